Source: an optimization exercise on an open RTL-to-GDS flow (aim: small area). Production flows keep margins and buffers that such runs may drop. Where RTL was checked, it was by simulation tests only, not by an equivalence proof against the original. The runs stand in the order in which they began. Some may have run side by side, so a run need not build on the results above it, and the first need not be the original design. Some runs may be left out. An edit can pass the tests and still lose a function that they never use. The RTL of runs 1 to 4 and 20 was laid out without a check of its function. The clock port is modelled as an ideal driver; clocking choices that lean on that would not hold on a real chip. Power and IR drop assume default switching activity.

==> design/flow/design.v <==
`timescale 1ns / 1ps
 `timescale 1ns / 1ps
module request_update (
	input	[31:0] di,
	input	re,	
	input	we,
	input	clk,
	input   rst,
	output	we_n,
	output	re_n,
	output	[8'd3-1:0]	r_adr,
	output	[8'd3-1:0]	w_adr,
	output  r_err,
	output  w_err,
	output  [31:0] data_out
);  
	wire full,empty;
	assign  we_n  = (we & (~full) & (~rst)) | (we & re & full);
	assign  re_n  = re & (~empty)& (~rst);
	assign  w_err  = we & (full);
	assign  r_err  = re & (empty);
	address_update  lut1(
	.clk	(clk),
	.rst	(rst),
	.re		(re),	
	.we		(we),
	.empty	(empty),
	.full	(full),
	.r_adr	(r_adr),
	.w_adr	(w_adr)
	);
	assign data_out  = di;
endmodule
module address_update (
	input   clk,
	input   rst,
	input	re,	
	input	we,
	output  empty,
	output	full,
	output	[8'd3-1:0] r_adr,
	output	[8'd3-1:0] w_adr
);
	reg  [8'd3:0] rd_addr;
	reg  [8'd3:0] wr_addr;
	reg  [3:0] count;
	assign  full  = (rd_addr[8'd3] ^ wr_addr[8'd3]) & (rd_addr[8'd3-1:0]==wr_addr[8'd3-1:0]);
	assign	empty = (rd_addr == wr_addr);
	always @(posedge clk ) begin
		if(rst) begin
			rd_addr <= 4'b0;
		end
		else if(re & ~empty ) begin
			rd_addr <= rd_addr +1'b1;
		end
	end
	always @(posedge clk ) begin
		if(rst) begin
			wr_addr <= 4'b0;
		end
		else if((we & ~full)|(we & re & full)) begin
			wr_addr <= wr_addr +1'b1;
		end
	end
	assign r_adr = rd_addr[8'd3-1:0];
	assign w_adr = wr_addr[8'd3-1:0];
endmodule
 `timescale 1ns / 1ps
module mem_ctr    (
	input	clk,
	input	rst,
	input	WE_N,
	input	RE_N,
	input	[8'd3-1:0] R_ADR,
	input	[8'd3-1:0] W_ADR,
	input	[31:0] DI,
 	output 	ENABLE_0,
	output	WE_0,
	output	[8'd3-2:0] A_0,
	output	[31:0] DI_0,
 	output 	ENABLE_1,
	output	WE_1,
	output	[8'd3-2:0] A_1,
	output	[31:0] DI_1
);
	wire	R_bit, W_bit;
	wire	[8'd3-2:0] R_A;
	wire	[8'd3-2:0] W_A;
	wire	CONFLICT;
	reg		W_bit_D;
	reg		[8'd3-2:0] W_A_D;
	reg		[31:0] DI_D; 	
	reg		flag;
	assign  {R_A,R_bit} = R_ADR;
	assign  {W_A,W_bit} = W_ADR;
	assign	CONFLICT = (RE_N & WE_N )&&(R_bit ^~ W_bit ) ? 1'b1 : 1'b0;
	always @(posedge clk ) begin
		if(rst) begin
			W_bit_D <= 1'b0 ;
			W_A_D	<= 31'b0 ;
			DI_D	<= 31'b0	;
			flag	<= 1'b0 ;
		end
		else if (CONFLICT) begin
			W_bit_D <= W_bit ;
			W_A_D	<= W_A   ;
			DI_D	<= DI	 ;
			flag	<= 1'b1 ;
		end
		else begin
			flag <= 1'b0;
		end
	end
	assign  ENABLE_0 = (RE_N & ~R_bit) | (WE_N & ~W_bit) | (flag & ~W_bit_D) ;
	assign  ENABLE_1 = (RE_N &  R_bit) | (WE_N &  W_bit) | (flag &  W_bit_D) ;
	assign	WE_0 = (~ (RE_N & ~R_bit) ) & ( WE_N & ~W_bit) | (flag & ~W_bit_D) ;
	assign	WE_1 = (~ (RE_N &  R_bit) ) & ( WE_N &  W_bit) | (flag &  W_bit_D) ;
	assign	A_0  = (RE_N & ~R_bit)   ? R_A   :
				   (flag & ~W_bit_D) ? W_A_D :
				   (WE_N & ~W_bit) 	 ? W_A   :
				   					   R_A   ;
	assign	A_1  = (RE_N & R_bit)   ? R_A   :
				   (flag & W_bit_D) ? W_A_D :
				   (WE_N & W_bit)   ? W_A   :
				   					  R_A   ;
	assign  DI_0 = (flag & ~W_bit_D ) ? DI_D:
				   (WE_N & ~W_bit)    ? DI  : 
									    DI_D;
	assign  DI_1 = (flag & W_bit_D )  ? DI_D:
				   (WE_N & W_bit)     ? DI  :
									    DI_D;
endmodule
 `timescale 1ns / 1ps
module single_port_ram (
	input clk,
	input rst,
	input ena,
	input wea,
	input	[31:0]	din,
	input	[8'd3-2:0] addr,
	output reg [31:0]	dout,
	output reg read_valid
);
	parameter  num = 32'b1<<8'd3;
	reg [31:0] ram[num-1:0];
	integer i;
	always @(posedge clk ) begin
		if(rst) begin
			for (i = 0;i<num ;i=i+1 ) begin
				ram[i] <= 32'b0;
			end
			dout <= 32'b0;			
			read_valid <=1'b0;
		end
		else if (ena && wea) begin
			ram[addr] <= din;
			read_valid <= 1'b0;
		end 
		else if (ena && ~wea) begin
			dout <= ram[addr];
			read_valid <=1'b1;
		end
		else
			read_valid <=1'b0;
	end
endmodule
 `timescale 1ns / 1ps
module fifo (
	input [31:0] DI,
	input	RE,
	input	WE,
	input   clk,
	input	rst,
	output	[31:0] res,
	output	read_valid,
	output	r_err,
	output	w_err
);
	wire	we_n;
	wire	re_n;
	wire	[8'd3-1:0]  r_adr;
	wire	[8'd3-1:0]  w_adr;	
	wire	[31:0] d_out;
	wire	read_valid_0,read_valid_1;
	request_update update_addr (
		.di		(DI),
		.re		(RE),	
		.we		(WE),
		.clk	(clk),
		.rst	(rst),
		.we_n	(we_n),
		.re_n	(re_n),
		.r_adr	(r_adr),
		.w_adr	(w_adr),
		.r_err	(r_err),
		.w_err	(w_err),
		.data_out (d_out)
	);
	wire	ENABLE_0,ENABLE_1;
	wire	WE_0,WE_1;
	wire	[8'd3-2:0] A_0;
	wire    [31:0] DI_0;
	wire	[8'd3-2:0] A_1;
	wire    [31:0] DI_1;
	wire    [31:0] RAM_0_out,RAM_1_out;
	mem_ctr mem_ctr_1(
		.clk	(clk),
		.rst	(rst),
		.WE_N	(we_n),
		.RE_N	(re_n),
		.R_ADR	(r_adr),
		.W_ADR	(w_adr),
		.DI		(d_out),
 		.ENABLE_0 (ENABLE_0),
		.WE_0	  (WE_0),
		.A_0	  (A_0)	,
		.DI_0	  (DI_0),
 		.ENABLE_1 (ENABLE_1),
		.WE_1	  (WE_1),
		.A_1	  (A_1),
		.DI_1	  (DI_1)
	);
	single_port_ram RAM_0(
		.clk	(clk),
		.rst	(rst),
		.ena	(ENABLE_0),
		.wea	(WE_0),
		.din	(DI_0),
		.addr	(A_0),
		.dout	(RAM_0_out),
		.read_valid (read_valid_0)
	);
	single_port_ram RAM_1(
		.clk	(clk),
		.rst	(rst),
		.ena	(ENABLE_1),
		.wea	(WE_1),
		.din	(DI_1),
		.addr	(A_1),
		.dout	(RAM_1_out),
		.read_valid (read_valid_1)
	);
	res_mux r(
		.clk	(clk),
		.rd_en	(RE),
		.en0	(read_valid_0),
		.en1	(read_valid_1),
		.data0	(RAM_0_out),
		.data1	(RAM_1_out),
		.out	(res),
		.read_valid (read_valid)
	);
endmodule
module res_mux (
	input	clk,
	input	rd_en,
	input 	en0,
	input 	en1,
	input [31:0] data0,
	input [31:0] data1,
	output [31:0] out,
	output read_valid
);
	reg en0_r;
	reg en1_r;
	assign out = (en0 ) ? data0 :
				 (en1 ) ? data1 :
				 	      32'hffffffff;
	assign read_valid = (en0 | en1);
endmodule
==> design/flow/run.sh <==
#!/bin/bash
# synth_recipe.tcl (not shown) runs the flow's synth.tcl, then flattens the netlist and writes it again
# the make line also repeats each setting of config.mk as NAME=value (left out here)
make -C /OpenROAD-flow-scripts/flow DESIGN_CONFIG=/design/flow/config.mk WORK_HOME=/design/flow/orfs CLKGATE_MAP_FILE= SYNTH_SCRIPT=/design/flow/synth_recipe.tcl finish
==> design/flow/config.mk <==
export PLATFORM = sky130hd
export DESIGN_NAME = fifo
export DESIGN_NICKNAME = fifo
export VERILOG_FILES = /design/flow/design.v
export SDC_FILE = /design/flow/constraint.sdc
export NUM_CORES = 4
export LEC_CHECK = 0
export CAP_MARGIN = 20
export CORE_MARGIN = 2
export CORE_UTILIZATION = 40
export SLEW_MARGIN = 20
==> design/flow/constraint.sdc <==
create_clock -name core_clock -period 5.0 [get_ports {clk}]
set_input_delay 1.0000 -clock core_clock [delete_from_list [all_inputs] [get_ports {clk}]]
set_output_delay 1.0000 -clock core_clock [all_outputs]
set_load 0.01 [all_outputs]
==> run_results.csv, run 1 <==
group,metric,value,unit
outcome,outcome,"finished clean",
power,pwr_density_cell,401,nW/um^2
timing,setup_viol,0,
setup_path,critical_path_class,"flop to flop",
clock_tree,cts_tree,"yes",
clock_tree,cts-root-buf,"clkbuf_16",
setup_path,crit_required,5.17,ns
setup_path,rrSetupSlack,1.08,ns
synthesis,syn_area_per_cell,11.4,sq um
cells_and_area,n_antenna_cell,0,
placed_design,placed_cells,1915,
cells_and_area,final_cell_mix,"305 x nor2_1, 256 x edfxtp_1, 177 x nand2_1, 162 x mux2i_1, 109 x dfxtp_1",
setup_path,critPathCaptureType,"flop",
timing,worst_pin_slew,0.948,ns
detailed_routing,first_pass_iters,5,
detailed_routing,vias_per_cell,5.46,
setup_path,crit_chain,"xor2_1, o41ai_4, nor3_1, nor3b_1, o21ai_0, or3_1, nand2_1, buf_4",
setup_path,path_delay_family,"simple AND/OR/NAND/NOR gates",
synthesis,synth_cell_types,50,
synthesis,synthCells,1395,
power,finalPower,7390,uW
setup_path,worst-path-stages,8,
clock_tree,postCtsHoldBufs,0,
setup_path,start_kind,"flop",
timing,hold_viol_final,0,
cells_and_area,area_growth_syn_to_layout,16.1,%
clock_tree,clock_sinks,366,
global_route,grt_pass1_vias,11100,
detailed_routing,drc_errors,0,
synthesis,yosysTopAreaCellShare,48.4,%
power,p_leak,0.00619,uW
clock_tree,ctsLongestPathBuffers,3,
job,timing.max_cap.violations,0,
synthesis,yosysTopAreaCell,"edfxtp_1",
placed_design,post_dp_cell_area,17200,sq um
min_path,hold_class,"flop to flop",
global_route,overflow,0,
placed_design,dp_hpwl,25600,um
timing,slew_headroom,36.6,%
detailed_routing,drt-total-wl,42800,um
setup_path,r2r-start,"update_addr.lut1.rd_addr[0]",
global_route,grt_start_max_net_pins,46,
floorplan,die_x,203,um
clock_tree,htreeDepth,2,
timing,post-route-period-util,78.4,%
min_path,worstHoldStart,"RAM_0.dout[24]",
cells_and_area,drive_gt1_share,9.79,%
setup_path,worstPathArrival,4.09,ns
timing,fin_hold_ws,0.469,ns
global_route,antenna_found_initial,0,
detailed_routing,antenna_left,0,
setup_path,r2r_end,"RAM_0.ram[2][8]",
synthesis,synth_flop_cell,"edfxtp_1",
cells_and_area,final_area,18400,sq um
min_path,hold-path-endpoint,"RAM_0.dout[24]",
setup_path,slowest_delay,0.68,ns
cells_and_area,fin_nets,1477,
floorplan,ios,71,
setup_path,r2r_cells,8,
setup_path,cp_slowest_cell,"o41ai_4",
synthesis,synth_edf_count,256,
detailed_routing,wire_per_inst,21.5,um
timing,tns,0,ns
clock_tree,cts_setup_buffers,0,
timing,slew_violations,0,
timing,finClkSkew,0.0150,ns
floorplan,initial_core_util,40.8,%
detailed_routing,drt_iter0_drc,732,
synthesis,ys_seq_area_share,62.3,%
floorplan,core,38900,sq um
cells_and_area,finalNonFillerCells,1989,
floorplan,fp-row-count,72,
detailed_routing,num_vias,10900,
power,peakVddDrop,0.260,mV
min_path,whs_path_depth,2,
setup_path,crit_buf_inv,1,
synthesis,synth_area_leaders,"edfxtp_1 48%, dfxtp_1 14%, mux2i_1 10%",
clock_tree,insertion_delay,0.55,ns
synthesis,syn_nets,1433,
timing,max_freq,255,MHz
clock_tree,clk_pin_slew,0.06,ns
timing,rsz0062_at_grt,"false",
clock_tree,cts_buffers,40,
floorplan,fp.dieH,203,um
synthesis,ys_warn_count,3,
floorplan,die_area,41300,sq um
global_route,grt_pass1_wl,66000,um
placed_design,gp_congestion,0.839,
placed_design,port_buffers,70,
setup_path,worstPathMaxFanout,32,
global_route,grt_usage,21.0,%
cells_and_area,final_common_cell,"nor2_1",
timing,period_minus_slack,3.92,ns
clock_tree,cts_resized,0,
synthesis,syn_area,15900,sq um
synthesis,synthArstFlopShare,0,%
synthesis,synth_seq_cells,366,
## logic make-up after synthesis
logic type | count (synthesis) | share of synthesized area (%)
simple gates | 553 | 14.1
flops | 366 | 62.3
mux | 194 | 12.5
compound gates | 159 | 7.21
buf+inv | 109 | 2.99
xor+xnor | 12 | 0.710
fa+ha+maj | 2 | 0.158
## routing by layer
layer	part of all wire, %	GRT usage, %
met4	2.7	6.75
met5	0	0
met2	49	35.8
met3	6.5	3.08
met1	42	27.6
## power breakdown
group	switching, uW	internal, uW
Combinational	616	364
Sequential	82.4	3410
Clock	1200	1710
## stage by stage
| stage | setup slack, ns | util (%) |
|---|---|---|
| floorplan | 0.355 | - |
| global placement | 0.778 | 44.1 |
| detailed placement | 0.631 | 44.1 |
| CTS | 1.15 | 47.4 |
| global route | 0.875 | 47.4 |
| finish | 1.08 | 47.4 |
## flip-flops by register name, summed over array words and instances (netlist names), 2 cells and up
signal and cells:
RAM_0.ram 128, mem_ctr_1.W_A_D 2, RAM_1.dout 32, RAM_0.dout 32, update_addr.lut1.rd_addr 4, RAM_1.ram 128
update_addr.lut1.wr_addr 4, mem_ctr_1.DI_D 32
## worst max path at each step
stage                                            from               end  slack (ns)
final                     update_addr.lut1.rd_addr[0]   RAM_0.ram[2][8]        1.08
after CTS                 update_addr.lut1.rd_addr[0]   RAM_0.ram[2][5]        1.15
after global placement                             RE  RAM_0.ram[2][30]        0.78
after detailed placement                           RE  RAM_0.ram[2][30]        0.63
after global routing      update_addr.lut1.rd_addr[0]   RAM_0.ram[0][8]        0.88
after floorplan                                   rst   RAM_1.ram[0][0]        0.35
## worst register-to-register path, delay by kind of cell (launching register included)
kind,cells,cell delay [ns]
simple gates,4,1.31
compound gates,2,0.91
flops,1,0.63
buf+inv,1,0.49
xor+xnor,1,0.21
## layout make-up
| type | instances | area (sq um) |
|---|---|---|
| fill | 3565 | 20500 |
| sequential | 366 | 9890 |
| multi-input combinational | 920 | 5590 |
| clock buffer | 61 | 1160 |
| timing repair buffer | 104 | 993 |
| tap | 518 | 648 |
| clock inverter | 13 | 120 |
| inverter | 7 | 26.3 |
## synth_stat cells, types with 2 or more instances
master,instances
a21oi_1,36
a31oi_1,2
and2_1,3
and3_1,2
buf_2,19
buf_4,11
clkbuf_1,72
dfxtp_1,110
edfxtp_1,256
ha_1,2
inv_1,6
mux2_2,32
mux2i_1,162
nand2_1,179
nand2b_1,4
nand3_1,6
nand4_1,2
nor2_1,307
nor2b_1,34
nor3_1,3
o21ai_0,39
o221ai_1,64
o2bb2ai_1,2
or2_2,2
or3_1,6
xnor2_1,5
xor2_1,6
==> inputs of run 2 (changes only) <==
==> design/flow/design.v (replaced) <==
module fifo (
	input [31:0] DI,
	input	RE,
	input	WE,
	input   clk,
	input	rst,
	output	[31:0] res,
	output	read_valid,
	output	r_err,
	output	w_err
);
	reg  [3:0]  rp, wp;
	reg  [31:0] mem [0:7];
	reg  [31:0] res_r;
	reg         rv_r;
	wire empty = (rp == wp);
	wire full  = (rp[2:0] == wp[2:0]) & (rp[3] ^ wp[3]);
	wire re_ok = RE & ~empty & ~rst;
	wire we_ok = WE & (~full | RE) & ~rst;
	assign r_err = RE & empty;
	assign w_err = WE & full;
	assign read_valid = rv_r;
	assign res = res_r;
	always @(posedge clk) begin
		if (rst) begin
			rp <= 4'd0;
			wp <= 4'd0;
		end else begin
			if (re_ok) rp <= rp + 4'd1;
			if (we_ok) wp <= wp + 4'd1;
		end
		rv_r <= re_ok;
	end
	always @(posedge clk)
		res_r <= mem[rp[2:0]];
	always @(posedge clk)
		if (we_ok) mem[wp[2:0]] <= DI;
endmodule
==> run 2 against run 1 <==
Compared with the run above:
- non-clock buffer count decreased by 22
- via count decreased by 54%
- combinational power increased by 0.8%
- cell area decreased by 29%
- routed wire length decreased by 53%
- highest routed layer unchanged
- worst setup slack improved by 0.33 ns
- worst hold slack improved by 0.070 ns
- critical path type is now flop to output pin
- die area decreased by 31%
- core utilization increased by 1.7 points
- power decreased by 14%
==> run_results.csv, run 2 <==
group,metric,value,unit
floorplan,die_area,28500,sq um
clock_tree,cts_setup_buffers,0,
setup_path,worstPathArrival,2.59,ns
clock_tree,clock_sinks,297,
timing,rsz0062_at_grt,"false",
timing,finClkSkew,0.0183,ns
detailed_routing,vias_per_cell,5.25,
clock_tree,htreeDepth,1,
setup_path,crit_required,4.00,ns
detailed_routing,route.met2.wl,10500,um
setup_path,r2r-start,"rp[0]",
detailed_routing,first_pass_iters,4,
floorplan,initial_core_util,40.6,%
detailed_routing,drt_iter0_drc,362,
setup_path,r2r_cells,5,
floorplan,die_x,169,um
cells_and_area,final_common_cell,"edfxtp_1",
global_route,overflow,0,
synthesis,synth_edf_count,256,
placed_design,port_buffers,70,
floorplan,ios,71,
global_route,grt_pass1_vias,5350,
timing,tns,0,ns
timing,period_minus_slack,3.59,ns
timing,worst_pin_slew,0.970,ns
power,swShare,22.3,%
clock_tree,cts-root-buf,"clkbuf_16",
synthesis,ys_seq_area_share,78.2,%
detailed_routing,m1WireLength,8250,um
outcome,outcome,"finished clean",
placed_design,post_dp_cell_area,12000,sq um
setup_path,r2r_end,"mem[1][9]",
synthesis,syn_nets,524,
detailed_routing,highest_layer,"met4",
synthesis,synthCells,486,
cells_and_area,fillers,2130,
synthesis,synth.mux.area_fraction,16.7,%
clock_tree,insertion_delay,0.55,ns
global_route,grt_start_max_net_pins,68,
clock_tree,cts_resized,0,
clock_tree,cts_buffers,30,
detailed_routing,drc_errors,0,
cells_and_area,final_area,13200,sq um
power,pwr_density_cell,481,nW/um^2
global_route,grt_pass1_wl,31100,um
synthesis,synth_compound_area_share,0.839,%
timing,setup_viol,0,
power,cellInternalPower,4920,uW
setup_path,critPathCaptureType,"output pin",
cells_and_area,largest_reg_flops,256,
placed_design,dpl_worst_slack,1.19,ns
floorplan,core,26800,sq um
synthesis,synth_top_family_by_area,"multiplexers",
clock_tree,postCtsHoldBufs,0,
min_path,worstHoldStart,"rp[3]",
power,comb_power_share,15.6,%
floorplan,fp.dieH,169,um
setup_path,critical_path_class,"flop to output pin",
synthesis,synthArstFlopShare,0,%
clock_tree,clk_pin_slew,0.06,ns
power,finalPower,6330,uW
synthesis,syn_area_per_cell,22.4,sq um
setup_path,worstPathMaxFanout,32,
synthesis,yosysMostFrequentCell,"edfxtp_1",
cells_and_area,final_cell_mix,"256 x edfxtp_1, 70 x clkdlybuf4s50_1, 64 x mux4_2, 38 x dfxtp_1, 32 x mux2_2",
cells_and_area,fin_nets,614,
detailed_routing,antenna_left,0,
timing,slew_violations,0,
clock_tree,ctsLongestPathBuffers,3,
power,p_leak,0.00415,uW
power,clockPowerShare,37.7,%
power,pwr-share-seq,46.7,%
job,timing.max_cap.violations,0,
synthesis,synth_area_leaders,"edfxtp_1 71%, mux4_2 13%, dfxtp_1 7.5%",
global_route,antenna_found_initial,1,
detailed_routing,num_vias,4947,
synthesis,synthAdderAreaFrac,0.230,%
timing,max_freq,278,MHz
detailed_routing,wl_met3,929,um
placed_design,dp_hpwl,11800,um
synthesis,synth_seq_cells,297,
min_path,whs_path_depth,2,
synthesis,synth-simple-area-share,2.04,%
cells_and_area,area_growth_syn_to_layout,20.9,%
synthesis,yosysTopAreaCell,"edfxtp_1",
clock_tree,cts_tree,"yes",
synthesis,ys_warn_count,1,
timing,hold_viol_final,0,
detailed_routing,wire_per_inst,21.5,um
timing,slew_headroom,35.4,%
synthesis,synthTopCellsByCount,"256 x edfxtp_1, 64 x mux4_2, 41 x dfxtp_1",
min_path,hold_class,"flop to flop",
detailed_routing,drt-total-wl,20300,um
synthesis,synth_cell_types,38,
global_route,grt_usage,14.5,%
synthesis,synth_flop_cell,"edfxtp_1",
placed_design,gp_congestion,0.726,
synthesis,synth-xor-area-share,0.483,%
synthesis,yosysTopAreaCellShare,70.7,%
setup_path,rrSetupSlack,1.99,ns
min_path,hold-path-endpoint,"rp[3]",
cells_and_area,drive_gt1_share,28.8,%
setup_path,start_kind,"flop",
timing,post-route-period-util,71.9,%
floorplan,fp-row-count,60,
power,netSwitchingPower,1410,uW
setup_path,crit_path_start,"rp[0]",
synthesis,syn_area,10900,sq um
timing,setup_ws,1.41,ns
power,peakVddDrop,0.297,mV
[run 2: final cells by class]
class,instances,area (sq um),area share (%)
flip-flops and latches,297,8520,64.7
inverters,5,18.8,0.143
repair buffers,82,843,6.41
clock inverters,20,259,1.97
clock buffers,36,825,6.27
diodes,1,2.50,0.0190
well taps,341,427,3.24
multi-input cells,160,2270,17.2
[run 2: worst max-delay path: stages, from the launching register on]
cell and delay [ns]:
dfxtp_4 0.76, xnor2_1 0.26, nand4_2 0.31, nor2_1 0.17
clkdlybuf4s50_1 0.55
[run 2: metrics by stage]
step,util [%],instances,hold WS (ns)
global placement,44.8,882,0.514
finish,49.1,942,0.539
global route,49.1,941,0.617
CTS,48.8,938,0.542
floorplan,-,486,0.495
detailed placement,44.8,882,0.533
[run 2: worst max path at each step]
stage / slack, ns / cells after the start / to
after floorplan: 0.81 / 4 / mem[4][0]
after global placement: 1.27 / 5 / mem[3][15]
after detailed placement: 1.19 / 4 / mem[5][15]
after CTS: 1.32 / 4 / w_err
after global routing: 1.20 / 4 / w_err
final: 1.41 / 4 / w_err
[run 2: logic make-up (layout without fill, tap and decap cells)]
kind of cell,Yosys count,count (layout)
AO/OA/AOI/OAI,13,13
XOR/XNOR,6,6
adder cells (fa/ha/maj),2,2
buffers and inverters,29,143
flip-flops,297,297
multiplexers,98,98
other,0,1
AND/OR/NAND/NOR,41,41
[run 2: power by group through the flow]
stage / registers [uW] / logic (uW) / clock network (uW)
final: 2960 / 988 / 2390
after global routing: 2980 / 1060 / 2530
after detailed placement: 3020 / 1010 / 0
after global placement: 3010 / 1000 / 0
after floorplan: 2990 / 648 / 0
after CTS: 2970 / 1010 / 2440
[run 2: per-layer routing]
layer	up-vias	track usage, %
met2	138	25.5
li1	2193	-
met1	2577	17.8
met4	0	5.36
met5	-	0
met3	39	2.69
==> inputs of run 3 (changes only) <==
--- a/design/flow/design.v
+++ b/design/flow/design.v
@@ -33,4 +33,11 @@
 	end
+	reg [31:0] head;
+	integer k;
+	always @* begin
+		head = 32'd0;
+		for (k = 0; k < 8; k = k + 1)
+			head = head | (mem[k] & {32{rp[2:0] == k}});
+	end
 	always @(posedge clk)
-		res_r <= mem[rp[2:0]];
+		res_r <= head;
 	always @(posedge clk)
--- a/design/flow/config.mk
+++ b/design/flow/config.mk
@@ -7,5 +7,7 @@
 export LEC_CHECK = 0
+export ABC_AREA = 1
 export CAP_MARGIN = 20
 export CORE_MARGIN = 2
-export CORE_UTILIZATION = 40
+export CORE_UTILIZATION = 60
+export CTS_BUF_LIST = sky130_fd_sc_hd__clkbuf_4 sky130_fd_sc_hd__clkbuf_2
 export SLEW_MARGIN = 20
==> run 3 against run 2 <==
Compared with the run above:
- sequential cell count stayed put
- power is 14% lower
- routed wire length is 1.1% higher
- synthesized cell count is 50% higher
- cell area is 4.2% lower
- sequential share of layout area is 2.8 points higher
- still clean on timing, DRC and antenna
- die area is 35% lower
- non-clock buffer count is 2 lower
- largest power group unchanged
- sequential power is 4% lower
- clock power is 17% lower
- critical path depth is 1 lower
==> run_results.csv, run 3 <==
group,metric,value,unit
cells_and_area,final_area,12600,sq um
clock_tree,ctsLongestPathBuffers,3,
power,p_leak,0.00437,uW
setup_path,crit_required,4.00,ns
synthesis,synthCells,727,
power,pwr_density_cell,434,nW/um^2
detailed_routing,vias_per_cell,5.44,
synthesis,ys_seq_area_share,80.7,%
placed_design,dpl_worst_slack,1.49,ns
setup_path,start_kind,"input port",
detailed_routing,antenna_left,0,
detailed_routing,first_pass_iters,5,
power,pwr-share-seq,52.1,%
timing,fin_hold_ws,0.451,ns
cells_and_area,largest_reg_flops,256,
synthesis,synth_edf_count,256,
floorplan,core,17200,sq um
placed_design,placed_cells,1002,
synthesis,synthTopCellsByCount,"256 x edfxtp_1, 227 x nand2_1, 55 x nand4_1",
global_route,grt_pass1_vias,6229,
setup_path,critPathCaptureType,"output pin",
global_route,grt_usage,22.7,%
clock_tree,insertion_delay,0.66,ns
synthesis,syn_nets,770,
timing,post-route-period-util,68.5,%
clock_tree,cts_tree,"yes",
synthesis,synthArstFlopShare,0,%
placed_design,dp_hpwl,11100,um
power,netSwitchingPower,1280,uW
detailed_routing,drc_errors,0,
placed_design,gp_congestion,0.818,
timing,finClkSkew,0.0242,ns
min_path,hold_class,"flop to flop",
cells_and_area,final_common_cell,"edfxtp_1",
power,clockPowerShare,36.4,%
timing,slew_violations,0,
global_route,grt_pass1_wl,31600,um
synthesis,yosysTopAreaCellShare,72.9,%
cells_and_area,drive_gt1_share,17.0,%
timing,hold_viol_final,0,
placed_design,post_dp_cell_area,11500,sq um
synthesis,syn_area_per_cell,14.5,sq um
floorplan,fp-row-count,48,
setup_path,worstPathArrival,2.42,ns
floorplan,die_area,18700,sq um
synthesis,synth_flop_cell,"edfxtp_1",
power,peakVddDrop,0.272,mV
detailed_routing,num_vias,6206,
timing,setup_ws,1.58,ns
setup_path,worstPathMaxFanout,8,
cells_and_area,finalNonFillerCells,1141,
global_route,overflow,0,
timing,period_minus_slack,3.42,ns
timing,tns,0,ns
clock_tree,cts-root-buf,"clkbuf_4",
detailed_routing,drt-total-wl,20500,um
timing,setup_viol,0,
cells_and_area,fillers,1121,
timing,rsz0062_at_grt,"false",
clock_tree,htreeDepth,3,
global_route,antenna_found_initial,1,
outcome,outcome,"finished clean",
synthesis,synth_seq_cells,297,
synthesis,synth_area_leaders,"edfxtp_1 73%, nand2_1 8.1%, dfxtp_1 7.8%",
power,swShare,23.4,%
synthesis,synth_cell_types,27,
clock_tree,cts_setup_buffers,0,
job,timing.max_cap.violations,0,
clock_tree,postCtsHoldBufs,0,
timing,slew_headroom,28.6,%
synthesis,yosysTopAreaCell,"edfxtp_1",
detailed_routing,drt_iter0_drc,353,
floorplan,ios,71,
timing,max_freq,292,MHz
floorplan,initial_core_util,61.2,%
clock_tree,cts_buffers,75,
setup_path,critical_path_class,"input port to output pin",
clock_tree,clock_sinks,297,
floorplan,die_x,137,um
cells_and_area,fin_nets,901,
cells_and_area,final_cell_mix,"256 x edfxtp_1, 227 x nand2_1, 123 x clkbuf_4, 70 x clkdlybuf4s50_1, 55 x nand4_1",
clock_tree,clk_pin_slew,0.06,ns
timing,worst_pin_slew,1.07,ns
synthesis,yosysMostFrequentCell,"edfxtp_1",
cells_and_area,area_growth_syn_to_layout,19.5,%
synthesis,syn_area,10500,sq um
clock_tree,cts_resized,0,
global_route,grt_start_max_net_pins,33,
detailed_routing,wire_per_inst,17.9,um
placed_design,port_buffers,70,
power,cellInternalPower,4190,uW
floorplan,fp.dieH,137,um
synthesis,ys_warn_count,1,
power,comb_power_share,11.5,%
setup_path,rrSetupSlack,2.25,ns
-- run 3: final timing paths --
check | depth (start not counted) | from | to
max | 3 | WE | w_err
min | 2 | mem[4][14] | res_r[14]
max reg2reg | 6 | rp[2] | mem[0][3]
min reg2reg | 2 | mem[4][14] | res_r[14]
-- run 3: kinds of logic (layout without fill, tap and decap cells) --
family / Yosys count / in the layout / synth area share, %
AOI/OAI and AO/OA: 54 / 54 / 3.08
xor gates and xnor gates: 3 / 3 / 0.320
adders and majority gates: 7 / 7 / 0.830
buffers and inverters: 49 / 237 / 1.95
DFF: 297 / 297 / 80.7
other: 0 / 1 / 0
and+or+nand+nor: 317 / 317 / 13.2
-- run 3: power groups by stage --
stage	clock, uW	combinational, uW	sequential, uW
2_1_floorplan	0	256	2940
3_3_place_gp	0	627	2900
3_5_place_dp	0	635	2900
4_1_cts	2040	639	2850
5_1_grt	2170	689	2860
6_report	1990	629	2850
-- run 3: final cells by class --
cell class | count | area [sq um] | share of cell area (%)
Sequential cell | 297 | 8510 | 67.5
Inverter | 23 | 86.3 | 0.685
Clock buffer | 123 | 923 | 7.32
Multi-Input combinational cell | 381 | 1920 | 15.2
Tap cell | 225 | 282 | 2.23
Timing Repair Buffer | 80 | 848 | 6.73
Antenna cell | 1 | 2.50 | 0.0198
Clock inverter | 11 | 41.3 | 0.327
-- run 3: critical path, stage by stage --
cell	delay, ns
clkdlybuf4s50_1	0.63
nor3b_1	0.23
clkdlybuf4s50_1	0.56
-- run 3: per-stage QoR --
stage	power, uW	utilization (%)
2_1_floorplan	3200	-
3_3_place_gp	3520	66.9
3_5_place_dp	3540	66.9
4_1_cts	5530	72.5
5_1_grt	5710	73.2
6_report	5470	73.2
-- run 3: layer usage --
layer  wire (um)  track usage [%]  vias to the layer above
li1            -                -                     2949
met1        9010             30.0                     3042
met2       10000             37.0                      183
met3        1100             5.04                       32
met4         361             9.49                        0
met5           0                0                        -
==> inputs of run 4 (changes only) <==
--- a/design/flow/design.v
+++ b/design/flow/design.v
@@ -33,11 +33,4 @@
 	end
-	reg [31:0] head;
-	integer k;
-	always @* begin
-		head = 32'd0;
-		for (k = 0; k < 8; k = k + 1)
-			head = head | (mem[k] & {32{rp[2:0] == k}});
-	end
 	always @(posedge clk)
-		res_r <= head;
+		res_r <= mem[rp[2:0]];
 	always @(posedge clk)
==> run 4 against run 3 <==
Compared with the run above:
- combinational power down about 20%
- register-to-register slack worse by 0.31 ns
- clock-buffer cell count down 11
- clock skew up 0.016 ns
- largest cell class unchanged
- fmax down 6.2%
- synthesized area up 4.5%
- power down 3.8%
- still clean on timing, DRC and antenna
- critical path depth up 4
- critical endpoint unchanged
- via count up 12%
- sequential share of layout area down 2.0 points
- critical path type is now flop to output pin
- first-iteration DRC count up 50%
==> run_results.csv, run 4 <==
group,metric,value,unit
clock_tree,cts_setup_buffers,0,
synthesis,yosysTopAreaCellShare,69.7,%
synthesis,synth_area_leaders,"edfxtp_1 70%, dfxtp_1 7.4%, o21ai_0 5.9%",
power,netSwitchingPower,1220,uW
cells_and_area,fin_nets,992,
clock_tree,postCtsHoldBufs,0,
timing,rsz0062_at_grt,"false",
cells_and_area,final_common_cell,"edfxtp_1",
setup_path,critPathCaptureType,"output pin",
cells_and_area,largest_reg_flops,256,
setup_path,r2r_cells,11,
power,peakVddDrop,0.295,mV
detailed_routing,m1WireLength,9330,um
floorplan,fp-row-count,49,
global_route,antenna_found_initial,1,
power,comb_power_share,9.5,%
synthesis,synth_flop_cell,"edfxtp_1",
cells_and_area,fillers,1247,
detailed_routing,num_vias,6969,
setup_path,crit_required,4.00,ns
synthesis,ys_warn_count,1,
detailed_routing,drt_iter0_drc,531,
synthesis,syn_area,11000,sq um
setup_path,critical_path_class,"flop to output pin",
floorplan,core,18000,sq um
setup_path,start_kind,"flop",
min_path,worstHoldStart,"wp[1]",
clock_tree,clk_pin_slew,0.07,ns
timing,slew_headroom,27.8,%
clock_tree,insertion_delay,0.66,ns
detailed_routing,route.met2.wl,10900,um
clock_tree,cts_tree,"yes",
detailed_routing,first_pass_iters,5,
detailed_routing,vias_per_cell,5.62,
floorplan,ios,71,
global_route,grt_pass1_vias,6905,
power,swShare,23.2,%
synthesis,synth_seq_cells,297,
floorplan,initial_core_util,61.2,%
timing,max_freq,274,MHz
power,pwr-share-seq,53.2,%
global_route,overflow,0,
detailed_routing,wire_per_inst,18.0,um
min_path,whs_path_depth,2,
synthesis,syn_area_per_cell,13.0,sq um
floorplan,die_area,19500,sq um
timing,post-route-period-util,73.0,%
synthesis,synth_edf_count,256,
clock_tree,ctsLongestPathBuffers,3,
timing,tns,0,ns
cells_and_area,drive_gt1_share,14.8,%
outcome,outcome,"finished clean",
setup_path,rrSetupSlack,1.94,ns
global_route,grt_usage,23.2,%
clock_tree,cts_buffers,73,
detailed_routing,antenna_left,0,
synthesis,ys_seq_area_share,77.2,%
cells_and_area,final_cell_mix,"256 x edfxtp_1, 136 x nor2_1, 129 x o21ai_0, 120 x nand2_1, 112 x clkbuf_4",
setup_path,worstPathArrival,2.65,ns
detailed_routing,drc_errors,0,
placed_design,dp_hpwl,11800,um
cells_and_area,area_growth_syn_to_layout,17.9,%
clock_tree,htreeDepth,3,
floorplan,die_x,140,um
synthesis,synth_cell_types,28,
timing,worst_pin_slew,1.08,ns
min_path,hold-path-endpoint,"wp[1]",
clock_tree,clock_sinks,297,
global_route,grt_start_max_net_pins,95,
synthesis,synthCells,845,
timing,finClkSkew,0.0401,ns
synthesis,synthTopCellsByCount,"256 x edfxtp_1, 144 x nor2_1, 129 x o21ai_0",
job,timing.max_cap.violations,0,
setup_path,r2r_end,"mem[0][2]",
floorplan,fp.dieH,140,um
timing,setup_viol,0,
synthesis,syn_nets,883,
synthesis,yosysMostFrequentCell,"edfxtp_1",
placed_design,port_buffers,70,
global_route,grt_pass1_wl,35000,um
clock_tree,cts_resized,0,
setup_path,worstPathMaxFanout,39,
timing,hold_viol_final,0,
synthesis,synthArstFlopShare,0,%
power,clockPowerShare,37.3,%
clock_tree,cts-root-buf,"clkbuf_4",
detailed_routing,drt-total-wl,22400,um
timing,slew_violations,0,
synthesis,yosysTopAreaCell,"edfxtp_1",
power,p_leak,0.00459,uW
placed_design,gp_congestion,0.806,
timing,period_minus_slack,3.65,ns
setup_path,r2r-start,"rp[1]",
power,pwr_density_cell,405,nW/um^2
detailed_routing,highest_layer,"met4",
detailed_routing,wl_met3,1590,um
min_path,hold_class,"flop to flop",
timing,fin_hold_ws,0.552,ns
power,cellInternalPower,4040,uW
[run 4: changes by cell type after synthesis, sizes merged, moves of 7 or more]
cell / before / now
a21oi: 36 / 4
a22o: 7 / 0
nor2: 22 / 145
inv: 23 / 15
clkbuf: 14 / 32
a221oi: 7 / 0
nand2: 228 / 123
nand4: 56 / 4
o21ai: 3 / 130
o22ai: 0 / 64
[run 4: cells by family (layout without fill, tap and decap cells)]
| family | count (synthesis) | count (layout) | share of synthesized area, % |
|---|---|---|---|
| other cells | 0 | 1 | 0 |
| simple gates | 279 | 279 | 10.1 |
| flops | 297 | 297 | 77.2 |
| fa+ha+maj | 2 | 2 | 0.227 |
| compound gates | 199 | 199 | 9.78 |
| buf+inv | 65 | 230 | 2.47 |
| xor+xnor | 3 | 3 | 0.238 |
[run 4: area by class of cell]
class	instances	area, sq um	share of cell area, %
Sequential cell	297	8510	65.5
Multi-Input combinational cell	483	2300	17.7
Timing Repair Buffer	84	896	6.89
Clock buffer	112	841	6.47
Tap cell	229	287	2.20
Clock inverter	19	97.6	0.751
Inverter	15	58.8	0.452
Antenna cell	1	2.50	0.0192
[run 4: how the worst max path moves through the flow]
stage               cells after the start         end   from
detailed placement                      7   mem[0][2]    rst
finish                                  7       w_err  rp[0]
global route                            7       w_err  rp[0]
floorplan                               5   mem[0][0]     WE
CTS                                     7       w_err  rp[0]
global placement                        8  mem[0][14]     RE
[run 4: power groups by stage]
stage	clock [uW]	sequential (uW)	combinational, uW
after floorplan	0	2870	258
after global placement	0	2850	488
after detailed placement	0	2850	501
after CTS	2010	2800	503
after global routing	2150	2810	554
final	1960	2800	501
[run 4: per-layer routing]
metal	vias up	track usage (%)
met5	-	0
met4	0	9.89
met3	43	5.20
met2	246	37.4
met1	3358	31.1
li1	3322	-
[run 4: worst max-delay path, stage by stage (launching register included)]
cell,delay (ns)
dfxtp_4,0.60
inv_4,0.24
nand2_2,0.12
nand2_2,0.07
nor2_4,0.17
nand2_1,0.07
nor3b_1,0.18
clkdlybuf4s50_1,0.56
[run 4: stage by stage]
step	setup slack [ns]	power, uW	area (sq um)	util [%]	std cells
2_1_floorplan	1.74	3130	11000	-	845
3_3_place_gp	1.51	3340	11900	66.2	1102
3_5_place_dp	1.44	3350	12000	66.5	1104
4_1_cts	1.30	5310	12900	71.7	1235
5_1_grt	1.14	5510	13000	72.1	1240
6_report	1.35	5260	13000	72.1	1240
==> inputs of run 5 (changes only) <==
--- a/design/flow/design.v
+++ b/design/flow/design.v
@@ -34,5 +34,24 @@
 	always @(posedge clk)
-		res_r <= mem[rp[2:0]];
+		if (we_ok) mem[wp[2:0]] <= DI;
+	wire [7:0] sel = 8'd1 << rp[2:0];
+	wire [31:0] n0, n1, n2;
+	ao222n g0 (.a(mem[0]), .b(mem[1]), .c(mem[2]), .sa(sel[0]), .sb(sel[1]), .sc(sel[2]), .y(n0));
+	ao222n g1 (.a(mem[3]), .b(mem[4]), .c(mem[5]), .sa(sel[3]), .sb(sel[4]), .sc(sel[5]), .y(n1));
+	ao22n  g2 (.a(mem[6]), .b(mem[7]), .sa(sel[6]), .sb(sel[7]), .y(n2));
 	always @(posedge clk)
-		if (we_ok) mem[wp[2:0]] <= DI;
+		res_r <= ~(n0 & n1 & n2);
 endmodule
+module ao222n (
+	input  [31:0] a, b, c,
+	input         sa, sb, sc,
+	output [31:0] y
+);
+	assign y = ~((a & {32{sa}}) | (b & {32{sb}}) | (c & {32{sc}}));
+endmodule
+module ao22n (
+	input  [31:0] a, b,
+	input         sa, sb,
+	output [31:0] y
+);
+	assign y = ~((a & {32{sa}}) | (b & {32{sb}}));
+endmodule
==> design/flow/flow/run.sh (new file) <==
#!/bin/bash
# Standard ORFS layout, with the smallest buffer on the ports and a
# clock tree of small buffers without dummy loads.
export BUFFER_PORTS_ARGS="-buffer_cell sky130_fd_sc_hd__buf_1"
export CTS_ARGS="-sink_clustering_enable -repair_clock_nets -dont_use_dummy_load -buf_list {sky130_fd_sc_hd__clkbuf_8} -sink_clustering_size 20 -sink_clustering_max_diameter 100"
bash standard.sh > standard.log 2>&1
==> design/flow/standard.sh (new file) <==
#!/bin/bash
# synth_recipe.tcl (not shown) runs the flow's synth.tcl, then flattens the netlist and writes it again
# the make line also repeats each setting of config.mk as NAME=value (left out here)
make -C /OpenROAD-flow-scripts/flow DESIGN_CONFIG=/design/flow/config.mk WORK_HOME=/design/flow/orfs CLKGATE_MAP_FILE= SYNTH_SCRIPT=/design/flow/synth_recipe.tcl "${@:-finish}"
==> design/flow/config.mk (replaced) <==
export PLATFORM = sky130hd
export DESIGN_NAME = fifo
export DESIGN_NICKNAME = fifo
export VERILOG_FILES = /design/flow/design.v
export SDC_FILE = /design/flow/constraint.sdc
export NUM_CORES = 4
export LEC_CHECK = 0
export ABC_AREA = 0
export CAP_MARGIN = 20
export CORE_MARGIN = 2
export CORE_UTILIZATION = 70
export SLEW_MARGIN = 20
export SYNTH_HIERARCHICAL = 1
export SYNTH_MINIMUM_KEEP_SIZE = 0
removed: design/flow/run.sh
==> run 5 against run 4 <==
Compared with the run above:
- still clean
- sequential share of layout area up 11 points
- power is 12% lower
- worst hold slack worse by 0.082 ns
- sequential cell count unchanged
- core utilization grew 4.4 points
- global-route usage grew 0.85 points
- clock skew fell by 0.0014 ns
- clock-buffer cell count down 94
- routed wire length fell by 16%
- first-iteration DRC count grew 41%
- clock power shrank about 50%
- synthesized area down 6.0%
- critical path type is now input port to output pin
- largest cell class unchanged
- largest power group unchanged
==> run_results.csv, run 5 <==
group,metric,value,unit
power,peakVddDrop,0.398,mV
clock_tree,cts_buffers,18,
synthesis,synth_edf_count,256,
cells_and_area,final_common_cell,"edfxtp_1",
clock_tree,cts_tree,"yes",
floorplan,core,14500,sq um
cells_and_area,register_area,8510,sq um
setup_path,crit_chain,"buf_1, inv_1, nor3_1, buf_1",
timing,fin_hold_ws,0.470,ns
synthesis,synthCells,539,
setup_path,rrSetupSlack,2.35,ns
cells_and_area,finalNonFillerCells,794,
setup_path,critical_path_class,"input port to output pin",
timing,max_freq,346,MHz
synthesis,ys_seq_area_share,82.1,%
clock_tree,clock_sinks,297,
setup_path,r2r_end,"mem[0][1]",
setup_path,worstPathArrival,1.89,ns
setup_path,cp_slowest_cell,"buf_1",
power,pwr_density_cell,416,nW/um^2
floorplan,fp-row-count,44,
min_path,hold-path-endpoint,"res_r[16]",
global_route,overflow,0,
setup_path,slowest_delay,0.31,ns
synthesis,syn_area_per_cell,19.2,sq um
min_path,hold_class,"flop to flop",
timing,slew_violations,0,
floorplan,initial_core_util,71.6,%
timing,slew_headroom,28.8,%
synthesis,synthTopCellsByCount,"256 x edfxtp_1, 64 x a222oi_1, 41 x dfxtp_1",
clock_tree,postCtsHoldBufs,0,
placed_design,dpl_worst_slack,1.60,ns
timing,tns,0,ns
clock_tree,cts-root-buf,"clkbuf_8",
cells_and_area,n_antenna_cell,0,
detailed_routing,antenna_left,0,
global_route,antenna_found_initial,0,
setup_path,crit_required,4.00,ns
clock_tree,insertion_delay,0.53,ns
power,p_leak,0.00341,uW
clock_tree,htreeDepth,1,
clock_tree,cts_setup_buffers,0,
setup_path,crit_top_cell,"buf_1",
synthesis,synth_cell_types,39,
outcome,outcome,"finished clean",
synthesis,yosysTopAreaCellShare,74.2,%
global_route,grt_start_max_net_pins,33,
timing,setup_viol,0,
clock_tree,clk_pin_slew,0.11,ns
timing,post-route-period-util,57.8,%
detailed_routing,vias_per_cell,6.65,
timing,finClkSkew,0.0387,ns
detailed_routing,drt_iter0_drc,747,
setup_path,crit_buf_inv,3,
placed_design,port_buffers,70,
detailed_routing,first_pass_iters,6,
synthesis,synth_seq_cells,297,
clock_tree,cts_resized,0,
setup_path,start_kind,"input port",
synthesis,synth_flop_cell,"edfxtp_1",
clock_tree,ctsLongestPathBuffers,3,
timing,rsz0062_at_grt,"false",
floorplan,die_x,126,um
floorplan,die_area,15800,sq um
setup_path,worstPathMaxFanout,10,
synthesis,synthArstFlopShare,0,%
cells_and_area,fin_nets,655,
floorplan,ios,71,
synthesis,syn_nets,582,
global_route,grt_usage,24.1,%
cells_and_area,largest_reg_flops,256,
min_path,worstHoldStart,"mem[7][16]",
min_path,whs_path_depth,2,
setup_path,r2r-start,"rp[2]",
synthesis,yosysMostFrequentCell,"edfxtp_1",
setup_path,critPathCaptureType,"output pin",
global_route,grt_pass1_vias,5297,
cells_and_area,final_cell_mix,"256 x edfxtp_1, 70 x buf_1, 64 x a222oi_1, 41 x dfxtp_1, 38 x nand3_1",
cells_and_area,area_growth_syn_to_layout,6.98,%
cells_and_area,fillers,841,
cells_and_area,multi_input_area,1640,sq um
timing,hold_viol_final,0,
timing,worst_pin_slew,1.07,ns
synthesis,syn_area,10400,sq um
detailed_routing,drc_errors,0,
synthesis,synth_area_leaders,"edfxtp_1 74%, dfxtp_1 7.9%, a222oi_1 6.2%",
synthesis,ys_warn_count,7,
synthesis,yosysTopAreaCell,"edfxtp_1",
detailed_routing,wire_per_inst,23.5,um
global_route,grt_pass1_wl,29400,um
placed_design,dp_hpwl,10300,um
placed_design,placed_cells,773,
floorplan,fp.dieH,126,um
setup_path,r2r_cells,5,
job,timing.max_cap.violations,0,
timing,period_minus_slack,2.89,ns
detailed_routing,num_vias,5280,
timing,setup_ws,2.11,ns
cells_and_area,drive_gt1_share,7.70,%
placed_design,gp_congestion,0.767,
detailed_routing,drt-total-wl,18700,um
setup_path,path_delay_family,"buffers and inverters",
## run 5: cell types whose count changed after synthesis, sizes merged, moves of 5 or more
cell and change:
nor2 -132, o21ai -129, nand2 -118, a222oi +64, o22ai -64, a22oi +32, nand3 +32, clkbuf -27
buf +8, inv -8, ha +5, nor3 +5
## run 5: metrics by stage
stage | utilization, % | cell area (sq um) | total power (uW)
after floorplan | - | 10400 | 3460
after detailed placement | 74.3 | 10800 | 3690
after global routing | 76.5 | 11100 | 4800
after global placement | 74.3 | 10800 | 3680
after CTS | 76.0 | 11000 | 4630
final | 76.5 | 11100 | 4610
## run 5: report_power, final
part | switching [uW] | internal, uW | total (uW)
combinational | 438 | 248 | 687
clock | 645 | 327 | 973
sequential | 70.4 | 2880 | 2950
total | 1150 | 3460 | 4610
## run 5: metal layers
metal	share of wire, %	vias up	GRT usage (%)
li1	-	2399	-
met1	41	2602	36.2
met2	49	255	39.2
met3	8.9	24	3.57
met4	1.5	0	4.77
met5	0	-	0
## run 5: worst max-delay path by stage
stage               start          to  slack, ns  cells past startpoint
global placement       WE  mem[0][25]       1.73                      6
finish                 RE       r_err       2.11                      4
detailed placement     WE  mem[0][27]       1.60                      6
CTS                 rp[2]       r_err       2.11                      4
global route           WE  mem[0][31]       1.96                      6
floorplan              WE   mem[0][0]       0.63                      5
## run 5: cells by family (layout without fill, tap and decap cells)
kind of cell,count (synthesis),in the layout,synth area share [%]
DFF,297,297,82.1
AOI/OAI and AO/OA,107,107,9.24
xor gates and xnor gates,6,6,0.652
muxes,2,2,0.193
adders and majority gates,7,7,0.845
and+or+nand+nor,82,82,4.28
buffers and inverters,38,109,2.67
## run 5: worst min-delay path, stage by stage, from the launching register on
cell and delay, ns:
edfxtp_1 0.34, a22oi_1 0.06, nand3_1 0.08
## run 5: per-module statistics from Yosys (local to each module, per instance)
module,copies in the design,cells,flip-flops and latches,area (sq um)
ao22n,1,38,0,289
ao222n,2,41,0,403
fifo,1,419,297,9270
## run 5: area by class of cell
cell class	instances	share of cell area [%]
clock buffers	18	2.24
inverters	7	0.237
multi-input cells	204	14.8
flip-flops and latches	297	76.8
well taps	184	2.08
repair buffers	84	3.91
==> inputs of run 6 (changes only) <==
==> design/flow/flow/run.sh (replaced) <==
#!/bin/bash
# Standard ORFS layout, with the smallest buffer on the ports and a
# clock tree of small buffers without dummy loads.
export BUFFER_PORTS_ARGS="-buffer_cell sky130_fd_sc_hd__buf_1"
export CTS_ARGS="-sink_clustering_enable -repair_clock_nets -dont_use_dummy_load -buf_list {sky130_fd_sc_hd__clkbuf_4} -sink_clustering_size 10 -sink_clustering_max_diameter 100"
bash standard.sh > standard.log 2>&1
==> run 6 against run 5 <==
Compared with the run above:
- still clean
- synthesized area is the same
- clock skew is 0.021 ns lower
- die area unchanged
- combinational power hardly changed
- clock-buffer cell count up 17
- critical path type is now flop to output pin
==> run_results.csv, run 6 <==
group,metric,value,unit
synthesis,syn_area_per_cell,19.2,sq um
setup_path,critPathCaptureType,"output pin",
timing,max_freq,338,MHz
synthesis,synth_edf_count,256,
timing,tns,0,ns
synthesis,synth-simple-area-share,4.28,%
global_route,grt_start_max_net_pins,33,
detailed_routing,first_pass_iters,6,
placed_design,gp_congestion,0.767,
cells_and_area,largest_reg_flops,256,
synthesis,synthCells,539,
clock_tree,ctsLongestPathBuffers,3,
cells_and_area,register_area,8510,sq um
clock_tree,insertion_delay,0.61,ns
timing,slew_headroom,28.0,%
placed_design,dp_hpwl,10300,um
cells_and_area,final_common_cell,"edfxtp_1",
clock_tree,clock_sinks,297,
placed_design,post_dp_cell_area,10800,sq um
setup_path,crit_chain,"xnor2_1, nand3_1, nor3_1, buf_1",
synthesis,synthArstFlopShare,0,%
detailed_routing,wl_met3,1570,um
timing,finClkSkew,0.0181,ns
power,clockPowerShare,21.5,%
global_route,grt_usage,24.5,%
setup_path,critical_path_class,"flop to output pin",
global_route,overflow,0,
power,peakVddDrop,0.301,mV
synthesis,synth_top_family_by_area,"compound AO/OA/AOI/OAI gates",
detailed_routing,wire_per_inst,23.4,um
timing,setup_viol,0,
timing,post-route-period-util,59.2,%
clock_tree,cts_buffers,35,
clock_tree,cts-root-buf,"clkbuf_4",
setup_path,rrSetupSlack,2.32,ns
detailed_routing,m1WireLength,7820,um
power,pwr-share-seq,63.7,%
detailed_routing,highest_layer,"met4",
setup_path,r2r_cells,5,
power,cellInternalPower,3450,uW
synthesis,syn_area,10400,sq um
floorplan,ios,71,
synthesis,synth-xor-area-share,0.652,%
global_route,grt_pass1_vias,5450,
cells_and_area,multi_input_area,1640,sq um
cells_and_area,fillers,845,
floorplan,fp-row-count,44,
detailed_routing,num_vias,5366,
setup_path,slowest_delay,0.58,ns
synthesis,synth_seq_cells,297,
clock_tree,cts_tree,"yes",
synthesis,ys_warn_count,7,
timing,slew_violations,0,
floorplan,die_x,126,um
timing,worst_pin_slew,1.08,ns
floorplan,initial_core_util,71.6,%
setup_path,crit_buf_inv,1,
setup_path,worstPathArrival,1.96,ns
detailed_routing,route.met2.wl,9290,um
cells_and_area,drive_gt1_share,10.1,%
detailed_routing,antenna_left,0,
timing,period_minus_slack,2.96,ns
min_path,hold_class,"flop to flop",
placed_design,port_buffers,70,
clock_tree,postCtsHoldBufs,0,
floorplan,fp.dieH,126,um
timing,fin_hold_ws,0.483,ns
timing,rsz0062_at_grt,"false",
setup_path,crit_path_start,"rp[2]",
cells_and_area,final_cell_mix,"256 x edfxtp_1, 70 x buf_1, 64 x a222oi_1, 41 x dfxtp_1, 38 x nand3_1",
synthesis,yosysTopAreaCell,"edfxtp_1",
cells_and_area,area_growth_syn_to_layout,6.86,%
setup_path,cp_slowest_cell,"dfxtp_1",
synthesis,synth_flop_cell,"edfxtp_1",
clock_tree,clk_pin_slew,0.09,ns
cells_and_area,fin_nets,671,
setup_path,crit_required,4.00,ns
global_route,grt_pass1_wl,29700,um
setup_path,worstPathMaxFanout,11,
synthesis,synth.mux.area_fraction,0.193,%
cells_and_area,n_antenna_cell,0,
detailed_routing,drt_iter0_drc,708,
floorplan,core,14500,sq um
synthesis,synthTopCellsByCount,"256 x edfxtp_1, 64 x a222oi_1, 41 x dfxtp_1",
synthesis,syn_nets,582,
global_route,antenna_found_initial,0,
timing,hold_viol_final,0,
floorplan,die_area,15800,sq um
power,comb_power_share,14.8,%
min_path,worstHoldStart,"mem[5][19]",
synthesis,synthAdderAreaFrac,0.845,%
synthesis,synth_cell_types,39,
detailed_routing,vias_per_cell,6.62,
detailed_routing,drc_errors,0,
outcome,outcome,"finished clean",
synthesis,synth_area_leaders,"edfxtp_1 74%, dfxtp_1 7.9%, a222oi_1 6.2%",
setup_path,start_kind,"flop",
synthesis,synth_compound_area_share,9.24,%
min_path,whs_path_depth,2,
setup_path,r2r-start,"rp[2]",
power,netSwitchingPower,1180,uW
setup_path,path_delay_family,"flip-flops",
job,timing.max_cap.violations,0,
cells_and_area,final_area,11100,sq um
clock_tree,htreeDepth,2,
synthesis,yosysTopAreaCellShare,74.2,%
power,p_leak,0.00343,uW
min_path,hold-path-endpoint,"res_r[19]",
power,pwr_density_cell,419,nW/um^2
synthesis,yosysMostFrequentCell,"edfxtp_1",
detailed_routing,drt-total-wl,18900,um
setup_path,r2r_end,"mem[0][19]",
power,swShare,25.5,%
clock_tree,cts_setup_buffers,0,
synthesis,ys_seq_area_share,82.1,%
clock_tree,cts_resized,0,
[run 6: changes by cell type in the layout (fill, tap and decap cells not counted)]
cell	change
buf_16	-1
clkbuf_4	+35
clkbuf_8	-18
[run 6: through the flow]
stage,setup WS [ns],cells,utilization (%),total power [uW]
floorplan,0.625,539,-,3460
global placement,1.73,773,74.3,3680
detailed placement,1.60,773,74.3,3690
CTS,1.99,808,76.1,4660
global route,1.85,810,76.5,4840
finish,2.04,810,76.5,4640
[run 6: metal layers]
layer,GRT usage [%],vias up
met5,0,-
met4,5.95,0
li1,-,2445
met3,5.52,23
met2,38.7,256
met1,36.1,2642
[run 6: cell families (layout without fill, tap and decap cells)]
| logic type | count (synthesis) | in the layout |
|---|---|---|
| AO/OA/AOI/OAI | 107 | 107 |
| XOR/XNOR | 6 | 6 |
| adder cells (fa/ha/maj) | 7 | 7 |
| buffers and inverters | 38 | 125 |
| flip-flops | 297 | 297 |
| multiplexers | 2 | 2 |
| AND/OR/NAND/NOR | 82 | 82 |
[run 6: layout make-up]
cell class	instances	area share, %
clock buffer	35	2.37
tap	184	2.08
sequential	297	76.9
timing repair buffer	83	3.66
inverter	7	0.237
multi-input combinational	204	14.8
[run 6: worst max path at each step]
stage	end	depth (start not counted)	slack, ns
2_1_floorplan	mem[0][0]	5	0.63
3_3_place_gp	mem[0][25]	6	1.73
3_5_place_dp	mem[0][27]	6	1.60
4_1_cts	r_err	4	1.99
5_1_grt	w_err	4	1.85
6_report	r_err	4	2.04
[run 6: modules after synthesis, one instance, submodules excluded]
module	area, sq um	flip-flops and latches
ao222n	403	0
ao22n	289	0
fifo	9270	297
[run 6: power by group through the flow]
stage | clock network, uW | logic (uW) | registers [uW]
after detailed placement | 0 | 685 | 3010
after global placement | 0 | 678 | 3000
final | 999 | 686 | 2950
after global routing | 1120 | 746 | 2970
after floorplan | 0 | 393 | 3060
after CTS | 1020 | 689 | 2950
[run 6: tightest hold or removal path, delay by kind of cell, from the launching register on]
family          cells  cell delay, ns
flops               1            0.33
compound gates      1            0.06
simple gates        1            0.07
==> inputs of run 7 (changes only) <==
--- a/design/flow/design.v
+++ b/design/flow/design.v
@@ -11,3 +11,4 @@
 );
-	reg  [3:0]  rp, wp;
+	reg  [2:0]  rp, wp;
+	reg         lastw;
 	reg  [31:0] mem [0:7];
@@ -15,6 +16,7 @@
 	reg         rv_r;
-	wire empty = (rp == wp);
-	wire full  = (rp[2:0] == wp[2:0]) & (rp[3] ^ wp[3]);
-	wire re_ok = RE & ~empty & ~rst;
-	wire we_ok = WE & (~full | RE) & ~rst;
+	wire eq    = (rp == wp);
+	wire empty = eq & ~lastw;
+	wire full  = eq & lastw;
+	wire re_ok = RE & ~empty;
+	wire we_ok = WE & (~full | RE);
 	assign r_err = RE & empty;
@@ -25,13 +27,16 @@
 		if (rst) begin
-			rp <= 4'd0;
-			wp <= 4'd0;
+			rp <= 3'd0;
+			wp <= 3'd0;
+			lastw <= 1'b0;
+			rv_r <= 1'b0;
 		end else begin
-			if (re_ok) rp <= rp + 4'd1;
-			if (we_ok) wp <= wp + 4'd1;
+			if (re_ok) rp <= rp + 3'd1;
+			if (we_ok) wp <= wp + 3'd1;
+			if (re_ok != we_ok) lastw <= we_ok;
+			rv_r <= re_ok;
 		end
-		rv_r <= re_ok;
 	end
 	always @(posedge clk)
-		if (we_ok) mem[wp[2:0]] <= DI;
-	wire [7:0] sel = 8'd1 << rp[2:0];
+		if (we_ok) mem[wp] <= DI;
+	wire [7:0] sel = 8'd1 << rp;
 	wire [31:0] n0, n1, n2;
==> run 7 against run 6 <==
Compared with the run above:
- still clean on timing, DRC and antenna
- cell area decreased by 1.8%
- core utilization decreased by 1.1 points
- first-iteration DRC count decreased by 8.9%
- worst setup slack improved by 0.089 ns
- global-route usage increased by 0.16 points
- power decreased by 4.5%
- largest cell class unchanged
- largest power group unchanged
==> run_results.csv, run 7 <==
group,metric,value,unit
synthesis,synthArstFlopShare,0,%
outcome,outcome,"finished clean",
setup_path,crit_buf_inv,1,
power,p_leak,0.00342,uW
setup_path,cp_slowest_cell,"dfxtp_1",
cells_and_area,utilization,75.4,%
setup_path,crit_chain,"xnor2_2, nand3_1, nor3_1, buf_1",
power,pwr-share-seq,65.6,%
synthesis,synth_edf_count,256,
cells_and_area,area_growth_syn_to_layout,5.91,%
clock_tree,ctsLongestPathBuffers,3,
global_route,grt_pass1_vias,5412,
setup_path,path_delay_family,"flip-flops",
global_route,grt_start_max_net_pins,33,
synthesis,ys_warn_count,7,
synthesis,yosysMostFrequentCell,"edfxtp_1",
synthesis,yosysTopAreaCell,"edfxtp_1",
floorplan,ios,71,
timing,tns,0,ns
setup_path,worstPathArrival,1.87,ns
detailed_routing,drc_errors,0,
synthesis,synth-xor-area-share,0.475,%
clock_tree,insertion_delay,0.63,ns
synthesis,synth-simple-area-share,3.75,%
cells_and_area,fin_nets,648,
synthesis,yosysTopAreaCellShare,74.9,%
detailed_routing,drt_iter0_drc,645,
clock_tree,clock_sinks,296,
synthesis,synthAdderAreaFrac,0.853,%
cells_and_area,n_antenna_cell,0,
power,cellInternalPower,3360,uW
floorplan,core,14400,sq um
clock_tree,cts_buffers,35,
power,peakVddDrop,0.261,mV
placed_design,gp_congestion,0.750,
setup_path,crit_required,4.00,ns
timing,setup_viol,0,
timing,slew_violations,0,
clock_tree,postCtsHoldBufs,0,
job,timing.max_cap.violations,0,
cells_and_area,final_common_cell,"edfxtp_1",
timing,period_minus_slack,2.87,ns
floorplan,die_x,125,um
synthesis,syn_nets,559,
cells_and_area,multi_input_area,1550,sq um
global_route,grt_pass1_wl,29300,um
synthesis,synthTopCellsByCount,"256 x edfxtp_1, 64 x a222oi_1, 40 x dfxtp_1",
timing,hold_viol_final,0,
clock_tree,cts-root-buf,"clkbuf_4",
setup_path,worstPathMaxFanout,9,
clock_tree,cts_resized,0,
power,netSwitchingPower,1070,uW
placed_design,post_dp_cell_area,10600,sq um
power,comb_power_share,11.6,%
timing,slew_headroom,33.7,%
power,swShare,24.1,%
timing,finClkSkew,0.0765,ns
global_route,overflow,0,
synthesis,syn_area_per_cell,19.9,sq um
detailed_routing,vias_per_cell,6.68,
synthesis,syn_area,10300,sq um
floorplan,initial_core_util,71.2,%
synthesis,synth.mux.area_fraction,0.634,%
placed_design,dp_hpwl,10100,um
synthesis,synth_area_leaders,"edfxtp_1 75%, dfxtp_1 7.8%, a222oi_1 6.2%",
min_path,hold_class,"flop to flop",
cells_and_area,drive_gt1_share,9.62,%
floorplan,die_area,15700,sq um
synthesis,synth_seq_cells,296,
detailed_routing,drt-total-wl,19000,um
timing,worst_pin_slew,0.995,ns
synthesis,synth_compound_area_share,9.23,%
cells_and_area,final_cell_mix,"256 x edfxtp_1, 70 x buf_1, 64 x a222oi_1, 40 x dfxtp_1, 35 x clkbuf_4",
cells_and_area,register_area,8490,sq um
synthesis,synth_flop_cell,"edfxtp_1",
setup_path,critical_path_class,"flop to output pin",
global_route,antenna_found_initial,0,
detailed_routing,antenna_left,0,
synthesis,synth_top_family_by_area,"compound AO/OA/AOI/OAI gates",
synthesis,ys_seq_area_share,82.7,%
setup_path,start_kind,"flop",
cells_and_area,largest_reg_flops,256,
synthesis,synthCells,516,
placed_design,port_buffers,70,
power,pwr_density_cell,407,nW/um^2
clock_tree,cts_tree,"yes",
detailed_routing,first_pass_iters,7,
detailed_routing,num_vias,5255,
clock_tree,cts_setup_buffers,0,
timing,rsz0062_at_grt,"false",
setup_path,slowest_delay,0.42,ns
clock_tree,htreeDepth,2,
cells_and_area,fillers,874,
floorplan,fp.dieH,125,um
power,clockPowerShare,22.7,%
cells_and_area,final_area,10900,sq um
global_route,grt_usage,24.7,%
timing,post-route-period-util,57.4,%
synthesis,synth_cell_types,30,
detailed_routing,wire_per_inst,24.1,um
floorplan,fp-row-count,44,
setup_path,critPathCaptureType,"output pin",
timing,max_freq,348,MHz
clock_tree,clk_pin_slew,0.10,ns
==> run 7: cell count changes in the layout (fill, tap and decap cells not counted), sizes merged, moves of 3 or more <==
cell and change:
nor2 -5, nand3 -5, mux2 +4, and3b +4, a41oi +3, buf -5
and3 +5
==> run 7: tightest hold or removal path: stages (launching register included) <==
cell,delay [ns]
edfxtp_1,0.33
a222oi_1,0.06
nand3_1,0.07
==> run 7: per-layer routing <==
metal | share of wire, % | global-route usage (%) | routed length (um)
met3 | 7.6 | 5.01 | 1440
met4 | 2.0 | 7.65 | 380
met5 | 0 | 0 | 0
met1 | 40 | 34.0 | 7570
met2 | 51 | 41.0 | 9590
==> run 7: layout make-up <==
class / instances / area share [%]
well taps: 184 / 2.12
flip-flops and latches: 296 / 78.1
inverters: 6 / 0.207
repair buffers: 78 / 2.97
clock buffers: 35 / 2.42
multi-input cells: 188 / 14.2
==> run 7: kinds of logic (layout without fill, tap and decap cells) <==
group,after synthesis,count (layout)
buffers and inverters,32,119
DFF,296,296
and+or+nand+nor,71,71
muxes,6,6
adders and majority gates,7,7
AOI/OAI and AO/OA,101,101
xor gates and xnor gates,3,3
==> run 7: per-stage QoR <==
| step | setup slack (ns) | power, uW | std cells | hold slack, ns |
|---|---|---|---|---|
| 6_report | 2.13 | 4430 | 787 | 0.438 |
| 5_1_grt | 1.95 | 4600 | 787 | 0.480 |
| 4_1_cts | 2.11 | 4460 | 787 | 0.447 |
| 3_5_place_dp | 2.21 | 3490 | 752 | 0.462 |
| 3_3_place_gp | 2.31 | 3470 | 752 | 0.454 |
| 2_1_floorplan | 2.53 | 3300 | 516 | 0.440 |
==> run 7: power by group through the flow <==
stage               Combinational (uW)  Clock [uW]  Sequential (uW)
floorplan                          289           0             3010
global placement                   508           0             2960
detailed placement                 520           0             2970
CTS                                522        1030             2910
global route                       563        1110             2920
finish                             516        1010             2910
==> run 7: modules after synthesis, one instance, submodules excluded <==
module,flip-flops and latches,copies in the design
fifo,296,1
ao222n,0,2
ao22n,0,1
==> run 7: path summary, 6_finish.rpt <==
path	startpoint	to	slack (ns)	cells after the start
max	rp[2]	r_err	2.13	4
min	mem[5][2]	res_r[2]	0.44	2
max reg2reg	rp[2]	mem[6][30]	2.75	3
min reg2reg	mem[5][2]	res_r[2]	0.44	2
==> inputs of run 8 (changes only) <==
==> design/flow/flow/run.sh (replaced) <==
#!/bin/bash
# Standard ORFS layout, with the smallest buffer on the ports, a clock
# tree of small buffers without dummy loads, and a pass after CTS that
# swaps cells for lower-drive ones of the same function where slew,
# capacitance and timing stay within margins.
set -euo pipefail
export BUFFER_PORTS_ARGS="-buffer_cell sky130_fd_sc_hd__buf_1"
export CTS_ARGS="-sink_clustering_enable -repair_clock_nets -dont_use_dummy_load -buf_list {sky130_fd_sc_hd__clkbuf_4} -sink_clustering_size 10 -sink_clustering_max_diameter 100"
bash standard.sh cts > standard_cts.log 2>&1
R=orfs/results/sky130hd/fifo/base
DS_ODB=$R/4_cts.odb DS_SDC=$R/4_cts.sdc openroad -no_init -exit flow/downsize.tcl > downsize.log 2>&1
bash standard.sh > standard.log 2>&1
==> design/flow/flow/downsize.tcl (new file) <==
# Swap each logic and clock-tree cell for the smallest cell of its family
# (same function, lower drive) that keeps slew, capacitance and timing
# within margins. Reads and writes the odb named by DS_ODB.
set plat $::env(FLOW_HOME)/platforms/sky130hd
read_liberty $plat/lib/sky130_fd_sc_hd__tt_025C_1v80.lib
read_db $::env(DS_ODB)
read_sdc $::env(DS_SDC)
source $plat/setRC.tcl
set_propagated_clock [all_clocks]
estimate_parasitics -placement

set clk_slew_max 0.110
set slew_frac 0.2
set setup_min 0.3
set hold_min 0.05

proc max_clk_slew {} {
  set mx 0
  foreach p [get_pins -hierarchical */CLK] {
    set s [get_property $p slew_max]
    if {$s > $mx} { set mx $s }
  }
  return $mx
}

proc design_ok {} {
  global clk_slew_max slew_frac setup_min hold_min
  estimate_parasitics -placement
  if {[sta::max_slew_violation_count] > 0} { return 0 }
  if {[sta::max_capacitance_violation_count] > 0} { return 0 }
  if {[sta::max_slew_check_slack_limit] < $slew_frac} { return 0 }
  if {[sta::worst_slack_cmd max] < $setup_min * 1e-9} { return 0 }
  if {[sta::worst_slack_cmd min] < $hold_min * 1e-9} { return 0 }
  if {[max_clk_slew] > $clk_slew_max} { return 0 }
  return 1
}

puts "start: ok=[design_ok] clk slew [max_clk_slew] setup [sta::worst_slack_cmd max] hold [sta::worst_slack_cmd min]"
set saved 0.0
foreach inst [get_cells *] {
  set m [get_property $inst ref_name]
  if {![regexp {^(sky130_fd_sc_hd__[a-z0-9]+)_([0-9]+)$} $m -> base drv]} { continue }
  if {[string match "*df*" $base] || [string match "*tap*" $base] || [string match "*fill*" $base] || [string match "*decap*" $base] || [string match "*conb*" $base]} { continue }
  set a0 [get_property [get_lib_cells $m] area]
  set cands {}
  foreach lc [get_lib_cells ${base}_*] {
    set n [get_name $lc]
    if {![regexp "^${base}_\[0-9\]+\$" $n]} { continue }
    if {[get_property $lc dont_use]} { continue }
    set a [get_property $lc area]
    if {$a < $a0} { lappend cands [list $a $n] }
  }
  foreach c [lsort -real -index 0 $cands] {
    lassign $c a n
    replace_cell $inst $n
    if {[design_ok]} {
      set saved [expr {$saved + $a0 - $a}]
      puts "downsized [get_full_name $inst] $m -> $n"
      break
    }
    replace_cell $inst $m
  }
}
estimate_parasitics -placement
puts "end: saved $saved um2, clk slew [max_clk_slew] setup [sta::worst_slack_cmd max] hold [sta::worst_slack_cmd min]"
write_db $::env(DS_ODB)
==> run 8 against run 7 <==
Compared with the run above:
- critical path depth stayed put
- synthesized cell count stayed put
- via count is 0.76% higher
- power is 1.0% lower
- routed wire length is 0.23% lower
- sequential share of layout area is 0.60 points higher
- synthesized area stayed put
- non-clock buffer count stayed put
- sequential cell count stayed put
- core utilization is 0.57 points lower
- die area stayed put
- largest cell class unchanged
==> run_results.csv, run 8 <==
group,metric,value,unit
setup_path,critPathCaptureType,"output pin",
cells_and_area,fin_nets,648,
timing,hold_viol_final,0,
power,p_leak,0.00340,uW
cells_and_area,multi_input_area,1500,sq um
synthesis,yosysTopAreaCellShare,74.9,%
synthesis,synth_seq_cells,296,
detailed_routing,drt_iter0_drc,656,
min_path,hold-path-endpoint,"lastw",
global_route,grt_pass1_vias,5413,
floorplan,ios,71,
synthesis,ys_seq_area_share,82.7,%
detailed_routing,vias_per_cell,6.72,
setup_path,start_kind,"flop",
cells_and_area,register_area,8490,sq um
detailed_routing,first_pass_iters,6,
global_route,antenna_found_initial,0,
timing,worst_pin_slew,1.07,ns
setup_path,critical_path_class,"flop to output pin",
global_route,overflow,0,
outcome,outcome,"finished clean",
global_route,grt_use_met1,33.9,%
cells_and_area,final_cell_mix,"256 x edfxtp_1, 71 x buf_1, 64 x a222oi_1, 40 x dfxtp_1, 33 x nand3_1",
synthesis,synth_cell_types,30,
setup_path,r2r-start,"rp[0]",
timing,finClkSkew,0.118,ns
global_route,use_met2,41.0,%
clock_tree,htreeDepth,2,
clock_tree,ctsLongestPathBuffers,3,
clock_tree,cts_resized,0,
floorplan,initial_core_util,71.2,%
setup_path,path_delay_family,"flip-flops",
global_route,grt_start_max_net_pins,33,
synthesis,yosysTopAreaCell,"edfxtp_1",
timing,slew_headroom,28.4,%
placed_design,post_dp_cell_area,10600,sq um
detailed_routing,antenna_left,0,
synthesis,syn_area,10300,sq um
timing,rsz0062_at_grt,"false",
global_route,grtUsageMet3,5.01,%
synthesis,synthCells,516,
timing,slew_violations,0,
cells_and_area,largest_reg_flops,256,
setup_path,cp_slowest_cell,"dfxtp_1",
power,pwr_density_cell,406,nW/um^2
floorplan,core,14400,sq um
setup_path,worstPathArrival,2.30,ns
timing,setup_viol,0,
synthesis,syn_nets,559,
synthesis,synth_edf_count,256,
detailed_routing,drt-total-wl,18900,um
cells_and_area,drive_gt1_share,8.29,%
floorplan,fp.dieH,125,um
clock_tree,cts_buffers,35,
clock_tree,clk_pin_slew,0.10,ns
synthesis,synth_area_leaders,"edfxtp_1 75%, dfxtp_1 7.8%, a222oi_1 6.2%",
setup_path,crit_chain,"xnor2_1, nand3_1, nor3_1, buf_1",
setup_path,crit_buf_inv,1,
cells_and_area,area_growth_syn_to_layout,5.11,%
detailed_routing,drc_errors,0,
timing,tns,0,ns
clock_tree,cts_tree,"yes",
synthesis,synth_flop_cell,"edfxtp_1",
clock_tree,cts_setup_buffers,0,
timing,max_freq,303,MHz
floorplan,die_x,125,um
min_path,worstHoldStart,"RE",
floorplan,fp-row-count,44,
clock_tree,clock_sinks,296,
synthesis,ys_warn_count,7,
timing,fin_hold_ws,0.287,ns
setup_path,r2r_end,"res_r[11]",
setup_path,rrSetupSlack,2.30,ns
setup_path,crit_required,4.00,ns
placed_design,gp_congestion,0.750,
synthesis,yosysMostFrequentCell,"edfxtp_1",
timing,period_minus_slack,3.30,ns
setup_path,worstPathMaxFanout,9,
job,timing.max_cap.violations,0,
detailed_routing,wire_per_inst,24.0,um
cells_and_area,fillers,891,
timing,post-route-period-util,66.0,%
cells_and_area,final_common_cell,"edfxtp_1",
setup_path,slowest_delay,0.40,ns
synthesis,syn_area_per_cell,19.9,sq um
floorplan,die_area,15700,sq um
placed_design,port_buffers,70,
placed_design,dp_hpwl,10100,um
clock_tree,insertion_delay,0.98,ns
global_route,grt_pass1_wl,29300,um
clock_tree,postCtsHoldBufs,0,
synthesis,synthArstFlopShare,0,%
power,peakVddDrop,0.260,mV
synthesis,synthTopCellsByCount,"256 x edfxtp_1, 64 x a222oi_1, 40 x dfxtp_1",
global_route,grt-busiest-layer,"met2",
min_path,hold_class,"input port to flop",
clock_tree,cts-root-buf,"clkbuf_4",
power,finalPower,4390,uW
min_path,whs_path_depth,2,
global_route,grt_usage,24.7,%
detailed_routing,num_vias,5295,
cells_and_area,final_area,10800,sq um
setup_path,worst-path-stages,4,
setup_path,r2r_cells,5,
[run 8: through the flow]
step	instances	worst slack (ns)	util, %
2_1_floorplan	516	2.53	-
3_3_place_gp	752	2.31	73.6
3_5_place_dp	752	2.21	73.6
4_1_cts	787	2.11	75.4
5_1_grt	787	1.40	74.8
6_report	788	1.70	74.8
[run 8: per-layer routing]
layer  share of wire, %  routed length [um]  up-vias
li1                   -                   -     2359
met1                 40                7500     2642
met2                 50                9550      251
met3                7.9                1500       43
met4                2.0                 375        0
met5                  0                   0        -
[run 8: Yosys stat by module, one instance, submodules excluded]
module / flip-flops and latches / cells
fifo: 296 / 396
ao22n: 0 / 38
ao222n: 0 / 41
[run 8: cell type report]
cell class | count | share of cell area (%)
inverter | 6 | 0.209
timing repair buffer | 78 | 2.79
antenna | 1 | 0.0232
clock buffer | 35 | 2.30
tap | 184 | 2.13
multi-input combinational | 188 | 13.9
sequential | 296 | 78.7
[run 8: worst max-delay path by stage]
stage | startpoint | endpoint | slack, ns
after floorplan | RE | mem[0][0] | 2.53
final | rp[2] | r_err | 1.70
after global routing | wp[0] | r_err | 1.40
after detailed placement | WE | mem[0][11] | 2.21
after CTS | rp[2] | r_err | 2.11
after global placement | WE | mem[0][16] | 2.31
[run 8: where the power goes]
| part | internal [uW] | total [uW] | switching (uW) |
|---|---|---|---|
| registers | 2860 | 2910 | 50.3 |
| logic | 172 | 500 | 329 |
| clock network | 296 | 979 | 683 |
| total | 3320 | 4390 | 1060 |
[run 8: cells by family after synthesis]
group | Yosys count | share of synthesized area, %
DFF | 296 | 82.7
AOI/OAI and AO/OA | 101 | 9.23
and+or+nand+nor | 71 | 3.75
buffers and inverters | 32 | 2.38
adders and majority gates | 7 | 0.853
muxes | 6 | 0.634
xor gates and xnor gates | 3 | 0.475
==> inputs of run 9 (changes only) <==
--- a/design/flow/config.mk
+++ b/design/flow/config.mk
@@ -10,3 +10,4 @@
 export CORE_MARGIN = 2
-export CORE_UTILIZATION = 70
+export CORE_UTILIZATION = 80
+export PLACE_DENSITY = 0.9
 export SLEW_MARGIN = 20
==> run 9 against run 8 <==
Compared with the run above:
- non-clock buffer count unchanged
- die area is 12% lower
- largest cell class unchanged
- sequential share of layout area fell by 0.49 points
- clock skew decreased by 0.058 ns
- worst hold slack improved by 0.19 ns
- via count grew 5.2%
- synthesized area is the same
- worst setup slack improved by 0.43 ns
- sequential power about the same
- critical path depth did not move
==> run_results.csv, run 9 <==
group,metric,value,unit
detailed_routing,first_pass_iters,7,
global_route,grt_pass1_vias,5693,
clock_tree,htreeDepth,2,
placed_design,dpl_worst_slack,2.25,ns
timing,hold_viol_final,0,
synthesis,syn_area_per_cell,19.9,sq um
min_path,hold_class,"flop to flop",
placed_design,port_buffers,70,
outcome,outcome,"finished clean",
synthesis,ys_warn_count,7,
power,finalPower,4470,uW
floorplan,die_area,13800,sq um
placed_design,placed_cells,740,
timing,setup_ws,2.13,ns
power,peakVddDrop,0.301,mV
global_route,grt_start_max_net_pins,33,
cells_and_area,finalNonFillerCells,775,
detailed_routing,vias_per_cell,7.19,
job,timing.max_cap.violations,0,
setup_path,critPathCaptureType,"output pin",
clock_tree,cts_buffers,35,
timing,tns,0,ns
cells_and_area,drive_gt1_share,9.62,%
power,pwr_density_cell,411,nW/um^2
detailed_routing,antenna_left,0,
timing,period_minus_slack,2.87,ns
synthesis,yosysTopAreaCellShare,74.9,%
floorplan,initial_core_util,81.7,%
cells_and_area,fillers,538,
cells_and_area,largest_reg_flops,256,
floorplan,ios,71,
setup_path,crit_required,4.00,ns
clock_tree,cts-root-buf,"clkbuf_4",
synthesis,yosysTopAreaCell,"edfxtp_1",
detailed_routing,drt_iter0_drc,760,
synthesis,synth_flop_cell,"edfxtp_1",
global_route,antenna_found_initial,0,
clock_tree,clk_pin_slew,0.12,ns
synthesis,synth_edf_count,256,
setup_path,critical_path_class,"flop to output pin",
synthesis,synthArstFlopShare,0,%
power,p_leak,0.00342,uW
synthesis,synthTopCellsByCount,"256 x edfxtp_1, 64 x a222oi_1, 40 x dfxtp_1",
setup_path,worstPathArrival,1.87,ns
clock_tree,cts_tree,"yes",
cells_and_area,register_area,8490,sq um
timing,slew_violations,0,
clock_tree,ctsLongestPathBuffers,3,
detailed_routing,num_vias,5572,
floorplan,fp-row-count,41,
detailed_routing,highest_layer,"met4",
clock_tree,insertion_delay,0.60,ns
floorplan,die_x,117,um
cells_and_area,final_common_cell,"edfxtp_1",
detailed_routing,route.met2.wl,10500,um
synthesis,ys_seq_area_share,82.7,%
timing,finClkSkew,0.0594,ns
cells_and_area,n_antenna_cell,0,
detailed_routing,drt-total-wl,20400,um
placed_design,dp_hpwl,10600,um
detailed_routing,drc_errors,0,
placed_design,gp_congestion,0.770,
cells_and_area,area_growth_syn_to_layout,5.76,%
synthesis,synth_area_leaders,"edfxtp_1 75%, dfxtp_1 7.8%, a222oi_1 6.2%",
synthesis,yosysMostFrequentCell,"edfxtp_1",
detailed_routing,m1WireLength,7140,um
floorplan,core,12600,sq um
global_route,grt_pass1_wl,30300,um
cells_and_area,final_cell_mix,"256 x edfxtp_1, 70 x buf_1, 64 x a222oi_1, 40 x dfxtp_1, 35 x clkbuf_4",
clock_tree,clock_sinks,296,
setup_path,start_kind,"flop",
timing,max_freq,349,MHz
timing,rsz0062_at_grt,"false",
timing,slew_headroom,35.4,%
floorplan,fp.dieH,117,um
detailed_routing,wl_met3,2010,um
cells_and_area,fin_nets,648,
global_route,overflow,0,
cells_and_area,multi_input_area,1550,sq um
synthesis,synth_cell_types,30,
global_route,grt_usage,30.6,%
timing,setup_viol,0,
clock_tree,postCtsHoldBufs,0,
synthesis,synthCells,516,
synthesis,syn_area,10300,sq um
synthesis,synth_seq_cells,296,
clock_tree,cts_setup_buffers,0,
setup_path,worstPathMaxFanout,9,
detailed_routing,wire_per_inst,26.3,um
synthesis,syn_nets,559,
clock_tree,cts_resized,0,
timing,post-route-period-util,57.4,%
timing,worst_pin_slew,0.969,ns
## run 9: modules after synthesis, one instance, submodules excluded
module,cell area [sq um],flops+latches,times used
fifo,9170,296,1
ao22n,289,0,1
ao222n,403,0,2
## run 9: critical path, stage by stage, from the launching register on
cell and delay [ns]:
dfxtp_1 0.44, xnor2_2 0.35, nand3_1 0.18, nor3_1 0.16, buf_1 0.17
## run 9: metal layers
layer	GRT usage [%]	vias to the layer above
li1	-	2361
met1	40.3	2711
met2	49.6	426
met3	5.82	74
met4	16.2	0
met5	0	-
## run 9: where the power goes
part | switching (uW) | internal [uW] | total (uW) | leakage [uW]
combinational | 355 | 182 | 538 | 0.000601
sequential | 60.6 | 2860 | 2920 | 0.00266
clock | 686 | 326 | 1010 | 0.000161
## run 9: area by class of cell
cell class,count,share of cell area [%]
sequential,296,78.2
tap,172,1.98
inverter,6,0.207
clock buffer,35,2.42
multi-input combinational,188,14.2
timing repair buffer,78,2.97
## run 9: stage by stage
step / hold WS [ns] / instance area [sq um] / utilization, %
2_1_floorplan: 0.440 / 10300 / -
3_3_place_gp: 0.455 / 10600 / 84.3
3_5_place_dp: 0.463 / 10600 / 84.3
4_1_cts: 0.485 / 10900 / 86.4
5_1_grt: 0.508 / 10900 / 86.4
6_report: 0.480 / 10900 / 86.4
## run 9: path summary, 6_finish.rpt
path	startpoint	endpoint	slack [ns]	cells past startpoint
worst max-delay path	rp[2]	r_err	2.13	4
worst min-delay path	mem[5][27]	res_r[27]	0.48	2
worst max register to register	rp[2]	mem[7][27]	2.71	3
worst min register to register	mem[5][27]	res_r[27]	0.48	2
## run 9: cells by family (layout without fill, tap and decap cells)
logic type / Yosys count / count (layout) / share of synthesized area (%)
AOI/OAI and AO/OA: 101 / 101 / 9.23
xor gates and xnor gates: 3 / 3 / 0.475
adders and majority gates: 7 / 7 / 0.853
buffers and inverters: 32 / 119 / 2.38
DFF: 296 / 296 / 82.7
muxes: 6 / 6 / 0.634
and+or+nand+nor: 71 / 71 / 3.75
==> inputs of run 10 (changes only) <==
--- a/design/flow/flow/run.sh
+++ b/design/flow/flow/run.sh
@@ -10,3 +10,3 @@
 R=orfs/results/sky130hd/fifo/base
-DS_ODB=$R/4_cts.odb DS_SDC=$R/4_cts.sdc openroad -no_init -exit flow/downsize.tcl > downsize.log 2>&1
+DS_SLEW_FRAC=0.1 DS_ODB=$R/4_cts.odb DS_SDC=$R/4_cts.sdc openroad -no_init -exit flow/downsize.tcl > downsize.log 2>&1
 bash standard.sh > standard.log 2>&1
--- a/design/flow/flow/downsize.tcl
+++ b/design/flow/flow/downsize.tcl
@@ -11,6 +11,7 @@
 
-set clk_slew_max 0.110
-set slew_frac 0.2
-set setup_min 0.3
-set hold_min 0.05
+proc envor {name def} { if {[info exists ::env($name)]} { return $::env($name) } { return $def } }
+set clk_slew_max [envor DS_CLK_SLEW 0.110]
+set slew_frac [envor DS_SLEW_FRAC 0.2]
+set setup_min [envor DS_SETUP 0.3]
+set hold_min [envor DS_HOLD 0.1]
 
@@ -26,3 +27,3 @@
 proc design_ok {} {
-  global clk_slew_max slew_frac setup_min hold_min
+  global clk_slew_max slew_frac cap_frac setup_min hold_min
   estimate_parasitics -placement
@@ -31,2 +32,3 @@
   if {[sta::max_slew_check_slack_limit] < $slew_frac} { return 0 }
+  if {[sta::max_capacitance_check_slack_limit] < $cap_frac} { return 0 }
   if {[sta::worst_slack_cmd max] < $setup_min * 1e-9} { return 0 }
@@ -37,2 +39,10 @@
 
+# never demand more than the layout already has
+estimate_parasitics -placement
+set clk_slew_max [expr {max($clk_slew_max, [max_clk_slew])}]
+set slew_frac [expr {min($slew_frac, [sta::max_slew_check_slack_limit])}]
+set cap_frac [expr {min($slew_frac, [sta::max_capacitance_check_slack_limit])}]
+set setup_min [expr {min($setup_min, [sta::worst_slack_cmd max] * 1e9)}]
+set hold_min [expr {min($hold_min, [sta::worst_slack_cmd min] * 1e9)}]
+puts "limits: clk slew $clk_slew_max slew frac $slew_frac setup $setup_min hold $hold_min"
 puts "start: ok=[design_ok] clk slew [max_clk_slew] setup [sta::worst_slack_cmd max] hold [sta::worst_slack_cmd min]"
--- a/design/flow/config.mk
+++ b/design/flow/config.mk
@@ -8,7 +8,6 @@
 export ABC_AREA = 0
-export CAP_MARGIN = 20
+export CAP_MARGIN = 5
 export CORE_MARGIN = 2
-export CORE_UTILIZATION = 80
-export PLACE_DENSITY = 0.9
-export SLEW_MARGIN = 20
+export CORE_UTILIZATION = 70
+export SLEW_MARGIN = 5
 export SYNTH_HIERARCHICAL = 1
==> run 10 against run 9 <==
Compared with the run above:
- cell count is 1.8% higher
- clock skew rose by 0.065 ns
- cell area is 0.54% lower
- worst hold slack got worse by 0.19 ns
- via count fell by 5.5%
- synthesized area is the same
- critical path depth did not move
- die area rose by 14%
- sequential cell count is the same
- power shrank 1.9%
- synthesized cell count unchanged
- combinational power shrank 6.7%
- still clean
==> run_results.csv, run 10 <==
group,metric,value,unit
setup_path,start_kind,"flop",
power,comb_power_share,11.4,%
floorplan,initial_core_util,71.2,%
cells_and_area,largest_reg_flops,256,
floorplan,core,14400,sq um
floorplan,die_x,125,um
floorplan,fp-row-count,44,
timing,setup_ws,1.70,ns
power,clockPowerShare,22.2,%
placed_design,post_dp_cell_area,10600,sq um
cells_and_area,fillers,891,
timing,hold_viol_final,0,
cells_and_area,final_common_cell,"edfxtp_1",
synthesis,synth_area_leaders,"edfxtp_1 75%, dfxtp_1 7.8%, a222oi_1 6.2%",
power,swShare,24.1,%
detailed_routing,drt-total-wl,19000,um
clock_tree,cts_buffers,35,
timing,fin_hold_ws,0.292,ns
synthesis,synthCells,516,
placed_design,port_buffers,70,
synthesis,synthTopCellsByCount,"256 x edfxtp_1, 64 x a222oi_1, 40 x dfxtp_1",
setup_path,r2r-start,"rp[0]",
job,timing.max_cap.violations,0,
detailed_routing,wire_per_inst,24.1,um
cells_and_area,final_area,10800,sq um
clock_tree,clock_sinks,296,
global_route,overflow,0,
placed_design,dpl_worst_slack,2.21,ns
synthesis,ys_seq_area_share,82.7,%
power,pwr-share-seq,66.3,%
synthesis,synth-simple-area-share,3.75,%
min_path,worstHoldStart,"RE",
synthesis,yosysTopAreaCell,"edfxtp_1",
synthesis,syn_area,10300,sq um
detailed_routing,drc_errors,0,
floorplan,ios,71,
global_route,grt_pass1_vias,5413,
power,netSwitchingPower,1060,uW
power,cellInternalPower,3320,uW
synthesis,ys_warn_count,7,
timing,tns,0,ns
synthesis,synthAdderAreaFrac,0.853,%
power,p_leak,0.00340,uW
timing,post-route-period-util,66.1,%
setup_path,rrSetupSlack,2.26,ns
synthesis,synth_top_family_by_area,"compound AO/OA/AOI/OAI gates",
cells_and_area,area_growth_syn_to_layout,5.19,%
detailed_routing,drt_iter0_drc,587,
timing,rsz0062_at_grt,"false",
global_route,grt_usage,24.7,%
clock_tree,htreeDepth,2,
global_route,grt_pass1_wl,29300,um
min_path,whs_path_depth,2,
cells_and_area,utilization,74.9,%
global_route,grt_start_max_net_pins,33,
setup_path,critical_path_class,"flop to output pin",
timing,worst_pin_slew,1.22,ns
min_path,hold_class,"input port to flop",
clock_tree,cts_tree,"yes",
setup_path,r2r_cells,5,
clock_tree,ctsLongestPathBuffers,3,
placed_design,dp_hpwl,10100,um
timing,max_freq,303,MHz
detailed_routing,antenna_left,0,
power,pwr_density_cell,406,nW/um^2
synthesis,synthArstFlopShare,0,%
synthesis,yosysTopAreaCellShare,74.9,%
clock_tree,postCtsHoldBufs,0,
synthesis,synth_cell_types,30,
synthesis,synth.mux.area_fraction,0.634,%
floorplan,fp.dieH,125,um
detailed_routing,num_vias,5265,
setup_path,crit_required,4.00,ns
timing,setup_viol,0,
timing,period_minus_slack,3.30,ns
clock_tree,cts-root-buf,"clkbuf_4",
synthesis,synth-xor-area-share,0.475,%
cells_and_area,final_cell_mix,"256 x edfxtp_1, 73 x buf_1, 64 x a222oi_1, 40 x dfxtp_1, 33 x nand3_1",
synthesis,synth_seq_cells,296,
floorplan,die_area,15700,sq um
clock_tree,insertion_delay,0.98,ns
synthesis,yosysMostFrequentCell,"edfxtp_1",
timing,slew_violations,0,
power,peakVddDrop,0.258,mV
outcome,outcome,"finished clean",
setup_path,critPathCaptureType,"output pin",
clock_tree,cts_setup_buffers,0,
synthesis,synth_compound_area_share,9.23,%
placed_design,gp_congestion,0.750,
synthesis,synth_flop_cell,"edfxtp_1",
cells_and_area,fin_nets,649,
detailed_routing,vias_per_cell,6.67,
setup_path,r2r_end,"res_r[11]",
clock_tree,cts_resized,0,
cells_and_area,drive_gt1_share,8.11,%
synthesis,syn_area_per_cell,19.9,sq um
global_route,antenna_found_initial,0,
synthesis,syn_nets,559,
clock_tree,clk_pin_slew,0.10,ns
setup_path,worstPathMaxFanout,9,
timing,finClkSkew,0.124,ns
setup_path,worstPathArrival,2.30,ns
min_path,hold-path-endpoint,"lastw",
timing,slew_headroom,18.5,%
detailed_routing,first_pass_iters,9,
synthesis,synth_edf_count,256,
==> run 10: worst max-delay path: stages, from the launching register on <==
cell and delay, ns:
dfxtp_1 0.41, xnor2_1 0.38, nand3_1 0.18, nor3_1 0.17, buf_1 0.17
==> run 10: worst max-delay path by stage <==
stage	from	to	slack, ns
global route	wp[0]	r_err	1.40
finish	rp[2]	r_err	1.70
global placement	WE	mem[0][16]	2.31
CTS	rp[2]	r_err	2.11
detailed placement	WE	mem[0][11]	2.21
floorplan	RE	mem[0][0]	2.53
==> run 10: final cells by class <==
cell class	instances	area, sq um	area share (%)
Inverter	6	22.5	0.209
Sequential cell	296	8490	78.6
Antenna cell	1	2.50	0.0232
Multi-Input combinational cell	188	1500	13.9
Timing Repair Buffer	79	310	2.87
Tap cell	184	230	2.13
Clock buffer	35	248	2.29
==> run 10: per-module statistics from Yosys, one instance, submodules excluded <==
module / cells inside / copies in the design / flip-flops and latches / area (sq um)
fifo: 396 / 1 / 296 / 9170
ao22n: 38 / 1 / 0 / 289
ao222n: 41 / 2 / 0 / 403
==> run 10: per-stage QoR <==
| step | cells | total power [uW] |
|---|---|---|
| 3_5_place_dp | 752 | 3490 |
| 3_3_place_gp | 752 | 3470 |
| 2_1_floorplan | 516 | 3300 |
| 6_report | 789 | 4380 |
| 4_1_cts | 787 | 4460 |
| 5_1_grt | 788 | 4550 |
==> run 10: cell families (layout without fill, tap and decap cells) <==
kind of cell | after synthesis | after routing
multiplexers | 6 | 6
XOR/XNOR | 3 | 3
AO/OA/AOI/OAI | 101 | 101
buffers and inverters | 32 | 120
flip-flops | 296 | 296
other | 0 | 1
AND/OR/NAND/NOR | 71 | 71
adder cells (fa/ha/maj) | 7 | 7
==> run 10: routing by layer <==
| layer | GRT usage [%] | vias to the layer above | share of wire [%] |
|---|---|---|---|
| met1 | 33.9 | 2629 | 40 |
| met4 | 7.65 | 0 | 1.9 |
| li1 | - | 2363 | - |
| met3 | 5.01 | 42 | 7.5 |
| met5 | 0 | - | 0 |
| met2 | 41.0 | 231 | 50 |
==> run 10: power by group through the flow <==
stage / Clock, uW / Sequential [uW] / Combinational, uW
final: 973 / 2910 / 502
after floorplan: 0 / 3010 / 289
after global routing: 1080 / 2920 / 548
after CTS: 1030 / 2910 / 522
after detailed placement: 0 / 2970 / 520
after global placement: 0 / 2960 / 508
==> inputs of run 11 (changes only) <==
--- a/design/flow/design.v
+++ b/design/flow/design.v
@@ -40,3 +40,4 @@
 		if (we_ok) mem[wp] <= DI;
-	wire [7:0] sel = 8'd1 << rp;
+	wire [7:0] sel;
+	dec3 rdec (.a(rp), .y(sel));
 	wire [31:0] n0, n1, n2;
@@ -62 +63,7 @@
 endmodule
+module dec3 (
+	input  [2:0] a,
+	output [7:0] y
+);
+	assign y = 8'd1 << a;
+endmodule
==> design/flow/flow/run.sh (replaced) <==
#!/bin/bash
# Standard ORFS layout with these changes:
# - synthesis is the standard flow's, but ABC maps with an area-oriented script
#   (flow/area.abc) instead of ORFS's speed script;
# - the ports get the smallest buffer;
# - the clock tree uses small buffers and no dummy loads;
# - after CTS, cells are swapped for lower-drive ones of the same
#   function where slew, capacitance and timing stay within margins.
set -euo pipefail
export FLOW_SYNTH=$PWD/synth_recipe.tcl
export AREA_ABC_SCRIPT=$PWD/flow/area.abc
export BUFFER_PORTS_ARGS="-buffer_cell sky130_fd_sc_hd__buf_1"
export CTS_ARGS="-sink_clustering_enable -repair_clock_nets -dont_use_dummy_load -buf_list {sky130_fd_sc_hd__clkbuf_4} -sink_clustering_size 10 -sink_clustering_max_diameter 100"
SYN=SYNTH_SCRIPT=$PWD/flow/synth_abc.tcl
bash standard.sh $SYN cts > standard_cts.log 2>&1
R=orfs/results/sky130hd/fifo/base
DS_ODB=$R/4_cts.odb DS_SDC=$R/4_cts.sdc openroad -no_init -exit flow/downsize.tcl > downsize.log 2>&1
bash standard.sh $SYN finish > standard.log 2>&1
==> design/flow/flow/area.abc (new file) <==
&get -n
&st
&dch
&nf -a
&put
==> design/flow/flow/synth_abc.tcl (new file) <==
# The standard flow's synthesis script, with ABC run on an area-oriented script of our
# own (AREA_ABC_SCRIPT) in place of ORFS's: every other argument, the
# dont_use list included, is kept.
proc abc {args} {
  set i [lsearch -exact $args -script]
  if {$i >= 0} {
    set args [lreplace $args $i [expr {$i + 1}] -script $::env(AREA_ABC_SCRIPT)]
  }
  yosys abc {*}$args
}
source $::env(FLOW_SYNTH)
--- a/design/flow/config.mk
+++ b/design/flow/config.mk
@@ -8,6 +8,6 @@
 export ABC_AREA = 0
-export CAP_MARGIN = 5
+export CAP_MARGIN = 20
 export CORE_MARGIN = 2
 export CORE_UTILIZATION = 70
-export SLEW_MARGIN = 5
+export SLEW_MARGIN = 20
 export SYNTH_HIERARCHICAL = 1
==> run 11 against run 10 <==
Compared with the run above:
- still clean on timing, DRC and antenna
- synthesized area is 4.0% lower
- worst setup slack better by 0.12 ns
- non-clock buffer count is 8 higher
- die area is 3.9% lower
- clock skew is 0.072 ns higher
==> run_results.csv, run 11 <==
group,metric,value,unit
power,peakVddDrop,0.269,mV
global_route,grt_start_max_net_pins,33,
setup_path,worstPathMaxFanout,11,
job,timing.max_cap.violations,0,
floorplan,die_x,123,um
timing,rsz0062_at_grt,"false",
setup_path,cp_slowest_cell,"dfxtp_1",
setup_path,crit_required,4.00,ns
floorplan,die_area,15000,sq um
synthesis,yosysMostFrequentCell,"edfxtp_1",
min_path,hold_class,"input port to flop",
cells_and_area,area_growth_syn_to_layout,9.07,%
clock_tree,cts_resized,0,
placed_design,post_dp_cell_area,10500,sq um
detailed_routing,antenna_left,0,
timing,max_freq,314,MHz
setup_path,crit_chain,"xnor2_1, and4_1, and2_0, buf_1",
synthesis,synthArstFlopShare,0,%
floorplan,ios,71,
synthesis,synth_area_leaders,"edfxtp_1 78%, dfxtp_1 8.1%, a222oi_1 6.5%",
clock_tree,clock_sinks,296,
synthesis,synthTopCellsByCount,"256 x edfxtp_1, 64 x a222oi_1, 40 x dfxtp_1",
synthesis,syn_area_per_cell,20.7,sq um
synthesis,ys_warn_count,7,
cells_and_area,final_area,10700,sq um
clock_tree,clk_pin_slew,0.11,ns
synthesis,syn_nets,514,
detailed_routing,drt-total-wl,19000,um
global_route,grt_usage,26.0,%
global_route,grt_pass1_vias,5204,
detailed_routing,wl_met3,1720,um
synthesis,syn_area,9850,sq um
cells_and_area,multi_input_area,1410,sq um
cells_and_area,utilization,77.7,%
detailed_routing,num_vias,5279,
timing,hold_viol_final,0,
timing,worst_pin_slew,1.20,ns
outcome,outcome,"finished clean",
detailed_routing,m1WireLength,7530,um
detailed_routing,drt_iter0_drc,755,
cells_and_area,largest_reg_flops,256,
timing,setup_viol,0,
power,p_leak,0.00334,uW
timing,tns,0,ns
global_route,overflow,0,
floorplan,initial_core_util,71.3,%
detailed_routing,route.met2.wl,9260,um
clock_tree,cts_tree,"yes",
placed_design,gp_congestion,0.765,
min_path,worstHoldStart,"DI[22]",
detailed_routing,highest_layer,"met4",
placed_design,dp_hpwl,10500,um
power,finalPower,4580,uW
setup_path,r2r-start,"rp[0]",
placed_design,placed_cells,741,
cells_and_area,fin_nets,638,
cells_and_area,drive_gt1_share,8.53,%
timing,finClkSkew,0.196,ns
detailed_routing,wire_per_inst,24.4,um
clock_tree,postCtsHoldBufs,0,
clock_tree,cts-root-buf,"clkbuf_4",
synthesis,synth_seq_cells,296,
cells_and_area,fillers,766,
timing,slew_violations,0,
power,pwr_density_cell,426,nW/um^2
timing,period_minus_slack,3.18,ns
placed_design,port_buffers,70,
detailed_routing,first_pass_iters,9,
clock_tree,ctsLongestPathBuffers,3,
clock_tree,insertion_delay,1.09,ns
clock_tree,cts_setup_buffers,0,
timing,slew_headroom,20.2,%
synthesis,ys_seq_area_share,86.1,%
global_route,antenna_found_initial,1,
floorplan,fp.dieH,123,um
cells_and_area,finalNonFillerCells,779,
setup_path,critical_path_class,"flop to output pin",
setup_path,start_kind,"flop",
synthesis,synth_flop_cell,"edfxtp_1",
synthesis,synth_edf_count,256,
detailed_routing,drc_errors,0,
setup_path,slowest_delay,0.58,ns
global_route,grt_pass1_wl,28700,um
synthesis,synthCells,476,
synthesis,synth_cell_types,25,
timing,post-route-period-util,63.6,%
cells_and_area,final_common_cell,"edfxtp_1",
detailed_routing,vias_per_cell,6.78,
setup_path,worstPathArrival,2.18,ns
synthesis,yosysTopAreaCellShare,78.0,%
setup_path,critPathCaptureType,"output pin",
clock_tree,htreeDepth,2,
clock_tree,cts_buffers,35,
floorplan,core,13800,sq um
cells_and_area,final_cell_mix,"256 x edfxtp_1, 74 x buf_1, 64 x a222oi_1, 40 x dfxtp_1",
setup_path,crit_path_start,"rp[0]",
floorplan,fp-row-count,43,
cells_and_area,register_area,8490,sq um
synthesis,yosysTopAreaCell,"edfxtp_1",
-- run 11: final cells by class --
cell class / instances / share of cell area, %
Clock buffer: 35 / 2.28
Multi-Input combinational cell: 178 / 13.1
Inverter: 2 / 0.0699
Tap cell: 180 / 2.10
Sequential cell: 296 / 79.0
Antenna cell: 1 / 0.0233
Timing Repair Buffer: 87 / 3.46
-- run 11: Yosys stat by module, one instance, submodules excluded --
module / flops+latches / cells / cell area (sq um)
ao222n: 0 / 32 / 320
ao22n: 0 / 32 / 240
dec3: 0 / 8 / 60.1
fifo: 296 / 372 / 8910
-- run 11: worst max-delay path: cells and delay by family (launching register included) --
kind	cells	cell delay, ns
xor gates and xnor gates	1	0.19
DFF	1	0.58
buffers and inverters	1	0.14
and+or+nand+nor	2	0.35
-- run 11: worst paths after layout --
kind / slack (ns) / cells after the start / endpoint
worst max register to register: 2.09 / 5 / mem[2][2]
worst min register to register: 0.36 / 2 / res_r[30]
worst max-delay path: 1.82 / 4 / r_err
worst min-delay path: 0.25 / 1 / mem[0][22]
-- run 11: routing by layer --
metal	up-vias	global-route usage, %
met5	-	0
met3	42	5.58
met4	0	8.69
met1	2605	36.8
met2	296	41.4
li1	2336	-
-- run 11: cell families after synthesis --
group,synth area share [%]
adders and majority gates,0.356
AOI/OAI and AO/OA,9.17
DFF,86.1
and+or+nand+nor,3.71
buffers and inverters,0.0762
xor gates and xnor gates,0.444
muxes,0.102
-- run 11: per-stage QoR --
step	hold slack, ns	setup slack, ns
floorplan	0.440	0.202
global route	0.162	1.59
finish	0.252	1.82
CTS	0.481	1.95
detailed placement	0.463	1.70
global placement	0.454	1.75
-- run 11: power breakdown --
group / switching [uW] / internal, uW
Combinational: 418 / 221
Clock: 682 / 291
Sequential: 70.4 / 2900
Total: 1170 / 3410
==> inputs of run 12 (changes only) <==
==> design/flow/flow/area.abc (replaced) <==
strash
dch
amap
topo
==> run 12 against run 11 <==
Compared with the run above:
- largest power group unchanged
- critical path type unchanged
- synthesized cell count rose by 1.3%
- still clean on timing, DRC and antenna
- core utilization is 0.20 points higher
- worst setup slack got worse by 0.36 ns
- highest routed layer unchanged
==> run_results.csv, run 12 <==
group,metric,value,unit
global_route,grt_pass1_vias,5292,
clock_tree,cts_buffers,35,
global_route,grt_start_max_net_pins,33,
timing,setup_viol,0,
clock_tree,postCtsHoldBufs,0,
detailed_routing,vias_per_cell,6.74,
timing,fin_hold_ws,0.246,ns
setup_path,slowest_delay,0.53,ns
synthesis,syn_area_per_cell,20.4,sq um
power,p_leak,0.00331,uW
setup_path,worstPathArrival,2.55,ns
synthesis,ys_seq_area_share,86.3,%
floorplan,core,13800,sq um
timing,tns,0,ns
setup_path,critical_path_class,"flop to output pin",
clock_tree,cts_tree,"yes",
synthesis,synthArstFlopShare,0,%
cells_and_area,final_area,10800,sq um
detailed_routing,first_pass_iters,10,
synthesis,ys_warn_count,7,
floorplan,initial_core_util,71.2,%
timing,hold_viol_final,0,
floorplan,die_x,123,um
floorplan,fp-row-count,43,
setup_path,cp_slowest_cell,"dfxtp_1",
clock_tree,insertion_delay,1.09,ns
placed_design,port_buffers,70,
clock_tree,cts_resized,0,
job,timing.max_cap.violations,0,
clock_tree,ctsLongestPathBuffers,3,
power,pwr_density_cell,393,nW/um^2
cells_and_area,finalNonFillerCells,782,
timing,finClkSkew,0.283,ns
cells_and_area,fin_nets,641,
synthesis,synth_cell_types,19,
clock_tree,cts_setup_buffers,0,
cells_and_area,area_growth_syn_to_layout,9.51,%
setup_path,worstPathMaxFanout,9,
placed_design,post_dp_cell_area,10500,sq um
floorplan,ios,71,
synthesis,synth_flop_cell,"edfxtp_1",
synthesis,synth_seq_cells,296,
power,peakVddDrop,0.274,mV
timing,max_freq,282,MHz
synthesis,syn_nets,520,
synthesis,synth_edf_count,256,
synthesis,synthTopCellsByCount,"256 x edfxtp_1, 64 x a222oi_1, 40 x dfxtp_1",
cells_and_area,fillers,749,
detailed_routing,antenna_left,0,
setup_path,crit_required,4.00,ns
setup_path,crit_buf_inv,2,
timing,post-route-period-util,70.9,%
setup_path,r2r-start,"rp[1]",
setup_path,start_kind,"flop",
timing,slew_headroom,27.6,%
setup_path,critPathCaptureType,"output pin",
timing,slew_violations,0,
timing,rsz0062_at_grt,"false",
outcome,outcome,"finished clean",
min_path,worstHoldStart,"DI[30]",
detailed_routing,drc_errors,0,
synthesis,yosysTopAreaCellShare,78.1,%
clock_tree,clock_sinks,296,
detailed_routing,drt-total-wl,18600,um
clock_tree,cts-root-buf,"clkbuf_4",
clock_tree,htreeDepth,2,
clock_tree,clk_pin_slew,0.11,ns
cells_and_area,final_common_cell,"edfxtp_1",
timing,period_minus_slack,3.55,ns
placed_design,dp_hpwl,10200,um
cells_and_area,final_cell_mix,"256 x edfxtp_1, 74 x buf_1, 64 x a222oi_1, 40 x dfxtp_1",
detailed_routing,num_vias,5274,
detailed_routing,drt_iter0_drc,768,
cells_and_area,utilization,77.9,%
cells_and_area,largest_reg_flops,256,
floorplan,die_area,15000,sq um
setup_path,crit_path_start,"rp[0]",
timing,worst_pin_slew,1.08,ns
min_path,hold_class,"input port to flop",
synthesis,yosysMostFrequentCell,"edfxtp_1",
setup_path,crit_chain,"clkinv_1, a221oi_1, o221ai_1, or2_0, nor2_1, buf_1",
detailed_routing,wire_per_inst,23.8,um
placed_design,gp_congestion,0.795,
synthesis,syn_area,9840,sq um
global_route,grt_usage,26.2,%
synthesis,yosysTopAreaCell,"edfxtp_1",
global_route,grt_pass1_wl,28800,um
cells_and_area,drive_gt1_share,8.49,%
floorplan,fp.dieH,123,um
synthesis,synth_area_leaders,"edfxtp_1 78%, dfxtp_1 8.1%, a222oi_1 6.5%",
placed_design,placed_cells,742,
global_route,antenna_found_initial,1,
setup_path,path_delay_family,"flip-flops",
synthesis,synthCells,482,
global_route,overflow,0,
run 12: cell count changes after synthesis, sizes merged, moves of 3 or more:
cell,change
and3b,-3
and3,-3
xnor2,-5
clkinv,+11
or2,+3
run 12: kinds of logic after synthesis:
logic type,count (synthesis),synth area share (%)
AOI/OAI and AO/OA,111,10.1
adders and majority gates,2,0.254
buffers and inverters,13,0.496
DFF,296,86.3
and+or+nand+nor,60,2.91
run 12: routing by layer:
layer | track usage (%) | vias to the layer above | part of all wire (%)
li1 | - | 2353 | -
met1 | 36.3 | 2648 | 41
met2 | 43.2 | 251 | 50
met3 | 4.69 | 22 | 7.7
met4 | 8.91 | 0 | 1.6
met5 | 0 | - | 0
run 12: modules after synthesis (local to each module, per instance):
module,flip-flops and latches,cells inside,area (sq um)
fifo,296,375,8910
ao222n,0,32,320
ao22n,0,32,240
dec3,0,11,51.3
run 12: path summary, 6_finish.rpt:
check | endpoint | slack, ns | depth (start not counted)
worst max-delay path | w_err | 1.45 | 6
worst min-delay path | mem[4][30] | 0.25 | 1
worst max register to register | mem[3][14] | 1.82 | 9
worst min register to register | res_r[7] | 0.33 | 2
run 12: layout make-up:
type                    count  area, sq um  area share, %
multi-input cells         173         1360           12.6
well taps                 180          225           2.09
clock buffers              35          245           2.28
flip-flops and latches    296         8490           78.8
repair buffers             84          403           3.74
diodes                      1         2.50         0.0232
inverters                  13         48.8          0.453
run 12: metrics by stage:
| stage | worst slack, ns | power, uW |
|---|---|---|
| global placement | 1.93 | 3310 |
| detailed placement | 1.75 | 3330 |
| finish | 1.45 | 4240 |
| CTS | 1.65 | 4300 |
| floorplan | 1.77 | 3140 |
| global route | 1.23 | 4410 |
run 12: power by group:
group	switching [uW]	internal [uW]	leakage (uW)
clock network	672	292	0.000152
registers	42.0	2820	0.00266
logic	273	138	0.000496
==> inputs of run 13 (changes only) <==
--- a/design/flow/flow/run.sh
+++ b/design/flow/flow/run.sh
@@ -16,3 +16,3 @@
 R=orfs/results/sky130hd/fifo/base
-DS_ODB=$R/4_cts.odb DS_SDC=$R/4_cts.sdc openroad -no_init -exit flow/downsize.tcl > downsize.log 2>&1
+DS_SLEW_FRAC=0.1 DS_ODB=$R/4_cts.odb DS_SDC=$R/4_cts.sdc openroad -no_init -exit flow/downsize.tcl > downsize.log 2>&1
 bash standard.sh $SYN finish > standard.log 2>&1
==> design/flow/flow/area.abc (replaced) <==
&get -n
&st
&dch
&nf -a
&put
--- a/design/flow/config.mk
+++ b/design/flow/config.mk
@@ -8,6 +8,6 @@
 export ABC_AREA = 0
-export CAP_MARGIN = 20
+export CAP_MARGIN = 0
 export CORE_MARGIN = 2
 export CORE_UTILIZATION = 70
-export SLEW_MARGIN = 20
+export SLEW_MARGIN = 0
 export SYNTH_HIERARCHICAL = 1
==> run 13 against run 12 <==
Compared with the run above:
- routed wire length increased by 2.1%
- critical path depth decreased by 2
- sequential share of layout area increased by 0.54 points
- synthesized area increased by 0.15%
- sequential cell count unchanged
- register-to-register slack about the same
- worst setup slack improved by 0.36 ns
- synthesized cell count decreased by 1.2%
- power increased by 8.0%
- sequential power increased by 4%
- largest cell class unchanged
==> run_results.csv, run 13 <==
group,metric,value,unit
setup_path,crit_required,4.00,ns
placed_design,dp_hpwl,10500,um
floorplan,core,13800,sq um
synthesis,yosysMostFrequentCell,"edfxtp_1",
global_route,grt_start_max_net_pins,33,
min_path,hold_class,"input port to flop",
detailed_routing,first_pass_iters,8,
power,peakVddDrop,0.270,mV
setup_path,critical_path_class,"flop to output pin",
cells_and_area,final_cell_mix,"256 x edfxtp_1, 75 x buf_1, 64 x a222oi_1, 40 x dfxtp_1",
power,p_leak,0.00332,uW
global_route,grt_usage,26.0,%
timing,finClkSkew,0.197,ns
clock_tree,insertion_delay,1.08,ns
detailed_routing,drt_iter0_drc,757,
global_route,antenna_found_initial,1,
clock_tree,cts_buffers,35,
synthesis,synth_area_leaders,"edfxtp_1 78%, dfxtp_1 8.1%, a222oi_1 6.5%",
floorplan,fp-row-count,43,
timing,period_minus_slack,3.18,ns
setup_path,worstPathArrival,2.18,ns
floorplan,die_x,123,um
detailed_routing,num_vias,5288,
detailed_routing,antenna_left,0,
synthesis,syn_nets,514,
synthesis,synth_seq_cells,296,
timing,worst_pin_slew,1.29,ns
cells_and_area,fin_nets,636,
detailed_routing,drc_errors,0,
clock_tree,ctsLongestPathBuffers,3,
setup_path,start_kind,"flop",
timing,rsz0062_at_grt,"false",
timing,fin_hold_ws,0.256,ns
cells_and_area,drive_gt1_share,8.05,%
synthesis,ys_seq_area_share,86.1,%
timing,tns,0,ns
setup_path,worstPathMaxFanout,11,
timing,post-route-period-util,63.7,%
clock_tree,cts_tree,"yes",
outcome,outcome,"finished clean",
clock_tree,cts_setup_buffers,0,
floorplan,fp.dieH,123,um
global_route,overflow,0,
synthesis,yosysTopAreaCellShare,78.0,%
placed_design,port_buffers,70,
clock_tree,postCtsHoldBufs,0,
synthesis,synth_cell_types,25,
detailed_routing,vias_per_cell,6.81,
floorplan,die_area,15000,sq um
setup_path,critPathCaptureType,"output pin",
global_route,grt_pass1_wl,28700,um
power,pwr_density_cell,427,nW/um^2
synthesis,synthArstFlopShare,0,%
synthesis,synth_flop_cell,"edfxtp_1",
synthesis,yosysTopAreaCell,"edfxtp_1",
timing,slew_headroom,14.1,%
synthesis,syn_area_per_cell,20.7,sq um
detailed_routing,drt-total-wl,19000,um
detailed_routing,wire_per_inst,24.4,um
floorplan,initial_core_util,71.3,%
cells_and_area,final_common_cell,"edfxtp_1",
timing,slew_violations,0,
job,timing.max_cap.violations,0,
cells_and_area,largest_reg_flops,256,
synthesis,ys_warn_count,7,
synthesis,synth_edf_count,256,
floorplan,ios,71,
clock_tree,htreeDepth,2,
timing,max_freq,314,MHz
timing,hold_viol_final,0,
setup_path,rrSetupSlack,1.83,ns
synthesis,synthTopCellsByCount,"256 x edfxtp_1, 64 x a222oi_1, 40 x dfxtp_1",
cells_and_area,area_growth_syn_to_layout,8.60,%
synthesis,synthCells,476,
synthesis,syn_area,9850,sq um
timing,setup_viol,0,
clock_tree,clk_pin_slew,0.11,ns
clock_tree,cts_resized,0,
clock_tree,cts-root-buf,"clkbuf_4",
placed_design,gp_congestion,0.765,
clock_tree,clock_sinks,296,
global_route,grt_pass1_vias,5204,
[run 13: cell count changes after synthesis, moves of 3 or more]
cell and change:
or2_0 -3, clkinv_1 -11, and3_1 +3, xnor2_1 +5, and3b_1 +3
[run 13: power breakdown]
part	internal (uW)	leakage, uW	total [uW]	switching [uW]
clock	291	0.000147	972	681
combinational	215	0.000511	635	420
sequential	2900	0.00266	2970	70.5
total	3400	0.00332	4570	1170
[run 13: critical path, stage by stage, from the launching register on]
cell     delay [ns]
dfxtp_1        0.58
xnor2_1        0.19
and4_1         0.23
and2_0         0.12
buf_1          0.14
[run 13: cells by family after synthesis]
kind of cell	count (synthesis)	synth area share, %
AOI/OAI and AO/OA	100	9.17
xor gates and xnor gates	5	0.444
adders and majority gates	3	0.356
buffers and inverters	2	0.0762
DFF	296	86.1
muxes	1	0.102
and+or+nand+nor	69	3.71
[run 13: final cells by class]
type	instances	area, sq um
inverters	2	7.51
well taps	180	225
diodes	1	2.50
fillers	776	3130
clock buffers	35	245
multi-input cells	178	1400
flip-flops and latches	296	8490
repair buffers	85	332
[run 13: per-layer routing]
metal	global-route usage (%)	wire length [um]	up-vias
met4	8.69	454	0
met2	41.4	9340	306
met1	36.8	7510	2613
li1	-	-	2331
met5	0	0	-
met3	5.58	1690	38
[run 13: path summary, 6_finish.rpt]
kind / startpoint / end / cells after the start
setup / recovery: rp[0] / r_err / 4
hold / removal: DI[22] / mem[0][22] / 1
setup reg to reg: rp[0] / mem[2][2] / 5
hold reg to reg: mem[7][30] / res_r[30] / 2
[run 13: per-module statistics from Yosys (local to each module, per instance)]
| module | flip-flops and latches | copies in the design | cell area [sq um] |
|---|---|---|---|
| fifo | 296 | 1 | 8910 |
| ao222n | 0 | 2 | 320 |
| ao22n | 0 | 1 | 240 |
| dec3 | 0 | 1 | 60.1 |
[run 13: metrics by stage]
step | util, % | instances | total power, uW | worst slack [ns] | cell area [sq um]
detailed placement | 76.1 | 741 | 3670 | 1.70 | 10500
global placement | 76.1 | 741 | 3640 | 1.75 | 10500
global route | 77.4 | 777 | 4760 | 1.52 | 10700
CTS | 78.0 | 776 | 4650 | 1.95 | 10800
finish | 77.4 | 777 | 4570 | 1.82 | 10700
floorplan | - | 476 | 3380 | 0.202 | 9850
==> inputs of run 14 (changes only) <==
--- a/design/flow/flow/run.sh
+++ b/design/flow/flow/run.sh
@@ -12,3 +12,3 @@
 export BUFFER_PORTS_ARGS="-buffer_cell sky130_fd_sc_hd__buf_1"
-export CTS_ARGS="-sink_clustering_enable -repair_clock_nets -dont_use_dummy_load -buf_list {sky130_fd_sc_hd__clkbuf_4} -sink_clustering_size 10 -sink_clustering_max_diameter 100"
+export CTS_ARGS="-sink_clustering_enable -repair_clock_nets -dont_use_dummy_load -buf_list {sky130_fd_sc_hd__clkbuf_8} -sink_clustering_size 12 -sink_clustering_max_diameter 100"
 SYN=SYNTH_SCRIPT=$PWD/flow/synth_abc.tcl
@@ -16,3 +16,3 @@
 R=orfs/results/sky130hd/fifo/base
-DS_SLEW_FRAC=0.1 DS_ODB=$R/4_cts.odb DS_SDC=$R/4_cts.sdc openroad -no_init -exit flow/downsize.tcl > downsize.log 2>&1
+DS_SLEW_FRAC=0.1 DS_CLK_SLEW=0.118 DS_ODB=$R/4_cts.odb DS_SDC=$R/4_cts.sdc openroad -no_init -exit flow/downsize.tcl > downsize.log 2>&1
 bash standard.sh $SYN finish > standard.log 2>&1
==> run 14 against run 13 <==
Compared with the run above:
- still clean
- core utilization decreased by 0.054 points
- combinational power about the same
- register-to-register slack worse by 0.08 ns
- critical endpoint is now mem[2][6]
- highest routed layer unchanged
==> run_results.csv, run 14 <==
group,metric,value,unit
placed_design,gp_congestion,0.765,
clock_tree,postCtsHoldBufs,0,
detailed_routing,highest_layer,"met4",
clock_tree,cts_resized,0,
synthesis,synth_flop_cell,"edfxtp_1",
synthesis,syn_nets,514,
global_route,grt_pass1_vias,5127,
synthesis,yosysTopAreaCellShare,78.0,%
clock_tree,cts_tree,"yes",
job,timing.max_cap.violations,0,
timing,period_minus_slack,3.25,ns
detailed_routing,drt_iter0_drc,833,
global_route,antenna_found_initial,1,
synthesis,synth_cell_types,25,
cells_and_area,fin_nets,629,
synthesis,syn_area,9850,sq um
setup_path,cp_slowest_cell,"nor3_2",
min_path,hold_class,"flop to flop",
cells_and_area,area_growth_syn_to_layout,8.52,%
setup_path,critPathCaptureType,"flop",
floorplan,initial_core_util,71.3,%
setup_path,r2r_cells,5,
timing,worst_pin_slew,1.25,ns
timing,max_freq,308,MHz
setup_path,slowest_delay,0.98,ns
floorplan,die_x,123,um
floorplan,die_area,15000,sq um
clock_tree,cts_setup_buffers,0,
clock_tree,clk_pin_slew,0.12,ns
cells_and_area,fillers,768,
cells_and_area,drive_gt1_share,7.47,%
detailed_routing,first_pass_iters,7,
outcome,outcome,"finished clean",
timing,finClkSkew,0.155,ns
floorplan,fp-row-count,43,
detailed_routing,m1WireLength,7530,um
placed_design,placed_cells,741,
setup_path,rrSetupSlack,1.75,ns
synthesis,ys_seq_area_share,86.1,%
synthesis,synthCells,476,
timing,rsz0062_at_grt,"false",
cells_and_area,final_cell_mix,"256 x edfxtp_1, 75 x buf_1, 64 x a222oi_1, 40 x dfxtp_1",
setup_path,critical_path_class,"flop to flop",
detailed_routing,wl_met3,1590,um
timing,fin_hold_ws,0.461,ns
floorplan,core,13800,sq um
global_route,grt_start_max_net_pins,33,
detailed_routing,num_vias,5258,
detailed_routing,antenna_left,0,
timing,setup_viol,0,
cells_and_area,register_area,8490,sq um
cells_and_area,final_common_cell,"edfxtp_1",
setup_path,worstPathArrival,3.55,ns
cells_and_area,largest_reg_flops,256,
setup_path,crit_required,5.30,ns
global_route,grt_pass1_wl,28300,um
power,peakVddDrop,0.295,mV
floorplan,fp.dieH,123,um
setup_path,crit_path_start,"rp[2]",
cells_and_area,multi_input_area,1400,sq um
setup_path,r2r_end,"mem[2][6]",
power,p_leak,0.00331,uW
clock_tree,htreeDepth,1,
synthesis,synthArstFlopShare,0,%
detailed_routing,wire_per_inst,24.4,um
placed_design,port_buffers,70,
setup_path,worstPathMaxFanout,19,
timing,slew_violations,0,
timing,hold_viol_final,0,
timing,post-route-period-util,65.0,%
clock_tree,clock_sinks,296,
detailed_routing,drc_errors,0,
setup_path,crit_chain,"xnor2_1, nand4_1, o21ai_0, nor3_2, buf_2",
min_path,hold-path-endpoint,"res_r[3]",
power,finalPower,4560,uW
detailed_routing,drt-total-wl,18800,um
cells_and_area,utilization,77.3,%
floorplan,ios,71,
clock_tree,cts-root-buf,"clkbuf_8",
detailed_routing,route.met2.wl,9310,um
synthesis,yosysTopAreaCell,"edfxtp_1",
synthesis,yosysMostFrequentCell,"edfxtp_1",
clock_tree,cts_buffers,28,
detailed_routing,vias_per_cell,6.83,
min_path,whs_path_depth,2,
cells_and_area,finalNonFillerCells,770,
synthesis,synth_seq_cells,296,
clock_tree,insertion_delay,0.77,ns
power,pwr_density_cell,426,nW/um^2
timing,slew_headroom,16.6,%
timing,tns,0,ns
global_route,overflow,0,
clock_tree,ctsLongestPathBuffers,3,
synthesis,synth_area_leaders,"edfxtp_1 78%, dfxtp_1 8.1%, a222oi_1 6.5%",
setup_path,r2r-start,"rp[2]",
synthesis,ys_warn_count,7,
setup_path,start_kind,"flop",
min_path,worstHoldStart,"mem[5][3]",
placed_design,dp_hpwl,10500,um
synthesis,syn_area_per_cell,20.7,sq um
global_route,grt_usage,25.5,%
synthesis,synth_edf_count,256,
synthesis,synthTopCellsByCount,"256 x edfxtp_1, 64 x a222oi_1, 40 x dfxtp_1",
[run 14: cell types whose count changed in the layout (fill, tap and decap cells not counted)]
| cell | delta |
|---|---|
| clkbuf_1 | -3 |
| clkbuf_4 | -8 |
| clkbuf_2 | -1 |
| clkbuf_8 | +5 |
[run 14: per-stage QoR]
step,worst slack [ns],instance area [sq um]
floorplan,0.202,9850
global placement,1.75,10500
detailed placement,1.70,10500
CTS,1.97,10900
global route,1.42,10700
finish,1.75,10700
[run 14: worst max-delay path by stage]
stage,end,cells past startpoint
floorplan,mem[0][0],2
global placement,mem[2][18],4
detailed placement,mem[2][9],4
CTS,mem[2][6],5
global route,mem[2][17],5
finish,mem[2][6],5
[run 14: cell families (layout without fill, tap and decap cells)]
logic type | count (synthesis) | count (layout) | synth area share [%]
other | 0 | 1 | 0
muxes | 1 | 1 | 0.102
DFF | 296 | 296 | 86.1
and+or+nand+nor | 69 | 69 | 3.71
xor gates and xnor gates | 5 | 5 | 0.444
buffers and inverters | 2 | 115 | 0.0762
AOI/OAI and AO/OA | 100 | 100 | 9.17
adders and majority gates | 3 | 3 | 0.356
[run 14: per-module statistics from Yosys, one instance, submodules excluded]
module	flops+latches	cells
fifo	296	372
ao222n	0	32
ao22n	0	32
dec3	0	8
[run 14: report_power, final]
part	total, uW	leakage, uW	switching (uW)	internal, uW
Sequential	2970	0.00266	69.7	2900
Clock	958	0.000138	662	295
Combinational	634	0.000511	418	215
Total	4560	0.00331	1150	3410
[run 14: final cells by class]
cell class | count | area share, %
Sequential cell | 296 | 79.4
Multi-Input combinational cell | 178 | 13.1
Timing Repair Buffer | 85 | 3.10
Clock buffer | 28 | 2.22
Tap cell | 180 | 2.11
Inverter | 2 | 0.0702
Antenna cell | 1 | 0.0234
[run 14: layer usage]
metal  up-vias  track usage (%)
met5         -                0
met4         0             7.04
met3        31             4.51
met2       297             41.3
met1      2619             36.7
li1       2311                -
[run 14: critical path, delay by kind of cell, from the launching register on]
family | cells | cell delay, ns
xor gates and xnor gates | 1 | 0.15
and+or+nand+nor | 2 | 1.14
DFF | 1 | 0.56
AOI/OAI and AO/OA | 1 | 0.25
buffers and inverters | 1 | 0.67
==> inputs of run 15 (changes only) <==
--- a/design/flow/flow/run.sh
+++ b/design/flow/flow/run.sh
@@ -12,3 +12,3 @@
 export BUFFER_PORTS_ARGS="-buffer_cell sky130_fd_sc_hd__buf_1"
-export CTS_ARGS="-sink_clustering_enable -repair_clock_nets -dont_use_dummy_load -buf_list {sky130_fd_sc_hd__clkbuf_8} -sink_clustering_size 12 -sink_clustering_max_diameter 100"
+export CTS_ARGS="-sink_clustering_enable -repair_clock_nets -dont_use_dummy_load -buf_list {sky130_fd_sc_hd__clkbuf_4} -sink_clustering_size 10 -sink_clustering_max_diameter 100"
 SYN=SYNTH_SCRIPT=$PWD/flow/synth_abc.tcl
@@ -16,3 +16,3 @@
 R=orfs/results/sky130hd/fifo/base
-DS_SLEW_FRAC=0.1 DS_CLK_SLEW=0.118 DS_ODB=$R/4_cts.odb DS_SDC=$R/4_cts.sdc openroad -no_init -exit flow/downsize.tcl > downsize.log 2>&1
+DS_SLEW_FRAC=0.1 DS_ODB=$R/4_cts.odb DS_SDC=$R/4_cts.sdc openroad -no_init -exit flow/downsize.tcl > downsize.log 2>&1
 bash standard.sh $SYN finish > standard.log 2>&1
--- a/design/flow/config.mk
+++ b/design/flow/config.mk
@@ -11,2 +11,3 @@
 export CORE_UTILIZATION = 70
+export GPL_TIMING_DRIVEN = 0
 export SLEW_MARGIN = 0
==> run 15 against run 14 <==
Compared with the run above:
- clock skew is 0.037 ns higher
- largest cell class unchanged
- sequential cell count stayed put
- still clean on timing, DRC and antenna
- routed wire length is 6.9% higher
- clock power is 2% higher
- sequential power hardly changed
- synthesized cell count stayed put
- first-iteration DRC count is 9.4% lower
- register-to-register slack worse by 0.57 ns
==> run_results.csv, run 15 <==
group,metric,value,unit
synthesis,synthTopCellsByCount,"256 x edfxtp_1, 64 x a222oi_1, 40 x dfxtp_1",
detailed_routing,wl_met3,1660,um
synthesis,synth_seq_cells,296,
detailed_routing,drt_iter0_drc,755,
cells_and_area,largest_reg_flops,256,
detailed_routing,m1WireLength,7810,um
timing,period_minus_slack,3.82,ns
cells_and_area,final_common_cell,"edfxtp_1",
placed_design,placed_cells,757,
timing,finClkSkew,0.192,ns
timing,post-route-period-util,76.4,%
setup_path,worst-path-stages,7,
clock_tree,clk_pin_slew,0.11,ns
setup_path,worstPathArrival,4.33,ns
floorplan,core,13800,sq um
synthesis,syn_nets,514,
global_route,grt_usage,28.0,%
synthesis,ys_warn_count,7,
synthesis,yosysMostFrequentCell,"edfxtp_1",
global_route,overflow,0,
power,pwr_density_cell,426,nW/um^2
setup_path,cp_slowest_cell,"nor3_2",
detailed_routing,highest_layer,"met4",
synthesis,synth_cell_types,25,
clock_tree,ctsLongestPathBuffers,3,
power,p_leak,0.00331,uW
detailed_routing,vias_per_cell,6.78,
floorplan,initial_core_util,71.3,%
timing,worst_pin_slew,1.28,ns
setup_path,crit_required,5.51,ns
timing,max_freq,262,MHz
setup_path,critical_path_class,"flop to flop",
setup_path,r2r-start,"rp[2]",
timing,slew_violations,0,
setup_path,path_delay_family,"buffers and inverters",
global_route,antenna_found_initial,1,
min_path,worstHoldStart,"DI[28]",
placed_design,port_buffers,70,
detailed_routing,wire_per_inst,25.4,um
timing,slew_headroom,14.4,%
clock_tree,cts_resized,0,
timing,fin_hold_ws,0.279,ns
clock_tree,insertion_delay,1.06,ns
setup_path,r2r_cells,7,
setup_path,crit_buf_inv,2,
synthesis,synth_edf_count,256,
cells_and_area,register_area,8490,sq um
synthesis,syn_area,9850,sq um
timing,hold_viol_final,0,
setup_path,crit_top_cell,"buf_1",
global_route,grt_start_max_net_pins,33,
power,peakVddDrop,0.282,mV
clock_tree,htreeDepth,2,
min_path,hold_class,"input port to flop",
min_path,hold-path-endpoint,"mem[6][28]",
clock_tree,cts_tree,"yes",
floorplan,ios,71,
cells_and_area,utilization,77.8,%
detailed_routing,antenna_left,0,
placed_design,dp_hpwl,12500,um
clock_tree,cts-root-buf,"clkbuf_4",
detailed_routing,first_pass_iters,7,
cells_and_area,fillers,762,
job,timing.max_cap.violations,0,
setup_path,worstPathMaxFanout,11,
cells_and_area,fin_nets,652,
global_route,grt_pass1_vias,5358,
min_path,whs_path_depth,1,
global_route,grt_pass1_wl,30000,um
placed_design,gp_congestion,0.709,
setup_path,crit_chain,"xnor2_1, nand4_1, o21a_1, nand2_1, nor3_2, buf_1, buf_1",
clock_tree,cts_setup_buffers,0,
synthesis,yosysTopAreaCellShare,78.0,%
setup_path,start_kind,"flop",
clock_tree,postCtsHoldBufs,0,
setup_path,r2r_end,"mem[1][17]",
cells_and_area,drive_gt1_share,7.84,%
clock_tree,clock_sinks,296,
synthesis,ys_seq_area_share,86.1,%
clock_tree,cts_buffers,35,
timing,tns,0,ns
setup_path,rrSetupSlack,1.18,ns
synthesis,yosysTopAreaCell,"edfxtp_1",
floorplan,fp.dieH,123,um
synthesis,syn_area_per_cell,20.7,sq um
synthesis,synth_flop_cell,"edfxtp_1",
floorplan,fp-row-count,43,
cells_and_area,multi_input_area,1400,sq um
cells_and_area,area_growth_syn_to_layout,9.13,%
synthesis,synthArstFlopShare,0,%
synthesis,synthCells,476,
floorplan,die_area,15000,sq um
synthesis,synth_area_leaders,"edfxtp_1 78%, dfxtp_1 8.1%, a222oi_1 6.5%",
timing,rsz0062_at_grt,"false",
floorplan,die_x,123,um
detailed_routing,num_vias,5373,
detailed_routing,drc_errors,0,
setup_path,critPathCaptureType,"flop",
cells_and_area,final_cell_mix,"256 x edfxtp_1, 98 x buf_1, 64 x a222oi_1, 40 x dfxtp_1",
timing,setup_viol,0,
outcome,outcome,"finished clean",
detailed_routing,route.met2.wl,10200,um
detailed_routing,drt-total-wl,20100,um
setup_path,slowest_delay,0.73,ns
cells_and_area,finalNonFillerCells,793,
[run 15: per-layer routing]
metal	vias up	GRT usage (%)
met5	-	0
met4	0	10.8
met3	37	4.93
met2	279	45.6
met1	2688	38.5
li1	2369	-
[run 15: how the worst max path moves through the flow]
| stage | end | from | slack, ns |
|---|---|---|---|
| global placement | mem[0][20] | RE | -2.72 |
| finish | mem[1][17] | rp[2] | 1.18 |
| global route | mem[1][6] | rp[2] | 0.96 |
| detailed placement | mem[1][6] | RE | 1.73 |
| CTS | mem[1][17] | rp[2] | 1.99 |
| floorplan | mem[0][0] | RE | 0.20 |
[run 15: where the power goes]
part           switching, uW  internal [uW]  leakage, uW  total, uW
Sequential              80.6           2900      0.00266       2980
Clock                    679            294     0.000150        973
Combinational            414            222     0.000502        635
Total                   1170           3410      0.00331       4590
[run 15: Yosys stat by module, one instance, submodules excluded]
module,cells inside,cell area (sq um),copies in the design
ao222n,32,320,2
ao22n,32,240,1
dec3,8,60.1,1
fifo,372,8910,1
[run 15: through the flow]
stage | total power (uW) | area (sq um) | worst slack, ns
after floorplan | 3380 | 9850 | 0.202
final | 4590 | 10800 | 1.18
after CTS | 4710 | 11000 | 1.99
after global placement | 3630 | 10300 | -2.72
after global routing | 4780 | 10800 | 0.957
after detailed placement | 3740 | 10800 | 1.73
[run 15: cells by family after synthesis]
logic type      synth area share, %
flops                          86.1
mux                           0.102
compound gates                 9.17
fa+ha+maj                     0.356
simple gates                   3.71
buf+inv                      0.0762
xor+xnor                      0.444
[run 15: layout make-up]
type,instances,area share (%)
Timing Repair Buffer,101,3.56
Antenna cell,1,0.0233
Clock buffer,35,2.29
Inverter,2,0.0698
Tap cell,180,2.09
Multi-Input combinational cell,178,13.0
Sequential cell,296,78.9
==> inputs of run 16 (changes only) <==
--- a/design/flow/config.mk
+++ b/design/flow/config.mk
@@ -10,4 +10,3 @@
 export CORE_MARGIN = 2
-export CORE_UTILIZATION = 70
-export GPL_TIMING_DRIVEN = 0
+export CORE_UTILIZATION = 55
 export SLEW_MARGIN = 0
==> run 16 against run 15 <==
Compared with the run above:
- clock skew shrank 0.14 ns
- highest routed layer unchanged
- die area grew 26%
- routed wire length shrank 3.5%
- cell area grew 0.19%
- power is essentially flat
- sequential power is essentially flat
- still clean on timing, DRC and antenna
- critical endpoint is now r_err
==> run_results.csv, run 16 <==
group,metric,value,unit
clock_tree,postCtsHoldBufs,0,
clock_tree,ctsLongestPathBuffers,3,
synthesis,syn_nets,514,
setup_path,worstPathMaxFanout,11,
synthesis,synth_compound_area_share,9.17,%
setup_path,critical_path_class,"flop to output pin",
detailed_routing,drt_iter0_drc,675,
power,comb_power_share,13.8,%
floorplan,die_area,19000,sq um
detailed_routing,drc_errors,0,
global_route,grt_pass1_vias,5302,
power,cellInternalPower,3410,uW
detailed_routing,antenna_left,0,
setup_path,crit_required,4.00,ns
setup_path,path_delay_family,"flip-flops",
global_route,antenna_found_initial,1,
synthesis,ys_seq_area_share,86.1,%
outcome,outcome,"finished clean",
synthesis,ys_warn_count,7,
clock_tree,cts_setup_buffers,0,
synthesis,yosysMostFrequentCell,"edfxtp_1",
timing,rsz0062_at_grt,"false",
cells_and_area,fillers,1312,
synthesis,synth_area_leaders,"edfxtp_1 78%, dfxtp_1 8.1%, a222oi_1 6.5%",
timing,period_minus_slack,3.11,ns
synthesis,synth_cell_types,25,
cells_and_area,multi_input_area,1410,sq um
setup_path,cp_slowest_cell,"dfxtp_1",
global_route,grt_usage,21.1,%
synthesis,synth-simple-area-share,3.71,%
setup_path,start_kind,"flop",
synthesis,synth_flop_cell,"edfxtp_1",
global_route,grt_start_max_net_pins,33,
floorplan,fp-row-count,48,
power,finalPower,4590,uW
setup_path,crit_buf_inv,1,
job,timing.max_cap.violations,0,
clock_tree,insertion_delay,0.91,ns
setup_path,worstPathArrival,2.11,ns
timing,hold_viol_final,0,
timing,tns,0,ns
synthesis,synthAdderAreaFrac,0.356,%
synthesis,synth_seq_cells,296,
floorplan,ios,71,
synthesis,syn_area_per_cell,20.7,sq um
synthesis,syn_area,9850,sq um
setup_path,slowest_delay,0.55,ns
power,pwr_density_cell,426,nW/um^2
cells_and_area,area_growth_syn_to_layout,9.33,%
synthesis,synth-xor-area-share,0.444,%
placed_design,port_buffers,70,
cells_and_area,fin_nets,637,
setup_path,critPathCaptureType,"output pin",
timing,max_freq,321,MHz
placed_design,placed_cells,787,
synthesis,synth_top_family_by_area,"compound AO/OA/AOI/OAI gates",
clock_tree,cts_buffers,35,
cells_and_area,largest_reg_flops,256,
clock_tree,clock_sinks,296,
cells_and_area,final_cell_mix,"256 x edfxtp_1, 77 x buf_1, 64 x a222oi_1, 40 x dfxtp_1",
min_path,hold_class,"input port to flop",
clock_tree,cts-root-buf,"clkbuf_4",
timing,post-route-period-util,62.3,%
power,pwr-share-seq,64.6,%
power,peakVddDrop,0.233,mV
global_route,overflow,0,
global_route,grt_pass1_wl,29400,um
synthesis,synthArstFlopShare,0,%
synthesis,yosysTopAreaCell,"edfxtp_1",
cells_and_area,utilization,61.9,%
clock_tree,cts_resized,0,
placed_design,gp_congestion,0.725,
clock_tree,clk_pin_slew,0.11,ns
floorplan,fp.dieH,138,um
cells_and_area,finalNonFillerCells,825,
synthesis,yosysTopAreaCellShare,78.0,%
detailed_routing,first_pass_iters,7,
synthesis,synthCells,476,
timing,slew_violations,0,
synthesis,synth.mux.area_fraction,0.102,%
power,netSwitchingPower,1180,uW
cells_and_area,final_common_cell,"edfxtp_1",
cells_and_area,final_area,10800,sq um
floorplan,die_x,138,um
detailed_routing,wire_per_inst,23.5,um
detailed_routing,vias_per_cell,6.30,
timing,worst_pin_slew,1.25,ns
cells_and_area,drive_gt1_share,8.54,%
floorplan,core,17400,sq um
synthesis,synth_edf_count,256,
power,p_leak,0.00332,uW
timing,slew_headroom,16.7,%
power,swShare,25.6,%
power,clockPowerShare,21.5,%
timing,finClkSkew,0.0544,ns
synthesis,synthTopCellsByCount,"256 x edfxtp_1, 64 x a222oi_1, 40 x dfxtp_1",
clock_tree,htreeDepth,2,
detailed_routing,drt-total-wl,19400,um
detailed_routing,num_vias,5201,
cells_and_area,register_area,8490,sq um
floorplan,initial_core_util,56.6,%
clock_tree,cts_tree,"yes",
timing,setup_viol,0,
placed_design,dp_hpwl,10800,um
setup_path,crit_chain,"xnor2_1, and4_1, and2_0, buf_1",
placed_design,post_dp_cell_area,10600,sq um
## run 16: cell count changes in the layout (fill, tap and decap cells not counted), sizes merged
cell   before  now
diode       1    3
buf       101   86
## run 16: through the flow
stage | hold WS (ns) | worst slack, ns
final | 0.427 | 1.89
after global routing | 0.348 | 1.65
after CTS | 0.480 | 2.07
after detailed placement | 0.472 | 1.77
after global placement | 0.470 | 1.82
after floorplan | 0.440 | 0.202
## run 16: path summary, 6_finish.rpt
kind                end  slack [ns]       start  cells after the start
max reg2reg    res_r[8]        1.93       rp[0]                      4
max               r_err        1.89       rp[0]                      4
min          mem[4][13]        0.43      DI[13]                      1
min reg2reg   res_r[17]        0.46  mem[7][17]                      2
## run 16: routing by layer
| metal | part of all wire [%] | track usage, % |
|---|---|---|
| met3 | 6.8 | 4.67 |
| met1 | 42 | 28.8 |
| met2 | 49 | 34.7 |
| met4 | 1.7 | 5.67 |
| met5 | 0 | 0 |
## run 16: kinds of logic after synthesis
kind of cell,count (synthesis)
buffers and inverters,2
adder cells (fa/ha/maj),3
flip-flops,296
XOR/XNOR,5
AND/OR/NAND/NOR,69
multiplexers,1
AO/OA/AOI/OAI,100
## run 16: cell type report
| type | instances | share of cell area, % |
|---|---|---|
| repair buffers | 86 | 3.10 |
| flip-flops and latches | 296 | 78.8 |
| inverters | 2 | 0.0697 |
| well taps | 225 | 2.61 |
| diodes | 3 | 0.0697 |
| clock buffers | 35 | 2.31 |
| multi-input cells | 178 | 13.0 |
## run 16: power groups by stage
stage / registers, uW / clock network [uW] / logic, uW
after detailed placement: 3020 / 0 / 652
final: 2960 / 987 / 635
after floorplan: 3080 / 0 / 293
after CTS: 2960 / 1050 / 655
after global routing: 2980 / 1110 / 697
after global placement: 3010 / 0 / 648
## run 16: Yosys stat by module, one instance, submodules excluded
module,cell area [sq um],cells
fifo,8910,372
ao222n,320,32
ao22n,240,32
dec3,60.1,8
==> inputs of run 17 (changes only) <==
--- a/design/flow/flow/run.sh
+++ b/design/flow/flow/run.sh
@@ -16,3 +16,3 @@
 R=orfs/results/sky130hd/fifo/base
-DS_SLEW_FRAC=0.1 DS_ODB=$R/4_cts.odb DS_SDC=$R/4_cts.sdc openroad -no_init -exit flow/downsize.tcl > downsize.log 2>&1
+DS_SLEW_FRAC=0.03 DS_ODB=$R/4_cts.odb DS_SDC=$R/4_cts.sdc openroad -no_init -exit flow/downsize.tcl > downsize.log 2>&1
 bash standard.sh $SYN finish > standard.log 2>&1
--- a/design/flow/config.mk
+++ b/design/flow/config.mk
@@ -10,3 +10,3 @@
 export CORE_MARGIN = 2
-export CORE_UTILIZATION = 55
+export CORE_UTILIZATION = 70
 export SLEW_MARGIN = 0
==> run 17 against run 16 <==
Compared with the run above:
- sequential cell count unchanged
- core utilization grew 16 points
- clock skew rose by 0.14 ns
- largest power group unchanged
- highest routed layer unchanged
==> run_results.csv, run 17 <==
group,metric,value,unit
timing,tns,0,ns
timing,setup_viol,0,
cells_and_area,drive_gt1_share,8.04,%
detailed_routing,antenna_left,0,
detailed_routing,drc_errors,0,
global_route,grt_pass1_vias,5204,
floorplan,fp.dieH,123,um
power,peakVddDrop,0.284,mV
setup_path,critPathCaptureType,"flop",
synthesis,synth_area_leaders,"edfxtp_1 78%, dfxtp_1 8.1%, a222oi_1 6.5%",
synthesis,yosysTopAreaCellShare,78.0,%
outcome,outcome,"finished clean",
setup_path,crit_required,5.53,ns
synthesis,synth_edf_count,256,
placed_design,dp_hpwl,10500,um
floorplan,die_x,123,um
synthesis,synth_cell_types,25,
timing,setup_ws,1.77,ns
setup_path,rrSetupSlack,1.77,ns
setup_path,worstPathArrival,3.77,ns
setup_path,critical_path_class,"flop to flop",
floorplan,initial_core_util,71.3,%
timing,fin_hold_ws,0.259,ns
power,pwr_density_cell,427,nW/um^2
timing,hold_viol_final,0,
timing,finClkSkew,0.191,ns
clock_tree,cts-root-buf,"clkbuf_4",
min_path,whs_path_depth,1,
setup_path,r2r-start,"rp[0]",
timing,max_freq,309,MHz
placed_design,dpl_worst_slack,1.70,ns
setup_path,crit_chain,"xnor2_1, nand4_1, o21ai_0, nor3_2, clkbuf_2",
detailed_routing,drt_iter0_drc,730,
synthesis,yosysTopAreaCell,"edfxtp_1",
detailed_routing,num_vias,5305,
clock_tree,ctsLongestPathBuffers,3,
global_route,antenna_found_initial,1,
timing,slew_headroom,15.1,%
synthesis,syn_nets,514,
detailed_routing,first_pass_iters,8,
clock_tree,htreeDepth,2,
min_path,hold_class,"input port to flop",
clock_tree,postCtsHoldBufs,0,
cells_and_area,final_cell_mix,"256 x edfxtp_1, 76 x buf_1, 64 x a222oi_1, 40 x dfxtp_1",
clock_tree,cts_buffers,35,
setup_path,r2r_cells,5,
floorplan,die_area,15000,sq um
cells_and_area,area_growth_syn_to_layout,8.70,%
setup_path,worstPathMaxFanout,19,
placed_design,port_buffers,70,
timing,post-route-period-util,64.7,%
synthesis,synthArstFlopShare,0,%
cells_and_area,fillers,776,
synthesis,synthTopCellsByCount,"256 x edfxtp_1, 64 x a222oi_1, 40 x dfxtp_1",
clock_tree,clock_sinks,296,
floorplan,core,13800,sq um
clock_tree,insertion_delay,1.09,ns
global_route,grt_start_max_net_pins,33,
setup_path,slowest_delay,1.00,ns
synthesis,synth_seq_cells,296,
timing,slew_violations,0,
global_route,grt_usage,26.0,%
cells_and_area,final_common_cell,"edfxtp_1",
detailed_routing,wire_per_inst,24.5,um
job,timing.max_cap.violations,0,
synthesis,syn_area,9850,sq um
timing,worst_pin_slew,1.27,ns
cells_and_area,largest_reg_flops,256,
setup_path,cp_slowest_cell,"nor3_2",
clock_tree,cts_setup_buffers,0,
clock_tree,cts_tree,"yes",
floorplan,ios,71,
setup_path,worst-path-stages,5,
floorplan,fp-row-count,43,
setup_path,start_kind,"flop",
synthesis,syn_area_per_cell,20.7,sq um
synthesis,synth_flop_cell,"edfxtp_1",
setup_path,r2r_end,"mem[2][2]",
synthesis,synthCells,476,
power,p_leak,0.00332,uW
cells_and_area,fin_nets,637,
setup_path,crit_buf_inv,1,
min_path,worstHoldStart,"DI[22]",
min_path,hold-path-endpoint,"mem[0][22]",
synthesis,ys_warn_count,7,
detailed_routing,drt-total-wl,19100,um
timing,rsz0062_at_grt,"false",
clock_tree,clk_pin_slew,0.11,ns
global_route,grt_pass1_wl,28700,um
setup_path,path_delay_family,"simple AND/OR/NAND/NOR gates",
clock_tree,cts_resized,0,
synthesis,yosysMostFrequentCell,"edfxtp_1",
placed_design,gp_congestion,0.765,
timing,period_minus_slack,3.23,ns
global_route,overflow,0,
detailed_routing,vias_per_cell,6.82,
synthesis,ys_seq_area_share,86.1,%
## run 17: kinds of logic (layout without fill, tap and decap cells)
| logic type | Yosys count | count (layout) | synth area share [%] |
|---|---|---|---|
| buffers and inverters | 2 | 123 | 0.0762 |
| and+or+nand+nor | 69 | 69 | 3.71 |
| xor gates and xnor gates | 5 | 5 | 0.444 |
| DFF | 296 | 296 | 86.1 |
| AOI/OAI and AO/OA | 100 | 100 | 9.17 |
| muxes | 1 | 1 | 0.102 |
| other | 0 | 1 | 0 |
| adders and majority gates | 3 | 3 | 0.356 |
## run 17: routing by layer
| metal | global-route usage, % | up-vias | wire length, um |
|---|---|---|---|
| met5 | 0 | - | 0 |
| met4 | 8.69 | 0 | 448 |
| met3 | 5.58 | 40 | 1530 |
| met2 | 41.4 | 285 | 9340 |
| met1 | 36.8 | 2648 | 7730 |
| li1 | - | 2332 | - |
## run 17: worst reg2reg max path, delay by kind of cell (launching register included)
family                 cells  cell delay [ns]
AO/OA/AOI/OAI              1             0.27
XOR/XNOR                   1             0.14
buffers and inverters      1             0.70
flip-flops                 1             0.57
AND/OR/NAND/NOR            2             1.15
## run 17: final cells by class
cell class,instances,area [sq um],area share (%)
Tap cell,180,225,2.10
Antenna cell,1,2.50,0.0234
Clock buffer,35,245,2.29
Sequential cell,296,8490,79.3
Timing Repair Buffer,86,342,3.19
Multi-Input combinational cell,178,1400,13.1
Inverter,2,7.51,0.0701
## run 17: per-module statistics from Yosys, one instance, submodules excluded
module	flops+latches	cell area, sq um
fifo	296	8910
ao22n	0	240
ao222n	0	320
dec3	0	60.1
## run 17: through the flow
| stage | util, % | cell area, sq um | instances | power, uW |
|---|---|---|---|---|
| floorplan | - | 9850 | 476 | 3380 |
| global placement | 76.1 | 10500 | 741 | 3640 |
| detailed placement | 76.1 | 10500 | 741 | 3670 |
| CTS | 78.0 | 10800 | 776 | 4650 |
| global route | 77.5 | 10700 | 778 | 4760 |
| finish | 77.5 | 10700 | 778 | 4580 |
## run 17: how the worst max path moves through the flow
stage / startpoint / endpoint
after floorplan: RE / mem[0][0]
after global placement: WE / mem[2][18]
after detailed placement: RE / mem[2][9]
after CTS: rp[0] / mem[2][2]
after global routing: rp[0] / mem[2][2]
final: rp[0] / mem[2][2]
## run 17: report_power, final
part           switching [uW]  total [uW]  internal, uW
Sequential               69.8        2970          2900
Clock                     683         975           291
Combinational             418         635           216
Total                    1170        4580          3400
==> inputs of run 18 (changes only) <==
--- a/design/flow/flow/run.sh
+++ b/design/flow/flow/run.sh
@@ -16,3 +16,3 @@
 R=orfs/results/sky130hd/fifo/base
-DS_SLEW_FRAC=0.03 DS_ODB=$R/4_cts.odb DS_SDC=$R/4_cts.sdc openroad -no_init -exit flow/downsize.tcl > downsize.log 2>&1
+DS_SLEW_FRAC=0.1 DS_ODB=$R/4_cts.odb DS_SDC=$R/4_cts.sdc openroad -no_init -exit flow/downsize.tcl > downsize.log 2>&1
 bash standard.sh $SYN finish > standard.log 2>&1
--- a/design/flow/config.mk
+++ b/design/flow/config.mk
@@ -11,2 +11,3 @@
 export CORE_UTILIZATION = 70
+export PLACE_DENSITY = 0.85
 export SLEW_MARGIN = 0
==> run 18 against run 17 <==
Compared with the run above:
- still clean on timing, DRC and antenna
- sequential cell count unchanged
- worst hold slack gained 0.10 ns
- cell area about the same
- register-to-register slack better by 0.08 ns
- clock-buffer cell count is the same
- critical path depth rose by 1
- core utilization down 0.054 points
- synthesized cell count is the same
- combinational power decreased by 2%
- largest cell class unchanged
- largest power group unchanged
==> run_results.csv, run 18 <==
group,metric,value,unit
outcome,outcome,"finished clean",
synthesis,synth_cell_types,25,
timing,slew_violations,0,
timing,post-route-period-util,63.0,%
floorplan,die_x,123,um
clock_tree,postCtsHoldBufs,0,
clock_tree,cts_tree,"yes",
clock_tree,cts-root-buf,"clkbuf_4",
synthesis,syn_nets,514,
synthesis,synthTopCellsByCount,"256 x edfxtp_1, 64 x a222oi_1, 40 x dfxtp_1",
detailed_routing,wire_per_inst,24.2,um
cells_and_area,final_common_cell,"edfxtp_1",
setup_path,critical_path_class,"flop to flop",
setup_path,start_kind,"flop",
timing,period_minus_slack,3.15,ns
power,pwr_density_cell,427,nW/um^2
timing,slew_headroom,14.3,%
synthesis,syn_area,9850,sq um
floorplan,fp-row-count,43,
synthesis,yosysMostFrequentCell,"edfxtp_1",
synthesis,synthCells,476,
synthesis,synth_area_leaders,"edfxtp_1 78%, dfxtp_1 8.1%, a222oi_1 6.5%",
timing,setup_ws,1.85,ns
detailed_routing,first_pass_iters,8,
global_route,grt_pass1_vias,5426,
cells_and_area,fillers,753,
setup_path,worstPathMaxFanout,21,
timing,setup_viol,0,
synthesis,ys_warn_count,7,
detailed_routing,drc_errors,0,
cells_and_area,drive_gt1_share,8.59,%
clock_tree,cts_resized,0,
clock_tree,htreeDepth,2,
clock_tree,cts_setup_buffers,0,
global_route,overflow,0,
floorplan,initial_core_util,71.3,%
floorplan,core,13800,sq um
synthesis,ys_seq_area_share,86.1,%
clock_tree,clk_pin_slew,0.10,ns
detailed_routing,drt-total-wl,18700,um
synthesis,yosysTopAreaCell,"edfxtp_1",
cells_and_area,multi_input_area,1410,sq um
timing,tns,0,ns
timing,max_freq,317,MHz
placed_design,dpl_worst_slack,1.72,ns
clock_tree,clock_sinks,296,
detailed_routing,antenna_left,0,
timing,worst_pin_slew,1.28,ns
synthesis,synth_flop_cell,"edfxtp_1",
placed_design,gp_congestion,0.832,
synthesis,yosysTopAreaCellShare,78.0,%
synthesis,synthArstFlopShare,0,%
global_route,grt_usage,26.2,%
floorplan,die_area,15000,sq um
cells_and_area,register_area,8490,sq um
cells_and_area,utilization,77.4,%
global_route,grt_start_max_net_pins,33,
detailed_routing,drt_iter0_drc,903,
synthesis,synth_edf_count,256,
power,p_leak,0.00333,uW
global_route,grt_pass1_wl,28700,um
clock_tree,cts_buffers,35,
cells_and_area,final_cell_mix,"256 x edfxtp_1, 73 x buf_1, 64 x a222oi_1, 40 x dfxtp_1",
timing,rsz0062_at_grt,"false",
placed_design,dp_hpwl,10700,um
floorplan,ios,71,
placed_design,port_buffers,70,
detailed_routing,vias_per_cell,6.86,
detailed_routing,num_vias,5320,
power,peakVddDrop,0.303,mV
floorplan,fp.dieH,123,um
min_path,hold_class,"input port to flop",
cells_and_area,area_growth_syn_to_layout,8.62,%
synthesis,syn_area_per_cell,20.7,sq um
cells_and_area,largest_reg_flops,256,
setup_path,critPathCaptureType,"flop",
job,timing.max_cap.violations,0,
setup_path,worstPathArrival,3.64,ns
timing,hold_viol_final,0,
clock_tree,ctsLongestPathBuffers,3,
synthesis,synth_seq_cells,296,
global_route,antenna_found_initial,1,
clock_tree,insertion_delay,1.00,ns
timing,finClkSkew,0.165,ns
cells_and_area,fin_nets,634,
setup_path,crit_required,5.49,ns
## run 18: changes by cell type in the layout (fill, tap and decap cells not counted)
| cell | change |
|---|---|
| clkbuf_2 | -1 |
| buf_2 | +3 |
| clkbuf_1 | -2 |
| clkbuf_4 | +1 |
| buf_6 | -1 |
| nor3_1 | -1 |
| nor3_2 | +1 |
| buf_1 | -3 |
## run 18: Yosys stat by module, one instance, submodules excluded
| module | times used | flops+latches |
|---|---|---|
| fifo | 1 | 296 |
| ao222n | 2 | 0 |
| ao22n | 1 | 0 |
| dec3 | 1 | 0 |
## run 18: kinds of logic after synthesis
family | synth area share, %
adder cells (fa/ha/maj) | 0.356
AO/OA/AOI/OAI | 9.17
flip-flops | 86.1
buffers and inverters | 0.0762
multiplexers | 0.102
AND/OR/NAND/NOR | 3.71
XOR/XNOR | 0.444
## run 18: final timing paths
path | startpoint | end | slack, ns | cells past startpoint
setup reg to reg | wp[0] | mem[1][17] | 1.85 | 6
setup / recovery | wp[0] | mem[1][17] | 1.85 | 6
hold / removal | DI[9] | mem[2][9] | 0.36 | 1
hold reg to reg | mem[5][1] | res_r[1] | 0.37 | 2
## run 18: metrics by stage
step	instances	power (uW)	hold slack, ns	area, sq um
floorplan	476	3380	0.440	9850
global placement	739	3630	0.457	10500
detailed placement	739	3660	0.466	10500
CTS	774	4620	0.490	10800
global route	774	4750	0.198	10700
finish	775	4570	0.362	10700
## run 18: worst max-delay path, cell delays in order (launching register included)
cell	delay (ns)
dfxtp_1	0.54
xnor2_1	0.15
nand4_1	0.16
o21a_1	0.22
nand2_1	0.25
nor3_2	0.81
buf_2	0.65
## run 18: area by class of cell
| cell class | instances | share of cell area, % |
|---|---|---|
| sequential | 296 | 79.3 |
| multi-input combinational | 178 | 13.1 |
| timing repair buffer | 83 | 3.03 |
| clock buffer | 35 | 2.34 |
| tap | 180 | 2.10 |
| inverter | 2 | 0.0701 |
| antenna | 1 | 0.0234 |
## run 18: per-layer routing
| metal | track usage [%] | wire length (um) |
|---|---|---|
| met4 | 11.9 | 462 |
| met2 | 43.2 | 9690 |
| met5 | 0 | 0 |
| met3 | 5.58 | 1740 |
| met1 | 34.1 | 6850 |
## run 18: where the power goes
group          internal [uW]  switching (uW)
Combinational            215             409
Sequential              2900            76.4
Clock                    301             672
Total                   3410            1160
==> inputs of run 19 (changes only) <==
--- a/design/flow/design.v
+++ b/design/flow/design.v
@@ -13,3 +13,3 @@
 	reg         lastw;
-	reg  [31:0] mem [0:7];
+	reg  [255:0] mem;	 
 	reg  [31:0] res_r;
@@ -38,4 +38,8 @@
 	end
+	wire [7:0] wen   = {8{we_ok}} & (8'd1 << wp);
+	wire [7:0] wen_n = ~wen;
+	wire [255:0] mem_nx;
+	hold8 hold (.d(DI), .q(mem), .we(wen), .we_n(wen_n), .y(mem_nx));
 	always @(posedge clk)
-		if (we_ok) mem[wp] <= DI;
+		mem <= mem_nx;
 	wire [7:0] sel;
@@ -43,5 +47,5 @@
 	wire [31:0] n0, n1, n2;
-	ao222n g0 (.a(mem[0]), .b(mem[1]), .c(mem[2]), .sa(sel[0]), .sb(sel[1]), .sc(sel[2]), .y(n0));
-	ao222n g1 (.a(mem[3]), .b(mem[4]), .c(mem[5]), .sa(sel[3]), .sb(sel[4]), .sc(sel[5]), .y(n1));
-	ao22n  g2 (.a(mem[6]), .b(mem[7]), .sa(sel[6]), .sb(sel[7]), .y(n2));
+	ao222n g0 (.a(mem[31:0]), .b(mem[63:32]), .c(mem[95:64]), .sa(sel[0]), .sb(sel[1]), .sc(sel[2]), .y(n0));
+	ao222n g1 (.a(mem[127:96]), .b(mem[159:128]), .c(mem[191:160]), .sa(sel[3]), .sb(sel[4]), .sc(sel[5]), .y(n1));
+	ao22n  g2 (.a(mem[223:192]), .b(mem[255:224]), .sa(sel[6]), .sb(sel[7]), .y(n2));
 	always @(posedge clk)
@@ -69 +73,15 @@
 endmodule
+module hold8 (
+	input  [31:0]  d,
+	input  [255:0] q,
+	input  [7:0]   we,
+	input  [7:0]   we_n,
+	output [255:0] y
+);
+	genvar w;
+	generate
+		for (w = 0; w < 8; w = w + 1) begin : word
+			assign y[32*w +: 32] = (d & {32{we[w]}}) | (q[32*w +: 32] & {32{we_n[w]}});
+		end
+	endgenerate
+endmodule
--- a/design/flow/config.mk
+++ b/design/flow/config.mk
@@ -11,3 +11,2 @@
 export CORE_UTILIZATION = 70
-export PLACE_DENSITY = 0.85
 export SLEW_MARGIN = 0
==> run 19 against run 18 <==
Compared with the run above:
- combinational power up 130%
- largest cell class unchanged
- via count up 49%
- die area down 2.4%
- critical path type unchanged
==> run_results.csv, run 19 <==
group,metric,value,unit
placed_design,port_buffers,70,
floorplan,core,13300,sq um
global_route,grt_usage,36.0,%
synthesis,synth_area_leaders,"dfxtp_1 62%, a22o_1 23%, a222oi_1 6.7%",
placed_design,dpl_worst_slack,1.20,ns
power,peakVddDrop,0.462,mV
cells_and_area,fin_nets,910,
clock_tree,insertion_delay,1.09,ns
global_route,antenna_found_initial,1,
floorplan,die_area,14700,sq um
cells_and_area,fillers,895,
clock_tree,clock_sinks,296,
synthesis,synth_seq_cells,296,
placed_design,gp_congestion,0.810,
cells_and_area,area_growth_syn_to_layout,8.49,%
job,timing.max_cap.violations,0,
setup_path,r2r_cells,7,
cells_and_area,final_common_cell,"dfxtp_1",
timing,post-route-period-util,79.9,%
synthesis,synth-xor-area-share,0.456,%
floorplan,initial_core_util,72.0,%
power,netSwitchingPower,1880,uW
synthesis,synth_top_family_by_area,"compound AO/OA/AOI/OAI gates",
power,clockPowerShare,16.3,%
timing,setup_viol,0,
setup_path,rrSetupSlack,1.01,ns
timing,slew_violations,0,
detailed_routing,num_vias,7902,
timing,hold_viol_final,0,
detailed_routing,drt-total-wl,26500,um
cells_and_area,drive_gt1_share,5.55,%
clock_tree,cts_setup_buffers,0,
detailed_routing,antenna_left,0,
setup_path,crit_path_start,"rp[0]",
timing,slew_headroom,11.0,%
synthesis,synth_cell_types,21,
clock_tree,clk_pin_slew,0.10,ns
clock_tree,cts_tree,"yes",
setup_path,r2r-start,"rp[0]",
outcome,outcome,"finished clean",
power,pwr_density_cell,594,nW/um^2
clock_tree,postCtsHoldBufs,0,
synthesis,yosysTopAreaCellShare,61.7,%
floorplan,fp.dieH,121,um
placed_design,post_dp_cell_area,10200,sq um
clock_tree,cts_buffers,35,
setup_path,critical_path_class,"flop to flop",
synthesis,synth.mux.area_fraction,0.104,%
timing,rsz0062_at_grt,"false",
timing,finClkSkew,0.131,ns
synthesis,syn_nets,786,
synthesis,yosysTopAreaCell,"dfxtp_1",
synthesis,ys_warn_count,7,
power,swShare,30.4,%
detailed_routing,wire_per_inst,25.4,um
detailed_routing,vias_per_cell,7.58,
min_path,hold_class,"input port to flop",
power,finalPower,6200,uW
detailed_routing,first_pass_iters,6,
cells_and_area,largest_reg_flops,256,
global_route,grt_start_max_net_pins,34,
detailed_routing,drc_errors,0,
synthesis,syn_area_per_cell,12.9,sq um
power,comb_power_share,23.1,%
setup_path,worstPathArrival,4.85,ns
power,cellInternalPower,4320,uW
global_route,overflow,0,
timing,worst_pin_slew,1.34,ns
cells_and_area,final_cell_mix,"296 x dfxtp_1, 256 x a22o_1, 73 x buf_1, 64 x a222oi_1, 35 x nand3_1",
synthesis,syn_area,9610,sq um
floorplan,fp-row-count,42,
floorplan,ios,71,
synthesis,synth_flop_cell,"dfxtp_1",
timing,tns,0,ns
timing,max_freq,250,MHz
synthesis,synthArstFlopShare,0,%
synthesis,synthCells,743,
placed_design,dp_hpwl,14400,um
synthesis,synth_edf_count,0,
timing,period_minus_slack,3.99,ns
power,p_leak,0.00427,uW
clock_tree,ctsLongestPathBuffers,3,
min_path,whs_path_depth,3,
synthesis,synthTopCellsByCount,"296 x dfxtp_1, 256 x a22o_1, 64 x a222oi_1",
setup_path,r2r_end,"mem[214]",
detailed_routing,drt_iter0_drc,1023,
setup_path,crit_required,5.85,ns
synthesis,synth-simple-area-share,3.49,%
synthesis,synth_compound_area_share,32.8,%
synthesis,synthAdderAreaFrac,0.911,%
setup_path,critPathCaptureType,"flop",
clock_tree,htreeDepth,2,
setup_path,worstPathMaxFanout,33,
global_route,grt_pass1_wl,41700,um
global_route,grt_pass1_vias,7817,
cells_and_area,final_area,10400,sq um
synthesis,ys_seq_area_share,61.7,%
power,pwr-share-seq,60.5,%
clock_tree,cts-root-buf,"clkbuf_4",
setup_path,critPathCapture,"mem[214]",
clock_tree,cts_resized,0,
floorplan,die_x,121,um
synthesis,yosysMostFrequentCell,"dfxtp_1",
timing,setup_ws,1.01,ns
setup_path,start_kind,"flop",
==> run 19: worst max-delay path, stage by stage (launching register included) <==
cell	delay, ns
dfxtp_1	0.54
xnor2_1	0.17
nand4_1	0.14
o21a_1	0.33
nand3_1	0.14
buf_2	0.65
clkinv_1	1.27
a22o_1	0.60
==> run 19: through the flow <==
stage               hold slack (ns)  util, %  cells
floorplan                     0.439        -    743
global placement              0.452     76.7   1006
detailed placement            0.454     76.7   1006
CTS                           0.483     78.7   1041
global route                  0.314     78.1   1042
finish                        0.320     78.1   1042
==> run 19: final cells by class <==
class	instances	area, sq um	area share (%)
Antenna cell	1	2.50	0.0240
Clock buffer	35	246	2.36
Inverter	14	52.6	0.504
Multi-Input combinational cell	433	3630	34.9
Sequential cell	296	5930	56.8
Tap cell	176	220	2.11
Timing Repair Buffer	87	344	3.30
==> run 19: cells by family after synthesis <==
logic type | count (synthesis)
AND/OR/NAND/NOR | 63
multiplexers | 1
buffers and inverters | 14
flip-flops | 296
AO/OA/AOI/OAI | 357
XOR/XNOR | 5
adder cells (fa/ha/maj) | 7
==> run 19: routing by layer <==
| layer | wire (um) | vias up | part of all wire [%] | global-route usage [%] |
|---|---|---|---|---|
| met2 | 12000 | 551 | 45 | 55.4 |
| met4 | 800 | 0 | 3.0 | 15.6 |
| met5 | 0 | - | 0 | 0 |
| met3 | 2950 | 83 | 11 | 8.27 |
| li1 | - | 3391 | - | - |
| met1 | 10700 | 3877 | 40 | 48.9 |
==> run 19: modules after synthesis (local to each module, per instance) <==
| module | area (sq um) | cells inside | times used | flip-flops and latches |
|---|---|---|---|---|
| ao22n | 240 | 32 | 1 | 0 |
| hold8 | 2240 | 256 | 1 | 0 |
| ao222n | 320 | 32 | 2 | 0 |
| fifo | 6430 | 383 | 1 | 296 |
| dec3 | 60.1 | 8 | 1 | 0 |
==> run 19: how the worst min path moves through the flow <==
stage,from,end
after CTS,mem[250],mem[250]
final,RE,rv_r
after global routing,RE,rv_r
after detailed placement,mem[20],mem[20]
after floorplan,mem[159],mem[159]
after global placement,mem[232],mem[232]
==> run 19: power by group through the flow <==
stage	Sequential, uW	Clock [uW]	Combinational [uW]
2_1_floorplan	3700	0	967
3_3_place_gp	3730	0	1350
3_5_place_dp	3770	0	1410
4_1_cts	3730	1050	1430
5_1_grt	3830	1110	1540
6_report	3750	1010	1430
==> inputs of run 20 (changes only) <==
--- a/design/flow/design.v
+++ b/design/flow/design.v
@@ -38,3 +38,5 @@
 	end
-	wire [7:0] wen   = {8{we_ok}} & (8'd1 << wp);
+	wire [7:0] wsel;
+	dec3 wdec (.a(wp), .y(wsel));
+	wire [7:0] wen   = {8{we_ok}} & wsel;
 	wire [7:0] wen_n = ~wen;
==> run 20 against run 19 <==
Compared with the run above:
- non-clock buffer count up 7
- worst hold slack better by 0.11 ns
- core utilization up 0.39 points
- fmax up 6.6%
- critical path type unchanged
- largest power group unchanged
- highest routed layer unchanged
==> run_results.csv, run 20 <==
group,metric,value,unit
timing,period_minus_slack,3.75,ns
setup_path,critical_path_class,"flop to flop",
min_path,worstHoldStart,"RE",
cells_and_area,utilization,78.5,%
timing,tns,0,ns
timing,finClkSkew,0.0962,ns
setup_path,worstPathMaxFanout,33,
clock_tree,cts_buffers,35,
clock_tree,ctsLongestPathBuffers,3,
timing,rsz0062_at_grt,"false",
synthesis,ys_warn_count,7,
timing,post-route-period-util,74.9,%
placed_design,gp_congestion,0.807,
synthesis,synth_cell_types,21,
cells_and_area,final_cell_mix,"296 x dfxtp_1, 256 x a22o_1, 78 x buf_1, 64 x a222oi_1",
timing,max_freq,267,MHz
floorplan,fp-row-count,42,
clock_tree,cts-root-buf,"clkbuf_4",
setup_path,crit_buf_inv,2,
floorplan,ios,71,
global_route,grt_start_max_net_pins,34,
global_route,grt_pass1_wl,42300,um
setup_path,path_delay_family,"buffers and inverters",
setup_path,worstPathArrival,4.48,ns
clock_tree,clk_pin_slew,0.11,ns
setup_path,r2r-start,"rp[0]",
outcome,outcome,"finished clean",
power,peakVddDrop,0.307,mV
synthesis,synth_edf_count,0,
setup_path,crit_chain,"xnor2_1, nand4_1, o21a_1, nand2_1, buf_2, clkinv_1, a22o_1",
cells_and_area,drive_gt1_share,5.84,%
synthesis,synth_seq_cells,296,
clock_tree,htreeDepth,2,
synthesis,ys_seq_area_share,61.8,%
clock_tree,cts_resized,0,
global_route,antenna_found_initial,0,
synthesis,yosysTopAreaCell,"dfxtp_1",
placed_design,dp_hpwl,15200,um
power,cellInternalPower,4010,uW
min_path,hold_class,"input port to flop",
job,timing.max_cap.violations,0,
floorplan,fp.dieH,121,um
cells_and_area,final_common_cell,"dfxtp_1",
detailed_routing,drc_errors,0,
power,finalPower,5770,uW
timing,hold_viol_final,0,
placed_design,port_buffers,70,
setup_path,cp_slowest_cell,"clkinv_1",
setup_path,slowest_delay,1.09,ns
clock_tree,cts_tree,"yes",
setup_path,start_kind,"flop",
detailed_routing,wire_per_inst,25.6,um
cells_and_area,largest_reg_flops,256,
floorplan,core,13300,sq um
setup_path,crit_required,5.73,ns
setup_path,critPathCaptureType,"flop",
floorplan,die_x,121,um
clock_tree,postCtsHoldBufs,0,
floorplan,initial_core_util,72.1,%
clock_tree,clock_sinks,296,
clock_tree,insertion_delay,0.90,ns
global_route,grt_usage,36.6,%
synthesis,yosysTopAreaCellShare,61.8,%
cells_and_area,fin_nets,913,
cells_and_area,area_growth_syn_to_layout,8.83,%
global_route,grt_pass1_vias,7851,
timing,slew_headroom,11.3,%
detailed_routing,drt_iter0_drc,1193,
clock_tree,cts_setup_buffers,0,
timing,worst_pin_slew,1.32,ns
synthesis,yosysMostFrequentCell,"dfxtp_1",
detailed_routing,antenna_left,0,
detailed_routing,vias_per_cell,7.50,
synthesis,synthTopCellsByCount,"296 x dfxtp_1, 256 x a22o_1, 64 x a222oi_1",
detailed_routing,num_vias,7864,
detailed_routing,first_pass_iters,9,
detailed_routing,drt-total-wl,26900,um
setup_path,crit_path_start,"rp[0]",
power,comb_power_share,22.9,%
synthesis,syn_nets,782,
synthesis,syn_area,9590,sq um
synthesis,synth_flop_cell,"dfxtp_1",
power,pwr_density_cell,553,nW/um^2
synthesis,synthArstFlopShare,0,%
synthesis,synth_area_leaders,"dfxtp_1 62%, a22o_1 23%, a222oi_1 6.7%",
cells_and_area,n_antenna_cell,0,
timing,setup_viol,0,
floorplan,die_area,14700,sq um
timing,slew_violations,0,
synthesis,synthCells,744,
global_route,overflow,0,
power,p_leak,0.00416,uW
power,netSwitchingPower,1760,uW
power,clockPowerShare,17.5,%
synthesis,syn_area_per_cell,12.9,sq um
power,pwr-share-seq,59.6,%
power,swShare,30.5,%
==> run 20: cell count changes after synthesis, sizes merged <==
cell / before / now
nor3: 5 / 7
ha: 7 / 2
clkinv: 14 / 11
a21oi: 2 / 3
and3: 5 / 4
nor3b: 3 / 6
nand3: 35 / 32
and3b: 3 / 6
a211oi: 2 / 1
nor2: 7 / 6
nand2: 2 / 8
==> run 20: cells by family (layout without fill, tap and decap cells) <==
group | Yosys count | count (layout) | synth area share (%)
fa+ha+maj | 2 | 2 | 0.261
flops | 296 | 296 | 61.8
mux | 1 | 1 | 0.104
buf+inv | 11 | 140 | 0.431
simple gates | 72 | 72 | 4.08
compound gates | 357 | 357 | 32.9
xor+xnor | 5 | 5 | 0.457
==> run 20: power by group through the flow <==
stage | clock [uW] | combinational, uW | sequential, uW
finish | 1010 | 1320 | 3440
CTS | 1040 | 1320 | 3420
detailed placement | 0 | 1310 | 3470
global route | 1100 | 1420 | 3500
floorplan | 0 | 845 | 3420
global placement | 0 | 1260 | 3420
==> run 20: per-stage QoR <==
stage | worst slack, ns | hold WS [ns] | cells | instance area (sq um)
6_report | 1.25 | 0.435 | 1049 | 10400
5_1_grt | 1.09 | 0.460 | 1049 | 10400
4_1_cts | 1.64 | 0.483 | 1049 | 10500
3_5_place_dp | 1.49 | 0.454 | 1014 | 10300
3_3_place_gp | 1.63 | 0.452 | 1014 | 10300
2_1_floorplan | 1.87 | 0.439 | 744 | 9590
==> run 20: path summary, 6_finish.rpt <==
path                    to  slack (ns)  depth (start not counted)
setup reg to reg  mem[194]        1.25                          7
hold / removal        rv_r        0.44                          3
setup / recovery  mem[194]        1.25                          7
hold reg to reg   mem[229]        0.48                          1
==> run 20: cell type report <==
class | instances | area, sq um
Sequential cell | 296 | 5930
Multi-Input combinational cell | 437 | 3630
Fill cell | 884 | 2860
Timing Repair Buffer | 94 | 373
Clock buffer | 35 | 249
Tap cell | 176 | 220
Inverter | 11 | 41.3
==> run 20: modules after synthesis, one instance, submodules excluded <==
module  cell area (sq um)  flip-flops and latches  cells  copies in the design
ao22n                 240                       0     32                     1
fifo                 6350                     296    376                     1
dec3                 60.1                       0      8                     2
ao222n                320                       0     32                     2
hold8                2240                       0    256                     1
==> run 20: worst min-delay path: stages <==
cell and delay (ns):
buf_1 0.09, clkinv_1 0.09, nor3_1 0.06
==> run 20: per-layer routing <==
metal	track usage, %	share of wire [%]	vias up
met2	56.8	46	516
met4	15.5	2.7	0
met3	7.28	11	67
met1	50.3	40	3872
met5	0	0	-
li1	-	-	3409
==> inputs of run 21 (changes only) <==
==> design/flow/design.v (replaced) <==
module fifo (
	input [31:0] DI,
	input	RE,
	input	WE,
	input   clk,
	input	rst,
	output	[31:0] res,
	output	read_valid,
	output	r_err,
	output	w_err
);
	reg  [3:0]   count;		 
	reg  [255:0] mem;		 
	reg  [31:0]  res_r;
	reg          rv_r;
	wire empty = (count == 4'd0);
	wire full  = count[3];
	wire re_ok = RE & ~empty;
	wire we_ok = WE & (~full | RE);
	assign r_err = RE & empty;
	assign w_err = WE & full;
	assign read_valid = rv_r;
	assign res = res_r;
	always @(posedge clk) begin
		if (rst) begin
			count <= 4'd0;
			rv_r <= 1'b0;
		end else begin
			if (we_ok & ~re_ok) count <= count + 4'd1;
			if (re_ok & ~we_ok) count <= count - 4'd1;
			rv_r <= re_ok;
		end
	end
	wire [255:0] mem_nx;
	shift8 shift (.d(DI), .q(mem), .we(we_ok), .we_n(~we_ok), .y(mem_nx));
	always @(posedge clk)
		mem <= mem_nx;
	wire [7:0] dsel;
	dec3 rdec (.a(count[2:0]), .y(dsel));
	wire [7:0] sel = {dsel[0], dsel[7:1]};
	wire [31:0] n0, n1, n2;
	ao222n g0 (.a(mem[31:0]), .b(mem[63:32]), .c(mem[95:64]), .sa(sel[0]), .sb(sel[1]), .sc(sel[2]), .y(n0));
	ao222n g1 (.a(mem[127:96]), .b(mem[159:128]), .c(mem[191:160]), .sa(sel[3]), .sb(sel[4]), .sc(sel[5]), .y(n1));
	ao22n  g2 (.a(mem[223:192]), .b(mem[255:224]), .sa(sel[6]), .sb(sel[7]), .y(n2));
	always @(posedge clk)
		res_r <= ~(n0 & n1 & n2);
endmodule
module shift8 (
	input  [31:0]  d,
	input  [255:0] q,
	input          we,
	input          we_n,
	output [255:0] y
);
	wire [255:0] below = {q[223:0], d};
	assign y = (below & {256{we}}) | (q & {256{we_n}});
endmodule
module ao222n (
	input  [31:0] a, b, c,
	input         sa, sb, sc,
	output [31:0] y
);
	assign y = ~((a & {32{sa}}) | (b & {32{sb}}) | (c & {32{sc}}));
endmodule
module ao22n (
	input  [31:0] a, b,
	input         sa, sb,
	output [31:0] y
);
	assign y = ~((a & {32{sa}}) | (b & {32{sb}}));
endmodule
module dec3 (
	input  [2:0] a,
	output [7:0] y
);
	assign y = 8'd1 << a;
endmodule
==> run 21 against run 20 <==
Compared with the run above:
- cell count is 4.0% lower
- cell area down 2.2%
- routed wire length fell by 20%
- power is 20% higher
- clock-buffer cell count did not move
- critical path type unchanged
- critical endpoint is now mem[209]
==> run_results.csv, run 21 <==
group,metric,value,unit
cells_and_area,finalNonFillerCells,1007,
clock_tree,ctsLongestPathBuffers,3,
setup_path,critPathCapture,"mem[209]",
clock_tree,clk_pin_slew,0.11,ns
timing,fin_hold_ws,0.209,ns
synthesis,synth_cell_types,23,
detailed_routing,vias_per_cell,7.08,
detailed_routing,wire_per_inst,21.3,um
synthesis,yosysTopAreaCell,"dfxtp_1",
clock_tree,insertion_delay,0.94,ns
power,peakVddDrop,0.521,mV
setup_path,worstPathArrival,3.96,ns
detailed_routing,drt_iter0_drc,946,
cells_and_area,final_cell_mix,"293 x dfxtp_1, 256 x a22o_1, 74 x buf_1, 64 x a222oi_1, 33 x nand3_1",
setup_path,r2r_cells,5,
floorplan,fp-row-count,42,
setup_path,worstPathMaxFanout,92,
synthesis,synthCells,715,
global_route,grt_start_max_net_pins,150,
clock_tree,clock_sinks,293,
floorplan,die_x,120,um
clock_tree,cts-root-buf,"clkbuf_4",
setup_path,crit_path_start,"count[3]",
cells_and_area,final_common_cell,"dfxtp_1",
synthesis,ys_seq_area_share,62.3,%
synthesis,synthTopCellsByCount,"293 x dfxtp_1, 256 x a22o_1, 64 x a222oi_1",
synthesis,synth_seq_cells,293,
timing,period_minus_slack,3.40,ns
min_path,hold_class,"flop to flop",
clock_tree,cts_buffers,35,
global_route,grt_pass1_wl,34300,um
cells_and_area,drive_gt1_share,5.30,%
setup_path,r2r-start,"count[3]",
floorplan,ios,71,
timing,slew_headroom,3.54,%
timing,worst_pin_slew,1.45,ns
global_route,grt_usage,29.2,%
synthesis,synth_edf_count,0,
setup_path,rrSetupSlack,1.60,ns
detailed_routing,antenna_left,0,
timing,post-route-period-util,68.0,%
timing,slew_violations,0,
synthesis,syn_area_per_cell,13.2,sq um
floorplan,die_area,14400,sq um
timing,rsz0062_at_grt,"false",
setup_path,crit_buf_inv,3,
setup_path,critical_path_class,"flop to flop",
power,p_leak,0.00406,uW
floorplan,fp.dieH,120,um
outcome,outcome,"finished clean",
setup_path,r2r_end,"mem[209]",
floorplan,core,13200,sq um
clock_tree,postCtsHoldBufs,0,
job,timing.max_cap.violations,0,
power,pwr-share-seq,57.7,%
power,netSwitchingPower,2390,uW
global_route,overflow,0,
setup_path,slowest_delay,1.00,ns
synthesis,yosysMostFrequentCell,"dfxtp_1",
power,clockPowerShare,14.2,%
clock_tree,htreeDepth,2,
power,swShare,34.5,%
timing,hold_viol_final,0,
global_route,grt_pass1_vias,6882,
cells_and_area,largest_reg_flops,256,
detailed_routing,drc_errors,0,
clock_tree,cts_tree,"yes",
setup_path,crit_required,5.56,ns
synthesis,ys_warn_count,7,
placed_design,placed_cells,971,
global_route,antenna_found_initial,1,
clock_tree,cts_resized,0,
floorplan,initial_core_util,71.3,%
cells_and_area,area_growth_syn_to_layout,8.51,%
synthesis,syn_nets,755,
power,cellInternalPower,4530,uW
detailed_routing,drt-total-wl,21500,um
clock_tree,cts_setup_buffers,0,
power,comb_power_share,28.1,%
timing,max_freq,294,MHz
cells_and_area,fin_nets,872,
setup_path,cp_slowest_cell,"buf_2",
setup_path,crit_chain,"clkinv_1, o21ai_0, buf_2, buf_4, a22o_1",
placed_design,gp_congestion,0.782,
detailed_routing,num_vias,7127,
synthesis,synth_area_leaders,"dfxtp_1 62%, a22o_1 24%, a222oi_1 6.8%",
timing,setup_viol,0,
synthesis,yosysTopAreaCellShare,62.3,%
synthesis,syn_area,9410,sq um
setup_path,start_kind,"flop",
synthesis,synthArstFlopShare,0,%
synthesis,synth_flop_cell,"dfxtp_1",
setup_path,critPathCaptureType,"flop",
placed_design,dp_hpwl,11800,um
timing,finClkSkew,0.374,ns
placed_design,port_buffers,70,
setup_path,worst-path-stages,5,
power,pwr_density_cell,678,nW/um^2
setup_path,path_delay_family,"buffers and inverters",
detailed_routing,first_pass_iters,8,
[run 21: cell types whose count changed in the layout (fill, tap and decap cells not counted), sizes merged, moves of 2 or more]
cell,change
xor2,+2
and3,-3
xnor2,-4
nand2,-8
buf,-14
nor3,-5
nor3b,-3
dfxtp,-3
and3b,-3
clkinv,-6
[run 21: per-layer routing]
metal / routed length, um / GRT usage, %
met5: 0 / 0
met1: 9200 / 40.3
met4: 424 / 10.9
met2: 10300 / 46.3
met3: 1540 / 4.85
[run 21: logic make-up after synthesis]
group / synth area share, %
mux: 0.106
flops: 62.3
compound gates: 33.6
xor+xnor: 0.279
fa+ha+maj: 0.612
buf+inv: 0.239
simple gates: 2.85
[run 21: worst min-delay path by stage]
stage                     startpoint        to  slack, ns  depth (start not counted)
after floorplan             mem[224]  mem[224]       0.44                          1
after global placement      mem[250]  mem[250]       0.45                          1
after detailed placement    mem[248]  mem[248]       0.46                          1
after CTS                   mem[179]  mem[211]       0.47                          1
after global routing          DI[31]   mem[31]       0.19                          2
final                         mem[8]   mem[40]       0.21                          1
[run 21: metrics by stage]
| step | TNS, ns | setup slack, ns | instance area, sq um | util, % | total power (uW) |
|---|---|---|---|---|---|
| after global routing | 0 | 1.35 | 10200 | 77.4 | 7290 |
| after global placement | 0 | 2.04 | 10000 | 76.0 | 5790 |
| after detailed placement | 0 | 1.86 | 10000 | 76.0 | 5970 |
| after CTS | 0 | 2.12 | 10300 | 78.0 | 6970 |
| after floorplan | -1280.43 | -5.01 | 9440 | - | 5300 |
| final | 0 | 1.60 | 10200 | 77.4 | 6920 |
[run 21: final cells by class]
class | count | area (sq um)
flip-flops and latches | 293 | 5870
multi-input cells | 416 | 3540
fillers | 890 | 2980
repair buffers | 80 | 313
clock buffers | 35 | 245
well taps | 176 | 220
inverters | 6 | 27.5
diodes | 1 | 2.50
[run 21: modules after synthesis, one instance, submodules excluded]
module,flops+latches,cells,copies in the design
ao222n,0,32,2
shift8,0,256,1
fifo,293,355,1
dec3,0,8,1
ao22n,0,32,1
[run 21: power by group through the flow]
stage               Clock [uW]  Sequential (uW)  Combinational [uW]
floorplan                    0             3870                1430
global placement             0             3940                1850
detailed placement           0             4020                1950
CTS                       1030             3980                1960
global route              1090             4100                2110
finish                     982             3990                1940
==> inputs of run 22 (changes only) <==
--- a/design/flow/design.v
+++ b/design/flow/design.v
@@ -23,2 +23,4 @@
 	assign res = res_r;
+	wire [3:0] count_nx;
+	updown cnt (.c(count), .inc(we_ok & ~re_ok), .dec(re_ok & ~we_ok), .y(count_nx));
 	always @(posedge clk) begin
@@ -28,4 +30,3 @@
 		end else begin
-			if (we_ok & ~re_ok) count <= count + 4'd1;
-			if (re_ok & ~we_ok) count <= count - 4'd1;
+			count <= count_nx;
 			rv_r <= re_ok;
@@ -77 +78,14 @@
 endmodule
+module updown (
+	input  [3:0] c,
+	input        inc,
+	input        dec,
+	output [3:0] y
+);
+	wire [3:0] t;
+	assign t[0] = inc | dec;
+	assign t[1] = (inc & c[0]) | (dec & ~c[0]);
+	assign t[2] = (inc & c[0] & c[1]) | (dec & ~c[0] & ~c[1]);
+	assign t[3] = (inc & c[0] & c[1] & c[2]) | (dec & ~c[0] & ~c[1] & ~c[2]);
+	assign y = c ^ t;
+endmodule
==> run 22 against run 21 <==
Compared with the run above:
- synthesized area is 0.35% lower
- still clean
- non-clock buffer count fell by 2
- fmax up 17%
- die area shrank 0.33%
- sequential share of layout area grew 0.091 points
- sequential power decreased by 7.8%
- largest power group unchanged
- synthesized cell count down 0.56%
==> run_results.csv, run 22 <==
group,metric,value,unit
outcome,outcome,"finished clean",
synthesis,yosysTopAreaCell,"dfxtp_1",
synthesis,synth_area_leaders,"dfxtp_1 63%, a22o_1 24%, a222oi_1 6.8%",
floorplan,die_x,120,um
cells_and_area,largest_reg_flops,256,
clock_tree,cts_buffers,35,
clock_tree,cts_tree,"yes",
cells_and_area,fin_nets,862,
detailed_routing,drt_iter0_drc,1032,
cells_and_area,final_common_cell,"dfxtp_1",
timing,slew_headroom,18.5,%
power,peakVddDrop,0.454,mV
synthesis,synth_edf_count,0,
detailed_routing,first_pass_iters,6,
setup_path,r2r_end,"res_r[26]",
timing,post-route-period-util,58.4,%
synthesis,synth-simple-area-share,3.16,%
job,timing.max_cap.violations,0,
clock_tree,clk_pin_slew,0.12,ns
setup_path,worstPathArrival,1.92,ns
setup_path,worstPathMaxFanout,14,
cells_and_area,final_cell_mix,"293 x dfxtp_1, 256 x a22o_1, 71 x buf_1, 64 x a222oi_1",
power,p_leak,0.00407,uW
synthesis,synth-xor-area-share,0.374,%
min_path,hold-path-endpoint,"mem[186]",
setup_path,start_kind,"flop",
global_route,antenna_found_initial,0,
min_path,worstHoldStart,"mem[154]",
floorplan,initial_core_util,71.4,%
global_route,grt_start_max_net_pins,169,
placed_design,port_buffers,70,
min_path,whs_path_depth,1,
timing,setup_viol,0,
detailed_routing,num_vias,7127,
clock_tree,ctsLongestPathBuffers,3,
cells_and_area,utilization,77.6,%
synthesis,ys_warn_count,7,
floorplan,die_area,14300,sq um
cells_and_area,area_growth_syn_to_layout,8.71,%
timing,tns,0,ns
timing,period_minus_slack,2.92,ns
cells_and_area,fillers,874,
floorplan,core,13100,sq um
detailed_routing,antenna_left,0,
global_route,overflow,0,
min_path,hold_class,"flop to flop",
synthesis,synth_flop_cell,"dfxtp_1",
synthesis,ys_seq_area_share,62.5,%
synthesis,synthCells,711,
synthesis,synth.mux.area_fraction,0.107,%
timing,slew_violations,0,
synthesis,yosysMostFrequentCell,"dfxtp_1",
global_route,grt_pass1_wl,33200,um
cells_and_area,final_area,10200,sq um
setup_path,critPathCaptureType,"output pin",
placed_design,post_dp_cell_area,10000,sq um
global_route,grt_usage,28.2,%
setup_path,critical_path_class,"flop to output pin",
synthesis,synth_cell_types,25,
timing,finClkSkew,0.311,ns
placed_design,dp_hpwl,10900,um
cells_and_area,drive_gt1_share,5.83,%
synthesis,synth_compound_area_share,33.7,%
floorplan,ios,71,
detailed_routing,wire_per_inst,20.5,um
detailed_routing,drt-total-wl,20500,um
clock_tree,insertion_delay,0.90,ns
timing,rsz0062_at_grt,"false",
synthesis,synthAdderAreaFrac,0,%
timing,hold_viol_final,0,
synthesis,syn_area,9380,sq um
detailed_routing,vias_per_cell,7.13,
placed_design,gp_congestion,0.727,
synthesis,syn_area_per_cell,13.2,sq um
clock_tree,cts-root-buf,"clkbuf_4",
floorplan,fp-row-count,42,
synthesis,yosysTopAreaCellShare,62.5,%
clock_tree,postCtsHoldBufs,0,
floorplan,fp.dieH,120,um
detailed_routing,drc_errors,0,
synthesis,synthArstFlopShare,0,%
cells_and_area,n_antenna_cell,0,
timing,worst_pin_slew,1.22,ns
timing,max_freq,343,MHz
clock_tree,cts_resized,0,
setup_path,r2r_cells,4,
synthesis,syn_nets,747,
clock_tree,clock_sinks,293,
setup_path,rrSetupSlack,2.26,ns
clock_tree,cts_setup_buffers,0,
global_route,grt_pass1_vias,6596,
power,finalPower,6230,uW
synthesis,synthTopCellsByCount,"293 x dfxtp_1, 256 x a22o_1, 64 x a222oi_1",
setup_path,r2r-start,"count[0]",
power,pwr_density_cell,611,nW/um^2
setup_path,crit_required,4.00,ns
synthesis,synth_seq_cells,293,
synthesis,synth_top_family_by_area,"compound AO/OA/AOI/OAI gates",
clock_tree,htreeDepth,2,
run 22: changes by cell type after synthesis, sizes merged, moves of 2 or more:
cell	before	now
a21oi	2	0
xnor2	1	3
nor2b	0	4
ha	3	0
clkinv	6	2
run 22: per-stage QoR:
| stage | setup slack [ns] | hold slack (ns) | std cells |
|---|---|---|---|
| 2_1_floorplan | 0.348 | 0.440 | 711 |
| 3_3_place_gp | 2.36 | 0.453 | 965 |
| 3_5_place_dp | 2.32 | 0.453 | 965 |
| 4_1_cts | 2.05 | 0.458 | 1000 |
| 5_1_grt | 1.99 | 0.169 | 1000 |
| 6_report | 2.08 | 0.204 | 1000 |
run 22: area by class of cell:
type / count / area (sq um) / area share (%)
timing repair buffer: 78 / 319 / 3.13
multi-input combinational: 416 / 3530 / 34.6
inverter: 2 / 7.51 / 0.0736
clock buffer: 35 / 253 / 2.48
tap: 176 / 220 / 2.16
sequential: 293 / 5870 / 57.5
run 22: power by group:
part | switching, uW | internal, uW | leakage, uW | total, uW
Sequential | 573 | 3110 | 0.00244 | 3680
Clock | 690 | 304 | 0.000154 | 994
Combinational | 779 | 770 | 0.00148 | 1550
Total | 2040 | 4190 | 0.00407 | 6230
run 22: routing by layer:
metal / part of all wire, % / GRT usage [%] / vias to the layer above
met4: 2.0 / 8.53 / 0
met5: 0 / 0 / -
li1: - / - / 3282
met3: 7.8 / 6.27 / 36
met1: 43 / 40.7 / 3501
met2: 47 / 42.9 / 308
run 22: worst max-delay path, cell delays in order, from the launching register on:
cell	delay [ns]
dfxtp_1	0.48
or4_1	0.58
nor2_1	0.10
buf_1	0.16
run 22: per-module statistics from Yosys (local to each module, per instance):
module / area [sq um] / copies in the design / cells / flip-flops and latches
fifo: 6110 / 1 / 340 / 293
ao222n: 320 / 2 / 32 / 0
updown: 80.1 / 1 / 11 / 0
ao22n: 240 / 1 / 32 / 0
dec3: 60.1 / 1 / 8 / 0
shift8: 2240 / 1 / 256 / 0
run 22: logic make-up after synthesis:
logic type / after synthesis
AOI/OAI and AO/OA: 357
xor gates and xnor gates: 4
buffers and inverters: 2
DFF: 293
muxes: 1
and+or+nand+nor: 54
run 22: worst max-delay path by stage:
stage,startpoint,endpoint,slack [ns],depth (start not counted)
floorplan,RE,mem[254],0.35,3
global placement,RE,r_err,2.36,4
detailed placement,RE,r_err,2.32,4
CTS,count[1],r_err,2.05,3
global route,count[1],r_err,1.99,3
finish,count[1],r_err,2.08,3
==> inputs of run 23 (changes only) <==
==> design/flow/design.v (replaced) <==
module fifo (
	input [31:0] DI,
	input	RE,
	input	WE,
	input   clk,
	input	rst,
	output	[31:0] res,
	output	read_valid,
	output	r_err,
	output	w_err
);
	reg  [3:0]   count;		 
	reg  [31:0]  head;
	reg  [223:0] sr;		 
	reg  [31:0]  res_r;
	reg          rv_r;
	wire empty = (count == 4'd0);
	wire full  = count[3];
	wire re_ok = RE & ~empty;
	wire we_ok = WE & (~full | RE);
	assign r_err = RE & empty;
	assign w_err = WE & full;
	assign read_valid = rv_r;
	assign res = res_r;
	wire [3:0] count_nx;
	updown cnt (.c(count), .inc(we_ok & ~re_ok), .dec(re_ok & ~we_ok), .y(count_nx));
	always @(posedge clk) begin
		if (rst) begin
			count <= 4'd0;
			rv_r <= 1'b0;
		end else begin
			count <= count_nx;
			rv_r <= re_ok;
		end
	end
	wire [223:0] sr_nx;
	shift7 shift (.d(DI), .q(sr), .we(we_ok), .we_n(~we_ok), .y(sr_nx));
	always @(posedge clk)
		sr <= sr_nx;
	wire [8:0] cdec;
	dec9 cd (.a(count), .y(cdec));
	wire s_di   = cdec[0] | (cdec[1] & RE);
	wire s_hold = ~cdec[0] & ~RE;
	wire [6:0] s_sr = cdec[8:2] & {7{RE}};
	wire [31:0] n0, n1, n2;
	ao222n g0 (.a(head), .b(DI), .c(sr[31:0]), .sa(s_hold), .sb(s_di), .sc(s_sr[0]), .y(n0));
	ao222n g1 (.a(sr[63:32]), .b(sr[95:64]), .c(sr[127:96]), .sa(s_sr[1]), .sb(s_sr[2]), .sc(s_sr[3]), .y(n1));
	ao222n g2 (.a(sr[159:128]), .b(sr[191:160]), .c(sr[223:192]), .sa(s_sr[4]), .sb(s_sr[5]), .sc(s_sr[6]), .y(n2));
	always @(posedge clk)
		head <= ~(n0 & n1 & n2);
	always @(posedge clk)
		res_r <= head;
endmodule
module shift7 (
	input  [31:0]  d,
	input  [223:0] q,
	input          we,
	input          we_n,
	output [223:0] y
);
	wire [223:0] below = {q[191:0], d};
	assign y = (below & {224{we}}) | (q & {224{we_n}});
endmodule
module updown (
	input  [3:0] c,
	input        inc,
	input        dec,
	output [3:0] y
);
	wire [3:0] t;
	assign t[0] = inc | dec;
	assign t[1] = (inc & c[0]) | (dec & ~c[0]);
	assign t[2] = (inc & c[0] & c[1]) | (dec & ~c[0] & ~c[1]);
	assign t[3] = (inc & c[0] & c[1] & c[2]) | (dec & ~c[0] & ~c[1] & ~c[2]);
	assign y = c ^ t;
endmodule
module ao222n (
	input  [31:0] a, b, c,
	input         sa, sb, sc,
	output [31:0] y
);
	assign y = ~((a & {32{sa}}) | (b & {32{sb}}) | (c & {32{sc}}));
endmodule
module dec9 (
	input  [3:0] a,
	output [8:0] y
);
	assign y[8] = a[3];
	assign y[7:0] = {8{~a[3]}} & (8'd1 << a[2:0]);
endmodule
==> run 23 against run 22 <==
Compared with the run above:
- routed wire length is 3.3% higher
- clock-buffer cell count stayed put
- power is 0.24% higher
- global-route usage is 1.5 points higher
- fmax is 11% lower
- worst setup slack worse by 0.36 ns
- worst hold slack better by 0.012 ns
==> run_results.csv, run 23 <==
group,metric,value,unit
floorplan,initial_core_util,70.7,%
timing,rsz0062_at_grt,"false",
synthesis,synthArstFlopShare,0,%
synthesis,synth_edf_count,0,
clock_tree,insertion_delay,1.02,ns
cells_and_area,largest_reg_flops,224,
floorplan,die_area,14200,sq um
setup_path,r2r-start,"count[3]",
power,pwr-share-seq,59.8,%
setup_path,r2r_end,"sr[94]",
clock_tree,clock_sinks,293,
floorplan,fp.dieH,119,um
timing,slew_violations,0,
timing,max_freq,305,MHz
detailed_routing,drt_iter0_drc,1290,
detailed_routing,wire_per_inst,21.6,um
placed_design,gp_congestion,0.765,
synthesis,yosysTopAreaCellShare,63.4,%
power,p_leak,0.00394,uW
global_route,overflow,0,
placed_design,dp_hpwl,11400,um
detailed_routing,vias_per_cell,7.21,
power,cellInternalPower,4200,uW
setup_path,critical_path_class,"flop to output pin",
global_route,grt_start_max_net_pins,134,
power,clockPowerShare,15.7,%
power,comb_power_share,24.6,%
detailed_routing,drt-total-wl,21200,um
clock_tree,cts_buffers,35,
synthesis,yosysMostFrequentCell,"dfxtp_1",
floorplan,die_x,119,um
outcome,outcome,"finished clean",
clock_tree,htreeDepth,2,
cells_and_area,final_common_cell,"dfxtp_1",
detailed_routing,drc_errors,0,
power,netSwitchingPower,2040,uW
setup_path,rrSetupSlack,1.73,ns
cells_and_area,utilization,76.8,%
global_route,grt_pass1_vias,6821,
global_route,antenna_found_initial,1,
timing,post-route-period-util,65.6,%
setup_path,slowest_delay,0.56,ns
placed_design,port_buffers,70,
synthesis,synthTopCellsByCount,"293 x dfxtp_1, 224 x a22o_1, 96 x a222oi_1",
setup_path,worstPathMaxFanout,14,
timing,worst_pin_slew,1.34,ns
job,timing.max_cap.violations,0,
setup_path,cp_slowest_cell,"or4_1",
synthesis,syn_nets,726,
power,pwr_density_cell,622,nW/um^2
synthesis,syn_area_per_cell,13.4,sq um
setup_path,crit_chain,"or4_1, nor2_1, buf_1",
timing,hold_viol_final,0,
setup_path,critPathCaptureType,"output pin",
clock_tree,cts_resized,0,
setup_path,start_kind,"flop",
timing,tns,0,ns
synthesis,ys_seq_area_share,63.4,%
synthesis,yosysTopAreaCell,"dfxtp_1",
clock_tree,cts-root-buf,"clkbuf_4",
cells_and_area,area_growth_syn_to_layout,8.55,%
detailed_routing,first_pass_iters,6,
synthesis,ys_warn_count,7,
clock_tree,ctsLongestPathBuffers,3,
setup_path,critPathCapture,"r_err",
timing,setup_viol,0,
synthesis,synth_area_leaders,"dfxtp_1 63%, a22o_1 21%, a222oi_1 10%",
floorplan,fp-row-count,42,
cells_and_area,final_cell_mix,"293 x dfxtp_1, 224 x a22o_1, 96 x a222oi_1, 75 x buf_1, 32 x nand3_1",
cells_and_area,fin_nets,844,
floorplan,ios,71,
setup_path,worstPathArrival,2.28,ns
floorplan,core,13100,sq um
clock_tree,cts_tree,"yes",
min_path,hold_class,"input port to flop",
detailed_routing,num_vias,7090,
cells_and_area,drive_gt1_share,4.96,%
synthesis,syn_area,9250,sq um
global_route,grt_usage,29.7,%
setup_path,crit_path_start,"count[1]",
power,swShare,32.7,%
setup_path,r2r_cells,4,
synthesis,synth_cell_types,25,
synthesis,synth_seq_cells,293,
synthesis,synth_flop_cell,"dfxtp_1",
clock_tree,cts_setup_buffers,0,
clock_tree,clk_pin_slew,0.11,ns
detailed_routing,antenna_left,0,
timing,finClkSkew,0.122,ns
clock_tree,postCtsHoldBufs,0,
power,finalPower,6240,uW
timing,fin_hold_ws,0.216,ns
timing,period_minus_slack,3.28,ns
synthesis,synthCells,690,
global_route,grt_pass1_wl,34500,um
min_path,worstHoldStart,"DI[7]",
timing,slew_headroom,10.4,%
power,peakVddDrop,0.725,mV
setup_path,crit_required,4.00,ns
[run 23: cell types whose count changed after synthesis, sizes merged, moves of 7 or more]
| cell | before | now |
|---|---|---|
| a222oi | 64 | 96 |
| a22o | 256 | 224 |
| a22oi | 32 | 0 |
| and2 | 2 | 9 |
[run 23: metal layers]
metal / routed length (um) / up-vias / GRT usage (%)
met5: 0 / - / 0
met4: 371 / 0 / 10.6
met3: 1600 / 32 / 4.79
met2: 10200 / 311 / 46.3
met1: 9030 / 3526 / 42.3
li1: - / 3221 / -
[run 23: kinds of logic (layout without fill, tap and decap cells)]
logic type	Yosys count	count (layout)	share of synthesized area [%]
AO/OA/AOI/OAI	325	325	32.0
multiplexers	1	1	0.108
buffers and inverters	3	119	0.162
XOR/XNOR	4	4	0.379
flip-flops	293	293	63.4
other	0	1	0
AND/OR/NAND/NOR	64	64	3.94
[run 23: final cells by class]
cell class              count  area [sq um]
multi-input cells         394          3380
fillers                   900          3040
diodes                      1          2.50
clock buffers              35           244
well taps                 176           220
inverters                   2          7.51
flip-flops and latches    293          5870
repair buffers             82           324
[run 23: power by group through the flow]
stage / combinational [uW] / clock, uW / sequential [uW]
finish: 1530 / 977 / 3730
global route: 1670 / 1100 / 3830
CTS: 1550 / 1030 / 3720
global placement: 1480 / 0 / 3710
floorplan: 1060 / 0 / 3670
detailed placement: 1540 / 0 / 3760
[run 23: Yosys stat by module, one instance, submodules excluded]
module / flip-flops and latches / times used / cells / area, sq um
ao222n: 0 / 3 / 32 / 320
dec9: 0 / 1 / 9 / 80.1
fifo: 293 / 1 / 350 / 6170
shift7: 0 / 1 / 224 / 1960
updown: 0 / 1 / 11 / 80.1
[run 23: worst min-delay path by stage]
stage,endpoint,cells past startpoint
2_1_floorplan,res_r[0],0
3_3_place_gp,res_r[23],0
3_5_place_dp,res_r[3],0
4_1_cts,res_r[7],0
5_1_grt,sr[29],2
6_report,sr[7],2
[run 23: through the flow]
| stage | instance area (sq um) | cells | setup WS, ns |
|---|---|---|---|
| global placement | 9880 | 947 | 2.02 |
| floorplan | 9280 | 690 | 0.630 |
| finish | 10000 | 983 | 1.72 |
| detailed placement | 9880 | 947 | 1.96 |
| CTS | 10100 | 982 | 2.04 |
| global route | 10000 | 983 | 1.40 |
[run 23: critical path: cells and delay by family, from the launching register on]
kind	cells	cell delay (ns)
buffers and inverters	1	0.16
DFF	1	0.46
and+or+nand+nor	2	0.66
==> inputs of run 24 (changes only) <==
--- a/design/flow/config.mk
+++ b/design/flow/config.mk
@@ -10,3 +10,3 @@
 export CORE_MARGIN = 2
-export CORE_UTILIZATION = 70
+export CORE_UTILIZATION = 80
 export SLEW_MARGIN = 0
==> run 24 against run 23 <==
Compared with the run above:
- sequential power hardly changed
- cell count is 3.5% lower
- non-clock buffer count stayed put
- clock-buffer cell count stayed put
- critical path depth stayed put
- core utilization is 11 points higher
- clock skew is 0.078 ns higher
- power is 0.92% higher
==> run_results.csv, run 24 <==
group,metric,value,unit
timing,max_freq,310,MHz
synthesis,synth_cell_types,25,
power,pwr-share-seq,59.7,%
setup_path,cp_slowest_cell,"or4_1",
global_route,overflow,0,
cells_and_area,largest_reg_flops,224,
synthesis,yosysTopAreaCellShare,63.4,%
clock_tree,insertion_delay,1.03,ns
power,swShare,33.3,%
synthesis,syn_area,9250,sq um
outcome,outcome,"finished clean",
detailed_routing,route.met2.wl,10600,um
global_route,antenna_found_initial,0,
clock_tree,cts_buffers,35,
setup_path,crit_chain,"or4_1, nor2_1, buf_1",
min_path,hold_class,"flop to flop",
detailed_routing,wire_per_inst,23.0,um
detailed_routing,drt_iter0_drc,1416,
setup_path,crit_buf_inv,1,
cells_and_area,final_area,10000,sq um
detailed_routing,m1WireLength,8870,um
detailed_routing,antenna_left,0,
placed_design,port_buffers,70,
power,comb_power_share,24.9,%
global_route,grt_pass1_wl,35200,um
floorplan,initial_core_util,81.4,%
setup_path,crit_required,4.00,ns
synthesis,synth_flop_cell,"dfxtp_1",
setup_path,r2r_cells,5,
setup_path,critPathCaptureType,"output pin",
synthesis,synthArstFlopShare,0,%
global_route,grt_start_max_net_pins,225,
timing,post-route-period-util,64.6,%
setup_path,r2r_end,"head[3]",
clock_tree,clk_pin_slew,0.11,ns
floorplan,ios,71,
detailed_routing,drc_errors,0,
setup_path,path_delay_family,"simple AND/OR/NAND/NOR gates",
clock_tree,htreeDepth,2,
clock_tree,cts_setup_buffers,0,
timing,setup_viol,0,
synthesis,syn_nets,726,
detailed_routing,drt-total-wl,21800,um
clock_tree,cts_resized,0,
cells_and_area,fin_nets,844,
cells_and_area,final_cell_mix,"293 x dfxtp_1, 224 x a22o_1, 96 x a222oi_1, 73 x buf_1, 32 x nand3_1",
placed_design,post_dp_cell_area,9830,sq um
setup_path,worstPathArrival,2.23,ns
cells_and_area,area_growth_syn_to_layout,8.14,%
floorplan,die_area,12400,sq um
global_route,grt_usage,34.2,%
synthesis,synth_edf_count,0,
synthesis,synthTopCellsByCount,"293 x dfxtp_1, 224 x a22o_1, 96 x a222oi_1",
min_path,hold-path-endpoint,"res_r[22]",
synthesis,ys_warn_count,7,
timing,slew_violations,0,
setup_path,critical_path_class,"flop to output pin",
setup_path,r2r-start,"count[1]",
power,peakVddDrop,0.783,mV
setup_path,start_kind,"flop",
power,pwr_density_cell,630,nW/um^2
timing,hold_viol_final,0,
setup_path,rrSetupSlack,2.15,ns
clock_tree,clock_sinks,293,
setup_path,slowest_delay,0.56,ns
min_path,worstHoldStart,"head[22]",
setup_path,worstPathMaxFanout,14,
synthesis,ys_seq_area_share,63.4,%
detailed_routing,vias_per_cell,7.63,
timing,tns,0,ns
timing,rsz0062_at_grt,"false",
detailed_routing,num_vias,7237,
placed_design,dp_hpwl,12000,um
job,timing.max_cap.violations,0,
min_path,whs_path_depth,0,
detailed_routing,wl_met3,1870,um
synthesis,yosysTopAreaCell,"dfxtp_1",
global_route,grt_pass1_vias,7006,
detailed_routing,first_pass_iters,9,
floorplan,fp-row-count,39,
floorplan,core,11400,sq um
timing,worst_pin_slew,1.31,ns
power,netSwitchingPower,2100,uW
clock_tree,cts_tree,"yes",
cells_and_area,final_common_cell,"dfxtp_1",
clock_tree,cts-root-buf,"clkbuf_4",
timing,period_minus_slack,3.23,ns
power,cellInternalPower,4200,uW
floorplan,die_x,112,um
synthesis,synthCells,690,
timing,finClkSkew,0.200,ns
synthesis,synth_seq_cells,293,
clock_tree,postCtsHoldBufs,0,
placed_design,gp_congestion,0.799,
synthesis,yosysMostFrequentCell,"dfxtp_1",
power,p_leak,0.00395,uW
timing,slew_headroom,12.9,%
floorplan,fp.dieH,112,um
synthesis,synth_area_leaders,"dfxtp_1 63%, a22o_1 21%, a222oi_1 10%",
cells_and_area,drive_gt1_share,5.09,%
detailed_routing,highest_layer,"met4",
synthesis,syn_area_per_cell,13.4,sq um
clock_tree,ctsLongestPathBuffers,3,
cells_and_area,n_antenna_cell,0,
power,clockPowerShare,15.4,%
-- run 24: cell families after synthesis --
kind of cell | share of synthesized area (%)
flip-flops | 63.4
multiplexers | 0.108
AND/OR/NAND/NOR | 3.94
XOR/XNOR | 0.379
AO/OA/AOI/OAI | 32.0
buffers and inverters | 0.162
-- run 24: area by class of cell --
cell class	instances	area, sq um
clock buffer	35	243
fill	563	1360
inverter	2	7.51
multi-input combinational	394	3380
sequential	293	5870
tap	143	179
timing repair buffer	82	332
-- run 24: how the worst max path moves through the flow --
stage | from | to | slack (ns) | cells past startpoint
global route | count[1] | r_err | 1.57 | 3
detailed placement | RE | head[30] | 1.99 | 5
CTS | RE | r_err | 2.03 | 4
finish | count[1] | r_err | 1.77 | 3
floorplan | RE | sr[222] | 0.63 | 3
global placement | RE | r_err | 2.04 | 4
-- run 24: stage by stage --
step           power, uW  util [%]  setup slack (ns)  instances  hold slack [ns]
6_report            6300      88.0              1.77        949            0.173
2_1_floorplan       4730         -             0.630        690            0.330
3_5_place_dp        5310      86.4              1.99        914            0.337
4_1_cts             6310      88.7              2.03        949            0.356
5_1_grt             6580      88.0              1.57        949            0.117
3_3_place_gp        5170      86.4              2.04        914            0.331
-- run 24: power groups by stage --
stage | Sequential (uW) | Clock [uW] | Combinational [uW]
global route | 3840 | 1070 | 1670
global placement | 3710 | 0 | 1460
finish | 3760 | 970 | 1570
floorplan | 3670 | 0 | 1060
CTS | 3740 | 1020 | 1550
detailed placement | 3780 | 0 | 1540
-- run 24: routing by layer --
layer | GRT usage, % | up-vias
met1 | 46.3 | 3524
met5 | 0 | -
met2 | 54.7 | 424
met3 | 6.59 | 61
met4 | 14.0 | 0
li1 | - | 3228
-- run 24: Yosys stat by module (local to each module, per instance) --
module | flops+latches | cells inside | copies in the design | cell area (sq um)
fifo | 293 | 350 | 1 | 6170
shift7 | 0 | 224 | 1 | 1960
ao222n | 0 | 32 | 3 | 320
dec9 | 0 | 9 | 1 | 80.1
updown | 0 | 11 | 1 | 80.1
==> inputs of run 25 (changes only) <==
==> design/flow/flow/area.abc (replaced) <==
&get -n
&st
&syn2
&dch -f
&nf -a -R 1000
&put
--- a/design/flow/config.mk
+++ b/design/flow/config.mk
@@ -10,3 +10,3 @@
 export CORE_MARGIN = 2
-export CORE_UTILIZATION = 80
+export CORE_UTILIZATION = 70
 export SLEW_MARGIN = 0
==> run 25 against run 24 <==
Compared with the run above:
- still clean on timing, DRC and antenna
- first-iteration DRC count down 27%
- non-clock buffer count unchanged
- combinational power up 24%
- synthesized area down 0.24%
- die area up 13%
- sequential cell count is the same
- power is 12% higher
- synthesized cell count increased by 0.58%
- global-route usage shrank 5.0 points
- largest power group unchanged
- highest routed layer unchanged
==> run_results.csv, run 25 <==
group,metric,value,unit
outcome,outcome,"finished clean",
timing,period_minus_slack,3.54,ns
synthesis,syn_area,9230,sq um
floorplan,die_x,119,um
floorplan,core,12700,sq um
placed_design,port_buffers,70,
synthesis,yosysMostFrequentCell,"dfxtp_1",
global_route,grt_pass1_wl,33800,um
synthesis,synth_area_leaders,"dfxtp_1 64%, a22o_1 21%, a222oi_1 10%",
cells_and_area,final_area,10000,sq um
clock_tree,cts_setup_buffers,0,
synthesis,ys_seq_area_share,63.5,%
synthesis,ys_warn_count,7,
synthesis,syn_nets,730,
cells_and_area,largest_reg_flops,224,
setup_path,crit_required,5.86,ns
job,timing.max_cap.violations,0,
detailed_routing,antenna_left,0,
clock_tree,cts_buffers,35,
power,finalPower,7040,uW
clock_tree,clock_sinks,293,
synthesis,synthArstFlopShare,0,%
timing,slew_headroom,12.2,%
clock_tree,htreeDepth,2,
floorplan,ios,71,
cells_and_area,fillers,831,
clock_tree,cts_tree,"yes",
synthesis,synth_cell_types,19,
timing,hold_viol_final,0,
clock_tree,insertion_delay,1.06,ns
cells_and_area,area_growth_syn_to_layout,8.46,%
cells_and_area,drive_gt1_share,4.81,%
setup_path,worstPathArrival,4.40,ns
setup_path,critical_path_class,"flop to flop",
cells_and_area,utilization,78.7,%
timing,post-route-period-util,70.8,%
cells_and_area,final_common_cell,"dfxtp_1",
detailed_routing,wire_per_inst,21.5,um
global_route,antenna_found_initial,0,
timing,setup_ws,1.46,ns
setup_path,start_kind,"flop",
placed_design,placed_cells,947,
global_route,grt_usage,29.2,%
synthesis,yosysTopAreaCellShare,63.5,%
detailed_routing,drc_errors,0,
clock_tree,clk_pin_slew,0.10,ns
min_path,hold_class,"input port to flop",
floorplan,fp-row-count,41,
setup_path,critPathCapture,"sr[192]",
clock_tree,postCtsHoldBufs,0,
detailed_routing,first_pass_iters,9,
floorplan,fp.dieH,119,um
global_route,overflow,0,
power,p_leak,0.00398,uW
timing,setup_viol,0,
power,pwr_density_cell,703,nW/um^2
detailed_routing,drt-total-wl,21100,um
floorplan,initial_core_util,72.6,%
detailed_routing,num_vias,7077,
placed_design,gp_congestion,0.782,
synthesis,yosysTopAreaCell,"dfxtp_1",
placed_design,dpl_worst_slack,1.56,ns
timing,rsz0062_at_grt,"false",
cells_and_area,fin_nets,848,
synthesis,syn_area_per_cell,13.3,sq um
timing,slew_violations,0,
cells_and_area,finalNonFillerCells,982,
detailed_routing,drt_iter0_drc,1035,
synthesis,synth_edf_count,0,
placed_design,post_dp_cell_area,9820,sq um
global_route,grt_pass1_vias,6783,
clock_tree,ctsLongestPathBuffers,3,
timing,worst_pin_slew,1.32,ns
placed_design,dp_hpwl,11500,um
timing,max_freq,283,MHz
setup_path,r2r_cells,5,
synthesis,synthCells,694,
setup_path,worstPathMaxFanout,188,
setup_path,crit_path_start,"count[3]",
timing,finClkSkew,0.153,ns
synthesis,synthTopCellsByCount,"293 x dfxtp_1, 224 x a22o_1, 96 x a222oi_1",
setup_path,critPathCaptureType,"flop",
clock_tree,cts-root-buf,"clkbuf_4",
floorplan,die_area,14100,sq um
power,peakVddDrop,0.636,mV
cells_and_area,n_antenna_cell,0,
setup_path,rrSetupSlack,1.46,ns
global_route,grt_start_max_net_pins,189,
synthesis,synth_flop_cell,"dfxtp_1",
cells_and_area,final_cell_mix,"293 x dfxtp_1, 224 x a22o_1, 96 x a222oi_1, 78 x buf_1, 33 x nand3_1",
setup_path,r2r-start,"count[3]",
setup_path,r2r_end,"sr[192]",
detailed_routing,vias_per_cell,7.21,
synthesis,synth_seq_cells,293,
clock_tree,cts_resized,0,
-- run 25: changes by cell type in the layout (fill, tap and decap cells not counted), sizes merged, moves of 2 or more --
| cell | change |
|---|---|
| nor2 | +2 |
| nor3 | +4 |
| nor4bb | -3 |
| clkinv | -2 |
| nor4b | -3 |
| nand2 | +2 |
| nand2b | +3 |
| nor3b | +2 |
-- run 25: report_power, final --
group          internal (uW)  switching (uW)
Clock                    289             684
Sequential              3390             728
Combinational            951            1000
-- run 25: worst min path at each step --
stage,startpoint,endpoint,slack (ns),cells past startpoint
2_1_floorplan,head[0],res_r[0],0.33,0
3_3_place_gp,head[6],res_r[6],0.33,0
3_5_place_dp,head[10],res_r[10],0.34,0
4_1_cts,head[12],res_r[12],0.34,0
5_1_grt,DI[24],sr[24],0.12,2
6_report,DI[28],sr[28],0.18,2
-- run 25: kinds of logic after synthesis --
| group | synth area share (%) |
|---|---|
| buf+inv | 0.122 |
| compound gates | 31.8 |
| simple gates | 4.01 |
| flops | 63.5 |
| xor+xnor | 0.380 |
| mux | 0.108 |
-- run 25: critical path, stage by stage, from the launching register on --
cell      delay, ns
dfxtp_1        0.42
nand2b_1       0.20
and2_2         0.52
inv_6          1.06
buf_1          0.72
a22o_1         0.27
-- run 25: per-stage QoR --
stage	hold slack, ns	setup TNS (ns)
6_report	0.181	0
5_1_grt	0.118	0
4_1_cts	0.342	0
3_5_place_dp	0.338	0
3_3_place_gp	0.333	0
2_1_floorplan	0.330	-409.34
-- run 25: layout make-up --
| type | instances | area, sq um | share of cell area [%] |
|---|---|---|---|
| flip-flops and latches | 293 | 5870 | 58.6 |
| multi-input cells | 399 | 3360 | 33.6 |
| repair buffers | 82 | 315 | 3.15 |
| clock buffers | 35 | 244 | 2.44 |
| inverters | 1 | 8.76 | 0.0875 |
| well taps | 172 | 215 | 2.15 |
-- run 25: routing by layer --
| metal | routed length, um | vias to the layer above | global-route usage, % |
|---|---|---|---|
| li1 | - | 3223 | - |
| met3 | 1570 | 37 | 6.23 |
| met5 | 0 | - | 0 |
| met4 | 401 | 0 | 9.45 |
| met1 | 8940 | 3490 | 39.8 |
| met2 | 10200 | 327 | 46.7 |
-- run 25: per-module statistics from Yosys (local to each module, per instance) --
| module | flops+latches | cells | copies in the design | area, sq um |
|---|---|---|---|---|
| fifo | 293 | 350 | 1 | 6160 |
| shift7 | 0 | 224 | 1 | 1960 |
| dec9 | 0 | 13 | 1 | 67.6 |
| updown | 0 | 11 | 1 | 76.3 |
| ao222n | 0 | 32 | 3 | 320 |
==> inputs of run 26 (changes only) <==
==> design/flow/design.v (replaced) <==
module fifo (
	input [31:0] DI,
	input	RE,
	input	WE,
	input   clk,
	input	rst,
	output	[31:0] res,
	output	read_valid,
	output	r_err,
	output	w_err
);
	reg  [3:0]   count;		 
	reg  [31:0]  head;
	reg  [223:0] sr;		 
	reg  [31:0]  res_r;
	reg          rv_r;
	wire re_ok, we_ok, we_n;
	wire [3:0] count_nx;
	wire       s_di, s_hold;
	wire [6:0] s_sr;
	ctl c (.count(count), .RE(RE), .WE(WE), .r_err(r_err), .w_err(w_err),
	       .re_ok(re_ok), .we_ok(we_ok), .we_n(we_n), .count_nx(count_nx),
	       .s_di(s_di), .s_hold(s_hold), .s_sr(s_sr));
	assign read_valid = rv_r;
	assign res = res_r;
	always @(posedge clk) begin
		if (rst) begin
			count <= 4'd0;
			rv_r <= 1'b0;
		end else begin
			count <= count_nx;
			rv_r <= re_ok;
		end
	end
	wire [223:0] sr_nx;
	shift7 shift (.d(DI), .q(sr), .we(we_ok), .we_n(we_n), .y(sr_nx));
	always @(posedge clk)
		sr <= sr_nx;
	wire [31:0] n0, n1, n2;
	ao222n g0 (.a(head), .b(DI), .c(sr[31:0]), .sa(s_hold), .sb(s_di), .sc(s_sr[0]), .y(n0));
	ao222n g1 (.a(sr[63:32]), .b(sr[95:64]), .c(sr[127:96]), .sa(s_sr[1]), .sb(s_sr[2]), .sc(s_sr[3]), .y(n1));
	ao222n g2 (.a(sr[159:128]), .b(sr[191:160]), .c(sr[223:192]), .sa(s_sr[4]), .sb(s_sr[5]), .sc(s_sr[6]), .y(n2));
	always @(posedge clk)
		head <= ~(n0 & n1 & n2);
	always @(posedge clk)
		res_r <= head;
endmodule
module shift7 (
	input  [31:0]  d,
	input  [223:0] q,
	input          we,
	input          we_n,
	output [223:0] y
);
	wire [223:0] below = {q[191:0], d};
	assign y = (below & {224{we}}) | (q & {224{we_n}});
endmodule
module ao222n (
	input  [31:0] a, b, c,
	input         sa, sb, sc,
	output [31:0] y
);
	assign y = ~((a & {32{sa}}) | (b & {32{sb}}) | (c & {32{sc}}));
endmodule
module ctl (
	input  [3:0] count,
	input        RE,
	input        WE,
	output       r_err,
	output       w_err,
	output       re_ok,
	output       we_ok,
	output       we_n,
	output [3:0] count_nx,
	output       s_di,
	output       s_hold,
	output [6:0] s_sr
);
	wire empty = (count == 4'd0);
	wire full  = count[3];
	assign re_ok = RE & ~empty;
	assign we_ok = WE & (~full | RE);
	assign we_n  = ~we_ok;
	assign r_err = RE & empty;
	assign w_err = WE & full;
	wire inc = we_ok & ~re_ok;
	wire dec = re_ok & ~we_ok;
	wire [3:0] t;
	assign t[0] = inc | dec;
	assign t[1] = (inc & count[0]) | (dec & ~count[0]);
	assign t[2] = (inc & count[0] & count[1]) | (dec & ~count[0] & ~count[1]);
	assign t[3] = (inc & count[0] & count[1] & count[2]) | (dec & ~count[0] & ~count[1] & ~count[2]);
	assign count_nx = count ^ t;
	wire [7:0] d = 8'd1 << count[2:0];	 
	assign s_di   = empty | (d[1] & RE);
	assign s_hold = ~empty & ~RE;
	assign s_sr   = {count[3], d[7:2]} & {7{RE}};
endmodule
==> run 26 against run 25 <==
Compared with the run above:
- synthesized area decreased by 0.42%
- non-clock buffer count decreased by 3
- largest cell class unchanged
- sequential cell count unchanged
- register-to-register slack better by 0.32 ns
==> run_results.csv, run 26 <==
group,metric,value,unit
outcome,outcome,"finished clean",
synthesis,synth_seq_cells,293,
timing,period_minus_slack,3.22,ns
synthesis,syn_nets,723,
setup_path,worstPathArrival,4.05,ns
floorplan,initial_core_util,72.2,%
setup_path,slowest_delay,1.16,ns
timing,post-route-period-util,64.3,%
global_route,grt-busiest-layer,"met2",
floorplan,ios,71,
global_route,grt_pass1_vias,6581,
power,peakVddDrop,0.347,mV
cells_and_area,register_area,5870,sq um
global_route,grt_usage,28.6,%
setup_path,cp_slowest_cell,"buf_2",
synthesis,yosysMostFrequentCell,"dfxtp_1",
cells_and_area,final_cell_mix,"293 x dfxtp_1, 224 x a22o_1, 96 x a222oi_1, 74 x buf_1, 32 x nand3_1",
global_route,grt_start_max_net_pins,226,
timing,tns,0,ns
placed_design,post_dp_cell_area,9830,sq um
power,pwr_density_cell,637,nW/um^2
global_route,use_met2,44.3,%
timing,setup_viol,0,
global_route,antenna_found_initial,0,
clock_tree,clock_sinks,293,
detailed_routing,num_vias,7072,
synthesis,syn_area_per_cell,13.4,sq um
cells_and_area,largest_reg_flops,224,
global_route,grtUsageMet3,6.37,%
synthesis,synth_flop_cell,"dfxtp_1",
setup_path,critPathCaptureType,"flop",
clock_tree,insertion_delay,0.94,ns
global_route,grt_use_met1,39.8,%
timing,max_freq,311,MHz
setup_path,crit_required,5.84,ns
floorplan,die_area,14100,sq um
detailed_routing,drt-total-wl,20900,um
cells_and_area,fillers,851,
clock_tree,ctsLongestPathBuffers,3,
timing,finClkSkew,0.0841,ns
cells_and_area,drive_gt1_share,5.38,%
floorplan,die_x,119,um
synthesis,synth_area_leaders,"dfxtp_1 64%, a22o_1 21%, a222oi_1 10%",
placed_design,gp_congestion,0.760,
timing,slew_headroom,7.83,%
placed_design,dp_hpwl,11000,um
job,timing.max_cap.violations,0,
global_route,grt_pass1_wl,33200,um
clock_tree,postCtsHoldBufs,0,
detailed_routing,first_pass_iters,7,
placed_design,placed_cells,936,
clock_tree,htreeDepth,2,
timing,worst_pin_slew,1.38,ns
timing,slew_violations,0,
detailed_routing,vias_per_cell,7.28,
timing,rsz0062_at_grt,"false",
synthesis,synthCells,685,
setup_path,worstPathMaxFanout,150,
synthesis,synthTopCellsByCount,"293 x dfxtp_1, 224 x a22o_1, 96 x a222oi_1",
global_route,overflow,0,
synthesis,ys_seq_area_share,63.8,%
clock_tree,cts-root-buf,"clkbuf_4",
clock_tree,cts_tree,"yes",
floorplan,fp.dieH,119,um
setup_path,crit_chain,"a21boi_0, inv_6, buf_2, a22o_1",
synthesis,synth_cell_types,21,
placed_design,port_buffers,70,
cells_and_area,area_growth_syn_to_layout,8.82,%
synthesis,synthArstFlopShare,0,%
cells_and_area,final_common_cell,"dfxtp_1",
cells_and_area,fin_nets,839,
synthesis,synth_edf_count,0,
synthesis,ys_warn_count,7,
floorplan,fp-row-count,41,
clock_tree,clk_pin_slew,0.11,ns
detailed_routing,drt_iter0_drc,1226,
power,p_leak,0.00392,uW
cells_and_area,multi_input_area,3340,sq um
cells_and_area,final_area,10000,sq um
detailed_routing,drc_errors,0,
detailed_routing,wire_per_inst,21.5,um
timing,hold_viol_final,0,
timing,fin_hold_ws,0.285,ns
setup_path,start_kind,"flop",
synthesis,syn_area,9190,sq um
min_path,hold_class,"flop to flop",
clock_tree,cts_resized,0,
clock_tree,cts_setup_buffers,0,
synthesis,yosysTopAreaCell,"dfxtp_1",
synthesis,yosysTopAreaCellShare,63.8,%
floorplan,core,12700,sq um
setup_path,critical_path_class,"flop to flop",
detailed_routing,antenna_left,0,
cells_and_area,finalNonFillerCells,972,
cells_and_area,utilization,78.6,%
clock_tree,cts_buffers,35,
## run 26: cell types whose count changed in the layout (fill, tap and decap cells not counted), sizes merged, moves of 2 or more
cell	delta
and2	-8
buf	-3
clkinv	+3
ha	+2
o21ai	-2
## run 26: layer usage
metal,wire length [um],share of wire [%]
met5,0,0
met4,422,2.0
met3,1900,9.1
met2,9800,47
met1,8800,42
## run 26: kinds of logic after synthesis
logic type | after synthesis | synth area share (%)
simple gates | 57 | 3.17
buf+inv | 4 | 0.163
fa+ha+maj | 2 | 0.272
compound gates | 324 | 32.1
xor+xnor | 4 | 0.381
flops | 293 | 63.8
mux | 1 | 0.109
## run 26: worst paths after layout
kind | from | endpoint | slack (ns) | depth (start not counted)
worst min register to register | head[8] | res_r[8] | 0.29 | 0
worst min-delay path | head[8] | res_r[8] | 0.29 | 0
worst max-delay path | count[3] | sr[53] | 1.78 | 4
worst max register to register | count[3] | sr[53] | 1.78 | 4
## run 26: metrics by stage
stage | total power, uW | setup slack, ns
floorplan | 4830 | -5.09
global placement | 5310 | 1.72
detailed placement | 5440 | 1.60
CTS | 6430 | 2.02
global route | 6710 | 1.63
finish | 6370 | 1.78
## run 26: cell type report
class                      count  share of cell area, %
antenna                        1                 0.0250
inverter                       4                  0.200
sequential                   293                   58.6
clock buffer                  35                   2.45
tap                          172                   2.15
multi-input combinational    388                   33.4
timing repair buffer          79                   3.13
## run 26: per-module statistics from Yosys (local to each module, per instance)
module	cells	times used	cell area (sq um)	flops+latches
fifo	330	1	6060	293
shift7	224	1	1960	0
ao222n	32	3	320	0
ctl	35	1	211	0
## run 26: power by group
group	total (uW)	leakage (uW)	switching (uW)	internal (uW)
logic	1620	0.00132	854	766
registers	3780	0.00245	576	3200
clock network	974	0.000152	682	293
## run 26: critical path, delay by kind of cell, from the launching register on
kind                   cells  cell delay (ns)
buffers and inverters      2             1.98
DFF                        1             0.48
AOI/OAI and AO/OA          2             0.59

what the ideal ports hide:
No port has a modelled driver above. Below, the same layouts with a new extraction and two added sets of constraints. Step 1: set_driving_cell puts a clkbuf_16 on clk and a buf_2 on each other input, an assumption about the parent block. Step 2, shift: input delay + t, output delay - t, t = (earliest + latest rising clock arrival at the registers) / 2. This alone moves slack from input paths to output paths. Slacks: ideal / step 1 / step 2; pairs: ideal / step 1.
| run | shift t [ns] | setup WS [ns] | latest minus earliest clock arrival (ns) | slew at the worst register clock pin (ns) |
|---|---|---|---|---|
| run 1 | 0.589 | 1.080 / 1.080 / 0.525 | 0.015 / 0.015 | 0.07 / 0.07 |
| run 2 | 0.583 | 1.405 / 1.360 / 1.218 | 0.019 / 0.019 | 0.06 / 0.06 |
| run 3 | 0.678 | 1.576 / 1.541 / 1.496 | 0.041 / 0.041 | 0.07 / 0.07 |
| run 4 | 0.677 | 1.349 / 1.311 / 1.418 | 0.044 / 0.044 | 0.07 / 0.07 |
| run 5 | 0.550 | 2.111 / 2.089 / 1.602 | 0.040 / 0.040 | 0.11 / 0.11 |
| run 6 | 0.637 | 2.039 / 2.002 / 1.602 | 0.021 / 0.021 | 0.10 / 0.10 |
| run 7 | 0.633 | 2.128 / 2.091 / 2.196 | 0.077 / 0.077 | 0.11 / 0.11 |
| run 8 | 0.961 | 1.700 / 1.666 / 2.174 | 0.119 / 0.119 | 0.11 / 0.11 |
| run 9 | 0.607 | 2.132 / 2.097 / 2.234 | 0.059 / 0.059 | 0.13 / 0.13 |
| run 10 | 0.953 | 1.696 / 1.662 / 2.171 | 0.125 / 0.124 | 0.11 / 0.11 |
| run 11 | 1.023 | 1.819 / 1.784 / 1.713 | 0.196 / 0.196 | 0.11 / 0.11 |
| run 12 | 0.989 | 1.455 / 1.417 / 1.696 | 0.283 / 0.282 | 0.11 / 0.11 |
| run 13 | 1.020 | 1.817 / 1.782 / 1.456 | 0.197 / 0.197 | 0.11 / 0.11 |
| run 14 | 0.730 | 1.752 / 1.752 / 1.520 | 0.159 / 0.158 | 0.12 / 0.12 |
| run 15 | 0.998 | 1.179 / 1.179 / 1.001 | 0.193 / 0.193 | 0.11 / 0.11 |
| run 16 | 0.913 | 1.886 / 1.849 / 1.574 | 0.057 / 0.057 | 0.11 / 0.11 |
| run 17 | 1.026 | 1.767 / 1.767 / 1.390 | 0.191 / 0.192 | 0.11 / 0.11 |
| run 18 | 0.950 | 1.848 / 1.838 / 1.456 | 0.165 / 0.165 | 0.11 / 0.11 |
| run 19 | 1.062 | 1.006 / 1.006 / 0.685 | 0.132 / 0.132 | 0.11 / 0.11 |
| run 20 | 0.884 | 1.253 / 1.253 / 1.072 | 0.096 / 0.096 | 0.11 / 0.11 |
| run 21 | 0.786 | 1.599 / 1.599 / 0.871 | 0.374 / 0.374 | 0.12 / 0.12 |
| run 22 | 0.760 | 2.082 / 2.047 / 1.673 | 0.353 / 0.354 | 0.12 / 0.12 |
| run 23 | 0.998 | 1.718 / 1.676 / 1.325 | 0.125 / 0.125 | 0.11 / 0.11 |
| run 24 | 0.963 | 1.770 / 1.736 / 1.664 | 0.204 / 0.204 | 0.11 / 0.11 |
| run 25 | 1.022 | 1.462 / 1.462 / 0.756 | 0.155 / 0.155 | 0.11 / 0.11 |
| run 26 | 0.930 | 1.785 / 1.785 / 1.036 | 0.084 / 0.084 | 0.11 / 0.11 |
In run 21 and run 22 the clock reaches the registers at very different times; t lies between them, and the last value is a rough guide only. For run 26, which loses most, drivers alone change the setup slack by 0.000 ns; drivers and shift together by -0.749 ns.
